Context: an optimization exercise on an open-source flow, tuned for small area. The choices shown serve that exercise and are no tape-out recipe. RTL that was checked went through simulation tests only; none was proved equivalent to the original. Order is by start time. A run may have started before the one above it ended, and the first run may already hold edits. Some runs may be left out. An edit can pass the tests and still lose a function that they never use. Function not checked in runs 2 to 6, 8, 9, 11 to 14 and 18: the RTL went through the layout flow alone. The flow treats the clock pin as an ideal source, which a real chip does not have. Power figures rest on the tool's default switching activity, not on a simulated workload.

`design.v`:
```
module timer_mary89(clock, reset,adjust, start_stop, mode, d5, d4, d3, d2, d1, d0);
	input         clock, reset, adjust, start_stop, mode;
	output reg [3:0] d5, d4, d3, d2, d1, d0;
	reg [7:0] state;
	reg [3:0] a_0, a_1, a_2, a_3, a_4, a_5;
	reg [3:0] c_0, c_1, c_2, c_3, c_4, c_5, h_0, s_0, s_1;
	reg [3:0] alarm_0, alarm_1, alarm_2, alarm_3, alarm_4, alarm_5, temp_0, temp_1, temp_2;
	reg [3:0] clock_0, clock_1, clock_2, clock_3, clock_4, clock_5;
   reg [5:0] tick;
   reg [4:0] flash;
	wire click, for_flash;
	reg snap;
	parameter s0=0, s1=1, s2=2, s3=3, s4=4, s5=5, s6=6, s7=7, s8=8, s9=9;
   parameter s10=10, s11=11, s12=12, s13=13, s14=14, s15=15, s16=16, s17=17, s18=18, s19=19, s20=20;
	always @(posedge clock or negedge reset)begin
		if(!reset)
			tick <=0;
		else if(tick == 6'd50)
			tick <= 0;
		else
			tick <= tick + 1;
	end
	always @(posedge clock or negedge reset)begin 
		if(!reset)
			flash <=0;
		else if(flash == 5'd25)
			flash <= 0;
		else
			flash <= flash + 1;
	end 
	assign click = ((tick == 6'd50)?1'b1:1'b0);
	assign for_flash = ((flash == 5'd25)?1'b1:1'b0);
	always @(posedge clock or negedge reset) begin
	   if(!reset)begin							 
		  state <= s0;								 
		end
		else begin
			case(state)
				s0:state <= s1;					 
				s1:begin
					if(mode)  						 
						state <= s2;  				 
					else 
						state <= s1;				 
					end 
				s2:begin     						 
					if(start_stop) 				 
						state <= s3;				 
					else if(mode)					 
						state <= s1;				 
					else if(adjust)				 
						state <= s2;				 
					else 
						state <= s2;				 
					end 
				s3: begin							 
					 if(adjust)   					 
						state <= s8;				 
					 else if(start_stop)			 
						state <= s10;				 
					 else if(mode)					 
						state <= s9;				 
					 else 
						state <= s3;
					 end
				s4: begin 							 
					 if(mode)						 
				   	state <= s5; 				 
					 else if(start_stop)			 
						state <= s6;             
					 else 
						state <= s4;				 
					 end 
				s5: begin
					 if(mode)						 
						state <=s4;					 
					 else if(start_stop)			 
						state <= s7;				 
					 else 
						state <= s5;				 
					 end 
				s6: begin							 
					 if(adjust)						 
						state <= s8;				 
					 else 
						state <= s6;
					 end 
			   s7: begin							 
						if(adjust)					 
							state <= s8;			 
						else
							state <= s7;			
					 end 
			   s8: begin								 
					  if(adjust)						 
					     state <= s4;					 
					  else if(start_stop)			 
						  state <= s18;
					  else 
						  state <=s8;				    
					  end 
			   s9: begin								 
				    if(mode)							 
						state <= s3;					
					 else if(adjust)					 
					   state <= s11;					 
					 else 
						state <= s9;					 
				    end 
				s10:begin								 
					 if(start_stop)					 
						state <= s3;					 
					 else if(adjust)					 
						state <= s8;					 
					 else 
						state <= s10;					 
					 end 
				s11:begin
				    if(start_stop)				 
					   state <= s12;				 
					 else 
					   state <= s11;				 
					 end
				s12:begin
					 if(mode)						 
						state <= s13;				 
					 else 
					   state <= s12;				 
				    end
				s13:begin
					  if(start_stop)				 
					    state <= s14;				  
					  else
						 state <= s13;				  
					 end
				s14:begin
					  if(mode)
						 state <= s15;			     
					  else 
						 state <= s14;				  
					 end 
			   s15:begin							 
					  if(start_stop)
						 state <= s16;				
					  else 
						 state <= s15;
					 end
				s16:begin
					  if(adjust)
						  state <= s17;
					  else 
						  state <= s16;
					 end 
				s17:begin
					 if(mode)
						state <= s3;
					 else 
						state <= s17;
					 end
				s18:begin
					 if(mode)
						state <= s9;
					 else if(start_stop)
					   state <= s19;
					 else 
						state <= s18;
					 end 
				s19:begin
					 if(start_stop)
					   state <= s18;
					 else 
						state <= s19;
					 end
				s20:begin
				     state <= s20;
					 end
			endcase 
	   end
	end
	always @(posedge clock)begin
		case(state)
			s0: begin 
				alarm_0 <= 4'd0; alarm_1 <= 4'd0; alarm_2 <= 4'd1;
				alarm_3 <= 4'd0; alarm_4 <= 4'd0; alarm_5 <= 4'ha;	
		   end
			s4:begin
			   if(for_flash)begin  
					if(alarm_4 == a_4)
				      alarm_4 <= 4'hb;
			      else 
				      alarm_4 <= a_4;
	       	   end
				end 
			s6: begin
				 if(start_stop)begin
					if(alarm_4 == 4'd0)begin
						alarm_4 <= 4'd9;
					end
					else begin
					  alarm_4 <= alarm_4 + 4'd1;
					end 
				 end 
				 end 
			s7: begin
				 if(start_stop)begin
					if(alarm_2 == 4'd0)begin
						alarm_2 <= 4'd9;
					end
					else begin
						alarm_2 <= alarm_2 + 4'd1;
					end 
				 end
				 end
			s18:begin
				 if(alarm_0 == 4'd0 && alarm_1 == 4'd0 && alarm_2 == 4'd0)begin
					 alarm_0 <= h_0; alarm_1 <= h_0; alarm_2 <= h_0;
				 end 
				 else begin
				 if(click)begin
				   if(alarm_0 == 4'd0)begin
							alarm_0 <= 4'd9;
							if(alarm_1 == 4'd0)begin
							   alarm_1 <= 4'd5;
								if(alarm_2 == 4'd0)begin
								 alarm_2 <= 4'd9;
								end 
								else begin
								 alarm_2 <= alarm_2 - 4'd1;
								end 
							 end
							 else begin
							   alarm_1 <= alarm_1-4'd1;
							 end 
						end
    					else begin
							alarm_0 <= alarm_0 - 4'd1;
						end
			     end 
				 end
			  end 	 
		endcase 
	end 
	always @(posedge clock or negedge reset)begin
	  if(!reset)begin
	    clock_0 <= 4'd0; clock_1 <= 4'd0; clock_2 <= 4'd0;
		 clock_3 <= 4'd0; clock_4 <= 4'd2; clock_5 <= 4'd1;
	  end
	  else begin
		 case(state)
			s14:begin
				  if(start_stop)begin
					  if(clock_2== 4'd9)begin
					     clock_2 <= 4'd0;
						  if(clock_3 == 4'd5)begin
						    clock_3 <= 4'd0;
						  end 
						  else begin
							 clock_3 <= clock_3 + 4'd1;
						  end 
					  end
					  else begin
						  clock_2 <= clock_2 + 4'd1;
					  end  
				  end 
				 end 
			  s16:begin
					if(start_stop)begin
						if(clock_4==4'd2)begin
						   clock_4 <= 4'd0;
							if(clock_5 == 4'd1)begin
								clock_5 <= 4'd0;
							end 
							else begin
								clock_5 <= clock_5 + 4'd1;
						   end 						
						end
						else begin
							clock_4 <= clock_4 + 4'd1;
						end 
					end 
				   end
			  s17:begin
						if(click)begin	
							if(clock_0 == 4'd9)begin
								clock_0 <= 4'd0;
								if(clock_1 == 4'd5)begin
									clock_1 <= 4'd0;
									if(clock_2 == 4'd9)begin
										clock_2 <= 4'd0;
										if(clock_3 == 4'd5)begin
											clock_3 <= 4'd0;
											if(clock_4 == 4'd2)begin
												clock_4 <= 4'd0;
												if(clock_5 == 4'd1)begin
													clock_5 <= 4'd0;
												end 
												else begin
													clock_5 <= clock_5 + 4'd1;
												end
											end
											else begin
												clock_4 <= clock_4 + 4'd1;
											end 
										end 
										else begin
											clock_3 <= clock_3 + 4'd1;
										end
									end
									else begin
										clock_2 <= clock_2 + 4'd1;
									end
								 end 
								 else begin
									 clock_1 <= clock_1 + 4'd1;
								 end 
							end
							else begin
								clock_0 <= clock_0 + 4'd1;
						   end			  
					 end
			      end
		 endcase 
		end 
	end 
	always @(posedge clock or negedge reset) begin	
	  if(!reset)begin
			a_0 <= 4'd0; a_1 <= 4'd0; a_2 <= 4'd1; a_3 <= 4'd0;
			a_4 <= 4'd0; a_5 <= 4'd0;
	  end
	  else begin
	    case(state)
			s3:begin
				if(click)begin
					if(a_2== 4'd1)begin
					   a_2 <= 4'd0;
					end 
					if(a_0 == 4'd0)begin
							a_0 <= 4'd9;
							if(a_1 == 4'd0)begin
							   a_1 <= 4'd5;
							 end 
							 else begin
							   a_1 <= a_1-4'd1;
							 end 
						end
    					else begin
							a_0 <= a_0 - 4'd1;
						end
			     end 
			 end
		  endcase 
		end
	 end
	 always @(posedge clock or negedge reset) begin
	  if(!reset)begin
			c_0 <= 4'd0; c_1 <= 4'd0; c_2 <= 4'd0; c_3 <= 4'd0;
			c_4 <= 4'd2; c_5 <= 4'd1;
	  end
	  else begin
		 if(click)begin	
			if(c_0 == 4'd9)begin
				c_0 <= 4'd0;
				if(c_1 == 4'd5)begin
					c_1 <= 4'd0;
					if(c_2 == 4'd9)begin
					   c_2 <= 4'd0;
						if(c_3 == 4'd5)begin
							c_3 <= 4'd0;
							if(c_4 == 4'd2)begin
							   c_4 <= 4'd0;
								if(c_5 == 4'd1)begin
									c_5 <= 4'd0;
								end 
								else begin
								   c_5 <= c_5 + 4'd1;
								end
							end
							else begin
							   c_4 <= c_4 + 4'd1;
							end 
						end 
						else begin
						   c_3 <= c_3 + 4'd1;
						end
					end
					else begin
					   c_2 <= c_2 + 4'd1;
					end
				 end 
				 else begin
					 c_1 <= c_1 + 4'd1;
				 end 
			end
			else begin
				c_0 <= c_0 + 4'd1;
			end			  
		 end
	  end
	 end 
	always @(posedge clock or negedge reset) begin
	   if(!reset)
		   h_0 <= 4'd0;
	   else if(for_flash)begin  
		   if(h_0 == 4'd0)
				  h_0 <= 4'hb;
			 else 
				  h_0 <= 4'd0;
		end
	end
	always @(*)begin
		d0 = 4'd0; d1 = 4'd0; d2 = 4'd0;
		d3 = 4'd0; d4 = 4'd0; d5 = 4'd0;
		case(state)
			s0:begin  
			   d0 = 4'h8; d1 = 4'h8;
				d2 = 4'h8; d3 = 4'h3;
				d4 = 4'hb; d5 = 4'hb;
			end
			s1:begin  
				d0 = clock_0; d1 = clock_1;
				d2 = clock_2; d3 = clock_3;
				d4 = clock_4; d5 = clock_5;
			end 
			s2:begin   
				d0 = 4'd0; d1 = 4'd0;
			   d2 = 4'd1; d3 = 4'd0;
			   d4 = 4'd0; d5 = alarm_5;
			end
			s3:begin   
				d0 = a_0;  d1 = a_1;
				d2 = a_2;  d3 = a_3;
				d4 = a_4;  d5 = alarm_5;
			end
			s4:begin 			 
				d0 = alarm_0; d1 = alarm_1;
				d2 = alarm_2; d3 = alarm_3;
				d4 = h_0;     d5 = alarm_5;
			end
			s5:begin 			 
				d0 = alarm_0;  d1 = alarm_1;
				d2 = h_0;      d3 = h_0;
				d4 = a_4;  d5 = alarm_5;
			end 
			s6:begin				 
				d0 = alarm_0;  d1 = alarm_1;
				d2 = alarm_2;  d3 = alarm_3;
				d4 = alarm_4;  d5 = alarm_5;	
			end 
			s7:begin				 
				d0 = alarm_0;  d1 = alarm_1;
				d2 = alarm_2;  d3 = alarm_3;
				d4 = a_4;  d5 = alarm_5;
			   end 
			s8:begin
				d0 = alarm_0; d1 = alarm_1;
			   d2 = alarm_2; d3 = alarm_3;
			   d4 = a_4; d5 = alarm_5;
				end 
			s9:begin
				d0 = c_0;     d1 = c_1;
			   d2 = c_2; 	  d3 = c_3;
			   d4 = c_4;     d5 = c_5;
				end 
			s10:begin  
				d0 = a_0;  d1 = a_1;
				d2 = a_2;  d3 = a_3;
				d4 = a_4;  d5 = alarm_5;
			end
			s11:begin  
				d0 = h_0; d1 = h_0;
				d2 = c_2; d3 = c_3;
				d4 = c_4; d5 = c_5;
				end
			s12:begin  
				 d0 = clock_0; d1 = clock_1;
				 d2 = c_2; d3 = c_3;
				 d4 = c_4; d5 = c_5;
				 end
			s13:begin
			    d0 = c_0; d1 = c_1;
				 d2 = h_0; d3 = h_0;
				 d4 = c_4; d5 = c_5;
				 end
			s14:begin
			    d0 = c_0; d1 = c_1;
				 d2 = clock_2; d3 = clock_3;
				 d4 = c_4; d5 = c_5;	 
				 end
			s15:begin
				 d0 = c_0; d1 = c_1;
				 d2 = c_2; d3 = c_3;
				 d4 = h_0; d5 = h_0;			
				 end	
         s16:begin
				 d0 = c_0; d1 = c_1;
				 d2 = c_2; d3 = c_3;
				 d4 = c_4; d5 = c_5;	
				 end
			s17:begin
			    d0 = clock_0; d1 = clock_1;
				 d2 = clock_2; d3 = clock_3;
				 d4 = clock_4; d5 = clock_5;	
				 end
			s18:begin
				 d0 = alarm_0; d1 = alarm_1;
				 d2 = alarm_2; d3 = alarm_3;
				 d4 = a_4;     d5 = alarm_5;
				 end 
			s19:begin  
				 d0 = alarm_0; d1 = alarm_1;
				 d2 = alarm_2; d3 = alarm_3;
				 d4 = a_4;     d5 = alarm_5;
				 end
		   s20:begin
			    d0 = h_0; d1 = h_0;
				 d2 = h_0; d3 = h_0;
				 d4 = h_0; d5 = alarm_5;
				 end
		endcase 		
	end 	
endmodule
```
`run.sh`:
```
#!/bin/bash
# synth_recipe.tcl (not shown) runs the flow's synth.tcl, then flattens the netlist and writes it again
# the make line also repeats each setting of config.mk as NAME=value (left out here)
make -C /OpenROAD-flow-scripts/flow DESIGN_CONFIG=/design/flow/config.mk WORK_HOME=/design/flow/orfs CLKGATE_MAP_FILE= SYNTH_SCRIPT=/design/flow/synth_recipe.tcl finish
```
`config.mk`:
```
export PLATFORM = sky130hd
export DESIGN_NAME = timer_mary89
export DESIGN_NICKNAME = timer_mary89
export VERILOG_FILES = /design/flow/design.v
export SDC_FILE = /design/flow/constraint.sdc
export NUM_CORES = 4
export LEC_CHECK = 0
export CAP_MARGIN = 20
export CORE_MARGIN = 2
export CORE_UTILIZATION = 40
export SLEW_MARGIN = 20
```
`constraint.sdc`:
```
create_clock -name core_clock -period 5.0 [get_ports {clock}]
set_input_delay 1.0000 -clock core_clock [delete_from_list [all_inputs] [get_ports {clock}]]
set_output_delay 1.0000 -clock core_clock [all_outputs]
set_load 0.01 [all_outputs]
```
==> results of run 1 <==
worst paths after layout:
path | end | slack (ns) | cells after the start
worst max-delay path | d1[1] | 0.83 | 7
max in group asynchronous | a_2 | 3.73 | 2
worst min-delay path | flash[0] | 0.49 | 1
min in group asynchronous | clock_5[2] | 0.61 | 1
worst max register to register | alarm_1[2] | 1.99 | 5
worst min register to register | flash[0] | 0.49 | 1
final cells by class:
type	count	area [sq um]
clock buffers	13	240
clock inverters	3	18.8
fillers	1323	7470
inverters	23	86.3
multi-input cells	493	3150
flip-flops and latches	90	2340
well taps	180	225
repair buffers	36	350
kinds of logic after synthesis:
group,synth area share (%)
AO/OA/AOI/OAI,19.3
flip-flops,41.0
buffers and inverters,3.71
multiplexers,2.66
AND/OR/NAND/NOR,25.5
adder cells (fa/ha/maj),1.76
XOR/XNOR,5.99
worst max-delay path, delay by kind of cell, from the launching register on:
kind | cells | cell delay (ns)
buf+inv | 2 | 0.86
simple gates | 3 | 0.79
compound gates | 2 | 0.58
flops | 1 | 0.58
power by group through the flow:
stage | sequential, mW | combinational, mW | clock [mW]
3_5_place_dp | 1.05 | 1.45 | 0
3_3_place_gp | 1.04 | 1.43 | 0
4_1_cts | 1.03 | 1.46 | 0.640
6_report | 1.04 | 1.47 | 0.627
2_1_floorplan | 0.912 | 1.02 | 0
5_1_grt | 1.06 | 1.61 | 0.672
placed cells by master, fill, tap and decap left out, types with 5 or more instances in the layout:
cell,netlist,routed
mux2i_1,5,5
inv_1,22,22
nand3_1,29,29
nor3b_1,6,6
a22oi_1,12,12
a21o_1,5,5
edfxtp_1,16,16
nor2b_1,12,12
nand2b_1,18,18
nand4_1,16,16
dfstp_2,5,5
and2_1,6,6
dfrtp_1,69,69
o21ai_0,41,41
nand2_1,75,75
ha_1,8,8
clkbuf_16,0,9
a221o_1,9,9
clkdlybuf4s50_1,0,27
a31oi_1,7,7
buf_4,2,8
nor2_1,47,47
a21oi_1,35,35
nor3_1,17,17
xor2_1,11,11
xnor2_1,28,28
or3_1,7,7
mux2_2,7,7
a22o_1,6,6
layer usage:
metal	routed length (um)	track usage, %	vias to the layer above
met5	0	0	-
met2	6910	32.2	174
li1	-	-	2366
met4	211	6.46	0
met1	6890	28.8	2487
met3	835	3.51	15
==> results.txt, run 1 <==
RUN STATUS
-------------------------------------------------------------------------------
Status                                                             complete, no violations

PLACE
-------------------------------------------------------------------------------
DPL Wire Length                                                        10600 um
DP Area                                                              6130 sq um
Number of port buffers                                                       28
Pre-CTS setup slack                                                     1.24 ns
Gpl congestion                                                            0.944
Cell total after placement                                                  821

DIE
-------------------------------------------------------------------------------
Total Die Area                                                      15200 sq um
Count of standard-cell rows                                                  43
Standard cell core area                                             13900 sq um
Io pins                                                                      29
Horizontal die dimension                                                 123 um
Starting utilization of the core area                                     41.0%
Height of the chip                                                       123 um

FLOW RUN
-------------------------------------------------------------------------------
Max-capacitance violation count                                               0

SYNTH
-------------------------------------------------------------------------------
Async set-reset flop share out of synthesis                               82.2%
Primary flip-flop cell chosen by synthesis mapping                      dfrtp_1
Mapped Nets                                                                 647
Sequential-to-total area share from yosys stat                            41.0%
Combined area of all synthesized cells                               5700 sq um
Number of flops mapped to enable cells by yosys                              16
Count of cell types in the netlist                                           73
Yosys top cell area share                                                 30.3%
Ranking of synthesized cells by area                               dfrtp_1 (30%), edfxtp_1 (8.4%), nand2_1 (4.9%)
Cell taking the most area after synthesis                               dfrtp_1
Number of register bits inferred by synthesis                                90
Mean instance size in the synthesized netlist                        8.99 sq um
Gate Count Post-Synth                                                       634
Synth cell count leaders                                           nand2_1 (75), dfrtp_1 (69), nor2_1 (47)
Number of warnings reported in the yosys synthesis log                        1
Library cell with the highest instance count after synthesis            nand2_1

MIN PATH
-------------------------------------------------------------------------------
Path type of the worst min-delay path                                   reg2reg
Worst Min Path Start                                                   flash[0]

ROUTING
-------------------------------------------------------------------------------
Final ANT Viol Nets                                                           0
DRC violation count after routing                                             0
DRT Pass-1 Iters                                                              6
Total number of vias                                                       5042
Overall routed net length                                              14900 um
Violation count after the first detailed-routing iteration                  563
Routed length per instance                                              17.7 um
Per-cell via count in the routed design                                    6.02

SETUP PATH
-------------------------------------------------------------------------------
Worst EP required                                                       4.00 ns
Critical Path Fanout Max                                                     19
Critical Path Slowest Stage Cell                                        dfrtp_1
Cell chain of the critical path                                    buf_4 -> nor2_1 -> nand3_1 -> o21ai_1 -> a22oi_1 -> nand4_1 -> clkdlybuf4s50_1
Critical setup path kind                                                reg2out
Launching element of the worst setup path                              state[0]
Largest stage delay, worst path                                         0.58 ns
Startpoint of the most critical register-to-register path              state[2]
Crit path launch type                                                      flop
Arrival time reported for the critical path endpoint                    3.17 ns
Type of element capturing the critical path                        primary output

POWER AND IR DROP
-------------------------------------------------------------------------------
P per Cell Area                                                     490 nW/um^2
IR Drop Worst-Case VDD                                                   201 uV
Part of the total power dissipated in sequential elements                 33.2%
Comb power frac                                                           46.8%
Clock group share of total power                                          20.0%
Total chip power                                                        3.14 mW
Leakage                                                                 2.55 nW
Net switching component of the power                                    1.33 mW
Internal power of the cells                                             1.81 mW
Switching share of power                                                  42.3%

TIMING
-------------------------------------------------------------------------------
Max transition margin                                                     40.4%
Hold_ws                                                                0.495 ns
Number of endpoints with negative hold slack in the final report              0
RSZ-0062 raised after global routing                                      false
Final Max Slew Viols                                                          0
Time the worst path needs with I/O delays and setup                     4.17 ns
Ratio of final minimum period to clock period                             83.3%
Final setup vio count                                                         0
Least-Margin Pin Slew                                                  0.888 ns
Clock skew after layout                                               0.0131 ns
Final Worst Setup Slack                                                0.834 ns
Max frequency                                                           240 MHz
Final total negative setup slack                                           0 ns

CELLS AND AREA
-------------------------------------------------------------------------------
Final core area utilization                                               46.2%
Post-Layout Cell Count                                                      838
Area added between synthesis and finish                                   12.5%
Fraction of layout instances using a drive strength above 1               7.75%
Number of diodes added for antenna fixing                                     0
Registers with the most flip-flops                                 tick x6, flash x5, state x5
Largest register FFs                                                          6
Net count of the finished layout                                            666
Post-route cell area                                                 6410 sq um
Most flop-heavy register                                                   tick

GRT
-------------------------------------------------------------------------------
Initial antenna violation count                                               0
Global-route wire length before repair                                 24700 um
Largest net degree at the start of global routing                            75
Overflow left after global routing                                            0
Combined global-route utilization of all metal layers                     20.5%
Vias in the first global route                                             4775

CLOCK TREE
-------------------------------------------------------------------------------
Hold buffers post-CTS                                                         0
Clk slew on worst S/H paths                                             0.06 ns
CTS H-Tree Depth                                                              3
Inserted Clock Buffers                                                        9
Buffer cell driving the clock tree root                               clkbuf_16
Deepest clock path buffer count                                               2
Clock tree from TritonCTS                                                 built
Clk Latency, worst-skew pair                                            0.36 ns
Buffer count from post-CTS setup fixing                                       0
Post_cts resized                                                              0
TritonCTS sink count                                                         90

==> run 2: changes to the inputs <==
==> design.v (replaced) <==
module timer_mary89(clock, reset, adjust, start_stop, mode, d5, d4, d3, d2, d1, d0);
	input            clock, reset, adjust, start_stop, mode;
	output reg [3:0] d5, d4, d3, d2, d1, d0;
	localparam [4:0] s0=5'd0, s1=5'd1, s2=5'd2, s3=5'd3, s4=5'd4, s5=5'd5, s6=5'd6,
	                 s7=5'd7, s8=5'd8, s9=5'd9, s10=5'd10, s11=5'd11, s12=5'd12,
	                 s13=5'd13, s14=5'd14, s15=5'd15, s16=5'd16, s17=5'd17, s18=5'd18,
	                 s19=5'd19;
	reg [4:0] state;
	reg [5:0] tick;      
	reg [4:0] flash;     
	reg       h;         
	reg [3:0] c0; reg [2:0] c1; reg [3:0] c2; reg [2:0] c3; reg [1:0] c4; reg c5;
	reg [3:0] k0; reg [2:0] k1; reg [3:0] k2; reg [2:0] k3; reg [1:0] k4; reg k5;
	reg [3:0] a0; reg [2:0] a1; reg a2;
	reg [3:0] al0, al1, al2; reg [2:0] al4;
	wire click = (tick[4] & ~tick[2] & ~tick[1] & ~tick[0]);
	wire tfb = tick[5] ^ tick[4];
	always @(posedge clock or negedge reset)
		if (!reset) tick <= 6'd49;
		else tick <= {tick[4:0], tfb ^ click};
	wire fl = (~flash[3] & ~flash[1] & ~flash[0]);
	wire ffb = flash[4] ^ flash[2];
	always @(posedge clock or negedge reset)
		if (!reset) flash <= 5'd9;
		else flash <= {flash[3:0], ffb ^ fl};
	wire [3:0] hv = {h, 1'b0, h, h};
	wire st0 = (state == s0);
	always @(posedge clock)
		if (st0) h <= 1'b0;
		else if (fl) h <= ~h;
	always @(posedge clock or negedge reset) begin
		if (!reset) state <= s0;
		else case (state)
			s0:  state <= s1;
			s1:  if (mode) state <= s2;
			s2:  if (start_stop) state <= s3; else if (mode) state <= s1;
			s3:  if (adjust) state <= s8; else if (start_stop) state <= s10; else if (mode) state <= s9;
			s4:  if (mode) state <= s5; else if (start_stop) state <= s6;
			s5:  if (mode) state <= s4; else if (start_stop) state <= s7;
			s6:  if (adjust) state <= s8;
			s7:  if (adjust) state <= s8;
			s8:  if (adjust) state <= s4; else if (start_stop) state <= s18;
			s9:  if (mode) state <= s3; else if (adjust) state <= s11;
			s10: if (start_stop) state <= s3; else if (adjust) state <= s8;
			s11: if (start_stop) state <= s12;
			s12: if (mode) state <= s13;
			s13: if (start_stop) state <= s14;
			s14: if (mode) state <= s15;
			s15: if (start_stop) state <= s16;
			s16: if (adjust) state <= s17;
			s17: if (mode) state <= s3;
			s18: if (mode) state <= s9; else if (start_stop) state <= s19;
			s19: if (start_stop) state <= s18;
			default: state <= state;
		endcase
	end
	wire c0w = (c0 == 4'd9), c1w = (c1 == 3'd5), c2w = (c2 == 4'd9), c3w = (c3 == 3'd5), c4w = (c4 == 2'd2);
	always @(posedge clock) begin
		if (st0) begin
			c0 <= 4'd0; c1 <= 3'd0; c2 <= 4'd0; c3 <= 3'd0; c4 <= 2'd2; c5 <= 1'b1;
		end else if (click) begin
			c0 <= c0w ? 4'd0 : c0 + 4'd1;
			if (c0w) begin
				c1 <= c1w ? 3'd0 : c1 + 3'd1;
				if (c1w) begin
					c2 <= c2w ? 4'd0 : c2 + 4'd1;
					if (c2w) begin
						c3 <= c3w ? 3'd0 : c3 + 3'd1;
						if (c3w) begin
							c4 <= c4w ? 2'd0 : c4 + 2'd1;
							if (c4w) c5 <= ~c5;
						end
					end
				end
			end
		end
	end
	wire k0w = (k0 == 4'd9), k1w = (k1 == 3'd5), k2w = (k2 == 4'd9), k3w = (k3 == 3'd5), k4w = (k4 == 2'd2);
	wire run  = (state == s17) && click;
	wire setm = (state == s14) && start_stop;
	wire seth = (state == s16) && start_stop;
	wire inc2 = setm || (run && k0w && k1w);
	wire inc4 = seth || (run && k0w && k1w && k2w && k3w);
	always @(posedge clock) begin
		if (st0) begin
			k0 <= 4'd0; k1 <= 3'd0; k2 <= 4'd0; k3 <= 3'd0; k4 <= 2'd2; k5 <= 1'b1;
		end else begin
			if (run) k0 <= k0w ? 4'd0 : k0 + 4'd1;
			if (run && k0w) k1 <= k1w ? 3'd0 : k1 + 3'd1;
			if (inc2) k2 <= k2w ? 4'd0 : k2 + 4'd1;
			if (inc2 && k2w) k3 <= k3w ? 3'd0 : k3 + 3'd1;
			if (inc4) k4 <= k4w ? 2'd0 : k4 + 2'd1;
			if (inc4 && k4w) k5 <= ~k5;
		end
	end
	always @(posedge clock) begin
		if (st0) begin
			a0 <= 4'd0; a1 <= 3'd0; a2 <= 1'b1;
		end else if (state == s3 && click) begin
			a2 <= 1'b0;
			a0 <= (a0 == 4'd0) ? 4'd9 : a0 - 4'd1;
			if (a0 == 4'd0) a1 <= (a1 == 3'd0) ? 3'd5 : a1 - 3'd1;
		end
	end
	wire al0z = (al0 == 4'd0), al1z = (al1 == 4'd0), al2z = (al2 == 4'd0);
	always @(posedge clock) begin
		case (state)
			s0: begin
				al0 <= 4'd0; al1 <= 4'd0; al2 <= 4'd1; al4 <= 3'd0;
			end
			s4: if (fl) al4 <= (al4 == 3'd0) ? 3'd3 : 3'd0;
			s6: if (start_stop) al4 <= al4 + 3'd1;
			s7: if (start_stop) al2 <= al2z ? 4'd9 : al2 + 4'd1;
			s18: begin
				if (al0z && al1z && al2z) begin
					al0 <= hv; al1 <= hv; al2 <= hv;
				end else if (click) begin
					al0 <= al0z ? 4'd9 : al0 - 4'd1;
					if (al0z) begin
						al1 <= al1z ? 4'd5 : al1 - 4'd1;
						if (al1z) al2 <= al2z ? 4'd9 : al2 - 4'd1;
					end
				end
			end
			default: ;
		endcase
	end
	wire [3:0] al4v = {|al4, al4};
	always @(*) begin
		d0 = 4'd0; d1 = 4'd0; d2 = 4'd0; d3 = 4'd0; d4 = 4'd0; d5 = 4'd0;
		case (state)
			s0:  begin d0 = 4'h8; d1 = 4'h8; d2 = 4'h8; d3 = 4'h3; d4 = 4'hb; d5 = 4'hb; end
			s1, s17: begin d0 = k0; d1 = k1; d2 = k2; d3 = k3; d4 = k4; d5 = k5; end
			s2:  begin d2 = 4'd1; d5 = 4'ha; end
			s3, s10: begin d0 = a0; d1 = a1; d2 = a2; d5 = 4'ha; end
			s4:  begin d0 = al0; d1 = al1; d2 = al2; d4 = hv; d5 = 4'ha; end
			s5:  begin d0 = al0; d1 = al1; d2 = hv; d3 = hv; d5 = 4'ha; end
			s6:  begin d0 = al0; d1 = al1; d2 = al2; d4 = al4v; d5 = 4'ha; end
			s7, s8, s18, s19: begin d0 = al0; d1 = al1; d2 = al2; d5 = 4'ha; end
			s9, s16: begin d0 = c0; d1 = c1; d2 = c2; d3 = c3; d4 = c4; d5 = c5; end
			s11: begin d0 = hv; d1 = hv; d2 = c2; d3 = c3; d4 = c4; d5 = c5; end
			s12: begin d0 = k0; d1 = k1; d2 = c2; d3 = c3; d4 = c4; d5 = c5; end
			s13: begin d0 = c0; d1 = c1; d2 = hv; d3 = hv; d4 = c4; d5 = c5; end
			s14: begin d0 = c0; d1 = c1; d2 = k2; d3 = k3; d4 = c4; d5 = c5; end
			s15: begin d0 = c0; d1 = c1; d2 = c2; d3 = c3; d4 = hv; d5 = hv; end
			default: ;
		endcase
	end
endmodule
==> run 2 against run 1 <==
Against the previous run: still clean; register-to-register slack better by 0.18 ns; largest power group unchanged; core utilization up 1.7 points; critical path depth down 2; combinational power down 6%.
==> results.txt, run 2 <==
CLOCK TREE
-------------------------------------------------------------------------------
Inserted Clock Buffers                                                        9   unchanged
Clk slew on worst S/H paths                                             0.06 ns   about the same
Deepest clock path buffer count                                               2   unchanged
CTS H-Tree Depth                                                              3   unchanged
Buffer count from post-CTS setup fixing                                       0   unchanged
Clk Latency, worst-skew pair                                            0.35 ns   about the same
Hold buffers post-CTS                                                         0   unchanged
Buffer cell driving the clock tree root                               clkbuf_16
Post_cts resized                                                              0   unchanged
Clock tree from TritonCTS                                                 built
TritonCTS sink count                                                         74   -18%

SYNTH
-------------------------------------------------------------------------------
Number of register bits inferred by synthesis                                74   -18%
Mapped Nets                                                                 549   -15%
Primary flip-flop cell chosen by synthesis mapping                      dfxtp_1
Gate Count Post-Synth                                                       539   -15%
Count of cell types in the netlist                                           75   +2.7%
Number of warnings reported in the yosys synthesis log                        1   unchanged
Library cell with the highest instance count after synthesis             nor2_1
Async set-reset flop share out of synthesis                               21.6%   -61 points
Combined area of all synthesized cells                               4560 sq um   -20%
Yosys top cell area share                                                 18.9%   -11 points
Sequential-to-total area share from yosys stat                            37.7%   -3.4 points
Number of flops mapped to enable cells by yosys                              15   -1
Ranking of synthesized cells by area                               dfxtp_1 (19%), edfxtp_1 (9.9%), dfrtp_1 (6.0%)
Synth cell count leaders                                           nor2_1 (56), nand2_1 (46), dfxtp_1 (43)
Cell taking the most area after synthesis                               dfxtp_1
Mean instance size in the synthesized netlist                        8.46 sq um   -5.9%

SETUP PATH
-------------------------------------------------------------------------------
Arrival time reported for the critical path endpoint                    3.34 ns   +0.17 ns
Critical Path Fanout Max                                                     17   -2
Type of element capturing the critical path                        primary output
Critical Path Slowest Stage Cell                                        nor2b_1
Crit path launch type                                                      flop
Critical setup path kind                                                reg2out
Worst EP required                                                       4.00 ns   about the same
Cell chain of the critical path                                    nor2b_1 -> a22oi_1 -> o22ai_1 -> a221o_1 -> clkdlybuf4s50_1
Largest stage delay, worst path                                         0.70 ns   +0.12 ns

PLACE
-------------------------------------------------------------------------------
Number of port buffers                                                       27   -3.6%
Cell total after placement                                                  683   -17%
DPL Wire Length                                                         8500 um   -20%
DP Area                                                              4920 sq um   -20%
Gpl congestion                                                            0.920   -2.6%
Pre-CTS setup slack                                                     1.15 ns   -0.0848 ns

POWER AND IR DROP
-------------------------------------------------------------------------------
Net switching component of the power                                    1.22 mW   -7.6%
Total chip power                                                        2.99 mW   -4.8%
Internal power of the cells                                             1.76 mW   -2.8%
IR Drop Worst-Case VDD                                                   412 uV   +110%
Clock group share of total power                                          24.1%   +4.1 points
Leakage                                                                 1.93 nW   -24%
Part of the total power dissipated in sequential elements                 29.6%   -3.6 points
P per Cell Area                                                     569 nW/um^2   +16%
Comb power frac                                                           46.3%   -0.5 points
Switching share of power                                                  41.0%   -1.2 points

DIE
-------------------------------------------------------------------------------
Total Die Area                                                      12300 sq um   -19%
Standard cell core area                                             11000 sq um   -21%
Starting utilization of the core area                                     41.5%   +0.48 points
Height of the chip                                                       111 um   -10%
Count of standard-cell rows                                                  38   -12%
Io pins                                                                      29   unchanged
Horizontal die dimension                                                 111 um   -10%

GRT
-------------------------------------------------------------------------------
Initial antenna violation count                                               0   unchanged
Global-route wire length before repair                                 20300 um   -18%
Overflow left after global routing                                            0   unchanged
Largest net degree at the start of global routing                            42   -44%
Combined global-route utilization of all metal layers                     20.5%   -0.038 points
Vias in the first global route                                             3917   -18%

MIN PATH
-------------------------------------------------------------------------------
Path type of the worst min-delay path                                   reg2reg

CELLS AND AREA
-------------------------------------------------------------------------------
Fraction of layout instances using a drive strength above 1               7.71%   -0.045 points
Post-Layout Cell Count                                                      698   -17%
Most flop-heavy register                                                   tick
Largest register FFs                                                          6   unchanged
Final core area utilization                                               47.8%   +1.7 points
Number of diodes added for antenna fixing                                     0   unchanged
Net count of the finished layout                                            564   -15%
Registers with the most flip-flops                                 tick x6, flash x5, state x5
Most common library cell in the layout ignoring fill and taps            nor2_1
Area added between synthesis and finish                                   15.1%
Post-route cell area                                                 5250 sq um   -18%
Filler Cell Count                                                          1066   -19%
Commonest cells after routing, fill and taps aside                 nor2_1 (56), nand2_1 (46), dfxtp_1 (43)

TIMING
-------------------------------------------------------------------------------
RSZ-0062 raised after global routing                                      false
Final Max Slew Viols                                                          0   unchanged
Time the worst path needs with I/O delays and setup                     4.34 ns   +0.174 ns
Max transition margin                                                     31.1%   -9.3 points
Final setup vio count                                                         0   unchanged
Clock skew after layout                                              0.00760 ns   -0.00553 ns
Hold_ws                                                                0.350 ns   -0.145 ns
Least-Margin Pin Slew                                                   1.03 ns   +0.146 ns
Ratio of final minimum period to clock period                             86.8%   +3.5 points
Max frequency                                                           230 MHz   -4.0%
Final total negative setup slack                                           0 ns   unchanged
Number of endpoints with negative hold slack in the final report              0   unchanged
Final Worst Setup Slack                                                0.660 ns   -0.174 ns

ROUTING
-------------------------------------------------------------------------------
DRT Pass-1 Iters                                                              5   -1
Per-cell via count in the routed design                                    6.05   +0.63%
Total number of vias                                                       4226   -16%
Violation count after the first detailed-routing iteration                  465   -17%
Final ANT Viol Nets                                                           0   unchanged
Routed length per instance                                              17.4 um   -1.7%
Overall routed net length                                              12200 um   -18%
DRC violation count after routing                                             0   unchanged

FLOW RUN
-------------------------------------------------------------------------------
Max-capacitance violation count                                               0   unchanged

RUN STATUS
-------------------------------------------------------------------------------
Status                                                             complete, no violations

## run 2: cell count changes after synthesis, moves of 9 or more
cell and change:
nand4_1 -10, nor2_1 +9, dfxtp_1 +43, o21ai_0 -15, dfrtp_1 -58, nand3_1 -16, xnor2_1 -15, nand2_1 -29
## run 2: cells by family after synthesis
group,synth area share (%)
other cells,0.0822
simple gates,27.1
compound gates,23.0
mux,2.03
xor+xnor,3.65
buf+inv,5.16
fa+ha+maj,1.37
flops,37.7
## run 2: worst paths after layout
check	endpoint	cells past startpoint	slack [ns]	start
hold reg to reg	tick[4]	0	0.35	tick[3]
setup reg to reg	al1[0]	5	2.17	al0[0]
hold / removal	tick[4]	0	0.35	tick[3]
min in group asynchronous	state[2]	1	1.07	reset
setup / recovery	d0[1]	5	0.66	state[3]
max in group asynchronous	tick[1]	1	3.47	reset
## run 2: layout make-up
type | count | area, sq um | area share, %
clock buffer | 12 | 289 | 5.50
sequential | 74 | 1720 | 32.7
multi-input combinational | 411 | 2610 | 49.7
inverter | 22 | 82.6 | 1.57
clock inverter | 3 | 41.3 | 0.786
tap | 140 | 175 | 3.34
timing repair buffer | 36 | 338 | 6.43
## run 2: worst max-delay path, delay by kind of cell (launching register included)
kind	cells	cell delay, ns
simple gates	1	0.70
buf+inv	1	0.54
flops	1	0.66
compound gates	3	1.09
## run 2: power by group through the flow
stage,Sequential (mW),Combinational [mW],Clock (mW)
6_report,0.884,1.38,0.720
5_1_grt,0.903,1.51,0.756
4_1_cts,0.877,1.37,0.731
3_5_place_dp,0.888,1.36,0
3_3_place_gp,0.888,1.36,0
2_1_floorplan,0.776,0.973,0
## run 2: layer usage
layer  track usage (%)  share of wire (%)  up-vias
li1                  -                  -     2021
met2              31.4                 45      173
met5                 0                  0        -
met4              6.92                1.7        0
met1              28.4                 46     2014
met3              4.87                6.5       18
==> run 3: changes to the inputs <==
==> flow/run.sh (new file) <==
#!/bin/bash
# Own layout flow: the standard ORFS flow (standard synthesis unchanged), with
# smaller port buffers and a clock tree built from small buffers without dummy loads.
set -euo pipefail
CTS="-sink_clustering_enable -repair_clock_nets -dont_use_dummy_load -buf_list sky130_fd_sc_hd__clkbuf_4 -sink_clustering_size 30 -sink_clustering_max_diameter 100"
bash standard.sh "CTS_ARGS=$CTS" "BUFFER_PORTS_ARGS=-buffer_cell sky130_fd_sc_hd__buf_1" finish > flow_orfs.log 2>&1
==> standard.sh (new file) <==
#!/bin/bash
# synth_recipe.tcl (not shown) runs the flow's synth.tcl, then flattens the netlist and writes it again
# the make line also repeats each setting of config.mk as NAME=value (left out here)
make -C /OpenROAD-flow-scripts/flow DESIGN_CONFIG=/design/flow/config.mk WORK_HOME=/design/flow/orfs CLKGATE_MAP_FILE= SYNTH_SCRIPT=/design/flow/synth_recipe.tcl "${@:-finish}"
removed: run.sh
==> run 3 against run 2 <==
Against the previous run: via count shrank 0.64%; first-iteration DRC count shrank 17%; critical path type unchanged; clock power shrank 63%; largest cell class unchanged; maximum frequency grew 4.4%; sequential share of layout area grew 3.0 points; cell count shrank 1.1%; setup slack gained 0.18 ns; non-clock buffer count shrank 2.
==> results.txt, run 3 <==
DIE
-------------------------------------------------------------------------------
Standard cell core area                                             11000 sq um   unchanged
Count of standard-cell rows                                                  38   unchanged
Height of the chip                                                       111 um   unchanged
Io pins                                                                      29   unchanged
Horizontal die dimension                                                 111 um   unchanged
Total Die Area                                                      12300 sq um   unchanged
Starting utilization of the core area                                     41.5%   unchanged

SETUP PATH
-------------------------------------------------------------------------------
Critical Path Slowest Stage Cell                                        dfrtp_1
Worst EP required                                                       4.00 ns   about the same
Arrival time reported for the critical path endpoint                    3.16 ns   -0.18 ns
Largest stage delay, worst path                                         1.02 ns   +0.32 ns
Cell repeated most along the worst path                                   inv_1
Cell chain of the critical path                                    inv_1 -> mux2i_1 -> o32ai_1 -> a222oi_1 -> inv_1 -> buf_1
Type of element capturing the critical path                        primary output
Critical setup path kind                                                reg2out
Critical Path Fanout Max                                                     32   +15
Crit path launch type                                                      flop

TIMING
-------------------------------------------------------------------------------
Ratio of final minimum period to clock period                             83.2%   -3.6 points
Least-Margin Pin Slew                                                   1.02 ns   -0.0109 ns
Final setup vio count                                                         0   unchanged
RSZ-0062 raised after global routing                                      false
Clock skew after layout                                               0.0303 ns   +0.0227 ns
Number of endpoints with negative hold slack in the final report              0   unchanged
Time the worst path needs with I/O delays and setup                     4.16 ns   -0.181 ns
Final Max Slew Viols                                                          0   unchanged
Max transition margin                                                     31.8%   +0.73 points
Final total negative setup slack                                           0 ns   unchanged
Max frequency                                                           240 MHz   +4.4%

CLOCK TREE
-------------------------------------------------------------------------------
Clock tree from TritonCTS                                                 built
Hold buffers post-CTS                                                         0   unchanged
Clk slew on worst S/H paths                                             0.10 ns   +0.04 ns
Clk Latency, worst-skew pair                                            0.43 ns   +0.08 ns
Inserted Clock Buffers                                                        9   unchanged
Deepest clock path buffer count                                               2   unchanged
CTS H-Tree Depth                                                              3   unchanged
Post_cts resized                                                              0   unchanged
Buffer cell driving the clock tree root                                clkbuf_4
TritonCTS sink count                                                         74   unchanged
Buffer count from post-CTS setup fixing                                       0   unchanged

SYNTH
-------------------------------------------------------------------------------
Cell taking the most area after synthesis                               dfxtp_1
Number of warnings reported in the yosys synthesis log                        1   unchanged
Number of register bits inferred by synthesis                                74   unchanged
Mapped Nets                                                                 549   unchanged
Yosys top cell area share                                                 18.9%   unchanged
Primary flip-flop cell chosen by synthesis mapping                      dfxtp_1
Ranking of synthesized cells by area                               dfxtp_1 (19%), edfxtp_1 (9.9%), dfrtp_1 (6.0%)
Synth cell count leaders                                           nor2_1 (56), nand2_1 (46), dfxtp_1 (43)
Number of flops mapped to enable cells by yosys                              15   unchanged
Sequential-to-total area share from yosys stat                            37.7%   unchanged
Async set-reset flop share out of synthesis                               21.6%   unchanged
Mean instance size in the synthesized netlist                        8.46 sq um   unchanged
Combined area of all synthesized cells                               4560 sq um   unchanged
Gate Count Post-Synth                                                       539   unchanged
Library cell with the highest instance count after synthesis             nor2_1
Count of cell types in the netlist                                           75   unchanged

CELLS AND AREA
-------------------------------------------------------------------------------
Seq. cell area                                                       1720 sq um   unchanged
Area of the multi-input gates                                        2610 sq um   unchanged
Largest register FFs                                                          6   unchanged
Number of diodes added for antenna fixing                                     0   unchanged
Fraction of layout instances using a drive strength above 1               6.36%   -1.3 points
Area added between synthesis and finish                                   5.35%
Most common library cell in the layout ignoring fill and taps            nor2_1
Registers with the most flip-flops                                 tick x6, flash x5, state x5
Net count of the finished layout                                            562   -0.35%
Most flop-heavy register                                                   tick
Commonest cells after routing, fill and taps aside                 nor2_1 (56), nand2_1 (46), dfxtp_1 (43)
Final core area utilization                                               43.7%   -4.1 points
Filler Cell Count                                                          1103   +3.5%

ROUTING
-------------------------------------------------------------------------------
Routed length per instance                                              17.1 um   -1.5%
Total number of vias                                                       4199   -0.64%
DRT Pass-1 Iters                                                              8   +3
DRC violation count after routing                                             0   unchanged
Per-cell via count in the routed design                                    6.09   +0.51%
Violation count after the first detailed-routing iteration                  387   -17%
Final ANT Viol Nets                                                           0   unchanged
Overall routed net length                                              11800 um   -2.6%

GRT
-------------------------------------------------------------------------------
Largest net degree at the start of global routing                            42   unchanged
Global-route wire length before repair                                 19400 um   -4.1%
Overflow left after global routing                                            0   unchanged
Combined global-route utilization of all metal layers                     19.3%   -1.2 points
Initial antenna violation count                                               0   unchanged
Vias in the first global route                                             3782   -3.4%

PLACE
-------------------------------------------------------------------------------
Number of port buffers                                                       27   unchanged
Gpl congestion                                                            0.893   -2.9%
DPL Wire Length                                                         8500 um   about the same

RUN STATUS
-------------------------------------------------------------------------------
Status                                                             complete, no violations

FLOW RUN
-------------------------------------------------------------------------------
Max-capacitance violation count                                               0   unchanged

POWER AND IR DROP
-------------------------------------------------------------------------------
P per Cell Area                                                     491 nW/um^2   -14%
Leakage                                                                 1.73 nW   -10%
IR Drop Worst-Case VDD                                                   259 uV   -37%

MIN PATH
-------------------------------------------------------------------------------
Path type of the worst min-delay path                                   reg2reg

run 3: cell counts after synthesis:
Identical to the previous run, type by type.
run 3: worst paths after layout:
check                               from  endpoint  slack, ns  cells after the start
min in group asynchronous          reset  state[0]       0.68                      1
max in group asynchronous          reset  state[3]       3.76                      1
worst max-delay path            state[2]     d2[2]       0.84                      6
worst max register to register    al0[2]    al1[2]       2.19                      5
worst min register to register   tick[3]   tick[4]       0.36                      0
worst min-delay path             tick[3]   tick[4]       0.36                      0
run 3: kinds of logic (layout without fill, tap and decap cells):
family                   after synthesis  in the layout  synth area share, %
AND/OR/NAND/NOR                      225            225                 27.1
XOR/XNOR                              19             19                 3.65
other                                  1              1               0.0822
multiplexers                           9              9                 2.03
AO/OA/AOI/OAI                        152            152                 23.0
adder cells (fa/ha/maj)                5              5                 1.37
buffers and inverters                 54             65                 5.16
flip-flops                            74             74                 37.7
run 3: stage by stage:
step / hold WS [ns] / area [sq um] / instances / power [mW] / worst slack [ns]
floorplan: 0.333 / 4560 / 539 / 1.75 / 2.11
global placement: 0.336 / 4740 / 681 / 2.07 / 1.40
detailed placement: 0.337 / 4740 / 681 / 2.08 / 1.35
CTS: 0.361 / 4800 / 690 / 2.35 / 0.903
global route: 0.365 / 4800 / 690 / 2.53 / 0.539
finish: 0.361 / 4800 / 690 / 2.36 / 0.841
run 3: per-layer routing:
metal | vias up | track usage, % | routed length (um)
met1 | 2038 | 27.4 | 5490
met3 | 13 | 3.12 | 660
met2 | 141 | 29.7 | 5530
met4 | 0 | 7.08 | 150
met5 | - | 0 | 0
li1 | 2007 | - | -
run 3: cell type report:
type                    instances  share of cell area, %
repair buffers                 34                   3.20
flip-flops and latches         74                   35.8
clock buffers                   9                   1.41
inverters                      22                   1.72
well taps                     140                   3.65
multi-input cells             411                   54.3
run 3: critical path, delay by kind of cell, from the launching register on:
kind / cells / cell delay [ns]
AO/OA/AOI/OAI: 2 / 1.02
buffers and inverters: 3 / 0.52
flip-flops: 1 / 1.02
multiplexers: 1 / 0.18
run 3: power breakdown:
part	switching [mW]	total [mW]	internal (mW)
clock	0.186	0.270	0.0837
combinational	0.784	1.22	0.435
sequential	0.166	0.871	0.705
total	1.14	2.36	1.22
==> run 4: changes to the inputs <==
==> run.sh (new file) <==
#!/bin/bash
# synth_recipe.tcl (not shown) runs the flow's synth.tcl, then flattens the netlist and writes it again
# the make line also repeats each setting of config.mk as NAME=value (left out here)
make -C /OpenROAD-flow-scripts/flow DESIGN_CONFIG=/design/flow/config.mk WORK_HOME=/design/flow/orfs CLKGATE_MAP_FILE= SYNTH_SCRIPT=/design/flow/synth_recipe.tcl finish
--- a/config.mk
+++ b/config.mk
@@ -10,2 +10,3 @@
 export CORE_UTILIZATION = 40
+export GPL_TIMING_DRIVEN = 0
 export SLEW_MARGIN = 20
removed: flow/run.sh
removed: standard.sh
==> run 4 against run 3 <==
Against the previous run: die area unchanged; cell count rose by 4.5%; critical path depth grew 2; largest cell class unchanged; combinational power increased by 27%; hold slack lost 0.0070 ns; power is 29% higher; routed wire length rose by 11%; first-iteration DRC count rose by 25%; final area grew 11%.
==> results.txt, run 4 <==
ROUTING
-------------------------------------------------------------------------------
Total number of vias                                                       4319   +2.9%
Highest metal layer used by the detailed router                            met4
Per-cell via count in the routed design                                    5.99   -1.6%
Detail Route met3 WL                                                     802 um   +22%
Overall routed net length                                              13100 um   +11%
Final ANT Viol Nets                                                           0   unchanged
Routed length per instance                                              18.2 um   +6.1%
Met1 routed wirelength after detailed routing                           6000 um   +9.2%
Violation count after the first detailed-routing iteration                  485   +25%
DRC violation count after routing                                             0   unchanged
DRT Pass-1 Iters                                                              7   -1
DR WL met2                                                              5980 um   +8.2%

PLACE
-------------------------------------------------------------------------------
Gpl congestion                                                            0.912   +2.2%
DP Area                                                              5000 sq um   +5.5%
DPL Wire Length                                                         9570 um   +13%
Number of port buffers                                                       26   -3.7%

FLOW RUN
-------------------------------------------------------------------------------
Max-capacitance violation count                                               0   unchanged

TIMING
-------------------------------------------------------------------------------
Max transition margin                                                     36.1%   +4.3 points
Time the worst path needs with I/O delays and setup                     4.45 ns   +0.289 ns
Number of endpoints with negative hold slack in the final report              0   unchanged
Clock skew after layout                                              0.00853 ns   -0.0217 ns
Max frequency                                                           225 MHz   -6.5%
Ratio of final minimum period to clock period                             89.0%   +5.8 points
RSZ-0062 raised after global routing                                      false
Final total negative setup slack                                           0 ns   unchanged
Final Max Slew Viols                                                          0   unchanged
Least-Margin Pin Slew                                                  0.955 ns   -0.0680 ns
Final setup vio count                                                         0   unchanged

GRT
-------------------------------------------------------------------------------
Vias in the first global route                                             4247   +12%
Largest net degree at the start of global routing                            17   -60%
Global-route wire length before repair                                 21600 um   +11%
Overflow left after global routing                                            0   unchanged
Combined global-route utilization of all metal layers                     21.6%   +2.3 points
Initial antenna violation count                                               0   unchanged

POWER AND IR DROP
-------------------------------------------------------------------------------
Comb power frac                                                           51.0%   -0.7 points
Leakage                                                                 1.94 nW   +12%
Net switching component of the power                                    1.28 mW   +12%
Clock group share of total power                                          22.8%   +11 points
Internal power of the cells                                             1.77 mW   +44%
Switching share of power                                                  41.9%   -6.2 points
IR Drop Worst-Case VDD                                                   276 uV   +6.4%
P per Cell Area                                                     572 nW/um^2   +16%
Part of the total power dissipated in sequential elements                 26.2%   -11 points

CLOCK TREE
-------------------------------------------------------------------------------
TritonCTS sink count                                                         74   unchanged
Post_cts resized                                                              0   unchanged
Hold buffers post-CTS                                                         0   unchanged
Buffer count from post-CTS setup fixing                                       0   unchanged
CTS H-Tree Depth                                                              3   unchanged
Clk slew on worst S/H paths                                             0.05 ns   -0.05 ns
Deepest clock path buffer count                                               2   unchanged
Inserted Clock Buffers                                                        9   unchanged
Clk Latency, worst-skew pair                                            0.34 ns   -0.09 ns
Buffer cell driving the clock tree root                               clkbuf_16
Clock tree from TritonCTS                                                 built

CELLS AND AREA
-------------------------------------------------------------------------------
Net count of the finished layout                                            586   +4.3%
Largest register FFs                                                          6   unchanged
Registers with the most flip-flops                                 tick x6, flash x5, state x5
Commonest cells after routing, fill and taps aside                 nor2_1 (56), nand2_1 (46), dfxtp_1 (43)
Seq. cell area                                                       1720 sq um   unchanged
Post-route cell area                                                 5330 sq um   +11%
Number of diodes added for antenna fixing                                     0   unchanged
Area added between synthesis and finish                                   16.8%
Filler Cell Count                                                          1063   -3.6%
Fraction of layout instances using a drive strength above 1               7.06%   +0.69 points
Area of the multi-input gates                                        2610 sq um   unchanged
Most flop-heavy register                                                   tick
Most common library cell in the layout ignoring fill and taps            nor2_1

SYNTH
-------------------------------------------------------------------------------
Combined area of all synthesized cells                               4560 sq um   unchanged
Gate Count Post-Synth                                                       539   unchanged
Number of register bits inferred by synthesis                                74   unchanged
Synth cell count leaders                                           nor2_1 (56), nand2_1 (46), dfxtp_1 (43)
Sequential-to-total area share from yosys stat                            37.7%   unchanged
Library cell with the highest instance count after synthesis             nor2_1
Yosys top cell area share                                                 18.9%   unchanged
Number of warnings reported in the yosys synthesis log                        1   unchanged
Mean instance size in the synthesized netlist                        8.46 sq um   unchanged
Ranking of synthesized cells by area                               dfxtp_1 (19%), edfxtp_1 (9.9%), dfrtp_1 (6.0%)
Cell taking the most area after synthesis                               dfxtp_1
Mapped Nets                                                                 549   unchanged
Number of flops mapped to enable cells by yosys                              15   unchanged
Primary flip-flop cell chosen by synthesis mapping                      dfxtp_1
Count of cell types in the netlist                                           75   unchanged
Async set-reset flop share out of synthesis                               21.6%   unchanged

DIE
-------------------------------------------------------------------------------
Io pins                                                                      29   unchanged
Starting utilization of the core area                                     41.5%   unchanged
Total Die Area                                                      12300 sq um   unchanged
Standard cell core area                                             11000 sq um   unchanged
Horizontal die dimension                                                 111 um   unchanged
Height of the chip                                                       111 um   unchanged
Count of standard-cell rows                                                  38   unchanged

SETUP PATH
-------------------------------------------------------------------------------
Worst R2R End                                                            al1[2]
Critical Path Fanout Max                                                     10   -69%
Crit path to                                                              d2[2]
Largest stage delay, worst path                                         0.81 ns   -0.21 ns
R2R setup slack                                                         2.20 ns   about the same
Critical setup path kind                                                reg2out
Critical Path Slowest Stage Cell                                        o32ai_1
Arrival time reported for the critical path endpoint                    3.45 ns   +0.29 ns
Cell chain of the critical path                                    buf_2 -> nor2b_1 -> clkbuf_1 -> mux2i_1 -> o32ai_1 -> a222oi_1 -> inv_1 -> clkdlybuf4s50_1
Worst-case reg-to-reg path depth                                              5   unchanged
Startpoint of the most critical register-to-register path                al0[0]
Type of element capturing the critical path                        primary output
Worst EP required                                                       4.00 ns   about the same
Crit path launch type                                                      flop
Launching element of the worst setup path                              state[3]

MIN PATH
-------------------------------------------------------------------------------
Path type of the worst min-delay path                                   reg2reg

RUN STATUS
-------------------------------------------------------------------------------
Status                                                             complete, no violations

[run 4: cell counts after synthesis]
Identical to the previous run, type by type.
[run 4: cells by family (layout without fill, tap and decap cells)]
logic type / after synthesis / after routing / share of synthesized area [%]
fa+ha+maj: 5 / 5 / 1.37
other cells: 1 / 1 / 0.0822
simple gates: 225 / 225 / 27.1
compound gates: 152 / 152 / 23.0
xor+xnor: 19 / 19 / 3.65
mux: 9 / 9 / 2.03
flops: 74 / 74 / 37.7
buf+inv: 54 / 96 / 5.16
[run 4: critical path, delay by kind of cell (launching register included)]
kind | cells | cell delay (ns)
buffers and inverters | 4 | 1.36
AO/OA/AOI/OAI | 2 | 1.09
flip-flops | 1 | 0.31
AND/OR/NAND/NOR | 1 | 0.21
multiplexers | 1 | 0.15
[run 4: final cells by class]
class                      instances  area share, %
inverter                          22           1.55
tap                              140           3.29
clock inverter                     2          0.235
timing repair buffer              26           4.89
sequential                        74           32.3
multi-input combinational        411           49.0
buffer                            32           2.87
clock buffer                      14           5.97
[run 4: per-layer routing]
| layer | vias up | track usage (%) |
|---|---|---|
| met1 | 2051 | 29.4 |
| met4 | 0 | 9.67 |
| met2 | 158 | 33.4 |
| li1 | 2081 | - |
| met3 | 29 | 3.99 |
| met5 | - | 0 |
[run 4: power groups by stage]
stage / logic [mW] / clock network [mW] / registers [mW]
after floorplan: 0.973 / 0 / 0.776
after global placement: 1.51 / 0 / 0.804
after detailed placement: 1.52 / 0 / 0.807
after CTS: 1.53 / 0.709 / 0.795
after global routing: 1.68 / 0.737 / 0.809
final: 1.55 / 0.695 / 0.797
[run 4: per-stage QoR]
step / setup slack [ns] / hold slack, ns / instances / utilization [%] / power [mW]
floorplan: 2.11 / 0.333 / 539 / - / 1.75
global placement: 1.01 / 0.335 / 705 / 45.5 / 2.32
detailed placement: 1.03 / 0.343 / 705 / 45.5 / 2.32
CTS: 0.659 / 0.356 / 721 / 48.5 / 3.03
global route: 0.328 / 0.366 / 721 / 48.5 / 3.22
finish: 0.551 / 0.354 / 721 / 48.5 / 3.04
[run 4: worst min path at each step]
stage	start	endpoint	slack, ns	cells after the start
global placement	tick[3]	tick[4]	0.34	0
global route	tick[3]	tick[4]	0.37	0
detailed placement	tick[3]	tick[4]	0.34	0
finish	tick[3]	tick[4]	0.35	0
CTS	tick[3]	tick[4]	0.36	0
floorplan	tick[3]	tick[4]	0.33	0
==> run 5: changes to the inputs <==
==> flow/run.sh (new file) <==
#!/bin/bash
# Own layout flow: the standard ORFS flow (standard synthesis unchanged), with
# buf_1 port buffers and a clock tree of small buffers without dummy loads.
set -euo pipefail
CTS="-sink_clustering_enable -repair_clock_nets -dont_use_dummy_load -buf_list sky130_fd_sc_hd__clkbuf_4 -sink_clustering_size 15 -sink_clustering_max_diameter 60"
bash standard.sh "CTS_ARGS=$CTS" "BUFFER_PORTS_ARGS=-buffer_cell sky130_fd_sc_hd__buf_1" GPL_KEEP_OVERFLOW=0 finish > flow_orfs.log 2>&1
==> standard.sh (new file) <==
#!/bin/bash
# synth_recipe.tcl (not shown) runs the flow's synth.tcl, then flattens the netlist and writes it again
# the make line also repeats each setting of config.mk as NAME=value (left out here)
make -C /OpenROAD-flow-scripts/flow DESIGN_CONFIG=/design/flow/config.mk WORK_HOME=/design/flow/orfs CLKGATE_MAP_FILE= SYNTH_SCRIPT=/design/flow/synth_recipe.tcl "${@:-finish}"
--- a/config.mk
+++ b/config.mk
@@ -10,3 +10,2 @@
 export CORE_UTILIZATION = 40
-export GPL_TIMING_DRIVEN = 0
 export SLEW_MARGIN = 20
removed: run.sh
==> run 5 against run 4 <==
Against the previous run: still clean; non-clock buffer count decreased by 30; hold slack better by 0.011 ns; clock skew up 0.014 ns; synthesized cell count did not move; sequential cell count unchanged; via count shrank 5.2%; register-to-register slack worse by 0.45 ns; core utilization shrank 5.0 points; cell count down 5.1%; routed wire length down 11%; global-route usage fell by 2.5 points; first-iteration DRC count fell by 25%; critical path type unchanged; critical endpoint unchanged; largest cell class unchanged.
==> results.txt, run 5 <==
CELLS AND AREA
-------------------------------------------------------------------------------
Area added between synthesis and finish                                   4.69%
Fraction of layout instances using a drive strength above 1               5.70%   -1.4 points
Final core area utilization                                               43.5%   -5.0 points
Largest register FFs                                                          6   unchanged
Commonest cells after routing, fill and taps aside                 nor2_1 (56), nand2_1 (46), dfxtp_1 (43)
Most common library cell in the layout ignoring fill and taps            nor2_1
Post-Layout Cell Count                                                      684   -5.1%
Registers with the most flip-flops                                 tick x6, flash x5, state x5
Most flop-heavy register                                                   tick
Number of diodes added for antenna fixing                                     0   unchanged
Net count of the finished layout                                            556   -5.1%
Post-route cell area                                                 4770 sq um   -10%

PLACE
-------------------------------------------------------------------------------
Pre-CTS setup slack                                                     1.03 ns   -0.00203 ns
Gpl congestion                                                            0.891   -2.3%
Number of port buffers                                                       27   +3.8%
Cell total after placement                                                  675   -4.3%
DPL Wire Length                                                         8380 um   -12%
DP Area                                                              4710 sq um   -5.8%

CLOCK TREE
-------------------------------------------------------------------------------
Deepest clock path buffer count                                               2   unchanged
CTS H-Tree Depth                                                              3   unchanged
Hold buffers post-CTS                                                         0   unchanged
Post_cts resized                                                              0   unchanged
TritonCTS sink count                                                         74   unchanged
Clk slew on worst S/H paths                                             0.12 ns   +0.07 ns
Inserted Clock Buffers                                                        9   unchanged
Buffer cell driving the clock tree root                                clkbuf_4
Buffer count from post-CTS setup fixing                                       0   unchanged
Clk Latency, worst-skew pair                                            0.44 ns   +0.10 ns
Clock tree from TritonCTS                                                 built

TIMING
-------------------------------------------------------------------------------
Final total negative setup slack                                           0 ns   unchanged
Hold_ws                                                                0.365 ns   +0.0112 ns
Clock skew after layout                                               0.0225 ns   +0.0140 ns
Final Worst Setup Slack                                                0.473 ns   -0.0783 ns
Least-Margin Pin Slew                                                   1.05 ns   +0.0959 ns
Max transition margin                                                     29.9%   -6.2 points
Max frequency                                                           221 MHz   -1.7%
Time the worst path needs with I/O delays and setup                     4.53 ns   +0.0783 ns
Ratio of final minimum period to clock period                             90.5%   +1.6 points
Final Max Slew Viols                                                          0   unchanged
RSZ-0062 raised after global routing                                      false
Final setup vio count                                                         0   unchanged
Number of endpoints with negative hold slack in the final report              0   unchanged

POWER AND IR DROP
-------------------------------------------------------------------------------
Total chip power                                                        2.34 mW   -23%
IR Drop Worst-Case VDD                                                   241 uV   -13%
P per Cell Area                                                     491 nW/um^2   -14%
Leakage                                                                 1.70 nW   -12%

ROUTING
-------------------------------------------------------------------------------
DRT Pass-1 Iters                                                              5   -2
Overall routed net length                                              11600 um   -11%
Per-cell via count in the routed design                                    5.99   about the same
Routed length per instance                                              17.0 um   -6.4%
Violation count after the first detailed-routing iteration                  363   -25%
Final ANT Viol Nets                                                           0   unchanged
Total number of vias                                                       4096   -5.2%
DRC violation count after routing                                             0   unchanged

SYNTH
-------------------------------------------------------------------------------
Gate Count Post-Synth                                                       539   unchanged
Ranking of synthesized cells by area                               dfxtp_1 (19%), edfxtp_1 (9.9%), dfrtp_1 (6.0%)
Number of warnings reported in the yosys synthesis log                        1   unchanged
Yosys top cell area share                                                 18.9%   unchanged
Combined area of all synthesized cells                               4560 sq um   unchanged
Library cell with the highest instance count after synthesis             nor2_1
Number of flops mapped to enable cells by yosys                              15   unchanged
Count of cell types in the netlist                                           75   unchanged
Primary flip-flop cell chosen by synthesis mapping                      dfxtp_1
Number of register bits inferred by synthesis                                74   unchanged
Async set-reset flop share out of synthesis                               21.6%   unchanged
Cell taking the most area after synthesis                               dfxtp_1
Sequential-to-total area share from yosys stat                            37.7%   unchanged
Mean instance size in the synthesized netlist                        8.46 sq um   unchanged
Synth cell count leaders                                           nor2_1 (56), nand2_1 (46), dfxtp_1 (43)
Mapped Nets                                                                 549   unchanged

DIE
-------------------------------------------------------------------------------
Count of standard-cell rows                                                  38   unchanged
Total Die Area                                                      12300 sq um   unchanged
Height of the chip                                                       111 um   unchanged
Starting utilization of the core area                                     41.5%   unchanged
Standard cell core area                                             11000 sq um   unchanged
Io pins                                                                      29   unchanged
Horizontal die dimension                                                 111 um   unchanged

SETUP PATH
-------------------------------------------------------------------------------
Type of element capturing the critical path                        primary output
Worst EP required                                                       4.00 ns   about the same
Arrival time reported for the critical path endpoint                    3.53 ns   +0.08 ns
Critical Path Fanout Max                                                     28   +18
Critical setup path kind                                                reg2out
R2R setup slack                                                         1.75 ns   -0.45 ns
Crit path launch type                                                      flop

GRT
-------------------------------------------------------------------------------
Vias in the first global route                                             3872   -8.8%
Combined global-route utilization of all metal layers                     19.1%   -2.5 points
Overflow left after global routing                                            0   unchanged
Largest net degree at the start of global routing                            40   +23
Initial antenna violation count                                               0   unchanged
Global-route wire length before repair                                 19500 um   -9.9%

RUN STATUS
-------------------------------------------------------------------------------
Status                                                             complete, no violations

MIN PATH
-------------------------------------------------------------------------------
Path type of the worst min-delay path                                   reg2reg

FLOW RUN
-------------------------------------------------------------------------------
Max-capacitance violation count                                               0   unchanged

[run 5: logic make-up (layout without fill, tap and decap cells)]
logic type      count (synthesis)  in the layout  synth area share [%]
flops                          74             74                  37.7
xor+xnor                       19             19                  3.65
buf+inv                        54             59                  5.16
mux                             9              9                  2.03
compound gates                152            152                  23.0
simple gates                  225            225                  27.1
other cells                     1              1                0.0822
fa+ha+maj                       5              5                  1.37
[run 5: power by group]
group          switching (mW)  internal [mW]  leakage (nW)
logic                   0.687          0.427         0.975
registers               0.248          0.704         0.685
clock network           0.193         0.0837        0.0414
[run 5: worst max-delay path, cell delays in order (launching register included)]
cell and delay, ns:
dfrtp_1 1.00, nor2b_1 0.65, mux2i_1 0.16, o32ai_1 0.79
a222oi_1 0.27, inv_1 0.09, buf_1 0.15
[run 5: path summary, 6_finish.rpt]
check,from,depth (start not counted),endpoint
min in group asynchronous,reset,1,state[2]
worst min-delay path,tick[3],0,tick[4]
max in group asynchronous,reset,1,state[4]
worst max register to register,tick[4],5,c4[0]
worst max-delay path,state[3],6,d2[2]
worst min register to register,tick[3],0,tick[4]
[run 5: routing by layer]
metal  vias to the layer above  global-route usage [%]  wire length (um)
met1                      1958                    26.6              5570
met5                         -                       0                 0
met4                         0                    6.50               188
li1                       2006                       -                 -
met2                       113                    29.9              5300
met3                        19                    3.61               588
[run 5: cell type report]
type                    count  area, sq um
fillers                  1114         6210
multi-input cells         411         2610
flip-flops and latches     74         1720
well taps                 140          175
repair buffers             28          121
inverters                  22         82.6
clock buffers               9         67.6
==> run 6: changes to the inputs <==
==> flow/run.sh (replaced) <==
#!/bin/bash
# Own layout flow: the standard ORFS flow (standard synthesis unchanged), with
# buf_1 port buffers and a clock tree of small buffers without dummy loads.
set -euo pipefail
CTS="-sink_clustering_enable -repair_clock_nets -dont_use_dummy_load -buf_list sky130_fd_sc_hd__clkbuf_8 -sink_clustering_size 30 -sink_clustering_max_diameter 100"
bash standard.sh "CTS_ARGS=$CTS" "BUFFER_PORTS_ARGS=-buffer_cell sky130_fd_sc_hd__buf_1"  finish > flow_orfs.log 2>&1
==> run 6 against run 5 <==
Against the previous run: critical path depth unchanged; highest routed layer unchanged; sequential power down 8.3%; combinational power up 9.9%; setup slack better by 0.46 ns; maximum frequency up 11%; still clean on timing, DRC and antenna; hold slack worse by 0.012 ns; routed wire length up 1.3%; critical endpoint unchanged; synthesized cell count unchanged.
==> results.txt, run 6 <==
RUN STATUS
-------------------------------------------------------------------------------
Status                                                             complete, no violations

CELLS AND AREA
-------------------------------------------------------------------------------
Fraction of layout instances using a drive strength above 1               6.36%   +0.67 points
Most flop-heavy register                                                   tick
Most common library cell in the layout ignoring fill and taps            nor2_1
Registers with the most flip-flops                                 tick x6, flash x5, state x5
Commonest cells after routing, fill and taps aside                 nor2_1 (56), nand2_1 (46), dfxtp_1 (43)
Area added between synthesis and finish                                   6.58%
Number of diodes added for antenna fixing                                     0   unchanged
Largest register FFs                                                          6   unchanged
Net count of the finished layout                                            562   +1.1%

GRT
-------------------------------------------------------------------------------
Combined global-route utilization of all metal layers                     19.4%   +0.21 points
Largest net degree at the start of global routing                            42   +5.0%
Initial antenna violation count                                               0   unchanged
Global-route wire length before repair                                 19500 um   about the same
Vias in the first global route                                             3807   -1.7%
Overflow left after global routing                                            0   unchanged

POWER AND IR DROP
-------------------------------------------------------------------------------
Part of the total power dissipated in sequential elements                 35.6%   -5.0 points
Comb power frac                                                           49.8%   +2.2 points
P per Cell Area                                                     503 nW/um^2   +2.6%
IR Drop Worst-Case VDD                                                   261 uV   +8.0%
Internal power of the cells                                             1.30 mW   +7.2%
Total chip power                                                        2.45 mW   +4.4%
Net switching component of the power                                    1.14 mW   +1.5%
Switching share of power                                                  46.8%   -1.4 points
Leakage                                                                 1.75 nW   +3.0%
Clock group share of total power                                          14.6%   +2.8 points

SETUP PATH
-------------------------------------------------------------------------------
Worst EP required                                                       4.00 ns   about the same
Crit path launch type                                                      flop
Startpoint of the most critical register-to-register path                al0[2]
Type of element capturing the critical path                        primary output
Critical Path Fanout Max                                                     32   +14%
Critical Path Slowest Stage Cell                                        dfrtp_1
Cell chain of the critical path                                    inv_1 -> mux2i_1 -> o32ai_1 -> a222oi_1 -> inv_1 -> buf_1
Arrival time reported for the critical path endpoint                    3.07 ns   -0.46 ns
Critical setup path kind                                                reg2out
Worst R2R End                                                            al1[3]
Worst-case reg-to-reg path depth                                              5   unchanged
R2R setup slack                                                         2.21 ns   +0.46 ns
Largest stage delay, worst path                                         1.02 ns   +0.02 ns
Cell repeated most along the worst path                                   inv_1

TIMING
-------------------------------------------------------------------------------
Max transition margin                                                     31.4%   +1.5 points
Ratio of final minimum period to clock period                             81.4%   -9.1 points
Hold_ws                                                                0.353 ns   -0.0124 ns
Final Worst Setup Slack                                                0.929 ns   +0.455 ns
RSZ-0062 raised after global routing                                      false
Time the worst path needs with I/O delays and setup                     4.07 ns   -0.455 ns
Clock skew after layout                                               0.0205 ns   -0.00195 ns
Number of endpoints with negative hold slack in the final report              0   unchanged
Least-Margin Pin Slew                                                   1.03 ns   -0.0223 ns
Final setup vio count                                                         0   unchanged
Final total negative setup slack                                           0 ns   unchanged
Final Max Slew Viols                                                          0   unchanged
Max frequency                                                           246 MHz   +11%

DIE
-------------------------------------------------------------------------------
Total Die Area                                                      12300 sq um   unchanged
Io pins                                                                      29   unchanged
Height of the chip                                                       111 um   unchanged
Standard cell core area                                             11000 sq um   unchanged
Starting utilization of the core area                                     41.5%   unchanged
Count of standard-cell rows                                                  38   unchanged
Horizontal die dimension                                                 111 um   unchanged

SYNTH
-------------------------------------------------------------------------------
Count of cell types in the netlist                                           75   unchanged
Number of flops mapped to enable cells by yosys                              15   unchanged
Number of warnings reported in the yosys synthesis log                        1   unchanged
Mean instance size in the synthesized netlist                        8.46 sq um   unchanged
Mapped Nets                                                                 549   unchanged
Number of register bits inferred by synthesis                                74   unchanged
Combined area of all synthesized cells                               4560 sq um   unchanged
Primary flip-flop cell chosen by synthesis mapping                      dfxtp_1
Gate Count Post-Synth                                                       539   unchanged
Async set-reset flop share out of synthesis                               21.6%   unchanged
Synth cell count leaders                                           nor2_1 (56), nand2_1 (46), dfxtp_1 (43)
Ranking of synthesized cells by area                               dfxtp_1 (19%), edfxtp_1 (9.9%), dfrtp_1 (6.0%)
Sequential-to-total area share from yosys stat                            37.7%   unchanged
Yosys top cell area share                                                 18.9%   unchanged
Cell taking the most area after synthesis                               dfxtp_1
Library cell with the highest instance count after synthesis             nor2_1

CLOCK TREE
-------------------------------------------------------------------------------
Post_cts resized                                                              0   unchanged
Buffer cell driving the clock tree root                                clkbuf_8
Clock tree from TritonCTS                                                 built
CTS H-Tree Depth                                                              3   unchanged
Hold buffers post-CTS                                                         0   unchanged
Clk Latency, worst-skew pair                                            0.35 ns   -0.09 ns
TritonCTS sink count                                                         74   unchanged
Deepest clock path buffer count                                               2   unchanged
Clk slew on worst S/H paths                                             0.07 ns   -0.05 ns
Buffer count from post-CTS setup fixing                                       0   unchanged
Inserted Clock Buffers                                                        9   unchanged

ROUTING
-------------------------------------------------------------------------------
Violation count after the first detailed-routing iteration                  325   -10%
DRC violation count after routing                                             0   unchanged
Per-cell via count in the routed design                                    6.07   +1.4%
Routed length per instance                                              17.1 um   +0.43%
Final ANT Viol Nets                                                           0   unchanged
Total number of vias                                                       4190   +2.3%
Overall routed net length                                              11800 um   +1.3%
DRT Pass-1 Iters                                                              5   unchanged

MIN PATH
-------------------------------------------------------------------------------
Worst Min Path Start                                                    tick[3]
Worst hold path endpoint                                                tick[4]
Hold Path Cell Cnt                                                            0   unchanged
Path type of the worst min-delay path                                   reg2reg

PLACE
-------------------------------------------------------------------------------
Pre-CTS setup slack                                                     1.35 ns   +0.320 ns
DPL Wire Length                                                         8500 um   +1.4%
Number of port buffers                                                       27   unchanged
Gpl congestion                                                            0.893   +0.17%

FLOW RUN
-------------------------------------------------------------------------------
Max-capacitance violation count                                               0   unchanged

==> run 6: cell type report <==
cell class,instances,area (sq um)
Clock buffer,9,124
Fill cell,1098,6120
Inverter,22,82.6
Multi-Input combinational cell,411,2610
Sequential cell,74,1720
Tap cell,140,175
Timing Repair Buffer,34,154
==> run 6: worst max-delay path by stage <==
stage,startpoint,end,slack [ns],depth (start not counted)
after global routing,state[2],d2[3],0.63,6
after global placement,state[2],d2[2],1.40,6
after CTS,state[2],d2[2],1.0,6
after floorplan,state[3],d2[2],2.11,7
after detailed placement,state[2],d2[2],1.35,6
final,state[2],d2[2],0.93,6
==> run 6: cells by family (layout without fill, tap and decap cells) <==
| logic type | count (synthesis) | in the layout | share of synthesized area (%) |
|---|---|---|---|
| xor+xnor | 19 | 19 | 3.65 |
| flops | 74 | 74 | 37.7 |
| compound gates | 152 | 152 | 23.0 |
| fa+ha+maj | 5 | 5 | 1.37 |
| simple gates | 225 | 225 | 27.1 |
| buf+inv | 54 | 65 | 5.16 |
| other cells | 1 | 1 | 0.0822 |
| mux | 9 | 9 | 2.03 |
==> run 6: metrics by stage <==
step                      utilization [%]  cells  area (sq um)
after floorplan                         -    539          4560
after global placement               43.1    681          4740
after detailed placement             43.1    681          4740
after CTS                            44.3    690          4860
after global routing                 44.3    690          4860
final                                44.3    690          4860
==> run 6: layer usage <==
metal	share of wire, %	vias up	track usage, %
li1	-	2012	-
met1	47	2009	27.3
met2	46	150	29.9
met3	5.7	19	3.44
met4	1.7	0	6.67
met5	0	-	0
==> run 6: worst max-delay path, delay by kind of cell (launching register included) <==
kind,cells,cell delay [ns]
DFF,1,1.02
AOI/OAI and AO/OA,2,1.02
buffers and inverters,3,0.52
muxes,1,0.18
==> run 6: power groups by stage <==
stage	sequential (mW)	clock [mW]	combinational (mW)
2_1_floorplan	0.776	0	0.973
3_3_place_gp	0.876	0	1.19
3_5_place_dp	0.877	0	1.20
4_1_cts	0.864	0.368	1.21
5_1_grt	0.884	0.395	1.34
6_report	0.872	0.358	1.22
==> run 7: changes to the inputs <==
==> design.v (replaced) <==
module timer_mary89(clock, reset, adjust, start_stop, mode, d5, d4, d3, d2, d1, d0);
	input        clock, reset, adjust, start_stop, mode;
	output [3:0] d5, d4, d3, d2, d1, d0;
	reg [4:0] state;
	reg [5:0] tick;      
	reg [4:0] flash;     
	reg       h;         
	reg [3:0] c0; reg [2:0] c1; reg [3:0] c2; reg [2:0] c3; reg [1:0] c4; reg c5;
	reg [3:0] k0; reg [2:0] k1; reg [3:0] k2; reg [2:0] k3; reg [1:0] k4; reg k5;
	reg [3:0] a0; reg [2:0] a1; reg a2;
	reg [3:0] al0, al1, al2; reg [2:0] al4;
	wire click = tick[4] & ~tick[2] & ~tick[1] & ~tick[0];
	always @(posedge clock or negedge reset)
		if (!reset) tick <= 6'd49;
		else tick <= {tick[4:0], tick[5] ^ tick[4] ^ click};
	wire fl = ~flash[3] & ~flash[1] & ~flash[0];
	always @(posedge clock or negedge reset)
		if (!reset) flash <= 5'd9;
		else flash <= {flash[3:0], flash[4] ^ flash[2] ^ fl};
	wire st0  = (~state[0] & ~state[1] & ~state[2] & ~state[3] & ~state[4]);
	wire st3  = (state[0] & state[1] & ~state[2] & ~state[3] & ~state[4]);
	wire st4  = (~state[0] & ~state[1] & state[2] & ~state[3]);
	wire st6  = (~state[0] & state[1] & state[2] & ~state[3]);
	wire st7  = (state[0] & state[1] & state[2] & ~state[3]);
	wire st14 = (~state[0] & state[1] & state[2] & state[3]);
	wire st16 = (~state[0] & ~state[1] & state[4]);
	wire st17 = (state[0] & ~state[1] & state[4]);
	wire st18 = (~state[0] & state[1] & state[4]);
	always @(posedge clock or negedge reset)
		if (!reset) state <= 5'd0;
		else begin
			state[0] <= (state[0] & state[3] & ~start_stop) | (state[0] & state[4] & ~start_stop) | (state[0] & state[1] & state[2] & ~state[3] & ~adjust) | (~state[0] & state[1] & ~state[2] & start_stop) | (state[0] & ~state[1] & ~state[2] & state[3]) | (state[0] & ~state[1] & state[4]) | (state[0] & ~state[1] & ~state[3] & ~mode) | (~state[0] & ~state[1] & state[2] & mode) | (~state[0] & ~state[1] & ~state[2] & ~state[3] & ~state[4]) | (~state[1] & state[4] & adjust) | (~state[0] & state[2] & state[3] & mode) | (~state[0] & state[1] & ~state[2] & ~state[3] & mode) | (state[0] & state[1] & ~adjust & ~start_stop);
			state[1] <= (~state[0] & state[1] & ~state[2] & ~state[3] & ~mode) | (state[0] & ~state[1] & ~state[2] & mode) | (~state[0] & ~state[2] & state[3] & ~adjust & start_stop) | (~state[0] & state[1] & ~state[2] & ~state[4] & start_stop) | (~state[1] & state[2] & ~state[3] & start_stop & ~mode) | (state[0] & state[1] & state[4]) | (state[0] & state[1] & state[3] & ~start_stop) | (~state[0] & state[1] & state[2] & state[3]) | (state[1] & state[2] & ~state[3] & ~adjust) | (state[0] & ~state[1] & state[2] & state[3] & start_stop) | (state[1] & state[3] & ~adjust & ~start_stop) | (state[1] & ~state[3] & ~adjust & ~mode) | (state[0] & ~state[1] & ~state[2] & state[3] & adjust) | (state[1] & ~state[3] & ~state[4] & ~adjust & start_stop);
			state[2] <= (~state[1] & state[2]) | (~state[0] & ~state[1] & state[3] & adjust) | (state[2] & state[3] & ~start_stop) | (state[2] & ~state[3] & ~adjust) | (state[0] & state[1] & ~state[2] & state[3] & start_stop) | (~state[0] & state[2] & state[3]);
			state[3] <= (state[1] & state[3] & ~start_stop) | (state[0] & state[1] & ~state[2] & ~state[4] & mode) | (~state[0] & state[3] & ~adjust & ~start_stop) | (~state[0] & state[1] & state[4] & mode) | (state[0] & state[1] & ~state[2] & ~state[4] & start_stop) | (~state[0] & state[2] & state[3]) | (~state[1] & state[2] & state[3]) | (state[1] & state[2] & ~state[3] & adjust) | (state[0] & ~state[1] & state[3] & ~mode) | (state[0] & state[1] & ~state[3] & ~state[4] & adjust);
			state[4] <= (~state[0] & ~state[1] & ~state[2] & state[3] & ~adjust & start_stop) | (state[4] & ~mode) | (state[0] & state[1] & state[2] & state[3] & start_stop) | (~state[0] & ~state[1] & state[4]) | (state[0] & state[1] & state[4]);
		end
	always @(posedge clock)
		if (st0) h <= 1'b0;
		else if (fl) h <= ~h;
	wire [3:0] hv = {h, 1'b0, h, h};
	wire c0w = (c0 == 4'd9), c1w = (c1 == 3'd5), c2w = (c2 == 4'd9), c3w = (c3 == 3'd5), c4w = (c4 == 2'd2);
	always @(posedge clock) begin
		if (st0) begin
			c0 <= 4'd0; c1 <= 3'd0; c2 <= 4'd0; c3 <= 3'd0; c4 <= 2'd2; c5 <= 1'b1;
		end else if (click) begin
			c0 <= c0w ? 4'd0 : c0 + 4'd1;
			if (c0w) begin
				c1 <= c1w ? 3'd0 : c1 + 3'd1;
				if (c1w) begin
					c2 <= c2w ? 4'd0 : c2 + 4'd1;
					if (c2w) begin
						c3 <= c3w ? 3'd0 : c3 + 3'd1;
						if (c3w) begin
							c4 <= c4w ? 2'd0 : c4 + 2'd1;
							if (c4w) c5 <= ~c5;
						end
					end
				end
			end
		end
	end
	wire k0w = (k0 == 4'd9), k1w = (k1 == 3'd5), k2w = (k2 == 4'd9), k3w = (k3 == 3'd5), k4w = (k4 == 2'd2);
	wire run  = st17 & click;
	wire inc2 = (st14 & start_stop) | (run & k0w & k1w);
	wire inc4 = (st16 & start_stop) | (run & k0w & k1w & k2w & k3w);
	always @(posedge clock) begin
		if (st0) begin
			k0 <= 4'd0; k1 <= 3'd0; k2 <= 4'd0; k3 <= 3'd0; k4 <= 2'd2; k5 <= 1'b1;
		end else begin
			if (run) k0 <= k0w ? 4'd0 : k0 + 4'd1;
			if (run & k0w) k1 <= k1w ? 3'd0 : k1 + 3'd1;
			if (inc2) k2 <= k2w ? 4'd0 : k2 + 4'd1;
			if (inc2 & k2w) k3 <= k3w ? 3'd0 : k3 + 3'd1;
			if (inc4) k4 <= k4w ? 2'd0 : k4 + 2'd1;
			if (inc4 & k4w) k5 <= ~k5;
		end
	end
	always @(posedge clock) begin
		if (st0) begin
			a0 <= 4'd0; a1 <= 3'd0; a2 <= 1'b1;
		end else if (st3 & click) begin
			a2 <= 1'b0;
			a0 <= (a0 == 4'd0) ? 4'd9 : a0 - 4'd1;
			if (a0 == 4'd0) a1 <= (a1 == 3'd0) ? 3'd5 : a1 - 3'd1;
		end
	end
	wire al0z = (al0 == 4'd0), al1z = (al1 == 4'd0), al2z = (al2 == 4'd0);
	always @(posedge clock) begin
		if (st0) begin
			al0 <= 4'd0; al1 <= 4'd0; al2 <= 4'd1; al4 <= 3'd0;
		end else begin
			if (st4 & fl) al4 <= (al4 == 3'd0) ? 3'd3 : 3'd0;
			if (st6 & start_stop) al4 <= al4 + 3'd1;
			if (st7 & start_stop) al2 <= al2z ? 4'd9 : al2 + 4'd1;
			if (st18) begin
				if (al0z & al1z & al2z) begin
					al0 <= hv; al1 <= hv; al2 <= hv;
				end else if (click) begin
					al0 <= al0z ? 4'd9 : al0 - 4'd1;
					if (al0z) begin
						al1 <= al1z ? 4'd5 : al1 - 4'd1;
						if (al1z) al2 <= al2z ? 4'd9 : al2 - 4'd1;
					end
				end
			end
		end
	end
	assign d0[0] = (k0[0] & ((state[0] & ~state[1] & ~state[2] & ~state[3]) | (~state[0] & ~state[1] & state[2] & state[3]))) | (a0[0] & ((~state[0] & state[1] & ~state[2] & state[3]) | (state[0] & state[1] & ~state[2] & ~state[3] & ~state[4]))) | (al0[0] & ((state[1] & state[4]) | (state[2] & ~state[3]) | (~state[0] & ~state[1] & ~state[2] & state[3]))) | (c0[0] & ((~state[0] & ~state[1] & state[4]) | (state[0] & ~state[1] & state[3]) | (state[1] & state[2] & state[3]))) | (h & ((state[0] & state[1] & ~state[2] & state[3])));
	assign d0[1] = (k0[1] & ((state[0] & ~state[1] & ~state[2] & ~state[3]) | (~state[0] & ~state[1] & state[2] & state[3]))) | (a0[1] & ((~state[0] & state[1] & ~state[2] & state[3]) | (state[0] & state[1] & ~state[2] & ~state[3] & ~state[4]))) | (al0[1] & ((state[1] & state[4]) | (state[2] & ~state[3]) | (~state[0] & ~state[1] & ~state[2] & state[3]))) | (c0[1] & ((~state[0] & ~state[1] & state[4]) | (state[0] & ~state[1] & state[3]) | (state[1] & state[2] & state[3]))) | (h & ((state[0] & state[1] & ~state[2] & state[3])));
	assign d0[2] = (k0[2] & ((state[0] & ~state[1] & ~state[2] & ~state[3]) | (~state[0] & ~state[1] & state[2] & state[3]))) | (a0[2] & ((~state[0] & state[1] & ~state[2] & state[3]) | (state[0] & state[1] & ~state[2] & ~state[3] & ~state[4]))) | (al0[2] & ((state[1] & state[4]) | (state[2] & ~state[3]) | (~state[0] & ~state[1] & ~state[2] & state[3]))) | (c0[2] & ((~state[0] & ~state[1] & state[4]) | (state[0] & ~state[1] & state[3]) | (state[1] & state[2] & state[3])));
	assign d0[3] = ((~state[0] & ~state[1] & ~state[2] & ~state[3] & ~state[4])) | (k0[3] & ((state[0] & ~state[1] & ~state[2] & ~state[3]) | (~state[0] & ~state[1] & state[2] & state[3]))) | (a0[3] & ((~state[0] & state[1] & ~state[2] & state[3]) | (state[0] & state[1] & ~state[2] & ~state[3] & ~state[4]))) | (al0[3] & ((state[1] & state[4]) | (state[2] & ~state[3]) | (~state[0] & ~state[1] & ~state[2] & state[3]))) | (c0[3] & ((~state[0] & ~state[1] & state[4]) | (state[0] & ~state[1] & state[3]) | (state[1] & state[2] & state[3]))) | (h & ((state[0] & state[1] & ~state[2] & state[3])));
	assign d1[0] = (k1[0] & ((state[0] & ~state[1] & ~state[2] & ~state[3]) | (~state[0] & ~state[1] & state[2] & state[3]))) | (a1[0] & ((~state[0] & state[1] & ~state[2] & state[3]) | (state[0] & state[1] & ~state[2] & ~state[3] & ~state[4]))) | (al1[0] & ((state[1] & state[4]) | (state[2] & ~state[3]) | (~state[0] & ~state[1] & ~state[2] & state[3]))) | (c1[0] & ((~state[0] & ~state[1] & state[4]) | (state[0] & ~state[1] & state[3]) | (state[1] & state[2] & state[3]))) | (h & ((state[0] & state[1] & ~state[2] & state[3])));
	assign d1[1] = (k1[1] & ((state[0] & ~state[1] & ~state[2] & ~state[3]) | (~state[0] & ~state[1] & state[2] & state[3]))) | (a1[1] & ((~state[0] & state[1] & ~state[2] & state[3]) | (state[0] & state[1] & ~state[2] & ~state[3] & ~state[4]))) | (al1[1] & ((state[1] & state[4]) | (state[2] & ~state[3]) | (~state[0] & ~state[1] & ~state[2] & state[3]))) | (c1[1] & ((~state[0] & ~state[1] & state[4]) | (state[0] & ~state[1] & state[3]) | (state[1] & state[2] & state[3]))) | (h & ((state[0] & state[1] & ~state[2] & state[3])));
	assign d1[2] = (k1[2] & ((state[0] & ~state[1] & ~state[2] & ~state[3]) | (~state[0] & ~state[1] & state[2] & state[3]))) | (a1[2] & ((~state[0] & state[1] & ~state[2] & state[3]) | (state[0] & state[1] & ~state[2] & ~state[3] & ~state[4]))) | (al1[2] & ((state[1] & state[4]) | (state[2] & ~state[3]) | (~state[0] & ~state[1] & ~state[2] & state[3]))) | (c1[2] & ((~state[0] & ~state[1] & state[4]) | (state[0] & ~state[1] & state[3]) | (state[1] & state[2] & state[3])));
	assign d1[3] = ((~state[0] & ~state[1] & ~state[2] & ~state[3] & ~state[4])) | (al1[3] & ((state[1] & state[4]) | (state[2] & ~state[3]) | (~state[0] & ~state[1] & ~state[2] & state[3]))) | (h & ((state[0] & state[1] & ~state[2] & state[3])));
	assign d2[0] = (k2[0] & ((state[0] & ~state[1] & ~state[2] & ~state[3]) | (~state[0] & state[1] & state[2] & state[3]))) | ((~state[0] & state[1] & ~state[2] & ~state[3] & ~state[4])) | (a2 & ((~state[0] & state[1] & ~state[2] & state[3]) | (state[0] & state[1] & ~state[2] & ~state[3] & ~state[4]))) | (al2[0] & ((state[1] & state[4]) | (~state[0] & ~state[1] & ~state[2] & state[3]) | (~state[0] & state[2] & ~state[3]) | (state[1] & state[2] & ~state[3]))) | (h & ((state[0] & ~state[1] & state[2]))) | (c2[0] & ((~state[0] & ~state[1] & state[4]) | (state[0] & ~state[2] & state[3]) | (~state[0] & ~state[1] & state[2] & state[3]) | (state[0] & state[1] & state[3])));
	assign d2[1] = (k2[1] & ((state[0] & ~state[1] & ~state[2] & ~state[3]) | (~state[0] & state[1] & state[2] & state[3]))) | (al2[1] & ((state[1] & state[4]) | (~state[0] & ~state[1] & ~state[2] & state[3]) | (~state[0] & state[2] & ~state[3]) | (state[1] & state[2] & ~state[3]))) | (h & ((state[0] & ~state[1] & state[2]))) | (c2[1] & ((~state[0] & ~state[1] & state[4]) | (state[0] & ~state[2] & state[3]) | (~state[0] & ~state[1] & state[2] & state[3]) | (state[0] & state[1] & state[3])));
	assign d2[2] = (k2[2] & ((state[0] & ~state[1] & ~state[2] & ~state[3]) | (~state[0] & state[1] & state[2] & state[3]))) | (al2[2] & ((state[1] & state[4]) | (~state[0] & ~state[1] & ~state[2] & state[3]) | (~state[0] & state[2] & ~state[3]) | (state[1] & state[2] & ~state[3]))) | (c2[2] & ((~state[0] & ~state[1] & state[4]) | (state[0] & ~state[2] & state[3]) | (~state[0] & ~state[1] & state[2] & state[3]) | (state[0] & state[1] & state[3])));
	assign d2[3] = ((~state[0] & ~state[1] & ~state[2] & ~state[3] & ~state[4])) | (k2[3] & ((state[0] & ~state[1] & ~state[2] & ~state[3]) | (~state[0] & state[1] & state[2] & state[3]))) | (al2[3] & ((state[1] & state[4]) | (~state[0] & ~state[1] & ~state[2] & state[3]) | (~state[0] & state[2] & ~state[3]) | (state[1] & state[2] & ~state[3]))) | (h & ((state[0] & ~state[1] & state[2]))) | (c2[3] & ((~state[0] & ~state[1] & state[4]) | (state[0] & ~state[2] & state[3]) | (~state[0] & ~state[1] & state[2] & state[3]) | (state[0] & state[1] & state[3])));
	assign d3[0] = ((~state[0] & ~state[1] & ~state[2] & ~state[3] & ~state[4])) | (k3[0] & ((state[0] & ~state[1] & ~state[2] & ~state[3]) | (~state[0] & state[1] & state[2] & state[3]))) | (h & ((state[0] & ~state[1] & state[2]))) | (c3[0] & ((~state[0] & ~state[1] & state[4]) | (state[0] & ~state[2] & state[3]) | (~state[0] & ~state[1] & state[2] & state[3]) | (state[0] & state[1] & state[3])));
	assign d3[1] = ((~state[0] & ~state[1] & ~state[2] & ~state[3] & ~state[4])) | (k3[1] & ((state[0] & ~state[1] & ~state[2] & ~state[3]) | (~state[0] & state[1] & state[2] & state[3]))) | (h & ((state[0] & ~state[1] & state[2]))) | (c3[1] & ((~state[0] & ~state[1] & state[4]) | (state[0] & ~state[2] & state[3]) | (~state[0] & ~state[1] & state[2] & state[3]) | (state[0] & state[1] & state[3])));
	assign d3[2] = (k3[2] & ((state[0] & ~state[1] & ~state[2] & ~state[3]) | (~state[0] & state[1] & state[2] & state[3]))) | (c3[2] & ((~state[0] & ~state[1] & state[4]) | (state[0] & ~state[2] & state[3]) | (~state[0] & ~state[1] & state[2] & state[3]) | (state[0] & state[1] & state[3])));
	assign d3[3] = (h & ((state[0] & ~state[1] & state[2])));
	assign d4[0] = ((~state[0] & ~state[1] & ~state[2] & ~state[3] & ~state[4])) | (k4[0] & ((state[0] & ~state[1] & ~state[2] & ~state[3]))) | (h & ((~state[0] & ~state[1] & state[2] & ~state[3]) | (state[0] & state[1] & state[2] & state[3]))) | (al4[0] & ((~state[0] & state[1] & state[2] & ~state[3]))) | (c4[0] & ((~state[0] & ~state[1] & state[4]) | (state[0] & ~state[2] & state[3]) | (~state[0] & state[2] & state[3]) | (~state[1] & state[2] & state[3])));
	assign d4[1] = ((~state[0] & ~state[1] & ~state[2] & ~state[3] & ~state[4])) | (k4[1] & ((state[0] & ~state[1] & ~state[2] & ~state[3]))) | (h & ((~state[0] & ~state[1] & state[2] & ~state[3]) | (state[0] & state[1] & state[2] & state[3]))) | (al4[1] & ((~state[0] & state[1] & state[2] & ~state[3]))) | (c4[1] & ((~state[0] & ~state[1] & state[4]) | (state[0] & ~state[2] & state[3]) | (~state[0] & state[2] & state[3]) | (~state[1] & state[2] & state[3])));
	assign d4[2] = (al4[2] & ((~state[0] & state[1] & state[2] & ~state[3])));
	assign d4[3] = ((~state[0] & ~state[1] & ~state[2] & ~state[3] & ~state[4])) | (h & ((~state[0] & ~state[1] & state[2] & ~state[3]) | (state[0] & state[1] & state[2] & state[3]))) | ((|al4) & ((~state[0] & state[1] & state[2] & ~state[3])));
	assign d5[0] = ((~state[0] & ~state[1] & ~state[2] & ~state[3] & ~state[4])) | (k5 & ((state[0] & ~state[1] & ~state[2] & ~state[3]))) | (c5 & ((~state[0] & ~state[1] & state[4]) | (state[0] & ~state[2] & state[3]) | (~state[0] & state[2] & state[3]) | (~state[1] & state[2] & state[3]))) | (h & ((state[0] & state[1] & state[2] & state[3])));
	assign d5[1] = ((state[1] & ~state[3]) | (state[2] & ~state[3]) | (~state[0] & ~state[2] & ~state[4])) | (h & ((state[0] & state[1] & state[2] & state[3])));
	assign d5[2] = 1'b0;
	assign d5[3] = ((state[1] & ~state[3]) | (state[2] & ~state[3]) | (~state[0] & ~state[2] & ~state[4])) | (h & ((state[0] & state[1] & state[2] & state[3])));
endmodule
==> flow/run.sh (replaced) <==
#!/bin/bash
# Own layout flow: the standard ORFS flow with the standard synthesis unchanged, and:
# * port buffers of the smallest buffer (buf_1) instead of the resizer's default choice;
# * timing-driven placement keeps no resizer buffers (GPL_KEEP_OVERFLOW=0);
# * a clock tree of clkbuf_4/clkbuf_8 cells without dummy loads.
# Each step's full output goes to the ORFS logs (orfs/logs/...) and to flow_orfs.log here.
set -euo pipefail
CTS="-sink_clustering_enable -repair_clock_nets -dont_use_dummy_load -root_buf sky130_fd_sc_hd__clkbuf_8 -buf_list sky130_fd_sc_hd__clkbuf_4"
bash standard.sh "CTS_ARGS=$CTS" "BUFFER_PORTS_ARGS=-buffer_cell sky130_fd_sc_hd__buf_1" GPL_KEEP_OVERFLOW=0 finish > flow_orfs.log 2>&1
==> run 7 against run 6 <==
Against the previous run: area after synthesis down 4.4%; cell count up 0.43%; critical path depth unchanged; sequential share of layout area down 1.6 points; largest power group unchanged; register-to-register slack worse by 0.66 ns; global-route usage up 0.72 points; core utilization down 1.1 points; synthesized cell count up 2.6%.
==> results.txt, run 7 <==
RUN STATUS
-------------------------------------------------------------------------------
Status                                                             complete, no violations

CELLS AND AREA
-------------------------------------------------------------------------------
Area added between synthesis and finish                                   6.52%   about the same
Most common library cell in the layout ignoring fill and taps            nor2_1
Filler Cell Count                                                          1100   +0.18%
Number of diodes added for antenna fixing                                     0   unchanged
Commonest cells after routing, fill and taps aside                 nor2_1 (63), nand2_1 (59), dfxtp_1 (58)
Most flop-heavy register                                                   tick
Registers with the most flip-flops                                 tick x6, flash x5, state x5
Fraction of layout instances using a drive strength above 1               4.70%   -1.7 points
Final core area utilization                                               43.2%   -1.1 points
Largest register FFs                                                          6   unchanged
Net count of the finished layout                                            565   +0.53%

GRT
-------------------------------------------------------------------------------
Initial antenna violation count                                               0   unchanged
Vias in the first global route                                             3792   -0.39%
Overflow left after global routing                                            0   unchanged
Combined global-route utilization of all metal layers                     20.1%   +0.72 points
Global-route wire length before repair                                 18700 um   -4.4%
Largest net degree at the start of global routing                            35   -17%

POWER AND IR DROP
-------------------------------------------------------------------------------
IR Drop Worst-Case VDD                                                   222 uV   -15%
Net switching component of the power                                     995 uW   -13%
Comb power frac                                                           42.9%   -6.9 points
Leakage                                                                 1.72 nW   -1.8%
Clock group share of total power                                          16.7%   +2.1 points
Part of the total power dissipated in sequential elements                 40.3%   +4.7 points
Internal power of the cells                                             1.17 mW   -10%
P per Cell Area                                                     466 nW/um^2   -7.4%
Switching share of power                                                  46.0%   -0.81 points

SETUP PATH
-------------------------------------------------------------------------------
Crit-path leading delay family                                     compound AO/OA/AOI/OAI gates
Crit path launch type                                                      flop
R2R setup slack                                                         1.55 ns   -0.66 ns
Largest stage delay, worst path                                         1.00 ns   -0.02 ns
Critical Path Slowest Stage Cell                                        dfrtp_1
Type of element capturing the critical path                        primary output
Critical Path Fanout Max                                                     34   +6.3%
Buf/Inv on CP                                                                 1   -2
Arrival time reported for the critical path endpoint                    3.06 ns   about the same
Critical setup path kind                                                reg2out
Worst EP required                                                       4.00 ns   about the same
Cell chain of the critical path                                    nor2_1 -> a221o_1 -> a21boi_0 -> a221oi_1 -> nand2_1 -> buf_1

PLACE
-------------------------------------------------------------------------------
DPL Wire Length                                                         7850 um   -7.6%
Number of port buffers                                                       27   unchanged
Gpl congestion                                                            0.901   +0.93%

DIE
-------------------------------------------------------------------------------
Io pins                                                                      29   unchanged
Standard cell core area                                             10700 sq um   -2.2%
Horizontal die dimension                                                 108 um   -2.2%
Total Die Area                                                      11700 sq um   -4.3%
Height of the chip                                                       108 um   -2.2%
Starting utilization of the core area                                     40.6%   -0.97 points
Count of standard-cell rows                                                  38   unchanged

ROUTING
-------------------------------------------------------------------------------
Final ANT Viol Nets                                                           0   unchanged
DRC violation count after routing                                             0   unchanged
Per-cell via count in the routed design                                    5.87   -3.3%
Overall routed net length                                              11200 um   -5.3%
DRT Pass-1 Iters                                                              7   +2
Routed length per instance                                              16.1 um   -5.7%
Total number of vias                                                       4068   -2.9%
Violation count after the first detailed-routing iteration                  435   +34%

FLOW RUN
-------------------------------------------------------------------------------
Max-capacitance violation count                                               0   unchanged

TIMING
-------------------------------------------------------------------------------
Least-Margin Pin Slew                                                  0.994 ns   -0.0341 ns
Clock skew after layout                                               0.0279 ns   +0.00732 ns
Hold_ws                                                                0.360 ns   +0.00730 ns
Time the worst path needs with I/O delays and setup                     4.06 ns   -0.00658 ns
RSZ-0062 raised after global routing                                      false
Final total negative setup slack                                           0 ns   unchanged
Final Max Slew Viols                                                          0   unchanged
Max transition margin                                                     33.7%   +2.3 points
Ratio of final minimum period to clock period                             81.3%   -0.13 points
Final setup vio count                                                         0   unchanged
Max frequency                                                           246 MHz   +0.16%
Number of endpoints with negative hold slack in the final report              0   unchanged

SYNTH
-------------------------------------------------------------------------------
Mapped Nets                                                                 563   +2.6%
Number of register bits inferred by synthesis                                74   unchanged
Library cell with the highest instance count after synthesis             nor2_1
Primary flip-flop cell chosen by synthesis mapping                      dfxtp_1
Yosys top cell area share                                                 26.6%   +7.8 points
Sequential-to-total area share from yosys stat                            36.0%   -1.7 points
Count of cell types in the netlist                                           67   -11%
Number of flops mapped to enable cells by yosys                               0   -15
Number of warnings reported in the yosys synthesis log                        1   unchanged
Synth cell count leaders                                           nor2_1 (63), nand2_1 (59), dfxtp_1 (58)
Async set-reset flop share out of synthesis                               21.6%   unchanged
Gate Count Post-Synth                                                       553   +2.6%
Mean instance size in the synthesized netlist                        7.88 sq um   -6.9%
Cell taking the most area after synthesis                               dfxtp_1
Combined area of all synthesized cells                               4360 sq um   -4.4%
Ranking of synthesized cells by area                               dfxtp_1 (27%), dfrtp_1 (6.3%), nor2_1 (5.4%)

CLOCK TREE
-------------------------------------------------------------------------------
CTS H-Tree Depth                                                              3   unchanged
Clk Latency, worst-skew pair                                            0.36 ns   about the same
Clock tree from TritonCTS                                                 built
Hold buffers post-CTS                                                         0   unchanged
TritonCTS sink count                                                         74   unchanged
Buffer cell driving the clock tree root                                clkbuf_8
Deepest clock path buffer count                                               2   unchanged
Inserted Clock Buffers                                                        9   unchanged
Clk slew on worst S/H paths                                             0.07 ns   about the same
Post_cts resized                                                              0   unchanged
Buffer count from post-CTS setup fixing                                       0   unchanged

MIN PATH
-------------------------------------------------------------------------------
Path type of the worst min-delay path                                   reg2reg

[run 7: path summary, 6_finish.rpt]
kind,from,cells after the start,to
min in group asynchronous,reset,1,state[4]
hold reg to reg,tick[3],0,tick[4]
hold / removal,tick[3],0,tick[4]
setup reg to reg,tick[4],5,c5
max in group asynchronous,reset,1,tick[2]
setup / recovery,state[1],6,d2[0]
[run 7: cells by family after synthesis]
kind of cell             count (synthesis)  share of synthesized area, %
multiplexers                             7                          1.61
XOR/XNOR                                17                          3.42
AO/OA/AOI/OAI                          157                          23.8
flip-flops                              74                          36.0
AND/OR/NAND/NOR                        238                          28.8
adder cells (fa/ha/maj)                  5                          1.44
buffers and inverters                   54                          4.94
other                                    1                        0.0861
[run 7: final cells by class]
cell class | count | area (sq um) | share of cell area, %
Inverter | 17 | 63.8 | 1.37
Tap cell | 140 | 175 | 3.77
Timing Repair Buffer | 28 | 129 | 2.78
Clock buffer | 9 | 124 | 2.67
Sequential cell | 74 | 1570 | 33.8
Multi-Input combinational cell | 425 | 2580 | 55.6
[run 7: per-stage QoR]
| stage | setup slack, ns | instances | cell area (sq um) | total power [mW] |
|---|---|---|---|---|
| 6_report | 0.935 | 693 | 4640 | 2.16 |
| 5_1_grt | 0.724 | 693 | 4640 | 2.34 |
| 4_1_cts | 1.00 | 693 | 4640 | 2.16 |
| 3_5_place_dp | 1.41 | 684 | 4520 | 1.80 |
| 3_3_place_gp | 0.660 | 683 | 4480 | 1.76 |
| 2_1_floorplan | 2.12 | 553 | 4360 | 1.53 |
[run 7: power groups by stage]
stage / clock (mW) / sequential [mW] / combinational, mW
6_report: 0.362 / 0.873 / 0.929
3_3_place_gp: 0 / 0.872 / 0.891
3_5_place_dp: 0 / 0.877 / 0.920
4_1_cts: 0.375 / 0.865 / 0.924
5_1_grt: 0.399 / 0.895 / 1.04
2_1_floorplan: 0 / 0.716 / 0.818
[run 7: per-layer routing]
metal  global-route usage [%]  share of wire [%]  routed length [um]  up-vias
li1                         -                  -                   -     2006
met1                     28.0                 48                5320     1917
met2                     30.7                 46                5140      125
met3                     3.62                4.8                 533       20
met4                     7.97                1.7                 193        0
met5                        0                  0                   0        -
==> run 8: changes to the inputs <==
--- a/design.v
+++ b/design.v
@@ -41,3 +41,103 @@
 	wire [3:0] hv = {h, 1'b0, h, h};
-	wire c0w = (c0 == 4'd9), c1w = (c1 == 3'd5), c2w = (c2 == 4'd9), c3w = (c3 == 3'd5), c4w = (c4 == 2'd2);
+	wire c0w;
+	assign c0w = (c0[0] & c0[3]);
+	wire [3:0] c0i;
+	assign c0i[0] = (~c0[0]);
+	assign c0i[1] = (c0[0] & ~c0[1] & ~c0[3]) | (~c0[0] & c0[1]);
+	assign c0i[2] = (c0[0] & c0[1] & ~c0[2]) | (~c0[1] & c0[2]) | (~c0[0] & c0[2]);
+	assign c0i[3] = (~c0[0] & c0[3]) | (c0[0] & c0[1] & c0[2]);
+	wire c1w;
+	assign c1w = (c1[0] & c1[2]);
+	wire [2:0] c1i;
+	assign c1i[0] = (~c1[0]);
+	assign c1i[1] = (c1[0] & ~c1[1] & ~c1[2]) | (~c1[0] & c1[1]);
+	assign c1i[2] = (c1[0] & c1[1]) | (~c1[0] & c1[2]);
+	wire c2w;
+	assign c2w = (c2[0] & c2[3]);
+	wire [3:0] c2i;
+	assign c2i[0] = (~c2[0]);
+	assign c2i[1] = (c2[0] & ~c2[1] & ~c2[3]) | (~c2[0] & c2[1]);
+	assign c2i[2] = (c2[0] & c2[1] & ~c2[2]) | (~c2[1] & c2[2]) | (~c2[0] & c2[2]);
+	assign c2i[3] = (~c2[0] & c2[3]) | (c2[0] & c2[1] & c2[2]);
+	wire c3w;
+	assign c3w = (c3[0] & c3[2]);
+	wire [2:0] c3i;
+	assign c3i[0] = (~c3[0]);
+	assign c3i[1] = (c3[0] & ~c3[1] & ~c3[2]) | (~c3[0] & c3[1]);
+	assign c3i[2] = (c3[0] & c3[1]) | (~c3[0] & c3[2]);
+	wire c4w;
+	assign c4w = (c4[1]);
+	wire [1:0] c4i;
+	assign c4i[0] = (~c4[0] & ~c4[1]);
+	assign c4i[1] = (c4[0]);
+	wire k0w;
+	assign k0w = (k0[0] & k0[3]);
+	wire [3:0] k0i;
+	assign k0i[0] = (~k0[0]);
+	assign k0i[1] = (k0[0] & ~k0[1] & ~k0[3]) | (~k0[0] & k0[1]);
+	assign k0i[2] = (k0[0] & k0[1] & ~k0[2]) | (~k0[1] & k0[2]) | (~k0[0] & k0[2]);
+	assign k0i[3] = (~k0[0] & k0[3]) | (k0[0] & k0[1] & k0[2]);
+	wire k1w;
+	assign k1w = (k1[0] & k1[2]);
+	wire [2:0] k1i;
+	assign k1i[0] = (~k1[0]);
+	assign k1i[1] = (k1[0] & ~k1[1] & ~k1[2]) | (~k1[0] & k1[1]);
+	assign k1i[2] = (k1[0] & k1[1]) | (~k1[0] & k1[2]);
+	wire k2w;
+	assign k2w = (k2[0] & k2[3]);
+	wire [3:0] k2i;
+	assign k2i[0] = (~k2[0]);
+	assign k2i[1] = (k2[0] & ~k2[1] & ~k2[3]) | (~k2[0] & k2[1]);
+	assign k2i[2] = (k2[0] & k2[1] & ~k2[2]) | (~k2[1] & k2[2]) | (~k2[0] & k2[2]);
+	assign k2i[3] = (~k2[0] & k2[3]) | (k2[0] & k2[1] & k2[2]);
+	wire k3w;
+	assign k3w = (k3[0] & k3[2]);
+	wire [2:0] k3i;
+	assign k3i[0] = (~k3[0]);
+	assign k3i[1] = (k3[0] & ~k3[1] & ~k3[2]) | (~k3[0] & k3[1]);
+	assign k3i[2] = (k3[0] & k3[1]) | (~k3[0] & k3[2]);
+	wire k4w;
+	assign k4w = (k4[1]);
+	wire [1:0] k4i;
+	assign k4i[0] = (~k4[0] & ~k4[1]);
+	assign k4i[1] = (k4[0]);
+	wire a0z;
+	assign a0z = (~a0[0] & ~a0[1] & ~a0[2] & ~a0[3]);
+	wire [3:0] a0d;
+	assign a0d[0] = (~a0[0]);
+	assign a0d[1] = (~a0[0] & a0[3]) | (a0[0] & a0[1]) | (~a0[0] & ~a0[1] & a0[2]);
+	assign a0d[2] = (~a0[0] & a0[3]) | (a0[0] & a0[2]) | (a0[1] & a0[2]);
+	assign a0d[3] = (~a0[0] & ~a0[1] & ~a0[2] & ~a0[3]) | (a0[0] & a0[3]);
+	wire a1z;
+	assign a1z = (~a1[0] & ~a1[1] & ~a1[2]);
+	wire [2:0] a1d;
+	assign a1d[0] = (~a1[0]);
+	assign a1d[1] = (a1[0] & a1[1]) | (~a1[0] & a1[2]);
+	assign a1d[2] = (~a1[0] & ~a1[1] & ~a1[2]) | (a1[0] & a1[2]);
+	wire al0z;
+	assign al0z = (~al0[0] & ~al0[1] & ~al0[2] & ~al0[3]);
+	wire [3:0] al0d;
+	assign al0d[0] = (~al0[0]);
+	assign al0d[1] = (al0[0] & al0[1]) | (~al0[0] & ~al0[1] & al0[3]) | (~al0[0] & ~al0[1] & al0[2]);
+	assign al0d[2] = (~al0[0] & ~al0[1] & al0[3]) | (al0[0] & al0[2]) | (al0[1] & al0[2]);
+	assign al0d[3] = (~al0[0] & ~al0[1] & ~al0[2] & ~al0[3]) | (al0[0] & al0[3]) | (al0[1] & al0[3]);
+	wire al1z;
+	assign al1z = (~al1[0] & ~al1[1] & ~al1[2] & ~al1[3]);
+	wire [3:0] al1d;
+	assign al1d[0] = (~al1[0]);
+	assign al1d[1] = (al1[0] & al1[1]) | (~al1[0] & ~al1[1] & al1[3]) | (~al1[0] & ~al1[1] & al1[2]);
+	assign al1d[2] = (~al1[0] & ~al1[1] & ~al1[2]) | (al1[0] & al1[2]) | (al1[1] & al1[2]);
+	assign al1d[3] = (al1[0] & al1[3]) | (al1[1] & al1[3]);
+	wire al2z;
+	assign al2z = (~al2[0] & ~al2[1] & ~al2[2] & ~al2[3]);
+	wire [3:0] al2d;
+	assign al2d[0] = (~al2[0]);
+	assign al2d[1] = (al2[0] & al2[1]) | (~al2[0] & ~al2[1] & al2[3]) | (~al2[0] & ~al2[1] & al2[2]);
+	assign al2d[2] = (al2[0] & al2[2]) | (~al2[0] & ~al2[1] & ~al2[2] & al2[3]) | (al2[1] & al2[2]);
+	assign al2d[3] = (~al2[0] & ~al2[1] & ~al2[2] & ~al2[3]) | (al2[0] & al2[3]) | (al2[1] & al2[3]) | (al2[2] & al2[3]);
+	wire [3:0] al2u;
+	assign al2u[0] = (~al2[0]);
+	assign al2u[1] = (al2[0] & ~al2[1]) | (~al2[0] & al2[1]);
+	assign al2u[2] = (al2[0] & al2[1] & ~al2[2]) | (~al2[1] & al2[2]) | (~al2[0] & al2[2]);
+	assign al2u[3] = (~al2[0] & ~al2[1] & ~al2[2]) | (al2[0] & al2[1] & al2[2] & ~al2[3]) | (~al2[2] & al2[3]) | (~al2[1] & al2[3]) | (~al2[0] & al2[3]);
 	always @(posedge clock) begin
@@ -46,11 +146,11 @@
 		end else if (click) begin
-			c0 <= c0w ? 4'd0 : c0 + 4'd1;
+			c0 <= c0i;
 			if (c0w) begin
-				c1 <= c1w ? 3'd0 : c1 + 3'd1;
+				c1 <= c1i;
 				if (c1w) begin
-					c2 <= c2w ? 4'd0 : c2 + 4'd1;
+					c2 <= c2i;
 					if (c2w) begin
-						c3 <= c3w ? 3'd0 : c3 + 3'd1;
+						c3 <= c3i;
 						if (c3w) begin
-							c4 <= c4w ? 2'd0 : c4 + 2'd1;
+							c4 <= c4i;
 							if (c4w) c5 <= ~c5;
@@ -62,3 +162,2 @@
 	end
-	wire k0w = (k0 == 4'd9), k1w = (k1 == 3'd5), k2w = (k2 == 4'd9), k3w = (k3 == 3'd5), k4w = (k4 == 2'd2);
 	wire run  = st17 & click;
@@ -70,7 +169,7 @@
 		end else begin
-			if (run) k0 <= k0w ? 4'd0 : k0 + 4'd1;
-			if (run & k0w) k1 <= k1w ? 3'd0 : k1 + 3'd1;
-			if (inc2) k2 <= k2w ? 4'd0 : k2 + 4'd1;
-			if (inc2 & k2w) k3 <= k3w ? 3'd0 : k3 + 3'd1;
-			if (inc4) k4 <= k4w ? 2'd0 : k4 + 2'd1;
+			if (run) k0 <= k0i;
+			if (run & k0w) k1 <= k1i;
+			if (inc2) k2 <= k2i;
+			if (inc2 & k2w) k3 <= k3i;
+			if (inc4) k4 <= k4i;
 			if (inc4 & k4w) k5 <= ~k5;
@@ -83,7 +182,6 @@
 			a2 <= 1'b0;
-			a0 <= (a0 == 4'd0) ? 4'd9 : a0 - 4'd1;
-			if (a0 == 4'd0) a1 <= (a1 == 3'd0) ? 3'd5 : a1 - 3'd1;
-		end
-	end
-	wire al0z = (al0 == 4'd0), al1z = (al1 == 4'd0), al2z = (al2 == 4'd0);
+			a0 <= a0d;
+			if (a0z) a1 <= a1d;
+		end
+	end
 	always @(posedge clock) begin
@@ -94,3 +192,3 @@
 			if (st6 & start_stop) al4 <= al4 + 3'd1;
-			if (st7 & start_stop) al2 <= al2z ? 4'd9 : al2 + 4'd1;
+			if (st7 & start_stop) al2 <= al2u;
 			if (st18) begin
@@ -99,6 +197,6 @@
 				end else if (click) begin
-					al0 <= al0z ? 4'd9 : al0 - 4'd1;
+					al0 <= al0d;
 					if (al0z) begin
-						al1 <= al1z ? 4'd5 : al1 - 4'd1;
-						if (al1z) al2 <= al2z ? 4'd9 : al2 - 4'd1;
+						al1 <= al1d;
+						if (al1z) al2 <= al2d;
 					end
==> flow/run.sh (replaced) <==
#!/bin/bash
# Own layout flow: the standard ORFS flow with the standard synthesis unchanged, and:
# * port buffers of the smallest buffer (buf_1) instead of the resizer's default choice;
# * timing-driven placement keeps no resizer buffers (GPL_KEEP_OVERFLOW=0);
# * the clock tree built by hand before CTS (flow/man_cts.tcl): the flip-flops split by
#   position into 3 clusters, each driven by one clkbuf_8 fed from the clock port;
#   TritonCTS skips those nets. Every register gets the same one-buffer clock path.
# Each step's full output goes to the ORFS logs (orfs/logs/...) and to flow_orfs.log here.
set -euo pipefail
here=$(pwd)
CTS="-sink_clustering_enable -repair_clock_nets -dont_use_dummy_load -buf_list sky130_fd_sc_hd__clkbuf_8"
bash standard.sh "CTS_ARGS=$CTS" "PRE_CTS_TCL=$here/flow/man_cts.tcl" \
  "BUFFER_PORTS_ARGS=-buffer_cell sky130_fd_sc_hd__buf_1" GPL_KEEP_OVERFLOW=0 MAN_CTS_N=4 MAN_CTS_BUF=sky130_fd_sc_hd__clkbuf_8 finish > flow_orfs.log 2>&1
==> flow/man_cts.tcl (new file) <==
# manual clock tree: cluster the flip-flops by position into N groups, one clock buffer each
proc manual_clock_tree {nclus bufcell} {
  set block [ord::get_db_block]
  set clknet [$block findNet clock]
  set sinks {}
  foreach it [$clknet getITerms] {
    set inst [$it getInst]
    lappend sinks [list $it [lindex [$inst getLocation] 0] [lindex [$inst getLocation] 1]]
  }
  # sort by x then split into columns: simple k-means on x,y
  set n [llength $sinks]
  # init centers along x-sorted order
  set sorted [lsort -integer -index 1 $sinks]
  set centers {}
  for {set c 0} {$c < $nclus} {incr c} {
    set s [lindex $sorted [expr {int(($c + 0.5) * $n / $nclus)}]]
    lappend centers [list [lindex $s 1] [lindex $s 2]]
  }
  for {set iter 0} {$iter < 20} {incr iter} {
    set assign {}
    foreach s $sinks {
      set best 0; set bd 1e18
      for {set c 0} {$c < $nclus} {incr c} {
        set dx [expr {[lindex $s 1] - [lindex [lindex $centers $c] 0]}]
        set dy [expr {[lindex $s 2] - [lindex [lindex $centers $c] 1]}]
        set d [expr {abs($dx) + abs($dy)}]
        if {$d < $bd} {set bd $d; set best $c}
      }
      lappend assign $best
    }
    set newc {}
    for {set c 0} {$c < $nclus} {incr c} {
      set sx 0; set sy 0; set k 0
      foreach s $sinks a $assign { if {$a == $c} { set sx [expr {$sx + [lindex $s 1]}]; set sy [expr {$sy + [lindex $s 2]}]; incr k } }
      if {$k > 0} { lappend newc [list [expr {$sx / $k}] [expr {$sy / $k}]] } else { lappend newc [lindex $centers $c] }
    }
    set centers $newc
  }
  set master [[ord::get_db] findMaster $bufcell]
  for {set c 0} {$c < $nclus} {incr c} {
    set inst [odb::dbInst_create $block $master "clkbuf_man_$c"]
    set net [odb::dbNet_create $block "clknet_man_$c"]
    $net setSigType CLOCK
    [$inst findITerm A] connect $clknet
    [$inst findITerm X] connect $net
    $inst setLocation [expr {int([lindex [lindex $centers $c] 0])}] [expr {int([lindex [lindex $centers $c] 1])}]
    $inst setPlacementStatus PLACED
    set k 0
    foreach s $sinks a $assign { if {$a == $c} { set it [lindex $s 0]; $it disconnect; $it connect $net; incr k } }
    puts "clock cluster $c: $k sinks"
  }
}
# Build the clock tree by hand: NCL clusters of flip-flops, one clock buffer each, driven
# straight from the clock port. TritonCTS is then told to skip these nets.
set ncl 3
set bufc sky130_fd_sc_hd__clkbuf_8
if {[info exists ::env(MAN_CTS_N)]} { set ncl $::env(MAN_CTS_N) }
if {[info exists ::env(MAN_CTS_BUF)]} { set bufc $::env(MAN_CTS_BUF) }
manual_clock_tree $ncl $bufc
set skip {clock}
for {set c 0} {$c < $ncl} {incr c} { lappend skip clknet_man_$c }
set_cts_config -skip_nets $skip
set_propagated_clock [all_clocks]
--- a/config.mk
+++ b/config.mk
@@ -9,3 +9,3 @@
 export CORE_MARGIN = 2
-export CORE_UTILIZATION = 40
+export CORE_UTILIZATION = 65
 export SLEW_MARGIN = 20
==> run 8 against run 7 <==
Against the previous run: area after synthesis fell by 5.3%; die area down 40%; register-to-register slack improved by 0.89 ns.
==> results.txt, run 8 <==
POWER AND IR DROP
-------------------------------------------------------------------------------
Total chip power                                                        2.19 mW   +1.2%
Comb power frac                                                           47.3%   +4.4 points
Switching share of power                                                  46.7%   +0.71 points
IR Drop Worst-Case VDD                                                   399 uV   +80%
Part of the total power dissipated in sequential elements                 42.9%   +2.6 points
P per Cell Area                                                     507 nW/um^2   +8.8%
Net switching component of the power                                    1.02 mW   +2.7%
Internal power of the cells                                             1.17 mW   -0.16%
Leakage                                                                 1.68 nW   -2.2%
Clock group share of total power                                           9.8%   -6.9 points

ROUTING
-------------------------------------------------------------------------------
Routed length per instance                                              16.5 um   +2.5%
DRC violation count after routing                                             0   unchanged
Overall routed net length                                               9950 um   -11%
Violation count after the first detailed-routing iteration                  374   -14%
Total number of vias                                                       3805   -6.5%
DRT Pass-1 Iters                                                              5   -2
Per-cell via count in the routed design                                    6.32   +7.7%
Final ANT Viol Nets                                                           0   unchanged

SYNTH
-------------------------------------------------------------------------------
Cell taking the most area after synthesis                               dfxtp_1
Mapped Nets                                                                 530   -5.9%
Primary flip-flop cell chosen by synthesis mapping                      dfxtp_1
Number of flops mapped to enable cells by yosys                               0   unchanged
Number of warnings reported in the yosys synthesis log                        1   unchanged
Sequential-to-total area share from yosys stat                            38.0%   +2.0 points
Async set-reset flop share out of synthesis                               21.6%   unchanged
Yosys top cell area share                                                 28.1%   +1.5 points
Gate Count Post-Synth                                                       521   -5.8%
Ranking of synthesized cells by area                               dfxtp_1 (28%), dfrtp_1 (6.7%), nand2_1 (5.8%)
Number of register bits inferred by synthesis                                74   unchanged
Synth cell count leaders                                           nand2_1 (64), nor2_1 (63), dfxtp_1 (58)
Count of cell types in the netlist                                           69   +3.0%
Combined area of all synthesized cells                               4130 sq um   -5.3%
Mean instance size in the synthesized netlist                        7.92 sq um   +0.47%
Library cell with the highest instance count after synthesis            nand2_1

GRT
-------------------------------------------------------------------------------
Overflow left after global routing                                            0   unchanged
Largest net degree at the start of global routing                            34   -2.9%
Vias in the first global route                                             3445   -9.2%
Global-route wire length before repair                                 16900 um   -9.5%
Combined global-route utilization of all metal layers                     28.2%   +8.1 points
Initial antenna violation count                                               0   unchanged

CELLS AND AREA
-------------------------------------------------------------------------------
Number of diodes added for antenna fixing                                     0   unchanged
Area added between synthesis and finish                                   4.61%
Commonest cells after routing, fill and taps aside                 nand2_1 (64), nor2_1 (63), dfxtp_1 (58)
Final core area utilization                                               69.1%   +26 points
Fraction of layout instances using a drive strength above 1               5.71%   +1.0 points
Registers with the most flip-flops                                 tick x6, flash x5, state x5
Most common library cell in the layout ignoring fill and taps           nand2_1
Post-Layout Cell Count                                                      602   -13%
Net count of the finished layout                                            536   -5.1%
Post-route cell area                                                 4320 sq um   -7.0%
Most flop-heavy register                                                   tick
Largest register FFs                                                          6   unchanged

CLOCK TREE
-------------------------------------------------------------------------------
Clk Latency, worst-skew pair                                            0.17 ns   -0.19 ns
Clk slew on worst S/H paths                                             0.12 ns   +0.05 ns
Hold buffers post-CTS                                                         0   unchanged
Post_cts resized                                                              0   unchanged
Buffer count from post-CTS setup fixing                                       0   unchanged

TIMING
-------------------------------------------------------------------------------
Final setup vio count                                                         0   unchanged
Final Worst Setup Slack                                                 1.20 ns   +0.265 ns
Final Max Slew Viols                                                          0   unchanged
Final total negative setup slack                                           0 ns   unchanged
Max frequency                                                           263 MHz   +7.0%
Max transition margin                                                     35.9%   +2.2 points
Clock skew after layout                                               0.0432 ns   +0.0153 ns
Time the worst path needs with I/O delays and setup                     3.80 ns   -0.265 ns
Number of endpoints with negative hold slack in the final report              0   unchanged
Ratio of final minimum period to clock period                             76.0%   -5.3 points
RSZ-0062 raised after global routing                                      false
Hold_ws                                                                0.365 ns   +0.00500 ns
Least-Margin Pin Slew                                                  0.959 ns   -0.0352 ns

PLACE
-------------------------------------------------------------------------------
Cell total after placement                                                  598   -13%
DPL Wire Length                                                         7200 um   -8.3%
Number of port buffers                                                       27   unchanged
Gpl congestion                                                            0.927   +2.9%
Pre-CTS setup slack                                                     1.46 ns   +0.0556 ns
DP Area                                                              4260 sq um   -5.7%

SETUP PATH
-------------------------------------------------------------------------------
Crit path launch type                                                      flop
Critical Path Fanout Max                                                     26   -24%
Critical setup path kind                                                reg2out
R2R setup slack                                                         2.44 ns   +0.89 ns
Worst EP required                                                       4.00 ns   about the same
Type of element capturing the critical path                        primary output
Arrival time reported for the critical path endpoint                    2.80 ns   -0.26 ns

DIE
-------------------------------------------------------------------------------
Total Die Area                                                       7000 sq um   -40%
Horizontal die dimension                                                83.7 um   -23%
Count of standard-cell rows                                                  29   -24%
Io pins                                                                      29   unchanged
Standard cell core area                                              6240 sq um   -42%
Starting utilization of the core area                                     66.1%   +26 points
Height of the chip                                                      83.7 um   -23%

RUN STATUS
-------------------------------------------------------------------------------
Status                                                             complete, no violations

FLOW RUN
-------------------------------------------------------------------------------
Max-capacitance violation count                                               0   unchanged

MIN PATH
-------------------------------------------------------------------------------
Path type of the worst min-delay path                                   reg2reg

## run 8: cell count changes after synthesis, sizes merged, moves of 5 or more
| cell | previous run | this run |
|---|---|---|
| clkbuf | 30 | 25 |
| o211ai | 7 | 2 |
| a31oi | 8 | 2 |
| o21ai | 38 | 31 |
| a211oi | 7 | 2 |
| nor2b | 14 | 8 |
| o31ai | 11 | 3 |
| nor3 | 13 | 21 |
| nor3b | 10 | 2 |
| nand2 | 59 | 64 |
| xor2 | 7 | 12 |
| nand3 | 16 | 28 |
## run 8: logic make-up (layout without fill, tap and decap cells)
group,count (synthesis),count (layout),share of synthesized area [%]
adders and majority gates,4,4,1.21
muxes,13,13,3.28
DFF,74,74,38.0
buffers and inverters,48,52,4.76
AOI/OAI and AO/OA,124,124,20.0
and+or+nand+nor,235,235,27.9
other,1,1,0.0909
xor gates and xnor gates,22,22,4.67
## run 8: layout make-up
| cell class | instances | area, sq um |
|---|---|---|
| Multi-Input combinational cell | 399 | 2370 |
| Timing Repair Buffer | 31 | 159 |
| Fill cell | 538 | 1930 |
| Tap cell | 77 | 96.3 |
| Inverter | 17 | 63.8 |
| Buffer | 4 | 55.1 |
| Sequential cell | 74 | 1570 |
## run 8: final timing paths
| kind | from | to | cells after the start |
|---|---|---|---|
| setup / recovery | state[2] | d0[3] | 6 |
| hold / removal | tick[3] | tick[4] | 0 |
| setup reg to reg | state[0] | al2[2] | 4 |
| hold reg to reg | tick[3] | tick[4] | 0 |
| max in group asynchronous | reset | tick[1] | 1 |
| min in group asynchronous | reset | flash[1] | 1 |
## run 8: power groups by stage
stage	registers, mW	logic (mW)	clock network [mW]
finish	0.940	1.04	0.214
global route	0.962	1.15	0.240
CTS	0.931	1.02	0.223
detailed placement	0.945	1.02	0
global placement	0.939	0.975	0
floorplan	0.766	0.901	0
## run 8: metal layers
metal	GRT usage, %	up-vias	wire, um	share of wire (%)
met2	45.2	135	4570	46
met3	2.37	14	593	6.0
met4	5.87	0	196	2.0
li1	-	1879	-	-
met1	41.8	1777	4590	46
met5	0	-	0	0
## run 8: worst max-delay path, cell delays in order, from the launching register on
cell      delay [ns]
dfrtp_1         0.87
clkinv_1        0.46
mux2_2          0.37
nor2_1          0.40
a222oi_1        0.19
nand4_1         0.15
buf_1           0.18
==> run 9: changes to the inputs <==
--- a/flow/run.sh
+++ b/flow/run.sh
@@ -12,2 +12,2 @@
 bash standard.sh "CTS_ARGS=$CTS" "PRE_CTS_TCL=$here/flow/man_cts.tcl" \
-  "BUFFER_PORTS_ARGS=-buffer_cell sky130_fd_sc_hd__buf_1" GPL_KEEP_OVERFLOW=0 MAN_CTS_N=4 MAN_CTS_BUF=sky130_fd_sc_hd__clkbuf_8 finish > flow_orfs.log 2>&1
+  "BUFFER_PORTS_ARGS=-buffer_cell sky130_fd_sc_hd__buf_1" GPL_KEEP_OVERFLOW=0 MAN_CTS_N=3 MAN_CTS_BUF=sky130_fd_sc_hd__clkbuf_16 finish > flow_orfs.log 2>&1
==> flow/man_cts.tcl (replaced) <==
# Clock tree built by hand before CTS: the flip-flops are split by position into NCL groups
# of equal size (alternate median cuts in x and y), each group driven by one clock buffer
# placed at its centre and fed straight from the clock port. TritonCTS then skips these nets.
proc split_groups {items n axis} {
  if {$n <= 1} { return [list $items] }
  set idx [expr {$axis == 0 ? 1 : 2}]
  set sorted [lsort -integer -index $idx $items]
  set n1 [expr {$n / 2}]
  set k [expr {int(round([llength $sorted] * double($n1) / $n))}]
  set a [lrange $sorted 0 [expr {$k - 1}]]
  set b [lrange $sorted $k end]
  return [concat [split_groups $a $n1 [expr {1 - $axis}]] [split_groups $b [expr {$n - $n1}] [expr {1 - $axis}]]]
}

proc manual_clock_tree {nclus bufcell} {
  set block [ord::get_db_block]
  set clknet [$block findNet clock]
  set sinks {}
  set xmin 1e18; set xmax -1e18; set ymin 1e18; set ymax -1e18
  foreach it [$clknet getITerms] {
    set inst [$it getInst]
    set bb [$inst getBBox]
    set x [expr {([$bb xMin] + [$bb xMax]) / 2}]
    set y [expr {([$bb yMin] + [$bb yMax]) / 2}]
    lappend sinks [list $it $x $y]
    set xmin [expr {min($xmin, $x)}]; set xmax [expr {max($xmax, $x)}]
    set ymin [expr {min($ymin, $y)}]; set ymax [expr {max($ymax, $y)}]
  }
  set axis [expr {($xmax - $xmin) >= ($ymax - $ymin) ? 0 : 1}]
  set groups [split_groups $sinks $nclus $axis]
  set master [[ord::get_db] findMaster $bufcell]
  set c 0
  foreach g $groups {
    set inst [odb::dbInst_create $block $master "clkbuf_man_$c"]
    set net [odb::dbNet_create $block "clknet_man_$c"]
    $net setSigType CLOCK
    [$inst findITerm A] connect $clknet
    [$inst findITerm X] connect $net
    set sx 0; set sy 0
    foreach s $g {
      set it [lindex $s 0]
      $it disconnect
      $it connect $net
      set sx [expr {$sx + [lindex $s 1]}]; set sy [expr {$sy + [lindex $s 2]}]
    }
    set k [llength $g]
    $inst setLocation [expr {int($sx / $k)}] [expr {int($sy / $k)}]
    $inst setPlacementStatus PLACED
    puts "clock group $c: $k flip-flops, buffer at [expr {$sx / $k / 1000.0}] [expr {$sy / $k / 1000.0}] um"
    incr c
  }
}

set ncl 4
set bufc sky130_fd_sc_hd__clkbuf_8
if {[info exists ::env(MAN_CTS_N)]} { set ncl $::env(MAN_CTS_N) }
if {[info exists ::env(MAN_CTS_BUF)]} { set bufc $::env(MAN_CTS_BUF) }
manual_clock_tree $ncl $bufc
set skip {clock}
for {set c 0} {$c < $ncl} {incr c} { lappend skip clknet_man_$c }
set_cts_config -skip_nets $skip
set_propagated_clock [all_clocks]
--- a/config.mk
+++ b/config.mk
@@ -9,3 +9,3 @@
 export CORE_MARGIN = 2
-export CORE_UTILIZATION = 65
+export CORE_UTILIZATION = 70
 export SLEW_MARGIN = 20
==> run 9 against run 8 <==
Against the previous run: setup slack lost 0.019 ns; first-iteration DRC count grew 43%; highest routed layer unchanged; routed wire length grew 3.1%; via count grew 4.7%; synthesized cell count is the same; clock skew shrank 0.034 ns; register-to-register slack lost 0.03 ns; critical path depth shrank 1; maximum frequency shrank 0.50%; combinational power is essentially flat; hold slack lost 0.00076 ns.
==> results.txt, run 9 <==
TIMING
-------------------------------------------------------------------------------
Ratio of final minimum period to clock period                             76.4%   +0.38 points
Final total negative setup slack                                           0 ns   unchanged
Final Max Slew Viols                                                          0   unchanged
Final setup vio count                                                         0   unchanged
RSZ-0062 raised after global routing                                      false
Max frequency                                                           262 MHz   -0.50%
Clock skew after layout                                              0.00963 ns   -0.0336 ns
Max transition margin                                                     37.7%   +1.8 points
Least-Margin Pin Slew                                                  0.934 ns   -0.0247 ns
Time the worst path needs with I/O delays and setup                     3.82 ns   +0.0192 ns
Number of endpoints with negative hold slack in the final report              0   unchanged

SETUP PATH
-------------------------------------------------------------------------------
Type of element capturing the critical path                        primary output
Worst R2R End                                                             k3[1]
Crit-path leading delay family                                     simple AND/OR/NAND/NOR gates
Cell chain of the critical path                                    nor2_1 -> nand3_1 -> o21ai_0 -> or2_2 -> buf_1
R2R setup slack                                                         2.41 ns   -0.03 ns
Critical Path Fanout Max                                                     33   +27%
Buf/Inv on CP                                                                 1   -1
Crit path launch type                                                      flop
Arrival time reported for the critical path endpoint                    2.82 ns   +0.02 ns
Largest stage delay, worst path                                         0.97 ns   +0.10 ns
Worst EP required                                                       4.00 ns   about the same
Worst-case reg-to-reg path depth                                              6   +2
Critical setup path kind                                                reg2out
Startpoint of the most critical register-to-register path              state[1]
Critical Path Slowest Stage Cell                                        dfrtp_1

CELLS AND AREA
-------------------------------------------------------------------------------
Area added between synthesis and finish                                   4.67%   about the same
Net count of the finished layout                                            535   -0.19%
Largest register FFs                                                          6   unchanged
Registers with the most flip-flops                                 tick x6, flash x5, state x5
Area of the multi-input gates                                        2370 sq um   unchanged
Most common library cell in the layout ignoring fill and taps           nand2_1
Commonest cells after routing, fill and taps aside                 nand2_1 (64), nor2_1 (63), dfxtp_1 (58)
Fraction of layout instances using a drive strength above 1               5.53%   -0.18 points
Seq. cell area                                                       1570 sq um   unchanged
Most flop-heavy register                                                   tick
Filler Cell Count                                                           423   -21%
Number of diodes added for antenna fixing                                     0   unchanged
Post-route cell area                                                 4320 sq um   about the same

PLACE
-------------------------------------------------------------------------------
DP Area                                                              4240 sq um   -0.41%
Gpl congestion                                                            0.978   +5.5%
Number of port buffers                                                       27   unchanged
DPL Wire Length                                                         7480 um   +3.8%

SYNTH
-------------------------------------------------------------------------------
Number of warnings reported in the yosys synthesis log                        1   unchanged
Yosys top cell area share                                                 28.1%   unchanged
Async set-reset flop share out of synthesis                               21.6%   unchanged
Adder and majority gate portion of the synthesized area                   1.21%   unchanged
Combined area of all synthesized cells                               4130 sq um   unchanged
Mean instance size in the synthesized netlist                        7.92 sq um   unchanged
Count of cell types in the netlist                                           69   unchanged
Number of register bits inferred by synthesis                                74   unchanged
Synth cell count leaders                                           nand2_1 (64), nor2_1 (63), dfxtp_1 (58)
Largest family of logic cells by synthesized area                  simple AND/OR/NAND/NOR gates
Library cell with the highest instance count after synthesis            nand2_1
Sequential-to-total area share from yosys stat                            38.0%   unchanged
Synth Area in XOR/XNOR                                                    4.67%   unchanged
Mapped Nets                                                                 530   unchanged
Ranking of synthesized cells by area                               dfxtp_1 (28%), dfrtp_1 (6.7%), nand2_1 (5.8%)
Gate Count Post-Synth                                                       521   unchanged
Compound-gate portion of the synthesized area                             20.0%   unchanged
Primary flip-flop cell chosen by synthesis mapping                      dfxtp_1
Post-Synth Simple-Gate Area                                               27.9%   unchanged
Multiplexer share of the synthesized area                                 3.28%   unchanged
Number of flops mapped to enable cells by yosys                               0   unchanged
Cell taking the most area after synthesis                               dfxtp_1

CLOCK TREE
-------------------------------------------------------------------------------
Clk slew on worst S/H paths                                             0.10 ns   -0.02 ns
Hold buffers post-CTS                                                         0   unchanged
Post_cts resized                                                              0   unchanged
Clk Latency, worst-skew pair                                            0.16 ns   about the same
Buffer count from post-CTS setup fixing                                       0   unchanged

ROUTING
-------------------------------------------------------------------------------
DRT Pass-1 Iters                                                              5   unchanged
Final ANT Viol Nets                                                           0   unchanged
Violation count after the first detailed-routing iteration                  533   +43%
Total number of vias                                                       3983   +4.7%
DRC violation count after routing                                             0   unchanged
Overall routed net length                                              10300 um   +3.1%
Routed length per instance                                              17.2 um   +4.1%
Per-cell via count in the routed design                                    6.68   +5.7%

DIE
-------------------------------------------------------------------------------
Horizontal die dimension                                                80.8 um   -3.5%
Count of standard-cell rows                                                  27   -6.9%
Total Die Area                                                       6520 sq um   -6.8%
Starting utilization of the core area                                     73.6%   +7.5 points
Io pins                                                                      29   unchanged
Height of the chip                                                      80.8 um   -3.5%
Standard cell core area                                              5610 sq um   -10%

MIN PATH
-------------------------------------------------------------------------------
Worst hold path endpoint                                                tick[4]
Hold Path Cell Cnt                                                            0   unchanged
Worst Min Path Start                                                    tick[3]
Path type of the worst min-delay path                                   reg2reg

POWER AND IR DROP
-------------------------------------------------------------------------------
Leakage                                                                 1.69 nW   +0.28%
P per Cell Area                                                     517 nW/um^2   +2.0%
IR Drop Worst-Case VDD                                                   361 uV   -9.5%

GRT
-------------------------------------------------------------------------------
Overflow left after global routing                                            0   unchanged
Global-route wire length before repair                                 16800 um   -0.41%
Initial antenna violation count                                               0   unchanged
Largest net degree at the start of global routing                            34   unchanged
Combined global-route utilization of all metal layers                     31.9%   +3.8 points
Vias in the first global route                                             3561   +3.4%

RUN STATUS
-------------------------------------------------------------------------------
Status                                                             complete, no violations

FLOW RUN
-------------------------------------------------------------------------------
Max-capacitance violation count                                               0   unchanged

==> run 9: area by class of cell <==
cell class | instances | share of cell area [%]
inverter | 17 | 1.48
timing repair buffer | 31 | 3.42
tap | 72 | 2.09
multi-input combinational | 399 | 55.0
buffer | 3 | 1.74
sequential | 74 | 36.3
==> run 9: stage by stage <==
stage                     instances  power [mW]  utilization (%)  hold WS [ns]  worst slack, ns
final                           596        2.23             77.0         0.364             1.18
after global routing            596        2.39             77.0         0.374            0.989
after CTS                       596        2.20             77.0         0.361             1.26
after detailed placement        593        1.95             75.7         0.345             1.46
after global placement          589        1.90             74.6         0.339            0.497
after floorplan                 521        1.67                -         0.333             2.15
==> run 9: logic make-up after synthesis <==
group                    after synthesis
XOR/XNOR                              22
other                                  1
multiplexers                          13
AO/OA/AOI/OAI                        124
flip-flops                            74
adder cells (fa/ha/maj)                4
AND/OR/NAND/NOR                      235
buffers and inverters                 48
==> run 9: power breakdown <==
group | switching [mW] | internal (mW)
combinational | 0.628 | 0.401
clock | 0.149 | 0.110
sequential | 0.261 | 0.685
total | 1.04 | 1.20
==> run 9: metal layers <==
metal / share of wire (%) / routed length (um) / vias to the layer above / GRT usage [%]
met5: 0 / 0 / - / 0
met1: 44 / 4480 / 1856 / 46.4
met3: 8.0 / 823 / 18 / 2.44
li1: - / - / 1884 / -
met2: 47 / 4810 / 225 / 53.9
met4: 1.5 / 151 / 0 / 4.41
==> run 9: worst max-delay path by stage <==
stage / start / to / cells after the start
5_1_grt: state[0] / d4[3] / 5
2_1_floorplan: state[0] / d5[3] / 5
3_5_place_dp: state[0] / d4[3] / 5
4_1_cts: state[0] / d4[3] / 5
3_3_place_gp: tick[4] / flop / 5
6_report: state[0] / d4[3] / 5
==> run 10: changes to the inputs <==
--- a/design.v
+++ b/design.v
@@ -11,10 +11,10 @@
 	reg [3:0] al0, al1, al2; reg [2:0] al4;
-	wire click = tick[4] & ~tick[2] & ~tick[1] & ~tick[0];
+	wire click = ~tick[5] & ~tick[4] & ~tick[2] & ~tick[0];
 	always @(posedge clock or negedge reset)
-		if (!reset) tick <= 6'd49;
-		else tick <= {tick[4:0], tick[5] ^ tick[4] ^ click};
+		if (!reset) tick <= 6'd16;
+		else tick <= {tick[4:3], tick[2], tick[1] & ~click, tick[0], tick[5] ^ tick[0]};
 	wire fl = ~flash[3] & ~flash[1] & ~flash[0];
 	always @(posedge clock or negedge reset)
-		if (!reset) flash <= 5'd9;
-		else flash <= {flash[3:0], flash[4] ^ flash[2] ^ fl};
+		if (!reset) flash <= 5'd1;
+		else flash <= {flash[3], flash[2] & ~fl, flash[1:0], flash[4] ^ flash[1]};
 	wire st0  = (~state[0] & ~state[1] & ~state[2] & ~state[3] & ~state[4]);
--- a/flow/run.sh
+++ b/flow/run.sh
@@ -5,3 +5,3 @@
 # * the clock tree built by hand before CTS (flow/man_cts.tcl): the flip-flops split by
-#   position into 3 clusters, each driven by one clkbuf_8 fed from the clock port;
+#   position into 3 equal groups, each driven by one clkbuf_16 fed from the clock port;
 #   TritonCTS skips those nets. Every register gets the same one-buffer clock path.
==> run 10 against run 9 <==
Against the previous run: hold slack improved by 0.0093 ns; via count decreased by 4.7%; maximum frequency increased by 0.48%; sequential cell count unchanged; final area decreased by 1.9%; sequential power increased by 11%; largest cell class unchanged; first-iteration DRC count decreased by 30%; area after synthesis decreased by 1.3%; clock skew decreased by 0.00052 ns; global-route usage decreased by 1.8 points; critical path type unchanged; synthesized cell count decreased by 2.7%.
==> results.txt, run 10 <==
DIE
-------------------------------------------------------------------------------
Count of standard-cell rows                                                  27   unchanged
Horizontal die dimension                                                80.3 um   -0.62%
Total Die Area                                                       6440 sq um   -1.2%
Starting utilization of the core area                                     73.0%   -0.52 points
Height of the chip                                                      80.3 um   -0.62%
Io pins                                                                      29   unchanged
Standard cell core area                                              5570 sq um   -0.60%

CLOCK TREE
-------------------------------------------------------------------------------
Hold buffers post-CTS                                                         0   unchanged
Buffer count from post-CTS setup fixing                                       0   unchanged
Clk Latency, worst-skew pair                                            0.16 ns   about the same
Clk slew on worst S/H paths                                             0.10 ns   about the same
Post_cts resized                                                              0   unchanged

SETUP PATH
-------------------------------------------------------------------------------
Critical setup path kind                                                reg2out
R2R setup slack                                                         1.90 ns   -0.51 ns
Arrival time reported for the critical path endpoint                    2.80 ns   -0.02 ns
Worst-case reg-to-reg path depth                                              5   -1
Critical Path Slowest Stage Cell                                        dfrtp_1
Crit path launch type                                                      flop
Crit path depth                                                               7   +2
Startpoint of the most critical register-to-register path              state[0]
Type of element capturing the critical path                        primary output
Worst R2R End                                                             a1[2]
Largest stage delay, worst path                                         0.97 ns   about the same
Worst EP required                                                       4.00 ns   about the same
Buf/Inv on CP                                                                 2   +1
Crit-path leading delay family                                       flip-flops
Crit path to                                                              d0[3]
Launching element of the worst setup path                              state[1]
Critical Path Fanout Max                                                     37   +12%
Cell chain of the critical path                                    nor2_1 -> and2_2 -> buf_12 -> a211oi_1 -> nand2_1 -> a221o_1 -> buf_1

TIMING
-------------------------------------------------------------------------------
Final total negative setup slack                                           0 ns   unchanged
Max frequency                                                           263 MHz   +0.48%
RSZ-0062 raised after global routing                                      false
Ratio of final minimum period to clock period                             76.0%   -0.37 points
Clock skew after layout                                              0.00911 ns   -0.000524 ns
Least-Margin Pin Slew                                                  0.943 ns   +0.00886 ns
Hold_ws                                                                0.374 ns   +0.00933 ns
Final Max Slew Viols                                                          0   unchanged
Number of endpoints with negative hold slack in the final report              0   unchanged
Final setup vio count                                                         0   unchanged
Max transition margin                                                     37.1%   -0.59 points
Final Worst Setup Slack                                                 1.20 ns   +0.0183 ns
Time the worst path needs with I/O delays and setup                     3.80 ns   -0.0183 ns

POWER AND IR DROP
-------------------------------------------------------------------------------
Switching share of power                                                  46.0%   -0.44 points
Net switching component of the power                                    1.13 mW   +8.9%
P per Cell Area                                                     580 nW/um^2   +12%
Leakage                                                                 1.66 nW   -1.6%
Clock group share of total power                                          10.5%   -1.1 points
Part of the total power dissipated in sequential elements                 42.9%   +0.5 points
Comb power frac                                                           46.6%   +0.6 points
Internal power of the cells                                             1.33 mW   +11%
IR Drop Worst-Case VDD                                                   483 uV   +34%

ROUTING
-------------------------------------------------------------------------------
Final ANT Viol Nets                                                           0   unchanged
Overall routed net length                                               9620 um   -6.2%
Per-cell via count in the routed design                                    6.58   -1.6%
DRC violation count after routing                                             0   unchanged
Total number of vias                                                       3794   -4.7%
DRT Pass-1 Iters                                                              5   unchanged
Violation count after the first detailed-routing iteration                  372   -30%
Routed length per instance                                              16.7 um   -3.2%

SYNTH
-------------------------------------------------------------------------------
Number of flops mapped to enable cells by yosys                               0   unchanged
Mean instance size in the synthesized netlist                        8.03 sq um   +1.4%
Mapped Nets                                                                 516   -2.6%
Number of warnings reported in the yosys synthesis log                        1   unchanged
Number of register bits inferred by synthesis                                74   unchanged
Primary flip-flop cell chosen by synthesis mapping                      dfxtp_1
Combined area of all synthesized cells                               4070 sq um   -1.3%
Synth cell count leaders                                           nor2_1 (60), dfxtp_1 (58), nand2_1 (47)
Async set-reset flop share out of synthesis                               21.6%   unchanged
Library cell with the highest instance count after synthesis             nor2_1
Cell taking the most area after synthesis                               dfxtp_1
Sequential-to-total area share from yosys stat                            38.4%   +0.41 points
Yosys top cell area share                                                 28.5%   +0.37 points
Ranking of synthesized cells by area                               dfxtp_1 (29%), dfrtp_1 (8.6%), nor2_1 (5.5%)
Count of cell types in the netlist                                           61   -12%
Gate Count Post-Synth                                                       507   -2.7%

PLACE
-------------------------------------------------------------------------------
Pre-CTS setup slack                                                     1.48 ns   +0.0161 ns
Cell total after placement                                                  574   -3.2%
DPL Wire Length                                                         6810 um   -8.9%
Number of port buffers                                                       27   unchanged
Gpl congestion                                                            0.958   -2.0%

MIN PATH
-------------------------------------------------------------------------------
Path type of the worst min-delay path                                   reg2reg
Hold Path Cell Cnt                                                            0   unchanged

FLOW RUN
-------------------------------------------------------------------------------
Max-capacitance violation count                                               0   unchanged

CELLS AND AREA
-------------------------------------------------------------------------------
Registers with the most flip-flops                                 tick x6, flash x5, state x5
Post-Layout Cell Count                                                      577   -3.2%
Commonest cells after routing, fill and taps aside                 nor2_1 (60), dfxtp_1 (58), nand2_1 (47)
Largest register FFs                                                          6   unchanged
Net count of the finished layout                                            516   -3.6%
Most flop-heavy register                                                   tick
Fraction of layout instances using a drive strength above 1               3.17%   -2.4 points
Area added between synthesis and finish                                   4.00%
Number of diodes added for antenna fixing                                     0   unchanged
Most common library cell in the layout ignoring fill and taps            nor2_1

RUN STATUS
-------------------------------------------------------------------------------
Status                                                             complete, no violations

GRT
-------------------------------------------------------------------------------
Overflow left after global routing                                            0   unchanged
Vias in the first global route                                             3380   -5.1%
Largest net degree at the start of global routing                            38   +12%
Combined global-route utilization of all metal layers                     30.1%   -1.8 points
Global-route wire length before repair                                 15900 um   -5.1%
Initial antenna violation count                                               0   unchanged

-- run 10: cell types whose count changed after synthesis, moves of 6 or more --
| cell | change |
|---|---|
| o21ai_0 | +6 |
| a221o_1 | +14 |
| nand3_1 | -7 |
| mux2i_1 | +6 |
| a22oi_1 | -10 |
| nand2_1 | -17 |
| nor2b_1 | +6 |
-- run 10: how the worst min path moves through the flow --
stage | startpoint | end
after floorplan | tick[3] | tick[4]
after detailed placement | tick[3] | tick[4]
final | tick[3] | tick[4]
after global placement | tick[3] | tick[4]
after global routing | tick[3] | tick[4]
after CTS | tick[3] | tick[4]
-- run 10: stage by stage --
step,util (%),power [mW],cell area (sq um)
2_1_floorplan,-,1.87,4070
3_3_place_gp,74.0,2.13,4130
3_5_place_dp,74.6,2.18,4160
4_1_cts,76.0,2.44,4230
5_1_grt,76.0,2.66,4230
6_report,76.0,2.46,4230
-- run 10: worst register-to-register path, delay by kind of cell (launching register included) --
family	cells	cell delay (ns)
DFF	1	0.90
and+or+nand+nor	4	1.98
AOI/OAI and AO/OA	1	0.15
-- run 10: power by group through the flow --
stage	Sequential [mW]	Clock (mW)	Combinational, mW
final	1.05	0.258	1.15
after global routing	1.09	0.283	1.29
after CTS	1.04	0.266	1.14
after detailed placement	1.06	0	1.13
after global placement	1.05	0	1.08
after floorplan	0.870	0	1.00
-- run 10: cell type report --
type	count	area [sq um]
Tap cell	72	90.1
Buffer	3	75.1
Sequential cell	74	1560
Multi-Input combinational cell	383	2320
Fill cell	421	1340
Timing Repair Buffer	29	126
Inverter	16	60.1
-- run 10: logic make-up after synthesis --
kind of cell	count (synthesis)	share of synthesized area, %
DFF	74	38.4
other	1	0.0921
xor gates and xnor gates	16	3.44
adders and majority gates	4	1.23
buffers and inverters	50	4.82
AOI/OAI and AO/OA	137	22.8
and+or+nand+nor	208	25.0
muxes	17	4.24
-- run 10: routing by layer --
metal  up-vias  share of wire (%)  routed length [um]  GRT usage, %
li1       1839                  -                   -             -
met1      1800                 45                4340          43.2
met2       141                 48                4620          51.3
met3        14                5.5                 525          1.35
met4         0                1.4                 131          5.25
met5         -                  0                   0             0
==> run 11: changes to the inputs <==
==> design.v (replaced) <==
module timer_mary89(clock, reset, adjust, start_stop, mode, d5, d4, d3, d2, d1, d0);
	input        clock, reset, adjust, start_stop, mode;
	output [3:0] d5, d4, d3, d2, d1, d0;
	reg [4:0] state;
	reg [5:0] tick;      
	reg [4:0] flash;     
	reg       h;         
	reg [3:0] c0; reg [2:0] c1; reg [3:0] c2; reg [2:0] c3; reg [1:0] c4; reg c5;
	reg [3:0] k0; reg [2:0] k1; reg [3:0] k2; reg [2:0] k3; reg [1:0] k4; reg k5;
	reg [3:0] a0; reg [2:0] a1;
	wire a2v = a1[2] & a1[1];
	wire [2:0] a1v = {a1[2] & ~a1[1], a1[1] & ~a1[2], a1[0] & ~a2v};
	reg [3:0] al0, al1, al2; reg [2:0] al4;
	wire click = ~tick[5] & ~tick[4] & ~tick[2] & ~tick[0];
	always @(posedge clock or negedge reset)
		if (!reset) tick <= 6'd16;
		else tick <= {tick[4:3], tick[2], tick[1] & ~click, tick[0], tick[5] ^ tick[0]};
	wire fl = ~flash[3] & ~flash[1] & ~flash[0];
	always @(posedge clock or negedge reset)
		if (!reset) flash <= 5'd1;
		else flash <= {flash[3], flash[2] & ~fl, flash[1:0], flash[4] ^ flash[1]};
	wire st0  = (~state[0] & ~state[1] & ~state[2] & ~state[3] & ~state[4]);
	wire st3  = (state[0] & state[1] & ~state[2] & ~state[3] & ~state[4]);
	wire st4  = (~state[0] & ~state[1] & state[2] & ~state[3]);
	wire st6  = (~state[0] & state[1] & state[2]);
	wire st7  = (state[0] & state[1] & state[2] & ~state[3]);
	wire st14 = (state[2] & state[4]);
	wire st16 = (~state[0] & ~state[1] & state[4]);
	wire st17 = (state[0] & ~state[1] & ~state[2] & state[4]);
	wire st18 = (~state[0] & state[1] & state[4]);
	always @(posedge clock or negedge reset)
		if (!reset) state <= 5'd0;
		else begin
			state[0] <= (state[0] & ~state[1] & ~mode) | (state[0] & state[3] & ~start_stop) | (state[0] & state[4] & ~start_stop) | (state[0] & state[1] & state[2] & ~state[3] & ~adjust) | (state[0] & ~state[1] & state[3]) | (state[0] & ~state[1] & state[4]) | (~state[0] & state[1] & ~state[2] & start_stop) | (~state[0] & ~state[1] & state[2] & mode) | (~state[0] & ~state[1] & ~state[2] & ~state[3] & ~state[4]) | (~state[1] & state[4] & adjust) | (~state[0] & state[1] & ~state[2] & ~state[3] & mode) | (state[0] & state[1] & ~adjust & ~start_stop);
			state[1] <= (~state[0] & state[1] & ~state[2] & ~state[3] & ~mode) | (state[0] & ~state[1] & ~state[2] & mode) | (~state[0] & ~state[2] & state[3] & ~adjust & start_stop) | (~state[0] & state[1] & ~state[2] & ~state[4] & start_stop) | (~state[1] & state[2] & ~state[3] & start_stop & ~mode) | (state[0] & ~state[1] & ~state[2] & state[3] & adjust) | (state[0] & state[4] & mode) | (state[0] & state[1] & state[3] & ~start_stop) | (state[1] & state[2] & ~state[3] & ~adjust) | (state[1] & state[4] & ~mode) | (state[1] & state[3] & ~adjust & ~start_stop) | (state[1] & ~state[3] & ~adjust & ~mode) | (state[0] & state[1] & ~state[3] & ~adjust & start_stop);
			state[2] <= (~state[1] & state[2]) | (~state[0] & ~state[1] & state[3] & adjust) | (state[2] & ~state[3] & ~adjust) | (state[0] & state[1] & ~state[2] & state[3] & start_stop) | (state[2] & state[3] & ~start_stop);
			state[3] <= (state[1] & state[3] & ~start_stop) | (state[0] & state[1] & ~state[2] & ~state[4] & mode) | (~state[0] & state[3] & ~adjust & ~start_stop) | (~state[0] & state[1] & state[4] & mode) | (state[0] & state[1] & ~state[2] & ~state[4] & start_stop) | (~state[1] & state[2] & state[3]) | (state[1] & state[2] & ~state[3] & adjust) | (state[0] & ~state[1] & state[3] & ~mode) | (state[0] & state[1] & ~state[3] & ~state[4] & adjust);
			state[4] <= (~state[0] & ~state[1] & state[4]) | (state[4] & ~mode) | (~state[0] & ~state[1] & ~state[2] & state[3] & ~adjust & start_stop) | (state[0] & state[2] & state[3] & ~state[4] & start_stop) | (state[0] & state[1] & state[4]);
		end
	always @(posedge clock or negedge reset)
		if (!reset) h <= 1'b0;
		else if (fl) h <= ~h;
	wire [3:0] hv = {h, 1'b0, h, h};
	wire c0w;
	assign c0w = (c0[0] & c0[3]);
	wire [3:0] c0i;
	assign c0i[0] = (~c0[0]);
	assign c0i[1] = (c0[0] & ~c0[1] & ~c0[3]) | (~c0[0] & c0[1]);
	assign c0i[2] = (c0[0] & c0[1] & ~c0[2]) | (~c0[1] & c0[2]) | (~c0[0] & c0[2]);
	assign c0i[3] = (~c0[0] & c0[3]) | (c0[0] & c0[1] & c0[2]);
	wire c1w;
	assign c1w = (c1[0] & c1[2]);
	wire [2:0] c1i;
	assign c1i[0] = (~c1[0]);
	assign c1i[1] = (c1[0] & ~c1[1] & ~c1[2]) | (~c1[0] & c1[1]);
	assign c1i[2] = (c1[0] & c1[1]) | (~c1[0] & c1[2]);
	wire c2w;
	assign c2w = (c2[0] & c2[3]);
	wire [3:0] c2i;
	assign c2i[0] = (~c2[0]);
	assign c2i[1] = (c2[0] & ~c2[1] & ~c2[3]) | (~c2[0] & c2[1]);
	assign c2i[2] = (c2[0] & c2[1] & ~c2[2]) | (~c2[1] & c2[2]) | (~c2[0] & c2[2]);
	assign c2i[3] = (~c2[0] & c2[3]) | (c2[0] & c2[1] & c2[2]);
	wire c3w;
	assign c3w = (c3[0] & c3[2]);
	wire [2:0] c3i;
	assign c3i[0] = (~c3[0]);
	assign c3i[1] = (c3[0] & ~c3[1] & ~c3[2]) | (~c3[0] & c3[1]);
	assign c3i[2] = (c3[0] & c3[1]) | (~c3[0] & c3[2]);
	wire c4w;
	assign c4w = (c4[1]);
	wire [1:0] c4i;
	assign c4i[0] = (~c4[0] & ~c4[1]);
	assign c4i[1] = (c4[0]);
	wire k0w;
	assign k0w = (k0[0] & k0[3]);
	wire [3:0] k0i;
	assign k0i[0] = (~k0[0]);
	assign k0i[1] = (k0[0] & ~k0[1] & ~k0[3]) | (~k0[0] & k0[1]);
	assign k0i[2] = (k0[0] & k0[1] & ~k0[2]) | (~k0[1] & k0[2]) | (~k0[0] & k0[2]);
	assign k0i[3] = (~k0[0] & k0[3]) | (k0[0] & k0[1] & k0[2]);
	wire k1w;
	assign k1w = (k1[0] & k1[2]);
	wire [2:0] k1i;
	assign k1i[0] = (~k1[0]);
	assign k1i[1] = (k1[0] & ~k1[1] & ~k1[2]) | (~k1[0] & k1[1]);
	assign k1i[2] = (k1[0] & k1[1]) | (~k1[0] & k1[2]);
	wire k2w;
	assign k2w = (k2[0] & k2[3]);
	wire [3:0] k2i;
	assign k2i[0] = (~k2[0]);
	assign k2i[1] = (k2[0] & ~k2[1] & ~k2[3]) | (~k2[0] & k2[1]);
	assign k2i[2] = (k2[0] & k2[1] & ~k2[2]) | (~k2[1] & k2[2]) | (~k2[0] & k2[2]);
	assign k2i[3] = (~k2[0] & k2[3]) | (k2[0] & k2[1] & k2[2]);
	wire k3w;
	assign k3w = (k3[0] & k3[2]);
	wire [2:0] k3i;
	assign k3i[0] = (~k3[0]);
	assign k3i[1] = (k3[0] & ~k3[1] & ~k3[2]) | (~k3[0] & k3[1]);
	assign k3i[2] = (k3[0] & k3[1]) | (~k3[0] & k3[2]);
	wire k4w;
	assign k4w = (k4[1]);
	wire [1:0] k4i;
	assign k4i[0] = (~k4[0] & ~k4[1]);
	assign k4i[1] = (k4[0]);
	wire a0z;
	assign a0z = (~a0[0] & ~a0[1] & ~a0[2] & ~a0[3]);
	wire [3:0] a0d;
	assign a0d[0] = (~a0[0]);
	assign a0d[1] = (~a0[0] & a0[3]) | (a0[0] & a0[1]) | (~a0[0] & ~a0[1] & a0[2]);
	assign a0d[2] = (~a0[0] & a0[3]) | (a0[0] & a0[2]) | (a0[1] & a0[2]);
	assign a0d[3] = (~a0[0] & ~a0[1] & ~a0[2] & ~a0[3]) | (a0[0] & a0[3]);
	wire a1z;
	assign a1z = (~a1[0] & ~a1[1] & ~a1[2]);
	wire [2:0] a1d;
	assign a1d[0] = (~a1[0]) | (a1[1] & a1[2]);
	assign a1d[1] = (a1[0] & a1[1] & ~a1[2]) | (~a1[0] & a1[2]);
	assign a1d[2] = (~a1[0] & ~a1[1] & ~a1[2]) | (a1[0] & a1[2]);
	wire al0z;
	assign al0z = (~al0[0] & ~al0[1] & ~al0[2] & ~al0[3]);
	wire [3:0] al0d;
	assign al0d[0] = (~al0[0]);
	assign al0d[1] = (al0[0] & al0[1]) | (~al0[0] & ~al0[1] & al0[3]) | (~al0[0] & ~al0[1] & al0[2]);
	assign al0d[2] = (~al0[0] & ~al0[1] & al0[3]) | (al0[0] & al0[2]) | (al0[1] & al0[2]);
	assign al0d[3] = (~al0[0] & ~al0[1] & ~al0[2] & ~al0[3]) | (al0[0] & al0[3]) | (al0[1] & al0[3]);
	wire al1z;
	assign al1z = (~al1[0] & ~al1[1] & ~al1[2] & ~al1[3]);
	wire [3:0] al1d;
	assign al1d[0] = (~al1[0]);
	assign al1d[1] = (al1[0] & al1[1]) | (~al1[0] & ~al1[1] & al1[3]) | (~al1[0] & ~al1[1] & al1[2]);
	assign al1d[2] = (~al1[0] & ~al1[1] & ~al1[2]) | (al1[0] & al1[2]) | (al1[1] & al1[2]);
	assign al1d[3] = (al1[0] & al1[3]) | (al1[1] & al1[3]);
	wire al2z;
	assign al2z = (~al2[0] & ~al2[1] & ~al2[2] & ~al2[3]);
	wire [3:0] al2d;
	assign al2d[0] = (~al2[0]);
	assign al2d[1] = (al2[0] & al2[1]) | (~al2[0] & ~al2[1] & al2[3]) | (~al2[0] & ~al2[1] & al2[2]);
	assign al2d[2] = (al2[0] & al2[2]) | (~al2[0] & ~al2[1] & ~al2[2] & al2[3]) | (al2[1] & al2[2]);
	assign al2d[3] = (~al2[0] & ~al2[1] & ~al2[2] & ~al2[3]) | (al2[0] & al2[3]) | (al2[1] & al2[3]) | (al2[2] & al2[3]);
	wire [3:0] al2u;
	assign al2u[0] = (~al2[0]);
	assign al2u[1] = (al2[0] & ~al2[1]) | (~al2[0] & al2[1]);
	assign al2u[2] = (al2[0] & al2[1] & ~al2[2]) | (~al2[1] & al2[2]) | (~al2[0] & al2[2]);
	assign al2u[3] = (~al2[0] & ~al2[1] & ~al2[2]) | (al2[0] & al2[1] & al2[2] & ~al2[3]) | (~al2[2] & al2[3]) | (~al2[1] & al2[3]) | (~al2[0] & al2[3]);
	always @(posedge clock) begin
		if (st0) begin
			c0 <= 4'd0; c1 <= 3'd0; c2 <= 4'd0; c3 <= 3'd0; c4 <= 2'd2; c5 <= 1'b1;
		end else if (click) begin
			c0 <= c0i;
			if (c0w) begin
				c1 <= c1i;
				if (c1w) begin
					c2 <= c2i;
					if (c2w) begin
						c3 <= c3i;
						if (c3w) begin
							c4 <= c4i;
							if (c4w) c5 <= ~c5;
						end
					end
				end
			end
		end
	end
	wire run  = st17 & click;
	wire inc2 = (st14 & start_stop) | (run & k0w & k1w);
	wire inc4 = (st16 & start_stop) | (run & k0w & k1w & k2w & k3w);
	always @(posedge clock) begin
		if (st0) begin
			k0 <= 4'd0; k1 <= 3'd0; k2 <= 4'd0; k3 <= 3'd0; k4 <= 2'd2; k5 <= 1'b1;
		end else begin
			if (run) k0 <= k0i;
			if (run & k0w) k1 <= k1i;
			if (inc2) k2 <= k2i;
			if (inc2 & k2w) k3 <= k3i;
			if (inc4) k4 <= k4i;
			if (inc4 & k4w) k5 <= ~k5;
		end
	end
	always @(posedge clock) begin
		if (st0) begin
			a0 <= 4'd0; a1 <= 3'd7;
		end else if (st3 & click) begin
			a0 <= a0d;
			if (a0z) a1 <= a1d;
		end
	end
	always @(posedge clock) begin
		if (st0) begin
			al0 <= 4'd0; al1 <= 4'd0; al2 <= 4'd1; al4 <= 3'd0;
		end else begin
			if (st4 & fl) al4 <= (al4 == 3'd0) ? 3'd3 : 3'd0;
			if (st6 & start_stop) al4 <= al4 + 3'd1;
			if (st7 & start_stop) al2 <= al2u;
			if (st18) begin
				if (al0z & al1z & al2z) begin
					al0 <= hv; al1 <= hv; al2 <= hv;
				end else if (click) begin
					al0 <= al0d;
					if (al0z) begin
						al1 <= al1d;
						if (al1z) al2 <= al2d;
					end
				end
			end
		end
	end
	assign d0[0] = (k0[0] & ((state[0] & ~state[1] & ~state[2] & ~state[3]) | (~state[0] & state[2] & state[3]))) | (a0[0] & ((~state[0] & state[1] & state[3]) | (state[0] & state[1] & ~state[2] & ~state[3] & ~state[4]))) | (al0[0] & ((state[1] & state[4]) | (state[2] & ~state[3]) | (~state[0] & ~state[1] & ~state[2] & state[3]))) | (c0[0] & ((~state[0] & ~state[1] & state[4]) | (state[0] & ~state[1] & state[3]) | (state[1] & state[2] & state[3]))) | (h & ((state[0] & state[1] & ~state[2] & state[3])));
	assign d0[1] = (k0[1] & ((state[0] & ~state[1] & ~state[2] & ~state[3]) | (~state[0] & state[2] & state[3]))) | (a0[1] & ((~state[0] & state[1] & state[3]) | (state[0] & state[1] & ~state[2] & ~state[3] & ~state[4]))) | (al0[1] & ((state[1] & state[4]) | (state[2] & ~state[3]) | (~state[0] & ~state[1] & ~state[2] & state[3]))) | (c0[1] & ((~state[0] & ~state[1] & state[4]) | (state[0] & ~state[1] & state[3]) | (state[1] & state[2] & state[3]))) | (h & ((state[0] & state[1] & ~state[2] & state[3])));
	assign d0[2] = (k0[2] & ((state[0] & ~state[1] & ~state[2] & ~state[3]) | (~state[0] & state[2] & state[3]))) | (a0[2] & ((~state[0] & state[1] & state[3]) | (state[0] & state[1] & ~state[2] & ~state[3] & ~state[4]))) | (al0[2] & ((state[1] & state[4]) | (state[2] & ~state[3]) | (~state[0] & ~state[1] & ~state[2] & state[3]))) | (c0[2] & ((~state[0] & ~state[1] & state[4]) | (state[0] & ~state[1] & state[3]) | (state[1] & state[2] & state[3])));
	assign d0[3] = ((~state[0] & ~state[1] & ~state[2] & ~state[3] & ~state[4])) | (k0[3] & ((state[0] & ~state[1] & ~state[2] & ~state[3]) | (~state[0] & state[2] & state[3]))) | (a0[3] & ((~state[0] & state[1] & state[3]) | (state[0] & state[1] & ~state[2] & ~state[3] & ~state[4]))) | (al0[3] & ((state[1] & state[4]) | (state[2] & ~state[3]) | (~state[0] & ~state[1] & ~state[2] & state[3]))) | (c0[3] & ((~state[0] & ~state[1] & state[4]) | (state[0] & ~state[1] & state[3]) | (state[1] & state[2] & state[3]))) | (h & ((state[0] & state[1] & ~state[2] & state[3])));
	assign d1[0] = (k1[0] & ((state[0] & ~state[1] & ~state[2] & ~state[3]) | (~state[0] & state[2] & state[3]))) | (a1v[0] & ((~state[0] & state[1] & state[3]) | (state[0] & state[1] & ~state[2] & ~state[3] & ~state[4]))) | (al1[0] & ((state[1] & state[4]) | (state[2] & ~state[3]) | (~state[0] & ~state[1] & ~state[2] & state[3]))) | (c1[0] & ((~state[0] & ~state[1] & state[4]) | (state[0] & ~state[1] & state[3]) | (state[1] & state[2] & state[3]))) | (h & ((state[0] & state[1] & ~state[2] & state[3])));
	assign d1[1] = (k1[1] & ((state[0] & ~state[1] & ~state[2] & ~state[3]) | (~state[0] & state[2] & state[3]))) | (a1v[1] & ((~state[0] & state[1] & state[3]) | (state[0] & state[1] & ~state[2] & ~state[3] & ~state[4]))) | (al1[1] & ((state[1] & state[4]) | (state[2] & ~state[3]) | (~state[0] & ~state[1] & ~state[2] & state[3]))) | (c1[1] & ((~state[0] & ~state[1] & state[4]) | (state[0] & ~state[1] & state[3]) | (state[1] & state[2] & state[3]))) | (h & ((state[0] & state[1] & ~state[2] & state[3])));
	assign d1[2] = (k1[2] & ((state[0] & ~state[1] & ~state[2] & ~state[3]) | (~state[0] & state[2] & state[3]))) | (a1v[2] & ((~state[0] & state[1] & state[3]) | (state[0] & state[1] & ~state[2] & ~state[3] & ~state[4]))) | (al1[2] & ((state[1] & state[4]) | (state[2] & ~state[3]) | (~state[0] & ~state[1] & ~state[2] & state[3]))) | (c1[2] & ((~state[0] & ~state[1] & state[4]) | (state[0] & ~state[1] & state[3]) | (state[1] & state[2] & state[3])));
	assign d1[3] = ((~state[0] & ~state[1] & ~state[2] & ~state[3] & ~state[4])) | (al1[3] & ((state[1] & state[4]) | (state[2] & ~state[3]) | (~state[0] & ~state[1] & ~state[2] & state[3]))) | (h & ((state[0] & state[1] & ~state[2] & state[3])));
	assign d2[0] = (k2[0] & ((state[0] & ~state[1] & ~state[2] & ~state[3]) | (state[2] & state[4]))) | ((~state[0] & state[1] & ~state[2] & ~state[3] & ~state[4])) | (a2v & ((~state[0] & state[1] & state[3]) | (state[0] & state[1] & ~state[2] & ~state[3] & ~state[4]))) | (al2[0] & ((state[1] & state[4]) | (~state[0] & ~state[1] & ~state[2] & state[3]) | (~state[0] & state[2] & ~state[3]) | (state[1] & state[2] & ~state[3]))) | (h & ((state[0] & ~state[1] & state[2] & ~state[4]))) | (c2[0] & ((~state[0] & ~state[1] & state[4]) | (state[0] & ~state[2] & state[3]) | (~state[0] & state[2] & state[3]) | (state[1] & state[2] & state[3])));
	assign d2[1] = (k2[1] & ((state[0] & ~state[1] & ~state[2] & ~state[3]) | (state[2] & state[4]))) | (al2[1] & ((state[1] & state[4]) | (~state[0] & ~state[1] & ~state[2] & state[3]) | (~state[0] & state[2] & ~state[3]) | (state[1] & state[2] & ~state[3]))) | (h & ((state[0] & ~state[1] & state[2] & ~state[4]))) | (c2[1] & ((~state[0] & ~state[1] & state[4]) | (state[0] & ~state[2] & state[3]) | (~state[0] & state[2] & state[3]) | (state[1] & state[2] & state[3])));
	assign d2[2] = (k2[2] & ((state[0] & ~state[1] & ~state[2] & ~state[3]) | (state[2] & state[4]))) | (al2[2] & ((state[1] & state[4]) | (~state[0] & ~state[1] & ~state[2] & state[3]) | (~state[0] & state[2] & ~state[3]) | (state[1] & state[2] & ~state[3]))) | (c2[2] & ((~state[0] & ~state[1] & state[4]) | (state[0] & ~state[2] & state[3]) | (~state[0] & state[2] & state[3]) | (state[1] & state[2] & state[3])));
	assign d2[3] = ((~state[0] & ~state[1] & ~state[2] & ~state[3] & ~state[4])) | (k2[3] & ((state[0] & ~state[1] & ~state[2] & ~state[3]) | (state[2] & state[4]))) | (al2[3] & ((state[1] & state[4]) | (~state[0] & ~state[1] & ~state[2] & state[3]) | (~state[0] & state[2] & ~state[3]) | (state[1] & state[2] & ~state[3]))) | (h & ((state[0] & ~state[1] & state[2] & ~state[4]))) | (c2[3] & ((~state[0] & ~state[1] & state[4]) | (state[0] & ~state[2] & state[3]) | (~state[0] & state[2] & state[3]) | (state[1] & state[2] & state[3])));
	assign d3[0] = ((~state[0] & ~state[1] & ~state[2] & ~state[3] & ~state[4])) | (k3[0] & ((state[0] & ~state[1] & ~state[2] & ~state[3]) | (state[2] & state[4]))) | (h & ((state[0] & ~state[1] & state[2] & ~state[4]))) | (c3[0] & ((~state[0] & ~state[1] & state[4]) | (state[0] & ~state[2] & state[3]) | (~state[0] & state[2] & state[3]) | (state[1] & state[2] & state[3])));
	assign d3[1] = ((~state[0] & ~state[1] & ~state[2] & ~state[3] & ~state[4])) | (k3[1] & ((state[0] & ~state[1] & ~state[2] & ~state[3]) | (state[2] & state[4]))) | (h & ((state[0] & ~state[1] & state[2] & ~state[4]))) | (c3[1] & ((~state[0] & ~state[1] & state[4]) | (state[0] & ~state[2] & state[3]) | (~state[0] & state[2] & state[3]) | (state[1] & state[2] & state[3])));
	assign d3[2] = (k3[2] & ((state[0] & ~state[1] & ~state[2] & ~state[3]) | (state[2] & state[4]))) | (c3[2] & ((~state[0] & ~state[1] & state[4]) | (state[0] & ~state[2] & state[3]) | (~state[0] & state[2] & state[3]) | (state[1] & state[2] & state[3])));
	assign d3[3] = (h & ((state[0] & ~state[1] & state[2] & ~state[4])));
	assign d4[0] = ((~state[0] & ~state[1] & ~state[2] & ~state[3] & ~state[4])) | (k4[0] & ((state[0] & ~state[1] & ~state[2] & ~state[3]))) | (h & ((~state[0] & ~state[1] & state[2] & ~state[3]) | (state[1] & state[2] & state[3]))) | (al4[0] & ((~state[0] & state[1] & state[2]))) | (c4[0] & ((~state[0] & ~state[1] & state[4]) | (state[0] & ~state[2] & state[3]) | (~state[1] & state[2] & state[3])));
	assign d4[1] = ((~state[0] & ~state[1] & ~state[2] & ~state[3] & ~state[4])) | (k4[1] & ((state[0] & ~state[1] & ~state[2] & ~state[3]))) | (h & ((~state[0] & ~state[1] & state[2] & ~state[3]) | (state[1] & state[2] & state[3]))) | (al4[1] & ((~state[0] & state[1] & state[2]))) | (c4[1] & ((~state[0] & ~state[1] & state[4]) | (state[0] & ~state[2] & state[3]) | (~state[1] & state[2] & state[3])));
	assign d4[2] = (al4[2] & ((~state[0] & state[1] & state[2])));
	assign d4[3] = ((~state[0] & ~state[1] & ~state[2] & ~state[3] & ~state[4])) | (h & ((~state[0] & ~state[1] & state[2] & ~state[3]) | (state[1] & state[2] & state[3]))) | ((|al4) & ((~state[0] & state[1] & state[2])));
	assign d5[0] = ((~state[0] & ~state[1] & ~state[2] & ~state[3] & ~state[4])) | (k5 & ((state[0] & ~state[1] & ~state[2] & ~state[3]))) | (c5 & ((~state[0] & ~state[1] & state[4]) | (state[0] & ~state[2] & state[3]) | (~state[1] & state[2] & state[3]))) | (h & ((state[1] & state[2] & state[3])));
	assign d5[1] = ((state[1] & ~state[3]) | (state[2] & ~state[3]) | (~state[0] & ~state[2] & ~state[4])) | (h & ((state[1] & state[2] & state[3])));
	assign d5[2] = 1'b0;
	assign d5[3] = ((state[1] & ~state[3]) | (state[2] & ~state[3]) | (~state[0] & ~state[2] & ~state[4])) | (h & ((state[1] & state[2] & state[3])));
endmodule
--- a/flow/run.sh
+++ b/flow/run.sh
@@ -10,4 +10,5 @@
 here=$(pwd)
+BUFS="sky130_fd_sc_hd__clkbuf_16 sky130_fd_sc_hd__clkbuf_16 sky130_fd_sc_hd__clkbuf_8"
 CTS="-sink_clustering_enable -repair_clock_nets -dont_use_dummy_load -buf_list sky130_fd_sc_hd__clkbuf_8"
 bash standard.sh "CTS_ARGS=$CTS" "PRE_CTS_TCL=$here/flow/man_cts.tcl" \
-  "BUFFER_PORTS_ARGS=-buffer_cell sky130_fd_sc_hd__buf_1" GPL_KEEP_OVERFLOW=0 MAN_CTS_N=3 MAN_CTS_BUF=sky130_fd_sc_hd__clkbuf_16 finish > flow_orfs.log 2>&1
+  "BUFFER_PORTS_ARGS=-buffer_cell sky130_fd_sc_hd__buf_1" GPL_KEEP_OVERFLOW=0 "MAN_CTS_BUFS=$BUFS" finish > flow_orfs.log 2>&1
--- a/flow/man_cts.tcl
+++ b/flow/man_cts.tcl
@@ -3,3 +3,4 @@
 # placed at its centre and fed straight from the clock port. TritonCTS then skips these nets.
-proc split_groups {items n axis} {
+proc split_groups {items weights axis} {
+  set n [llength $weights]
   if {$n <= 1} { return [list $items] }
@@ -8,9 +9,15 @@
   set n1 [expr {$n / 2}]
-  set k [expr {int(round([llength $sorted] * double($n1) / $n))}]
+  set wa 0.0; set wt 0.0
+  for {set i 0} {$i < $n} {incr i} {
+    set wt [expr {$wt + [lindex $weights $i]}]
+    if {$i < $n1} { set wa [expr {$wa + [lindex $weights $i]}] }
+  }
+  set k [expr {int(round([llength $sorted] * $wa / $wt))}]
   set a [lrange $sorted 0 [expr {$k - 1}]]
   set b [lrange $sorted $k end]
-  return [concat [split_groups $a $n1 [expr {1 - $axis}]] [split_groups $b [expr {$n - $n1}] [expr {1 - $axis}]]]
+  return [concat [split_groups $a [lrange $weights 0 [expr {$n1 - 1}]] [expr {1 - $axis}]] \
+                 [split_groups $b [lrange $weights $n1 end] [expr {1 - $axis}]]]
 }
 
-proc manual_clock_tree {nclus bufcell} {
+proc manual_clock_tree {bufcells} {
   set block [ord::get_db_block]
@@ -29,6 +36,8 @@
   set axis [expr {($xmax - $xmin) >= ($ymax - $ymin) ? 0 : 1}]
-  set groups [split_groups $sinks $nclus $axis]
-  set master [[ord::get_db] findMaster $bufcell]
+  set weights {}
+  foreach b $bufcells { lappend weights [expr {[string match *_16 $b] ? 2.0 : 1.0}] }
+  set groups [split_groups $sinks $weights $axis]
   set c 0
-  foreach g $groups {
+  foreach g $groups bufcell $bufcells {
+    set master [[ord::get_db] findMaster $bufcell]
     set inst [odb::dbInst_create $block $master "clkbuf_man_$c"]
@@ -48,3 +57,3 @@
     $inst setPlacementStatus PLACED
-    puts "clock group $c: $k flip-flops, buffer at [expr {$sx / $k / 1000.0}] [expr {$sy / $k / 1000.0}] um"
+    puts "clock group $c: $k flip-flops, $bufcell at [expr {$sx / $k / 1000.0}] [expr {$sy / $k / 1000.0}] um"
     incr c
@@ -53,9 +62,7 @@
 
-set ncl 4
-set bufc sky130_fd_sc_hd__clkbuf_8
-if {[info exists ::env(MAN_CTS_N)]} { set ncl $::env(MAN_CTS_N) }
-if {[info exists ::env(MAN_CTS_BUF)]} { set bufc $::env(MAN_CTS_BUF) }
-manual_clock_tree $ncl $bufc
+set bufs {sky130_fd_sc_hd__clkbuf_16 sky130_fd_sc_hd__clkbuf_16 sky130_fd_sc_hd__clkbuf_16}
+if {[info exists ::env(MAN_CTS_BUFS)]} { set bufs $::env(MAN_CTS_BUFS) }
+manual_clock_tree $bufs
 set skip {clock}
-for {set c 0} {$c < $ncl} {incr c} { lappend skip clknet_man_$c }
+for {set c 0} {$c < [llength $bufs]} {incr c} { lappend skip clknet_man_$c }
 set_cts_config -skip_nets $skip
==> run 11 against run 10 <==
Against the previous run: still clean; via count grew 0.16%; synthesized cell count shrank 0.39%; area after synthesis shrank 1.0%; critical path type unchanged; largest power group unchanged; highest routed layer unchanged.
==> results.txt, run 11 <==
CELLS AND AREA
-------------------------------------------------------------------------------
Filler Cell Count                                                           436   +3.6%
Most flop-heavy register                                                   tick
Net count of the finished layout                                            521   +0.97%
Area added between synthesis and finish                                   4.28%
Most common library cell in the layout ignoring fill and taps           nand2_1
Number of diodes added for antenna fixing                                     0   unchanged
Post-Layout Cell Count                                                      582   +0.87%
Largest register FFs                                                          6   unchanged
Fraction of layout instances using a drive strength above 1               4.90%   +1.7 points
Registers with the most flip-flops                                 tick x6, flash x5, state x5
Post-route cell area                                                 4200 sq um   -0.74%
Commonest cells after routing, fill and taps aside                 nand2_1 (67), dfxtp_1 (56), nor2_1 (49)

CLOCK TREE
-------------------------------------------------------------------------------
Clk slew on worst S/H paths                                             0.11 ns   about the same
Buffer count from post-CTS setup fixing                                       0   unchanged
Clk Latency, worst-skew pair                                            0.17 ns   about the same
Hold buffers post-CTS                                                         0   unchanged
Post_cts resized                                                              0   unchanged

TIMING
-------------------------------------------------------------------------------
Hold_ws                                                                0.364 ns   -0.00962 ns
Ratio of final minimum period to clock period                             78.9%   +2.9 points
Number of endpoints with negative hold slack in the final report              0   unchanged
Final Max Slew Viols                                                          0   unchanged
Final total negative setup slack                                           0 ns   unchanged
Final setup vio count                                                         0   unchanged
Max frequency                                                           254 MHz   -3.6%
Time the worst path needs with I/O delays and setup                     3.94 ns   +0.143 ns
Clock skew after layout                                               0.0154 ns   +0.00630 ns
Least-Margin Pin Slew                                                  0.970 ns   +0.0267 ns
Max transition margin                                                     35.3%   -1.8 points
RSZ-0062 raised after global routing                                      false

ROUTING
-------------------------------------------------------------------------------
Violation count after the first detailed-routing iteration                  446   +20%
Total number of vias                                                       3800   +0.16%
Final ANT Viol Nets                                                           0   unchanged
Overall routed net length                                               9570 um   -0.49%
DRC violation count after routing                                             0   unchanged
DRT Pass-1 Iters                                                              5   unchanged
Routed length per instance                                              16.4 um   -1.3%
Per-cell via count in the routed design                                    6.53   -0.70%

SYNTH
-------------------------------------------------------------------------------
Yosys top cell area share                                                 27.8%   -0.70 points
Ranking of synthesized cells by area                               dfxtp_1 (28%), dfrtp_1 (9.3%), nand2_1 (6.2%)
Number of flops mapped to enable cells by yosys                               0   unchanged
Synth cell count leaders                                           nand2_1 (67), dfxtp_1 (56), nor2_1 (49)
Sequential-to-total area share from yosys stat                            38.4%   about the same
Mean instance size in the synthesized netlist                        7.98 sq um   -0.62%
Number of warnings reported in the yosys synthesis log                        1   unchanged
Gate Count Post-Synth                                                       505   -0.39%
Async set-reset flop share out of synthesis                               23.3%   +1.7 points
Combined area of all synthesized cells                               4030 sq um   -1.0%
Primary flip-flop cell chosen by synthesis mapping                      dfxtp_1
Mapped Nets                                                                 514   -0.39%
Count of cell types in the netlist                                           67   +9.8%
Library cell with the highest instance count after synthesis            nand2_1
Cell taking the most area after synthesis                               dfxtp_1
Number of register bits inferred by synthesis                                73   -1.4%

SETUP PATH
-------------------------------------------------------------------------------
Worst EP required                                                       4.00 ns   about the same
Worst R2R End                                                             a1[2]
Buf/Inv on CP                                                                 3   +1
Crit path launch type                                                      flop
Critical setup path kind                                                reg2out
Critical Path Slowest Stage Cell                                        dfrtp_1
Type of element capturing the critical path                        primary output
R2R setup slack                                                         2.03 ns   +0.13 ns
Crit-path leading delay family                                     simple AND/OR/NAND/NOR gates
Worst-case reg-to-reg path depth                                              5   unchanged
Critical Path Fanout Max                                                     34   -8.1%
Cell repeated most along the worst path                                   buf_2
Arrival time reported for the critical path endpoint                    2.94 ns   +0.14 ns
Largest stage delay, worst path                                         0.76 ns   -0.21 ns
Startpoint of the most critical register-to-register path              state[0]
Cell chain of the critical path                                    or2_2 -> nor4_2 -> buf_2 -> buf_2 -> a211oi_1 -> nand3_1 -> buf_1

FLOW RUN
-------------------------------------------------------------------------------
Max-capacitance violation count                                               0   unchanged

GRT
-------------------------------------------------------------------------------
Vias in the first global route                                             3482   +3.0%
Initial antenna violation count                                               0   unchanged
Largest net degree at the start of global routing                            35   -7.9%
Overflow left after global routing                                            0   unchanged
Global-route wire length before repair                                 16300 um   +2.5%
Combined global-route utilization of all metal layers                     31.3%   +1.2 points

PLACE
-------------------------------------------------------------------------------
Gpl congestion                                                            0.862   -10%
Number of port buffers                                                       27   unchanged
DPL Wire Length                                                         6860 um   +0.67%
Cell total after placement                                                  579   +0.87%
DP Area                                                              4140 sq um   -0.48%

RUN STATUS
-------------------------------------------------------------------------------
Status                                                             complete, no violations

MIN PATH
-------------------------------------------------------------------------------
Worst hold path endpoint                                                tick[4]
Path type of the worst min-delay path                                   reg2reg
Hold Path Cell Cnt                                                            0   unchanged
Worst Min Path Start                                                    tick[3]

DIE
-------------------------------------------------------------------------------
Horizontal die dimension                                                79.9 um   -0.49%
Starting utilization of the core area                                     72.7%   -0.30 points
Standard cell core area                                              5540 sq um   -0.61%
Io pins                                                                      29   unchanged
Total Die Area                                                       6380 sq um   -0.97%
Height of the chip                                                      79.9 um   -0.49%
Count of standard-cell rows                                                  27   unchanged

POWER AND IR DROP
-------------------------------------------------------------------------------
P per Cell Area                                                     562 nW/um^2   -3.2%
IR Drop Worst-Case VDD                                                   326 uV   -33%
Leakage                                                                 1.68 nW   +1.0%

[run 11: cell count changes in the layout (fill, tap and decap cells not counted), sizes merged, moves of 4 or more]
cell | before | now
a221o | 16 | 2
buf | 29 | 35
nand2 | 47 | 67
nor2b | 14 | 9
o21ai | 36 | 23
a22oi | 4 | 9
a221oi | 3 | 7
and3 | 8 | 3
nor3 | 20 | 28
nor2 | 60 | 49
a21oi | 34 | 29
[run 11: per-layer routing]
metal  share of wire, %  vias to the layer above  track usage [%]
li1                   -                     1862                -
met1                 45                     1784             44.5
met2                 47                      138             53.2
met3                5.7                       16             1.92
met4                1.4                        0             5.93
met5                  0                        -                0
[run 11: worst max path at each step]
stage,start,to,cells past startpoint,slack (ns)
detailed placement,state[2],d0[3],7,1.36
floorplan,state[1],d5[0],6,2.08
global placement,state[2],d4[3],5,-3.80
CTS,state[2],d0[3],7,1.14
finish,state[2],d0[3],7,1.06
global route,state[2],d0[3],7,0.86
[run 11: cells by family after synthesis]
kind of cell | count (synthesis) | share of synthesized area, %
other | 1 | 0.0930
AOI/OAI and AO/OA | 128 | 21.8
muxes | 13 | 3.26
xor gates and xnor gates | 16 | 3.48
DFF | 73 | 38.4
adders and majority gates | 4 | 1.24
buffers and inverters | 49 | 4.97
and+or+nand+nor | 221 | 26.7
[run 11: through the flow]
stage / utilization [%] / power [mW] / worst slack, ns
after CTS: 75.9 / 2.34 / 1.14
after global placement: 73.7 / 2.05 / -3.80
after floorplan: - / 1.80 / 2.08
after detailed placement: 74.7 / 2.10 / 1.36
after global routing: 75.9 / 2.56 / 0.862
final: 75.9 / 2.36 / 1.06
[run 11: final cells by class]
cell class | instances | area, sq um | share of cell area [%]
sequential | 73 | 1550 | 36.9
multi-input combinational | 383 | 2290 | 54.6
buffer | 3 | 63.8 | 1.52
timing repair buffer | 35 | 146 | 3.48
inverter | 16 | 60.1 | 1.43
tap | 72 | 90.1 | 2.14
[run 11: where the power goes]
part	leakage, nW	internal (mW)	switching [mW]
sequential	0.675	0.717	0.287
clock	0.0318	0.0929	0.148
combinational	0.971	0.449	0.667
total	1.68	1.26	1.10
==> run 12: changes to the inputs <==
--- a/config.mk
+++ b/config.mk
@@ -9,3 +9,3 @@
 export CORE_MARGIN = 2
-export CORE_UTILIZATION = 70
+export CORE_UTILIZATION = 80
 export SLEW_MARGIN = 20
==> run 12 against run 11 <==
Against the previous run: sequential share of layout area is 0.077 points lower; register-to-register slack is essentially flat; combinational power barely moved; clock power about the same; core utilization rose by 12 points; synthesized cell count stayed put; clock skew grew 0.0096 ns; sequential power is essentially flat; hold slack improved by 0.010 ns; critical endpoint unchanged; critical path type unchanged; routed wire length is 8.0% higher; critical path depth increased by 1.
==> results.txt, run 12 <==
ROUTING
-------------------------------------------------------------------------------
DRT Pass-1 Iters                                                              6   +1
Routed length per instance                                              17.9 um   +8.7%
Violation count after the first detailed-routing iteration                  566   +27%
Final ANT Viol Nets                                                           0   unchanged
Overall routed net length                                              10300 um   +8.0%
DRC violation count after routing                                             0   unchanged
Total number of vias                                                       3995   +5.1%
Per-cell via count in the routed design                                    6.91   +5.9%

SETUP PATH
-------------------------------------------------------------------------------
Critical Path Fanout Max                                                     34   unchanged
Crit path launch type                                                      flop
Worst-case reg-to-reg path depth                                              7   +2
Worst EP required                                                       4.00 ns   about the same
Arrival time reported for the critical path endpoint                    3.10 ns   +0.16 ns
Critical setup path kind                                                reg2out
Type of element capturing the critical path                        primary output
Startpoint of the most critical register-to-register path              state[2]
Worst R2R End                                                            al1[0]
R2R setup slack                                                         2.02 ns   about the same

DIE
-------------------------------------------------------------------------------
Total Die Area                                                       5620 sq um   -12%
Height of the chip                                                      75.0 um   -6.1%
Io pins                                                                      29   unchanged
Standard cell core area                                              4790 sq um   -14%
Horizontal die dimension                                                75.0 um   -6.1%
Starting utilization of the core area                                     84.2%   +11 points
Count of standard-cell rows                                                  25   -7.4%

CLOCK TREE
-------------------------------------------------------------------------------
Post_cts resized                                                              0   unchanged
Buffer count from post-CTS setup fixing                                       0   unchanged
Clk Latency, worst-skew pair                                            0.17 ns   about the same
Hold buffers post-CTS                                                         0   unchanged
Clk slew on worst S/H paths                                             0.11 ns   about the same

CELLS AND AREA
-------------------------------------------------------------------------------
Seq. cell area                                                       1550 sq um   unchanged
Fraction of layout instances using a drive strength above 1               5.09%   +0.19 points
Number of diodes added for antenna fixing                                     0   unchanged
Largest register FFs                                                          6   unchanged
Registers with the most flip-flops                                 tick x6, flash x5, state x5
Final core area utilization                                               88.0%   +12 points
Area added between synthesis and finish                                   4.50%
Area of the multi-input gates                                        2290 sq um   unchanged
Post-Layout Cell Count                                                      578   -0.69%
Commonest cells after routing, fill and taps aside                 nand2_1 (67), dfxtp_1 (56), nor2_1 (49)
Net count of the finished layout                                            522   +0.19%
Filler Cell Count                                                           253   -42%
Most common library cell in the layout ignoring fill and taps           nand2_1
Most flop-heavy register                                                   tick
Post-route cell area                                                 4210 sq um   +0.21%

SYNTH
-------------------------------------------------------------------------------
Number of register bits inferred by synthesis                                73   unchanged
Synth cell count leaders                                           nand2_1 (67), dfxtp_1 (56), nor2_1 (49)
Combined area of all synthesized cells                               4030 sq um   unchanged
Number of warnings reported in the yosys synthesis log                        1   unchanged
Primary flip-flop cell chosen by synthesis mapping                      dfxtp_1
Sequential-to-total area share from yosys stat                            38.4%   unchanged
Mean instance size in the synthesized netlist                        7.98 sq um   unchanged
Number of flops mapped to enable cells by yosys                               0   unchanged
Ranking of synthesized cells by area                               dfxtp_1 (28%), dfrtp_1 (9.3%), nand2_1 (6.2%)
Library cell with the highest instance count after synthesis            nand2_1
Async set-reset flop share out of synthesis                               23.3%   unchanged
Gate Count Post-Synth                                                       505   unchanged
Cell taking the most area after synthesis                               dfxtp_1
Count of cell types in the netlist                                           67   unchanged
Mapped Nets                                                                 514   unchanged
Yosys top cell area share                                                 27.8%   unchanged

POWER AND IR DROP
-------------------------------------------------------------------------------
Leakage                                                                 1.69 nW   +0.44%
Switching share of power                                                  47.5%   +0.83 points
Clock group share of total power                                          10.0%   -0.2 points
Internal power of the cells                                             1.26 mW   +0.11%
IR Drop Worst-Case VDD                                                   403 uV   +24%
Total chip power                                                        2.40 mW   +1.7%
Net switching component of the power                                    1.14 mW   +3.5%
Comb power frac                                                           48.0%   +0.8 points
P per Cell Area                                                     570 nW/um^2   +1.5%
Part of the total power dissipated in sequential elements                 42.0%   -0.6 points

GRT
-------------------------------------------------------------------------------
Overflow left after global routing                                            0   unchanged
Largest net degree at the start of global routing                            35   unchanged
Global-route wire length before repair                                 16100 um   -1.7%
Combined global-route utilization of all metal layers                     36.0%   +4.7 points
Initial antenna violation count                                               0   unchanged
Vias in the first global route                                             3383   -2.8%

MIN PATH
-------------------------------------------------------------------------------
Path type of the worst min-delay path                                   reg2reg
Hold Path Cell Cnt                                                            0   unchanged
Worst Min Path Start                                                    tick[3]
Worst hold path endpoint                                                tick[4]

TIMING
-------------------------------------------------------------------------------
Least-Margin Pin Slew                                                  0.930 ns   -0.0398 ns
RSZ-0062 raised after global routing                                      false
Ratio of final minimum period to clock period                             82.1%   +3.2 points
Number of endpoints with negative hold slack in the final report              0   unchanged
Final setup vio count                                                         0   unchanged
Max frequency                                                           244 MHz   -3.9%
Time the worst path needs with I/O delays and setup                     4.10 ns   +0.160 ns
Final Worst Setup Slack                                                0.895 ns   -0.160 ns
Max transition margin                                                     38.0%   +2.7 points
Clock skew after layout                                               0.0250 ns   +0.00963 ns
Final Max Slew Viols                                                          0   unchanged

PLACE
-------------------------------------------------------------------------------
DP Area                                                              4130 sq um   -0.15%
Gpl congestion                                                            0.890   +3.2%
DPL Wire Length                                                         7230 um   +5.4%
Number of port buffers                                                       27   unchanged
Pre-CTS setup slack                                                     1.21 ns   -0.146 ns
Cell total after placement                                                  574   -0.86%

RUN STATUS
-------------------------------------------------------------------------------
Status                                                             complete, no violations

FLOW RUN
-------------------------------------------------------------------------------
Max-capacitance violation count                                               0   unchanged

-- run 12: worst max path at each step --
stage / from / to / slack (ns) / depth (start not counted)
global placement: state[2] / d4[3] / -3.42 / 5
detailed placement: state[2] / d0[3] / 1.21 / 8
global route: state[2] / d0[3] / 0.73 / 8
finish: state[2] / d0[3] / 0.90 / 8
floorplan: state[1] / d5[0] / 2.08 / 6
CTS: state[2] / d0[3] / 1.0 / 8
-- run 12: cell families after synthesis --
group                      count (synthesis)  share of synthesized area, %
xor gates and xnor gates                  16                          3.48
buffers and inverters                     49                          4.97
adders and majority gates                  4                          1.24
AOI/OAI and AO/OA                        128                          21.8
and+or+nand+nor                          221                          26.7
DFF                                       73                          38.4
muxes                                     13                          3.26
other                                      1                        0.0930
-- run 12: final cells by class --
cell class / count / share of cell area, %
inverter: 16 / 1.43
buffer: 3 / 1.52
multi-input combinational: 383 / 54.5
sequential: 73 / 36.8
tap: 67 / 1.99
timing repair buffer: 36 / 3.83
-- run 12: layer usage --
layer / global-route usage, % / part of all wire (%) / vias up
li1: - / - / 1851
met1: 49.6 / 40 / 1852
met2: 60.9 / 48 / 256
met3: 3.35 / 9.0 / 36
met4: 10.3 / 3.1 / 0
met5: 0 / 0 / -
-- run 12: critical path, cell delays in order, from the launching register on --
cell and delay, ns:
dfrtp_1 0.74, or2_2 0.49, nor4_2 0.56, buf_4 0.28
buf_2 0.24, buf_2 0.24, a211oi_1 0.08, nand3_1 0.13
buf_1 0.16
-- run 12: per-stage QoR --
| step | hold WS [ns] | setup TNS, ns |
|---|---|---|
| global route | 0.389 | 0 |
| floorplan | 0.333 | 0 |
| global placement | 0.345 | -113.73 |
| detailed placement | 0.344 | 0 |
| CTS | 0.379 | 0 |
| finish | 0.374 | 0 |
-- run 12: power by group through the flow --
stage | sequential [mW] | combinational [mW] | clock (mW)
CTS | 0.993 | 1.12 | 0.242
global placement | 0.994 | 1.05 | 0
floorplan | 0.830 | 0.966 | 0
finish | 1.01 | 1.15 | 0.241
detailed placement | 1.01 | 1.11 | 0
global route | 1.04 | 1.26 | 0.258
==> run 13: changes to the inputs <==
--- a/flow/run.sh
+++ b/flow/run.sh
@@ -10,3 +10,3 @@
 here=$(pwd)
-BUFS="sky130_fd_sc_hd__clkbuf_16 sky130_fd_sc_hd__clkbuf_16 sky130_fd_sc_hd__clkbuf_8"
+BUFS="sky130_fd_sc_hd__clkbuf_16 sky130_fd_sc_hd__clkbuf_16 sky130_fd_sc_hd__clkbuf_16"
 CTS="-sink_clustering_enable -repair_clock_nets -dont_use_dummy_load -buf_list sky130_fd_sc_hd__clkbuf_8"
--- a/config.mk
+++ b/config.mk
@@ -9,3 +9,3 @@
 export CORE_MARGIN = 2
-export CORE_UTILIZATION = 80
+export CORE_UTILIZATION = 70
 export SLEW_MARGIN = 20
==> run 13 against run 12 <==
Against the previous run: area after synthesis stayed put; power is 0.82% lower; setup slack better by 0.22 ns; final area hardly changed; maximum frequency is 5.6% higher; sequential cell count stayed put; largest power group unchanged; routed wire length is 7.2% lower; largest cell class unchanged; hold slack worse by 0.013 ns.
==> results.txt, run 13 <==
RUN STATUS
-------------------------------------------------------------------------------
Status                                                             complete, no violations

CELLS AND AREA
-------------------------------------------------------------------------------
Registers with the most flip-flops                                 tick x6, flash x5, state x5
Commonest cells after routing, fill and taps aside                 nand2_1 (67), dfxtp_1 (56), nor2_1 (49)
Area added between synthesis and finish                                   4.56%   about the same
Final core area utilization                                               76.1%   -12 points
Fraction of layout instances using a drive strength above 1               4.90%   -0.19 points
Largest register FFs                                                          6   unchanged
Post-route cell area                                                 4210 sq um   about the same
Number of diodes added for antenna fixing                                     0   unchanged
Net count of the finished layout                                            521   -0.19%
Most common library cell in the layout ignoring fill and taps           nand2_1
Filler Cell Count                                                           433   +71%
Most flop-heavy register                                                   tick

DIE
-------------------------------------------------------------------------------
Io pins                                                                      29   unchanged
Total Die Area                                                       6380 sq um   +13%
Count of standard-cell rows                                                  27   +8.0%
Horizontal die dimension                                                79.9 um   +6.5%
Starting utilization of the core area                                     72.7%   -11 points
Height of the chip                                                      79.9 um   +6.5%
Standard cell core area                                              5540 sq um   +16%

SYNTH
-------------------------------------------------------------------------------
Cell taking the most area after synthesis                               dfxtp_1
Async set-reset flop share out of synthesis                               23.3%   unchanged
Number of register bits inferred by synthesis                                73   unchanged
Primary flip-flop cell chosen by synthesis mapping                      dfxtp_1
Mean instance size in the synthesized netlist                        7.98 sq um   unchanged
Count of cell types in the netlist                                           67   unchanged
Gate Count Post-Synth                                                       505   unchanged
Library cell with the highest instance count after synthesis            nand2_1
Mapped Nets                                                                 514   unchanged
Ranking of synthesized cells by area                               dfxtp_1 (28%), dfrtp_1 (9.3%), nand2_1 (6.2%)
Synth cell count leaders                                           nand2_1 (67), dfxtp_1 (56), nor2_1 (49)
Sequential-to-total area share from yosys stat                            38.4%   unchanged
Number of warnings reported in the yosys synthesis log                        1   unchanged
Combined area of all synthesized cells                               4030 sq um   unchanged
Number of flops mapped to enable cells by yosys                               0   unchanged
Yosys top cell area share                                                 27.8%   unchanged

TIMING
-------------------------------------------------------------------------------
Hold_ws                                                                0.361 ns   -0.0135 ns
Number of endpoints with negative hold slack in the final report              0   unchanged
Ratio of final minimum period to clock period                             77.7%   -4.4 points
Clock skew after layout                                               0.0101 ns   -0.0150 ns
Max frequency                                                           257 MHz   +5.6%
Max transition margin                                                     37.4%   -0.58 points
Time the worst path needs with I/O delays and setup                     3.89 ns   -0.218 ns
Final setup vio count                                                         0   unchanged
Least-Margin Pin Slew                                                  0.939 ns   +0.00866 ns
RSZ-0062 raised after global routing                                      false
Final Max Slew Viols                                                          0   unchanged

ROUTING
-------------------------------------------------------------------------------
Overall routed net length                                               9600 um   -7.2%
Violation count after the first detailed-routing iteration                  495   -13%
Routed length per instance                                              16.5 um   -7.8%
Per-cell via count in the routed design                                    6.58   -4.8%
Final ANT Viol Nets                                                           0   unchanged
DRT Pass-1 Iters                                                              9   +3
DRC violation count after routing                                             0   unchanged
Total number of vias                                                       3831   -4.1%

SETUP PATH
-------------------------------------------------------------------------------
Crit path launch type                                                      flop
Worst EP required                                                       4.00 ns   about the same
Critical Path Fanout Max                                                     34   unchanged
Cell repeated most along the worst path                                   buf_2
Crit-path leading delay family                                     simple AND/OR/NAND/NOR gates
Buf/Inv on CP                                                                 3   -1
Cell chain of the critical path                                    or2_2 -> nor4_2 -> buf_2 -> buf_2 -> a211oi_1 -> nand3_1 -> buf_1
Critical Path Slowest Stage Cell                                        dfrtp_1
Type of element capturing the critical path                        primary output
Largest stage delay, worst path                                         0.74 ns   about the same
Critical setup path kind                                                reg2out
Arrival time reported for the critical path endpoint                    2.89 ns   -0.21 ns

GRT
-------------------------------------------------------------------------------
Initial antenna violation count                                               0   unchanged
Largest net degree at the start of global routing                            35   unchanged
Vias in the first global route                                             3474   +2.7%
Global-route wire length before repair                                 16300 um   +1.3%
Overflow left after global routing                                            0   unchanged
Combined global-route utilization of all metal layers                     31.1%   -4.9 points

FLOW RUN
-------------------------------------------------------------------------------
Max-capacitance violation count                                               0   unchanged

PLACE
-------------------------------------------------------------------------------
Number of port buffers                                                       27   unchanged
DPL Wire Length                                                         6860 um   -5.2%
Gpl congestion                                                            0.862   -3.1%
DP Area                                                              4140 sq um   +0.15%

CLOCK TREE
-------------------------------------------------------------------------------
Clk Latency, worst-skew pair                                            0.16 ns   about the same
Clk slew on worst S/H paths                                             0.10 ns   about the same
Buffer count from post-CTS setup fixing                                       0   unchanged
Post_cts resized                                                              0   unchanged
Hold buffers post-CTS                                                         0   unchanged

MIN PATH
-------------------------------------------------------------------------------
Path type of the worst min-delay path                                   reg2reg

POWER AND IR DROP
-------------------------------------------------------------------------------
Leakage                                                                 1.68 nW   -0.14%
P per Cell Area                                                     565 nW/um^2   -0.88%
IR Drop Worst-Case VDD                                                   423 uV   +4.9%

-- run 13: changes by cell type in the layout (fill, tap and decap cells not counted) --
cell,change
buf_8,-1
clkbuf_16,+1
clkbuf_8,-1
-- run 13: worst paths after layout --
path / start / endpoint / slack, ns / cells after the start
min: tick[3] / tick[4] / 0.36 / 0
max: state[2] / d0[3] / 1.11 / 7
min in group asynchronous: reset / state[2] / 0.94 / 1
max reg2reg: state[0] / a1[2] / 2.10 / 5
min reg2reg: tick[3] / tick[4] / 0.36 / 0
max in group asynchronous: reset / flash[1] / 3.51 / 1
-- run 13: cell families (layout without fill, tap and decap cells) --
logic type / Yosys count / in the layout / share of synthesized area (%)
AND/OR/NAND/NOR: 221 / 221 / 26.7
AO/OA/AOI/OAI: 128 / 128 / 21.8
flip-flops: 73 / 73 / 38.4
buffers and inverters: 49 / 54 / 4.97
XOR/XNOR: 16 / 16 / 3.48
multiplexers: 13 / 13 / 3.26
adder cells (fa/ha/maj): 4 / 4 / 1.24
other: 1 / 1 / 0.0930
-- run 13: cell type report --
type / instances / area, sq um / share of cell area (%)
Buffer: 3 / 75.1 / 1.78
Inverter: 16 / 60.1 / 1.43
Multi-Input combinational cell: 383 / 2290 / 54.4
Sequential cell: 73 / 1550 / 36.8
Tap cell: 72 / 90.1 / 2.14
Timing Repair Buffer: 35 / 146 / 3.47
-- run 13: metal layers --
layer  track usage, %  share of wire [%]  wire, um
met5                0                  0         0
met2             53.6                 48      4560
met4             5.59                1.5       148
met1             43.7                 44      4240
met3             2.04                6.7       640
-- run 13: worst reg2reg max path, cell delays in order (launching register included) --
cell,delay (ns)
dfrtp_1,0.93
nand4bb_1,0.32
or4_4,0.52
or4_1,0.55
or4_1,0.44
nand3_1,0.09
-- run 13: where the power goes --
group,switching [mW],internal [mW]
logic,0.666,0.448
clock network,0.152,0.110
registers,0.287,0.717
-- run 13: metrics by stage --
step	total power [mW]	worst slack [ns]	std cells	TNS [ns]
floorplan	1.80	2.08	505	0
global placement	2.05	-3.80	571	-130.24
detailed placement	2.10	1.36	579	0
CTS	2.36	1.16	582	0
global route	2.57	0.886	582	0
finish	2.38	1.11	582	0
==> run 14: changes to the inputs <==
--- a/flow/run.sh
+++ b/flow/run.sh
@@ -10,3 +10,3 @@
 here=$(pwd)
-BUFS="sky130_fd_sc_hd__clkbuf_16 sky130_fd_sc_hd__clkbuf_16 sky130_fd_sc_hd__clkbuf_16"
+BUFS="sky130_fd_sc_hd__clkbuf_16 sky130_fd_sc_hd__clkbuf_16 sky130_fd_sc_hd__clkbuf_8"
 CTS="-sink_clustering_enable -repair_clock_nets -dont_use_dummy_load -buf_list sky130_fd_sc_hd__clkbuf_8"
--- a/config.mk
+++ b/config.mk
@@ -7,5 +7,5 @@
 export LEC_CHECK = 0
-export CAP_MARGIN = 20
+export CAP_MARGIN = 0
 export CORE_MARGIN = 2
 export CORE_UTILIZATION = 70
-export SLEW_MARGIN = 20
+export SLEW_MARGIN = 0
==> run 14 against run 13 <==
Against the previous run: largest power group unchanged; final area barely moved; still clean; first-iteration DRC count shrank 12%; sequential power is essentially flat; maximum frequency is 1.7% higher; power decreased by 0.37%; sequential cell count unchanged; via count shrank 2.1%.
==> results.txt, run 14 <==
POWER AND IR DROP
-------------------------------------------------------------------------------
P per Cell Area                                                     563 nW/um^2   -0.28%
IR Drop Worst-Case VDD                                                   324 uV   -23%
Leakage                                                                 1.67 nW   -0.64%

TIMING
-------------------------------------------------------------------------------
Final Max Slew Viols                                                          0   unchanged
Max frequency                                                           262 MHz   +1.7%
Number of endpoints with negative hold slack in the final report              0   unchanged
Max transition margin                                                     34.4%   -3.0 points
Clock skew after layout                                               0.0164 ns   +0.00636 ns
Time the worst path needs with I/O delays and setup                     3.82 ns   -0.0641 ns
RSZ-0062 raised after global routing                                      false
Final setup vio count                                                         0   unchanged
Least-Margin Pin Slew                                                  0.976 ns   +0.0367 ns
Ratio of final minimum period to clock period                             76.5%   -1.3 points
Final Worst Setup Slack                                                 1.18 ns   +0.0641 ns

SETUP PATH
-------------------------------------------------------------------------------
Crit path launch type                                                      flop
Buf/Inv on CP                                                                 4   +1
Worst R2R End                                                             c4[0]
Type of element capturing the critical path                        primary output
R2R setup slack                                                         1.89 ns   -0.21 ns
Cell repeated most along the worst path                                   buf_6
Worst EP required                                                       4.00 ns   about the same
Crit path depth                                                               7   unchanged
Worst-case reg-to-reg path depth                                              6   +1
Critical Path Slowest Stage Cell                                        dfrtp_1
Arrival time reported for the critical path endpoint                    2.82 ns   -0.07 ns
Critical setup path kind                                                reg2out
Largest stage delay, worst path                                         0.76 ns   +0.02 ns
Crit-path leading delay family                                     simple AND/OR/NAND/NOR gates
Critical Path Fanout Max                                                     34   unchanged
Startpoint of the most critical register-to-register path               tick[5]
Cell chain of the critical path                                    or2_2 -> nor4_2 -> buf_4 -> buf_6 -> buf_6 -> a211o_1 -> buf_1

CELLS AND AREA
-------------------------------------------------------------------------------
Largest register FFs                                                          6   unchanged
Number of diodes added for antenna fixing                                     0   unchanged
Seq. cell area                                                       1550 sq um   unchanged
Post-Layout Cell Count                                                      580   -0.34%
Filler Cell Count                                                           426   -1.6%
Registers with the most flip-flops                                 tick x6, flash x5, state x5
Area of the multi-input gates                                        2290 sq um   unchanged
Most common library cell in the layout ignoring fill and taps           nand2_1
Commonest cells after routing, fill and taps aside                 nand2_1 (67), dfxtp_1 (56), nor2_1 (49)
Net count of the finished layout                                            519   -0.38%
Fraction of layout instances using a drive strength above 1               4.53%   -0.37 points
Most flop-heavy register                                                   tick
Area added between synthesis and finish                                   4.47%   about the same

SYNTH
-------------------------------------------------------------------------------
Multiplexer share of the synthesized area                                 3.26%   unchanged
Combined area of all synthesized cells                               4030 sq um   unchanged
Library cell with the highest instance count after synthesis            nand2_1
Adder and majority gate portion of the synthesized area                   1.24%   unchanged
Mean instance size in the synthesized netlist                        7.98 sq um   unchanged
Number of register bits inferred by synthesis                                73   unchanged
Number of warnings reported in the yosys synthesis log                        1   unchanged
Number of flops mapped to enable cells by yosys                               0   unchanged
Mapped Nets                                                                 514   unchanged
Synth Area in XOR/XNOR                                                    3.48%   unchanged
Async set-reset flop share out of synthesis                               23.3%   unchanged
Compound-gate portion of the synthesized area                             21.8%   unchanged
Ranking of synthesized cells by area                               dfxtp_1 (28%), dfrtp_1 (9.3%), nand2_1 (6.2%)
Sequential-to-total area share from yosys stat                            38.4%   unchanged
Count of cell types in the netlist                                           67   unchanged
Cell taking the most area after synthesis                               dfxtp_1
Yosys top cell area share                                                 27.8%   unchanged
Largest family of logic cells by synthesized area                  simple AND/OR/NAND/NOR gates
Synth cell count leaders                                           nand2_1 (67), dfxtp_1 (56), nor2_1 (49)
Gate Count Post-Synth                                                       505   unchanged
Post-Synth Simple-Gate Area                                               26.7%   unchanged
Primary flip-flop cell chosen by synthesis mapping                      dfxtp_1

GRT
-------------------------------------------------------------------------------
Largest net degree at the start of global routing                            35   unchanged
Combined global-route utilization of all metal layers                     30.6%   -0.50 points
Met3 usage in global routing                                              1.81%   -0.23 points
Overflow left after global routing                                            0   unchanged
Initial antenna violation count                                               0   unchanged
Vias in the first global route                                             3395   -2.3%
Global-route wire length before repair                                 16000 um   -1.6%
Met1 track utilization from global routing                                43.9%   +0.22 points
Global-route met2 utilization                                             52.1%   -1.5 points
Routing layer with the top usage in global route                           met2

ROUTING
-------------------------------------------------------------------------------
Total number of vias                                                       3749   -2.1%
DRC violation count after routing                                             0   unchanged
Final ANT Viol Nets                                                           0   unchanged
Violation count after the first detailed-routing iteration                  437   -12%
DRT Pass-1 Iters                                                              5   -4
Per-cell via count in the routed design                                    6.46   -1.8%
Routed length per instance                                              16.4 um   -0.77%
Overall routed net length                                               9490 um   -1.1%

CLOCK TREE
-------------------------------------------------------------------------------
Post_cts resized                                                              0   unchanged
Clk Latency, worst-skew pair                                            0.17 ns   about the same
Hold buffers post-CTS                                                         0   unchanged
Buffer count from post-CTS setup fixing                                       0   unchanged
Clk slew on worst S/H paths                                             0.11 ns   about the same

MIN PATH
-------------------------------------------------------------------------------
Worst Min Path Start                                                    tick[3]
Path type of the worst min-delay path                                   reg2reg
Worst hold path endpoint                                                tick[4]
Hold Path Cell Cnt                                                            0   unchanged

DIE
-------------------------------------------------------------------------------
Height of the chip                                                      79.9 um   unchanged
Io pins                                                                      29   unchanged
Starting utilization of the core area                                     72.7%   unchanged
Horizontal die dimension                                                79.9 um   unchanged
Standard cell core area                                              5540 sq um   unchanged
Count of standard-cell rows                                                  27   unchanged
Total Die Area                                                       6380 sq um   unchanged

PLACE
-------------------------------------------------------------------------------
Number of port buffers                                                       27   unchanged
DPL Wire Length                                                         6850 um   -0.21%
Cell total after placement                                                  577   -0.35%
Pre-CTS setup slack                                                     1.47 ns   +0.107 ns
Gpl congestion                                                            0.862   unchanged

FLOW RUN
-------------------------------------------------------------------------------
Max-capacitance violation count                                               0   unchanged

RUN STATUS
-------------------------------------------------------------------------------
Status                                                             complete, no violations

run 14: changes by cell type in the layout (fill, tap and decap cells not counted):
cell	before	now
buf_6	0	2
buf_2	6	0
clkbuf_8	0	1
clkbuf_16	3	2
buf_4	2	4
run 14: metal layers:
| metal | up-vias | routed length [um] |
|---|---|---|
| met2 | 133 | 4470 |
| met5 | - | 0 |
| met3 | 12 | 484 |
| met1 | 1752 | 4410 |
| li1 | 1852 | - |
| met4 | 0 | 124 |
run 14: worst max path at each step:
stage / from / to / slack, ns
floorplan: state[1] / d5[0] / 2.08
global placement: state[2] / d4[3] / -3.80
detailed placement: state[2] / d1[3] / 1.47
CTS: state[2] / d1[3] / 1.25
global route: state[2] / d1[3] / 1.00
finish: state[2] / d1[3] / 1.18
run 14: power breakdown:
| part | switching [mW] | internal (mW) | leakage (nW) |
|---|---|---|---|
| Sequential | 0.291 | 0.717 | 0.675 |
| Combinational | 0.666 | 0.457 | 0.965 |
| Clock | 0.148 | 0.0929 | 0.0318 |
run 14: worst register-to-register path, stage by stage, from the launching register on:
cell and delay, ns:
dfrtp_1 0.44, nor4_2 0.85, buf_4 0.30, nand4_1 0.42
nor4_1 0.66, mux2i_1 0.27, nor2_1 0.06
run 14: final cells by class:
cell class | instances | area share [%]
Timing Repair Buffer | 33 | 3.66
Buffer | 3 | 1.52
Multi-Input combinational cell | 383 | 54.5
Tap cell | 72 | 2.14
Inverter | 16 | 1.43
Sequential cell | 73 | 36.8
run 14: kinds of logic after synthesis:
logic type,after synthesis
simple gates,221
compound gates,128
flops,73
buf+inv,49
xor+xnor,16
mux,13
fa+ha+maj,4
other cells,1
run 14: through the flow:
step	util (%)	hold WS, ns	setup TNS, ns	total power, mW	instance area (sq um)
floorplan	-	0.333	0	1.80	4030
global placement	73.7	0.336	-130.24	2.05	4080
detailed placement	74.8	0.340	0	2.11	4150
CTS	76.0	0.365	0	2.35	4210
global route	76.0	0.385	0	2.55	4210
finish	76.0	0.365	0	2.37	4210
==> run 15: changes to the inputs <==
==> design.v (replaced) <==
module timer_mary89(clock, reset, adjust, start_stop, mode, d5, d4, d3, d2, d1, d0);
	input        clock, reset, adjust, start_stop, mode;
	output [3:0] d5, d4, d3, d2, d1, d0;
	reg [4:0] state;
	reg [5:0] tick;      
	reg [4:0] flash;     
	reg       h;         
	reg [3:0] c0; reg [2:0] c1; reg [3:0] c2; reg [2:0] c3; reg [1:0] c4; reg c5;
	reg [3:0] k0; reg [2:0] k1; reg [3:0] k2; reg [2:0] k3; reg [1:0] k4; reg k5;
	reg [3:0] a0; reg [2:0] a1;
	wire a2v = a1[2] & a1[1];
	wire [2:0] a1v = {a1[2] & ~a1[1], a1[1] & ~a1[2], a1[0] & ~a2v};
	reg [3:0] al0, al1, al2; reg [2:0] al4;
	wire click = ~tick[5] & ~tick[4] & ~tick[2] & ~tick[0];
	always @(posedge clock or negedge reset)
		if (!reset) tick <= 6'd16;
		else tick <= {tick[4:3], tick[2], tick[1] & ~click, tick[0], tick[5] ^ tick[0]};
	wire fl = ~flash[3] & ~flash[1] & ~flash[0];
	always @(posedge clock or negedge reset)
		if (!reset) flash <= 5'd1;
		else flash <= {flash[3], flash[2] & ~fl, flash[1:0], flash[4] ^ flash[1]};
	wire st0  = (~state[0] & ~state[1] & ~state[2] & ~state[4]);
	wire st3  = (state[0] & state[1] & ~state[2] & ~state[3] & ~state[4]);
	wire st4  = (~state[0] & ~state[1] & state[2] & ~state[3] & ~state[4]);
	wire st6  = (~state[0] & state[1] & state[2] & ~state[4]);
	wire st7  = (state[0] & state[1] & state[2] & ~state[3]);
	wire st14 = (state[3] & state[4]);
	wire st16 = (~state[0] & ~state[1] & ~state[2] & state[4]);
	wire st17 = (state[0] & ~state[1] & ~state[2] & state[4]);
	wire st18 = (state[0] & state[1] & state[4]);
	always @(posedge clock or negedge reset)
		if (!reset) state <= 5'd0;
		else begin
			state[0] <= (state[0] & ~state[1] & ~mode) | (~state[0] & ~state[1] & ~state[4] & mode) | (~state[0] & ~state[2] & ~state[3] & ~state[4] & mode) | (state[0] & state[1] & state[2] & ~state[3] & ~adjust) | (state[0] & state[3] & ~state[4] & ~start_stop) | (~state[0] & state[1] & ~state[2] & start_stop) | (state[0] & ~state[2] & state[4] & mode) | (~state[0] & ~state[1] & ~state[2] & adjust) | (~state[2] & state[3] & start_stop) | (state[0] & state[1] & ~adjust & ~start_stop) | (~state[1] & state[3] & ~state[4] & mode) | (~state[0] & ~state[1] & ~state[2] & ~state[4]) | (~state[0] & state[1] & state[4] & ~adjust & start_stop) | (state[0] & state[4] & ~start_stop & ~mode);
			state[1] <= (state[2] & ~state[3] & ~state[4] & start_stop & ~mode) | (state[0] & ~state[2] & mode) | (state[1] & ~state[2] & state[4]) | (state[1] & ~state[2] & ~mode) | (state[1] & state[2] & ~state[3] & ~state[4]) | (state[1] & state[3] & ~start_stop) | (state[1] & state[4] & ~adjust) | (state[1] & ~state[2] & start_stop);
			state[2] <= (state[2] & ~start_stop) | (state[0] & state[1] & ~state[3] & ~state[4] & adjust) | (~state[0] & state[3] & adjust & ~start_stop) | (state[2] & ~state[4]) | (state[1] & state[2] & adjust) | (state[0] & state[2]) | (state[0] & state[3] & adjust & ~mode);
			state[3] <= (state[0] & state[1] & ~state[2] & ~state[3] & ~adjust & mode) | (~state[0] & state[3] & ~adjust & ~start_stop) | (state[0] & state[3] & ~mode) | (state[0] & state[1] & state[4] & mode) | (state[2] & state[3] & ~state[4]) | (state[0] & state[1] & ~state[2] & ~state[3] & ~state[4] & ~adjust & start_stop);
			state[4] <= (state[0] & state[1] & ~state[3] & ~state[4] & adjust) | (~state[0] & ~state[2] & state[4]) | (state[0] & ~state[1] & state[3] & start_stop) | (~state[1] & state[2] & state[4]) | (~state[2] & state[4] & ~mode) | (state[2] & state[4] & ~adjust) | (state[1] & state[2] & ~state[3] & ~state[4] & adjust) | (~state[0] & ~state[2] & state[3] & adjust & ~start_stop);
		end
	always @(posedge clock or negedge reset)
		if (!reset) h <= 1'b0;
		else if (fl) h <= ~h;
	wire [3:0] hv = {h, 1'b0, h, h};
	wire c0w;
	assign c0w = (c0[0] & c0[3]);
	wire [3:0] c0i;
	assign c0i[0] = (~c0[0]);
	assign c0i[1] = (c0[0] & ~c0[1] & ~c0[3]) | (~c0[0] & c0[1]);
	assign c0i[2] = (c0[0] & c0[1] & ~c0[2]) | (~c0[1] & c0[2]) | (~c0[0] & c0[2]);
	assign c0i[3] = (~c0[0] & c0[3]) | (c0[0] & c0[1] & c0[2]);
	wire c1w;
	assign c1w = (c1[0] & c1[2]);
	wire [2:0] c1i;
	assign c1i[0] = (~c1[0]);
	assign c1i[1] = (c1[0] & ~c1[1] & ~c1[2]) | (~c1[0] & c1[1]);
	assign c1i[2] = (c1[0] & c1[1]) | (~c1[0] & c1[2]);
	wire c2w;
	assign c2w = (c2[0] & c2[3]);
	wire [3:0] c2i;
	assign c2i[0] = (~c2[0]);
	assign c2i[1] = (c2[0] & ~c2[1] & ~c2[3]) | (~c2[0] & c2[1]);
	assign c2i[2] = (c2[0] & c2[1] & ~c2[2]) | (~c2[1] & c2[2]) | (~c2[0] & c2[2]);
	assign c2i[3] = (~c2[0] & c2[3]) | (c2[0] & c2[1] & c2[2]);
	wire c3w;
	assign c3w = (c3[0] & c3[2]);
	wire [2:0] c3i;
	assign c3i[0] = (~c3[0]);
	assign c3i[1] = (c3[0] & ~c3[1] & ~c3[2]) | (~c3[0] & c3[1]);
	assign c3i[2] = (c3[0] & c3[1]) | (~c3[0] & c3[2]);
	wire c4w;
	assign c4w = (c4[1]);
	wire [1:0] c4i;
	assign c4i[0] = (~c4[0] & ~c4[1]);
	assign c4i[1] = (c4[0]);
	wire k0w;
	assign k0w = (k0[0] & k0[3]);
	wire [3:0] k0i;
	assign k0i[0] = (~k0[0]);
	assign k0i[1] = (k0[0] & ~k0[1] & ~k0[3]) | (~k0[0] & k0[1]);
	assign k0i[2] = (k0[0] & k0[1] & ~k0[2]) | (~k0[1] & k0[2]) | (~k0[0] & k0[2]);
	assign k0i[3] = (~k0[0] & k0[3]) | (k0[0] & k0[1] & k0[2]);
	wire k1w;
	assign k1w = (k1[0] & k1[2]);
	wire [2:0] k1i;
	assign k1i[0] = (~k1[0]);
	assign k1i[1] = (k1[0] & ~k1[1] & ~k1[2]) | (~k1[0] & k1[1]);
	assign k1i[2] = (k1[0] & k1[1]) | (~k1[0] & k1[2]);
	wire k2w;
	assign k2w = (k2[0] & k2[3]);
	wire [3:0] k2i;
	assign k2i[0] = (~k2[0]);
	assign k2i[1] = (k2[0] & ~k2[1] & ~k2[3]) | (~k2[0] & k2[1]);
	assign k2i[2] = (k2[0] & k2[1] & ~k2[2]) | (~k2[1] & k2[2]) | (~k2[0] & k2[2]);
	assign k2i[3] = (~k2[0] & k2[3]) | (k2[0] & k2[1] & k2[2]);
	wire k3w;
	assign k3w = (k3[0] & k3[2]);
	wire [2:0] k3i;
	assign k3i[0] = (~k3[0]);
	assign k3i[1] = (k3[0] & ~k3[1] & ~k3[2]) | (~k3[0] & k3[1]);
	assign k3i[2] = (k3[0] & k3[1]) | (~k3[0] & k3[2]);
	wire k4w;
	assign k4w = (k4[1]);
	wire [1:0] k4i;
	assign k4i[0] = (~k4[0] & ~k4[1]);
	assign k4i[1] = (k4[0]);
	wire a0z;
	assign a0z = (~a0[0] & ~a0[1] & ~a0[2] & ~a0[3]);
	wire [3:0] a0d;
	assign a0d[0] = (~a0[0]);
	assign a0d[1] = (~a0[0] & a0[3]) | (a0[0] & a0[1]) | (~a0[0] & ~a0[1] & a0[2]);
	assign a0d[2] = (~a0[0] & a0[3]) | (a0[0] & a0[2]) | (a0[1] & a0[2]);
	assign a0d[3] = (~a0[0] & ~a0[1] & ~a0[2] & ~a0[3]) | (a0[0] & a0[3]);
	wire a1z;
	assign a1z = (~a1[0] & ~a1[1] & ~a1[2]);
	wire [2:0] a1d;
	assign a1d[0] = (~a1[0]) | (a1[1] & a1[2]);
	assign a1d[1] = (a1[0] & a1[1] & ~a1[2]) | (~a1[0] & a1[2]);
	assign a1d[2] = (~a1[0] & ~a1[1] & ~a1[2]) | (a1[0] & a1[2]);
	wire al0z;
	assign al0z = (~al0[0] & ~al0[1] & ~al0[2] & ~al0[3]);
	wire [3:0] al0d;
	assign al0d[0] = (~al0[0]);
	assign al0d[1] = (al0[0] & al0[1]) | (~al0[0] & ~al0[1] & al0[3]) | (~al0[0] & ~al0[1] & al0[2]);
	assign al0d[2] = (~al0[0] & ~al0[1] & al0[3]) | (al0[0] & al0[2]) | (al0[1] & al0[2]);
	assign al0d[3] = (~al0[0] & ~al0[1] & ~al0[2] & ~al0[3]) | (al0[0] & al0[3]) | (al0[1] & al0[3]);
	wire al1z;
	assign al1z = (~al1[0] & ~al1[1] & ~al1[2] & ~al1[3]);
	wire [3:0] al1d;
	assign al1d[0] = (~al1[0]);
	assign al1d[1] = (al1[0] & al1[1]) | (~al1[0] & ~al1[1] & al1[3]) | (~al1[0] & ~al1[1] & al1[2]);
	assign al1d[2] = (~al1[0] & ~al1[1] & ~al1[2]) | (al1[0] & al1[2]) | (al1[1] & al1[2]);
	assign al1d[3] = (al1[0] & al1[3]) | (al1[1] & al1[3]);
	wire al2z;
	assign al2z = (~al2[0] & ~al2[1] & ~al2[2] & ~al2[3]);
	wire [3:0] al2d;
	assign al2d[0] = (~al2[0]);
	assign al2d[1] = (al2[0] & al2[1]) | (~al2[0] & ~al2[1] & al2[3]) | (~al2[0] & ~al2[1] & al2[2]);
	assign al2d[2] = (al2[0] & al2[2]) | (~al2[0] & ~al2[1] & ~al2[2] & al2[3]) | (al2[1] & al2[2]);
	assign al2d[3] = (~al2[0] & ~al2[1] & ~al2[2] & ~al2[3]) | (al2[0] & al2[3]) | (al2[1] & al2[3]) | (al2[2] & al2[3]);
	wire [3:0] al2u;
	assign al2u[0] = (~al2[0]);
	assign al2u[1] = (al2[0] & ~al2[1]) | (~al2[0] & al2[1]);
	assign al2u[2] = (al2[0] & al2[1] & ~al2[2]) | (~al2[1] & al2[2]) | (~al2[0] & al2[2]);
	assign al2u[3] = (~al2[0] & ~al2[1] & ~al2[2]) | (al2[0] & al2[1] & al2[2] & ~al2[3]) | (~al2[2] & al2[3]) | (~al2[1] & al2[3]) | (~al2[0] & al2[3]);
	always @(posedge clock) begin
		if (st0) begin
			c0 <= 4'd0; c1 <= 3'd0; c2 <= 4'd0; c3 <= 3'd0; c4 <= 2'd2; c5 <= 1'b1;
		end else if (click) begin
			c0 <= c0i;
			if (c0w) begin
				c1 <= c1i;
				if (c1w) begin
					c2 <= c2i;
					if (c2w) begin
						c3 <= c3i;
						if (c3w) begin
							c4 <= c4i;
							if (c4w) c5 <= ~c5;
						end
					end
				end
			end
		end
	end
	wire run  = st17 & click;
	wire inc2 = (st14 & start_stop) | (run & k0w & k1w);
	wire inc4 = (st16 & start_stop) | (run & k0w & k1w & k2w & k3w);
	always @(posedge clock) begin
		if (st0) begin
			k0 <= 4'd0; k1 <= 3'd0; k2 <= 4'd0; k3 <= 3'd0; k4 <= 2'd2; k5 <= 1'b1;
		end else begin
			if (run) k0 <= k0i;
			if (run & k0w) k1 <= k1i;
			if (inc2) k2 <= k2i;
			if (inc2 & k2w) k3 <= k3i;
			if (inc4) k4 <= k4i;
			if (inc4 & k4w) k5 <= ~k5;
		end
	end
	always @(posedge clock) begin
		if (st0) begin
			a0 <= 4'd0; a1 <= 3'd7;
		end else if (st3 & click) begin
			a0 <= a0d;
			if (a0z) a1 <= a1d;
		end
	end
	always @(posedge clock) begin
		if (st0) begin
			al0 <= 4'd0; al1 <= 4'd0; al2 <= 4'd1; al4 <= 3'd0;
		end else begin
			if (st4 & fl) al4 <= (al4 == 3'd0) ? 3'd3 : 3'd0;
			if (st6 & start_stop) al4 <= al4 + 3'd1;
			if (st7 & start_stop) al2 <= al2u;
			if (st18) begin
				if (al0z & al1z & al2z) begin
					al0 <= hv; al1 <= hv; al2 <= hv;
				end else if (click) begin
					al0 <= al0d;
					if (al0z) begin
						al1 <= al1d;
						if (al1z) al2 <= al2d;
					end
				end
			end
		end
	end
	assign d0[0] = (k0[0] & ((state[0] & ~state[1] & ~state[2]) | (~state[0] & state[2] & state[3]))) | (a0[0] & ((state[0] & state[1] & ~state[2] & ~state[3] & ~state[4]) | (~state[0] & ~state[2] & state[3]))) | (al0[0] & ((state[1] & state[4]) | (state[2] & ~state[3] & ~state[4]))) | (c0[0] & ((~state[0] & ~state[1] & state[4]) | (state[0] & ~state[1] & state[3]) | (state[0] & ~state[2] & state[3]))) | (h & ((state[1] & state[2] & state[3])));
	assign d0[1] = (k0[1] & ((state[0] & ~state[1] & ~state[2]) | (~state[0] & state[2] & state[3]))) | (a0[1] & ((state[0] & state[1] & ~state[2] & ~state[3] & ~state[4]) | (~state[0] & ~state[2] & state[3]))) | (al0[1] & ((state[1] & state[4]) | (state[2] & ~state[3] & ~state[4]))) | (c0[1] & ((~state[0] & ~state[1] & state[4]) | (state[0] & ~state[1] & state[3]) | (state[0] & ~state[2] & state[3]))) | (h & ((state[1] & state[2] & state[3])));
	assign d0[2] = (k0[2] & ((state[0] & ~state[1] & ~state[2]) | (~state[0] & state[2] & state[3]))) | (a0[2] & ((state[0] & state[1] & ~state[2] & ~state[3] & ~state[4]) | (~state[0] & ~state[2] & state[3]))) | (al0[2] & ((state[1] & state[4]) | (state[2] & ~state[3] & ~state[4]))) | (c0[2] & ((~state[0] & ~state[1] & state[4]) | (state[0] & ~state[1] & state[3]) | (state[0] & ~state[2] & state[3])));
	assign d0[3] = ((~state[0] & ~state[1] & ~state[2] & ~state[4])) | (k0[3] & ((state[0] & ~state[1] & ~state[2]) | (~state[0] & state[2] & state[3]))) | (a0[3] & ((state[0] & state[1] & ~state[2] & ~state[3] & ~state[4]) | (~state[0] & ~state[2] & state[3]))) | (al0[3] & ((state[1] & state[4]) | (state[2] & ~state[3] & ~state[4]))) | (c0[3] & ((~state[0] & ~state[1] & state[4]) | (state[0] & ~state[1] & state[3]) | (state[0] & ~state[2] & state[3]))) | (h & ((state[1] & state[2] & state[3])));
	assign d1[0] = (k1[0] & ((state[0] & ~state[1] & ~state[2]) | (~state[0] & state[2] & state[3]))) | (a1v[0] & ((state[0] & state[1] & ~state[2] & ~state[3] & ~state[4]) | (~state[0] & ~state[2] & state[3]))) | (al1[0] & ((state[1] & state[4]) | (state[2] & ~state[3] & ~state[4]))) | (c1[0] & ((~state[0] & ~state[1] & state[4]) | (state[0] & ~state[1] & state[3]) | (state[0] & ~state[2] & state[3]))) | (h & ((state[1] & state[2] & state[3])));
	assign d1[1] = (k1[1] & ((state[0] & ~state[1] & ~state[2]) | (~state[0] & state[2] & state[3]))) | (a1v[1] & ((state[0] & state[1] & ~state[2] & ~state[3] & ~state[4]) | (~state[0] & ~state[2] & state[3]))) | (al1[1] & ((state[1] & state[4]) | (state[2] & ~state[3] & ~state[4]))) | (c1[1] & ((~state[0] & ~state[1] & state[4]) | (state[0] & ~state[1] & state[3]) | (state[0] & ~state[2] & state[3]))) | (h & ((state[1] & state[2] & state[3])));
	assign d1[2] = (k1[2] & ((state[0] & ~state[1] & ~state[2]) | (~state[0] & state[2] & state[3]))) | (a1v[2] & ((state[0] & state[1] & ~state[2] & ~state[3] & ~state[4]) | (~state[0] & ~state[2] & state[3]))) | (al1[2] & ((state[1] & state[4]) | (state[2] & ~state[3] & ~state[4]))) | (c1[2] & ((~state[0] & ~state[1] & state[4]) | (state[0] & ~state[1] & state[3]) | (state[0] & ~state[2] & state[3])));
	assign d1[3] = ((~state[0] & ~state[1] & ~state[2] & ~state[4])) | (al1[3] & ((state[1] & state[4]) | (state[2] & ~state[3] & ~state[4]))) | (h & ((state[1] & state[2] & state[3])));
	assign d2[0] = (k2[0] & ((state[0] & ~state[1] & ~state[2]) | (state[3] & state[4]))) | ((~state[0] & state[1] & ~state[2] & ~state[3] & ~state[4])) | (a2v & ((state[0] & state[1] & ~state[2] & ~state[3] & ~state[4]) | (~state[0] & ~state[2] & state[3]))) | (al2[0] & ((state[1] & state[4]) | (~state[0] & state[2] & ~state[3] & ~state[4]) | (state[1] & state[2] & ~state[3]))) | (h & ((state[0] & ~state[1] & state[2] & ~state[4]))) | (c2[0] & ((~state[0] & ~state[1] & state[4]) | (state[0] & state[1] & state[3]) | (~state[0] & state[2] & state[3])));
	assign d2[1] = (k2[1] & ((state[0] & ~state[1] & ~state[2]) | (state[3] & state[4]))) | (al2[1] & ((state[1] & state[4]) | (~state[0] & state[2] & ~state[3] & ~state[4]) | (state[1] & state[2] & ~state[3]))) | (h & ((state[0] & ~state[1] & state[2] & ~state[4]))) | (c2[1] & ((~state[0] & ~state[1] & state[4]) | (state[0] & state[1] & state[3]) | (~state[0] & state[2] & state[3])));
	assign d2[2] = (k2[2] & ((state[0] & ~state[1] & ~state[2]) | (state[3] & state[4]))) | (al2[2] & ((state[1] & state[4]) | (~state[0] & state[2] & ~state[3] & ~state[4]) | (state[1] & state[2] & ~state[3]))) | (c2[2] & ((~state[0] & ~state[1] & state[4]) | (state[0] & state[1] & state[3]) | (~state[0] & state[2] & state[3])));
	assign d2[3] = ((~state[0] & ~state[1] & ~state[2] & ~state[4])) | (k2[3] & ((state[0] & ~state[1] & ~state[2]) | (state[3] & state[4]))) | (al2[3] & ((state[1] & state[4]) | (~state[0] & state[2] & ~state[3] & ~state[4]) | (state[1] & state[2] & ~state[3]))) | (h & ((state[0] & ~state[1] & state[2] & ~state[4]))) | (c2[3] & ((~state[0] & ~state[1] & state[4]) | (state[0] & state[1] & state[3]) | (~state[0] & state[2] & state[3])));
	assign d3[0] = ((~state[0] & ~state[1] & ~state[2] & ~state[4])) | (k3[0] & ((state[0] & ~state[1] & ~state[2]) | (state[3] & state[4]))) | (h & ((state[0] & ~state[1] & state[2] & ~state[4]))) | (c3[0] & ((~state[0] & ~state[1] & state[4]) | (state[0] & state[1] & state[3]) | (~state[0] & state[2] & state[3])));
	assign d3[1] = ((~state[0] & ~state[1] & ~state[2] & ~state[4])) | (k3[1] & ((state[0] & ~state[1] & ~state[2]) | (state[3] & state[4]))) | (h & ((state[0] & ~state[1] & state[2] & ~state[4]))) | (c3[1] & ((~state[0] & ~state[1] & state[4]) | (state[0] & state[1] & state[3]) | (~state[0] & state[2] & state[3])));
	assign d3[2] = (k3[2] & ((state[0] & ~state[1] & ~state[2]) | (state[3] & state[4]))) | (c3[2] & ((~state[0] & ~state[1] & state[4]) | (state[0] & state[1] & state[3]) | (~state[0] & state[2] & state[3])));
	assign d3[3] = (h & ((state[0] & ~state[1] & state[2] & ~state[4])));
	assign d4[0] = ((~state[0] & ~state[1] & ~state[2] & ~state[4])) | (k4[0] & ((state[0] & ~state[1] & ~state[2]))) | (h & ((~state[0] & ~state[1] & state[2] & ~state[3]))) | (al4[0] & ((~state[0] & state[1] & state[2] & ~state[4]))) | (c4[0] & ((~state[0] & ~state[1] & ~state[2] & state[4]) | (state[0] & state[3]) | (state[2] & state[3])));
	assign d4[1] = ((~state[0] & ~state[1] & ~state[2] & ~state[4])) | (k4[1] & ((state[0] & ~state[1] & ~state[2]))) | (h & ((~state[0] & ~state[1] & state[2] & ~state[3]))) | (al4[1] & ((~state[0] & state[1] & state[2] & ~state[4]))) | (c4[1] & ((~state[0] & ~state[1] & ~state[2] & state[4]) | (state[0] & state[3]) | (state[2] & state[3])));
	assign d4[2] = (al4[2] & ((~state[0] & state[1] & state[2] & ~state[4])));
	assign d4[3] = ((~state[0] & ~state[1] & ~state[2] & ~state[4])) | (h & ((~state[0] & ~state[1] & state[2] & ~state[3]))) | ((|al4) & ((~state[0] & state[1] & state[2] & ~state[4])));
	assign d5[0] = ((~state[0] & ~state[1] & ~state[2] & ~state[4])) | (k5 & ((state[0] & ~state[1] & ~state[2]))) | (c5 & ((~state[0] & ~state[1] & ~state[2] & state[4]) | (state[0] & state[3]) | (state[2] & state[3]))) | (h & ((~state[0] & ~state[1] & state[2] & state[4])));
	assign d5[1] = ((state[1] & ~state[3]) | (~state[0] & ~state[3] & ~state[4]) | (~state[0] & state[1]) | (state[0] & state[2] & ~state[3])) | (h & ((~state[0] & ~state[1] & state[2] & state[4])));
	assign d5[2] = 1'b0;
	assign d5[3] = ((state[1] & ~state[3]) | (~state[0] & ~state[3] & ~state[4]) | (~state[0] & state[1]) | (state[0] & state[2] & ~state[3])) | (h & ((~state[0] & ~state[1] & state[2] & state[4])));
endmodule
--- a/flow/run.sh
+++ b/flow/run.sh
@@ -4,4 +4,5 @@
 # * timing-driven placement keeps no resizer buffers (GPL_KEEP_OVERFLOW=0);
-# * the clock tree built by hand before CTS (flow/man_cts.tcl): the flip-flops split by
-#   position into 3 equal groups, each driven by one clkbuf_16 fed from the clock port;
+# * the clock tree built by hand before CTS (flow/man_cts.tcl): the flip-flops are split by
+#   position into groups, one per buffer in BUFS, with sizes in proportion to the buffers'
+#   strength; each group is driven by its buffer, fed straight from the clock port.
 #   TritonCTS skips those nets. Every register gets the same one-buffer clock path.
--- a/config.mk
+++ b/config.mk
@@ -7,5 +7,5 @@
 export LEC_CHECK = 0
-export CAP_MARGIN = 0
+export CAP_MARGIN = 20
 export CORE_MARGIN = 2
 export CORE_UTILIZATION = 70
-export SLEW_MARGIN = 0
+export SLEW_MARGIN = 20
==> run 15 against run 14 <==
Against the previous run: cell count shrank 1.7%; combinational power is 4% higher; highest routed layer unchanged; largest cell class unchanged; global-route usage increased by 0.96 points; hold slack improved by 0.0081 ns.
==> results.txt, run 15 <==
SYNTH
-------------------------------------------------------------------------------
Synth cell count leaders                                           nand2_1 (57), dfxtp_1 (56), nor2_1 (42)
Number of register bits inferred by synthesis                                73   unchanged
Gate Count Post-Synth                                                       490   -3.0%
Mapped Nets                                                                 499   -2.9%
Ranking of synthesized cells by area                               dfxtp_1 (29%), dfrtp_1 (9.6%), nand2_1 (5.5%)
Sequential-to-total area share from yosys stat                            39.6%   +1.2 points
Cell taking the most area after synthesis                               dfxtp_1
Primary flip-flop cell chosen by synthesis mapping                      dfxtp_1
Yosys top cell area share                                                 28.7%   +0.84 points
Mean instance size in the synthesized netlist                        7.98 sq um   about the same
Count of cell types in the netlist                                           58   -13%
Number of warnings reported in the yosys synthesis log                        1   unchanged
Combined area of all synthesized cells                               3910 sq um   -2.9%
Number of flops mapped to enable cells by yosys                               0   unchanged
Async set-reset flop share out of synthesis                               23.3%   unchanged
Library cell with the highest instance count after synthesis            nand2_1

TIMING
-------------------------------------------------------------------------------
Number of endpoints with negative hold slack in the final report              0   unchanged
Ratio of final minimum period to clock period                             74.5%   -1.9 points
Max transition margin                                                     31.7%   -2.7 points
Max frequency                                                           268 MHz   +2.6%
RSZ-0062 raised after global routing                                      false
Final setup vio count                                                         0   unchanged
Least-Margin Pin Slew                                                   1.02 ns   +0.0454 ns
Hold_ws                                                                0.373 ns   +0.00813 ns
Clock skew after layout                                               0.0175 ns   +0.00103 ns
Time the worst path needs with I/O delays and setup                     3.73 ns   -0.0959 ns
Final total negative setup slack                                           0 ns   unchanged
Final Worst Setup Slack                                                 1.27 ns   +0.0959 ns
Final Max Slew Viols                                                          0   unchanged

SETUP PATH
-------------------------------------------------------------------------------
Worst R2R End                                                             a1[2]
Type of element capturing the critical path                        primary output
R2R setup slack                                                         1.96 ns   +0.07 ns
Worst EP required                                                       4.00 ns   about the same
Startpoint of the most critical register-to-register path              state[1]
Crit path launch type                                                      flop
Cell chain of the critical path                                    or4bb_1 -> a21oi_1 -> a32oi_1 -> nand3_1 -> buf_1
Largest stage delay, worst path                                         0.85 ns   +0.09 ns
Critical setup path kind                                                reg2out
Critical Path Fanout Max                                                     25   -26%
Worst-case reg-to-reg path depth                                              5   -1
Arrival time reported for the critical path endpoint                    2.73 ns   -0.09 ns
Critical Path Slowest Stage Cell                                        dfrtp_1

POWER AND IR DROP
-------------------------------------------------------------------------------
Internal power of the cells                                             1.31 mW   +3.0%
Total chip power                                                        2.51 mW   +6.0%
IR Drop Worst-Case VDD                                                   441 uV   +36%
Clock group share of total power                                           9.6%   -0.6 points
Part of the total power dissipated in sequential elements                 44.0%   +1.5 points
Net switching component of the power                                    1.21 mW   +9.6%
Switching share of power                                                  48.1%   +1.5 points
Leakage                                                                 1.61 nW   -3.9%
P per Cell Area                                                     613 nW/um^2   +8.9%
Comb power frac                                                           46.4%   -1.0 points

PLACE
-------------------------------------------------------------------------------
Number of port buffers                                                       27   unchanged
DPL Wire Length                                                         6950 um   +1.6%
Cell total after placement                                                  567   -1.7%
Pre-CTS setup slack                                                     1.58 ns   +0.114 ns
DP Area                                                              4040 sq um   -2.7%
Gpl congestion                                                            0.962   +12%

CELLS AND AREA
-------------------------------------------------------------------------------
Filler Cell Count                                                           457   +7.3%
Largest register FFs                                                          6   unchanged
Post-Layout Cell Count                                                      570   -1.7%
Commonest cells after routing, fill and taps aside                 nand2_1 (57), dfxtp_1 (56), nor2_1 (42)
Number of diodes added for antenna fixing                                     0   unchanged
Fraction of layout instances using a drive strength above 1               3.01%   -1.5 points
Most common library cell in the layout ignoring fill and taps           nand2_1
Most flop-heavy register                                                   tick
Post-route cell area                                                 4100 sq um   -2.6%
Net count of the finished layout                                            509   -1.9%
Seq. cell area                                                       1550 sq um   unchanged
Final core area utilization                                               75.4%   -0.61 points
Area of the multi-input gates                                        2200 sq um   -4.3%
Area added between synthesis and finish                                   4.80%
Registers with the most flip-flops                                 tick x6, flash x5, state x5

DIE
-------------------------------------------------------------------------------
Height of the chip                                                      78.8 um   -1.4%
Count of standard-cell rows                                                  27   unchanged
Standard cell core area                                              5440 sq um   -1.8%
Total Die Area                                                       6200 sq um   -2.8%
Io pins                                                                      29   unchanged
Starting utilization of the core area                                     71.9%   -0.81 points
Horizontal die dimension                                                78.8 um   -1.4%

GRT
-------------------------------------------------------------------------------
Combined global-route utilization of all metal layers                     31.6%   +0.96 points
Vias in the first global route                                             3372   -0.68%
Initial antenna violation count                                               0   unchanged
Global-route wire length before repair                                 16300 um   +1.8%
Largest net degree at the start of global routing                            31   -11%
Overflow left after global routing                                            0   unchanged

RUN STATUS
-------------------------------------------------------------------------------
Status                                                             complete, no violations

MIN PATH
-------------------------------------------------------------------------------
Worst hold path endpoint                                                tick[4]
Worst Min Path Start                                                    tick[3]
Hold Path Cell Cnt                                                            0   unchanged
Path type of the worst min-delay path                                   reg2reg

CLOCK TREE
-------------------------------------------------------------------------------
Clk slew on worst S/H paths                                             0.11 ns   about the same
Post_cts resized                                                              0   unchanged
Hold buffers post-CTS                                                         0   unchanged
Buffer count from post-CTS setup fixing                                       0   unchanged
Clk Latency, worst-skew pair                                            0.17 ns   about the same

ROUTING
-------------------------------------------------------------------------------
Total number of vias                                                       3836   +2.3%
Per-cell via count in the routed design                                    6.73   +4.1%
Final ANT Viol Nets                                                           0   unchanged
Violation count after the first detailed-routing iteration                  608   +39%
DRC violation count after routing                                             0   unchanged
DRT Pass-1 Iters                                                              7   +2
Routed length per instance                                              17.2 um   +5.1%
Overall routed net length                                               9800 um   +3.3%

FLOW RUN
-------------------------------------------------------------------------------
Max-capacitance violation count                                               0   unchanged

-- run 15: cell types whose count changed in the layout (fill, tap and decap cells not counted), sizes merged, moves of 5 or more --
cell	before	now
nor2	49	42
o21ai	23	40
nand2	67	57
nand4	5	11
a221oi	7	2
-- run 15: layout make-up --
class | count | area share (%)
Buffer | 3 | 1.56
Inverter | 20 | 1.83
Multi-Input combinational cell | 370 | 53.6
Sequential cell | 73 | 37.8
Tap cell | 72 | 2.20
Timing Repair Buffer | 32 | 3.08
-- run 15: how the worst max path moves through the flow --
stage	startpoint	end	slack (ns)	cells after the start
floorplan	state[0]	d5[3]	2.18	6
global placement	state[2]	k2[0]	-0.37	2
detailed placement	state[1]	d1[0]	1.58	5
CTS	state[1]	d1[0]	1.37	5
global route	state[0]	d0[3]	1.11	4
finish	state[1]	d1[0]	1.27	5
-- run 15: power groups by stage --
stage          Sequential [mW]  Clock [mW]  Combinational, mW
3_5_place_dp              1.10           0               1.14
5_1_grt                   1.14       0.264               1.31
3_3_place_gp              1.09           0               1.10
6_report                  1.11       0.241               1.17
4_1_cts                   1.09       0.245               1.15
2_1_floorplan            0.906           0              0.984
-- run 15: layer usage --
layer / vias to the layer above / part of all wire, % / global-route usage (%)
li1: 1818 / - / -
met1: 1815 / 44 / 44.6
met2: 187 / 47 / 53.2
met3: 16 / 7.6 / 3.75
met4: 0 / 1.3 / 5.26
met5: - / 0 / 0
-- run 15: worst max-delay path, delay by kind of cell (launching register included) --
kind / cells / cell delay (ns)
buffers and inverters: 1 / 0.16
AND/OR/NAND/NOR: 2 / 0.71
AO/OA/AOI/OAI: 2 / 0.82
flip-flops: 1 / 0.85
-- run 15: logic make-up after synthesis --
family / count (synthesis) / synth area share (%)
other: 1 / 0.0958
adder cells (fa/ha/maj): 4 / 1.28
XOR/XNOR: 16 / 3.58
AND/OR/NAND/NOR: 204 / 25.6
multiplexers: 12 / 3.07
flip-flops: 73 / 39.6
AO/OA/AOI/OAI: 133 / 22.0
buffers and inverters: 47 / 4.76
==> run 16: changes to the inputs <==
--- a/flow/run.sh
+++ b/flow/run.sh
@@ -14,2 +14,2 @@
 bash standard.sh "CTS_ARGS=$CTS" "PRE_CTS_TCL=$here/flow/man_cts.tcl" \
-  "BUFFER_PORTS_ARGS=-buffer_cell sky130_fd_sc_hd__buf_1" GPL_KEEP_OVERFLOW=0 "MAN_CTS_BUFS=$BUFS" finish > flow_orfs.log 2>&1
+  "BUFFER_PORTS_ARGS=-buffer_cell sky130_fd_sc_hd__buf_1" GPL_KEEP_OVERFLOW=0 RECOVER_POWER=100 "MAN_CTS_BUFS=$BUFS" finish > flow_orfs.log 2>&1
==> run 16 against run 15 <==
Against the previous run: still clean; sequential cell count is the same; first-iteration DRC count grew 7.6%; clock power is essentially flat; setup slack lost 0.0049 ns; maximum frequency shrank 0.13%; critical endpoint unchanged; largest power group unchanged.
==> results.txt, run 16 <==
RUN STATUS
-------------------------------------------------------------------------------
Status                                                             complete, no violations

TIMING
-------------------------------------------------------------------------------
Time the worst path needs with I/O delays and setup                     3.73 ns   +0.00493 ns
Clock skew after layout                                               0.0165 ns   -0.000994 ns
Final Max Slew Viols                                                          0   unchanged
Max frequency                                                           268 MHz   -0.13%
Ratio of final minimum period to clock period                             74.6%   +0.099 points
Least-Margin Pin Slew                                                   1.31 ns   +0.289 ns
Final total negative setup slack                                           0 ns   unchanged
Final setup vio count                                                         0   unchanged
RSZ-0062 raised after global routing                                      false
Max transition margin                                                     11.8%   -20 points
Final Worst Setup Slack                                                 1.27 ns   -0.00493 ns
Number of endpoints with negative hold slack in the final report              0   unchanged
Hold_ws                                                                0.375 ns   +0.00233 ns

SETUP PATH
-------------------------------------------------------------------------------
Largest stage delay, worst path                                         0.85 ns   about the same
Cell chain of the critical path                                    or4bb_1 -> a21oi_1 -> a32oi_1 -> nand3_1 -> buf_1
Type of element capturing the critical path                        primary output
Worst EP required                                                       4.00 ns   about the same
Buf/Inv on CP                                                                 1   unchanged
R2R setup slack                                                         1.92 ns   -0.04 ns
Critical setup path kind                                                reg2out
Startpoint of the most critical register-to-register path              state[1]
Worst-case reg-to-reg path depth                                              5   unchanged
Critical Path Fanout Max                                                     25   unchanged
Worst R2R End                                                             a1[2]
Crit path launch type                                                      flop
Crit-path leading delay family                                       flip-flops
Arrival time reported for the critical path endpoint                    2.73 ns   about the same
Critical Path Slowest Stage Cell                                        dfrtp_1

POWER AND IR DROP
-------------------------------------------------------------------------------
P per Cell Area                                                     614 nW/um^2   +0.19%
Leakage                                                                 1.58 nW   -1.6%
Net switching component of the power                                    1.20 mW   -0.69%
Internal power of the cells                                             1.30 mW   -0.35%
IR Drop Worst-Case VDD                                                   437 uV   -0.90%
Comb power frac                                                           46.4%   about the same
Clock group share of total power                                           9.7%   about the same
Switching share of power                                                  48.0%   -0.086 points
Part of the total power dissipated in sequential elements                 44.0%   about the same

ROUTING
-------------------------------------------------------------------------------
Total number of vias                                                       3824   -0.31%
DRT Pass-1 Iters                                                              5   -2
Overall routed net length                                               9760 um   -0.50%
Routed length per instance                                              17.1 um   -0.50%
DRC violation count after routing                                             0   unchanged
Per-cell via count in the routed design                                    6.71   -0.31%
Final ANT Viol Nets                                                           0   unchanged
Violation count after the first detailed-routing iteration                  654   +7.6%

PLACE
-------------------------------------------------------------------------------
Number of port buffers                                                       27   unchanged
DP Area                                                              4040 sq um   unchanged
Cell total after placement                                                  567   unchanged
Pre-CTS setup slack                                                     1.58 ns   unchanged
DPL Wire Length                                                         6950 um   unchanged
Gpl congestion                                                            0.962   unchanged

GRT
-------------------------------------------------------------------------------
Combined global-route utilization of all metal layers                     31.6%   unchanged
Vias in the first global route                                             3372   unchanged
Overflow left after global routing                                            0   unchanged
Largest net degree at the start of global routing                            31   unchanged
Initial antenna violation count                                               0   unchanged
Global-route wire length before repair                                 16300 um   unchanged

CELLS AND AREA
-------------------------------------------------------------------------------
Number of diodes added for antenna fixing                                     0   unchanged
Most common library cell in the layout ignoring fill and taps           nand2_1
Post-Layout Cell Count                                                      570   unchanged
Commonest cells after routing, fill and taps aside                 nand2_1 (57), dfxtp_1 (56), nor2_1 (42)
Filler Cell Count                                                           461   +0.88%
Fraction of layout instances using a drive strength above 1               1.00%   -2.0 points
Seq. cell area                                                       1550 sq um   unchanged
Area added between synthesis and finish                                   4.06%
Area of the multi-input gates                                        2170 sq um   -1.0%
Post-route cell area                                                 4070 sq um   -0.70%
Registers with the most flip-flops                                 tick x6, flash x5, state x5
Net count of the finished layout                                            509   unchanged
Most flop-heavy register                                                   tick
Largest register FFs                                                          6   unchanged

SYNTH
-------------------------------------------------------------------------------
Sequential-to-total area share from yosys stat                            39.6%   unchanged
Library cell with the highest instance count after synthesis            nand2_1
Gate Count Post-Synth                                                       490   unchanged
Cell taking the most area after synthesis                               dfxtp_1
Number of register bits inferred by synthesis                                73   unchanged
Mean instance size in the synthesized netlist                        7.98 sq um   unchanged
Number of flops mapped to enable cells by yosys                               0   unchanged
Mapped Nets                                                                 499   unchanged
Count of cell types in the netlist                                           58   unchanged
Ranking of synthesized cells by area                               dfxtp_1 (29%), dfrtp_1 (9.6%), nand2_1 (5.5%)
Combined area of all synthesized cells                               3910 sq um   unchanged
Post-Synth Simple-Gate Area                                               25.6%   unchanged
Multiplexer share of the synthesized area                                 3.07%   unchanged
Synth cell count leaders                                           nand2_1 (57), dfxtp_1 (56), nor2_1 (42)
Adder and majority gate portion of the synthesized area                   1.28%   unchanged
Largest family of logic cells by synthesized area                  simple AND/OR/NAND/NOR gates
Primary flip-flop cell chosen by synthesis mapping                      dfxtp_1
Yosys top cell area share                                                 28.7%   unchanged
Synth Area in XOR/XNOR                                                    3.58%   unchanged
Async set-reset flop share out of synthesis                               23.3%   unchanged
Compound-gate portion of the synthesized area                             22.0%   unchanged
Number of warnings reported in the yosys synthesis log                        1   unchanged

MIN PATH
-------------------------------------------------------------------------------
Hold Path Cell Cnt                                                            0   unchanged
Worst Min Path Start                                                    tick[3]
Worst hold path endpoint                                                tick[4]
Path type of the worst min-delay path                                   reg2reg

DIE
-------------------------------------------------------------------------------
Starting utilization of the core area                                     71.9%   unchanged
Horizontal die dimension                                                78.8 um   unchanged
Io pins                                                                      29   unchanged
Standard cell core area                                              5440 sq um   unchanged
Count of standard-cell rows                                                  27   unchanged
Total Die Area                                                       6200 sq um   unchanged
Height of the chip                                                      78.8 um   unchanged

CLOCK TREE
-------------------------------------------------------------------------------
Post_cts resized                                                              0   unchanged
Clk slew on worst S/H paths                                             0.11 ns   about the same
Buffer count from post-CTS setup fixing                                       0   unchanged
Hold buffers post-CTS                                                         0   unchanged
Clk Latency, worst-skew pair                                            0.17 ns   about the same

FLOW RUN
-------------------------------------------------------------------------------
Max-capacitance violation count                                               0   unchanged

## run 16: cell counts after synthesis
Identical to the previous run, type by type.
## run 16: worst reg2reg max path: cells and delay by family, from the launching register on
family | cells | cell delay (ns)
simple gates | 5 | 2.15
flops | 1 | 0.85
## run 16: cell type report
type	instances	share of cell area, %
buffer	3	1.57
inverter	20	1.84
timing repair buffer	32	2.95
multi-input combinational	370	53.4
sequential	73	38.0
tap	72	2.21
## run 16: how the worst max path moves through the flow
stage | startpoint | to | slack (ns) | cells past startpoint
detailed placement | state[1] | d1[0] | 1.58 | 5
global route | state[0] | d0[3] | 1.12 | 4
CTS | state[1] | d1[0] | 1.37 | 5
global placement | state[2] | k2[0] | -0.37 | 2
finish | state[1] | d1[0] | 1.27 | 5
floorplan | state[0] | d5[3] | 2.18 | 6
## run 16: power by group through the flow
stage	sequential, mW	combinational [mW]	clock (mW)
after floorplan	0.906	0.984	0
after global placement	1.09	1.10	0
after detailed placement	1.10	1.14	0
after CTS	1.09	1.15	0.245
after global routing	1.13	1.30	0.264
final	1.10	1.16	0.242
## run 16: logic make-up after synthesis
group,count (synthesis)
AOI/OAI and AO/OA,133
xor gates and xnor gates,16
adders and majority gates,4
buffers and inverters,47
DFF,73
muxes,12
other,1
and+or+nand+nor,204
## run 16: metal layers
layer	up-vias	part of all wire [%]	GRT usage, %
met3	24	8.4	3.75
met5	-	0	0
met2	207	47	53.2
met4	0	1.8	5.26
met1	1781	43	44.6
li1	1812	-	-
## run 16: per-stage QoR
step | utilization [%] | total power [mW]
global placement | 73.4 | 2.18
global route | 74.9 | 2.70
floorplan | - | 1.89
CTS | 75.4 | 2.48
detailed placement | 74.2 | 2.24
finish | 74.9 | 2.50
==> run 17: changes to the inputs <==
--- a/flow/run.sh
+++ b/flow/run.sh
@@ -4,2 +4,3 @@
 # * timing-driven placement keeps no resizer buffers (GPL_KEEP_OVERFLOW=0);
+# * after global routing, gates off the critical paths are downsized (RECOVER_POWER=100);
 # * the clock tree built by hand before CTS (flow/man_cts.tcl): the flip-flops are split by
==> run 17 against run 16 <==
Against the previous run: register-to-register slack is essentially flat; area after synthesis is the same; sequential share of layout area is the same; setup slack is the same; critical path type unchanged; largest power group unchanged.
==> results.txt, run 17 <==
RUN STATUS
-------------------------------------------------------------------------------
Status                                                             complete, no violations

TIMING
-------------------------------------------------------------------------------
Final Max Slew Viols                                                          0   unchanged
Number of endpoints with negative hold slack in the final report              0   unchanged
Final total negative setup slack                                           0 ns   unchanged
RSZ-0062 raised after global routing                                      false
Ratio of final minimum period to clock period                             74.6%   unchanged
Final setup vio count                                                         0   unchanged
Max frequency                                                           268 MHz   unchanged
Time the worst path needs with I/O delays and setup                     3.73 ns   unchanged
Clock skew after layout                                               0.0165 ns   unchanged
Final Worst Setup Slack                                                 1.27 ns   unchanged
Max transition margin                                                     11.8%   unchanged
Least-Margin Pin Slew                                                   1.31 ns   unchanged

DIE
-------------------------------------------------------------------------------
Height of the chip                                                      78.8 um   unchanged
Standard cell core area                                              5440 sq um   unchanged
Count of standard-cell rows                                                  27   unchanged
Starting utilization of the core area                                     71.9%   unchanged
Io pins                                                                      29   unchanged
Horizontal die dimension                                                78.8 um   unchanged
Total Die Area                                                       6200 sq um   unchanged

GRT
-------------------------------------------------------------------------------
Initial antenna violation count                                               0   unchanged
Largest net degree at the start of global routing                            31   unchanged
Overflow left after global routing                                            0   unchanged
Combined global-route utilization of all metal layers                     31.6%   unchanged
Global-route wire length before repair                                 16300 um   unchanged
Vias in the first global route                                             3372   unchanged

CELLS AND AREA
-------------------------------------------------------------------------------
Number of diodes added for antenna fixing                                     0   unchanged
Final core area utilization                                               74.9%   unchanged
Filler Cell Count                                                           461   unchanged
Commonest cells after routing, fill and taps aside                 nand2_1 (57), dfxtp_1 (56), nor2_1 (42)
Fraction of layout instances using a drive strength above 1               1.00%   unchanged
Net count of the finished layout                                            509   unchanged
Post-Layout Cell Count                                                      570   unchanged
Most common library cell in the layout ignoring fill and taps           nand2_1
Registers with the most flip-flops                                 tick x6, flash x5, state x5
Area added between synthesis and finish                                   4.06%   unchanged
Largest register FFs                                                          6   unchanged
Most flop-heavy register                                                   tick

PLACE
-------------------------------------------------------------------------------
Gpl congestion                                                            0.962   unchanged
DPL Wire Length                                                         6950 um   unchanged
Cell total after placement                                                  567   unchanged
Number of port buffers                                                       27   unchanged
Pre-CTS setup slack                                                     1.58 ns   unchanged

SYNTH
-------------------------------------------------------------------------------
Library cell with the highest instance count after synthesis            nand2_1
Synth cell count leaders                                           nand2_1 (57), dfxtp_1 (56), nor2_1 (42)
Combined area of all synthesized cells                               3910 sq um   unchanged
Mean instance size in the synthesized netlist                        7.98 sq um   unchanged
Primary flip-flop cell chosen by synthesis mapping                      dfxtp_1
Ranking of synthesized cells by area                               dfxtp_1 (29%), dfrtp_1 (9.6%), nand2_1 (5.5%)
Yosys top cell area share                                                 28.7%   unchanged
Gate Count Post-Synth                                                       490   unchanged
Async set-reset flop share out of synthesis                               23.3%   unchanged
Number of register bits inferred by synthesis                                73   unchanged
Number of warnings reported in the yosys synthesis log                        1   unchanged
Mapped Nets                                                                 499   unchanged
Count of cell types in the netlist                                           58   unchanged
Cell taking the most area after synthesis                               dfxtp_1
Number of flops mapped to enable cells by yosys                               0   unchanged
Sequential-to-total area share from yosys stat                            39.6%   unchanged

MIN PATH
-------------------------------------------------------------------------------
Hold Path Cell Cnt                                                            0   unchanged
Path type of the worst min-delay path                                   reg2reg

POWER AND IR DROP
-------------------------------------------------------------------------------
Total chip power                                                        2.50 mW   unchanged
IR Drop Worst-Case VDD                                                   437 uV   unchanged
P per Cell Area                                                     614 nW/um^2   unchanged
Leakage                                                                 1.58 nW   unchanged

SETUP PATH
-------------------------------------------------------------------------------
Crit path launch type                                                      flop
Critical setup path kind                                                reg2out
Worst EP required                                                       4.00 ns   about the same
Type of element capturing the critical path                        primary output
Worst-case reg-to-reg path depth                                              5   unchanged
Critical Path Fanout Max                                                     25   unchanged
Arrival time reported for the critical path endpoint                    2.73 ns   about the same
R2R setup slack                                                         1.92 ns   about the same

ROUTING
-------------------------------------------------------------------------------
Violation count after the first detailed-routing iteration                  654   unchanged
Total number of vias                                                       3824   unchanged
Routed length per instance                                              17.1 um   unchanged
Final ANT Viol Nets                                                           0   unchanged
Per-cell via count in the routed design                                    6.71   unchanged
DRC violation count after routing                                             0   unchanged
DRT Pass-1 Iters                                                              5   unchanged
Overall routed net length                                               9760 um   unchanged

CLOCK TREE
-------------------------------------------------------------------------------
Buffer count from post-CTS setup fixing                                       0   unchanged
Hold buffers post-CTS                                                         0   unchanged
Clk slew on worst S/H paths                                             0.11 ns   about the same
Clk Latency, worst-skew pair                                            0.17 ns   about the same
Post_cts resized                                                              0   unchanged

FLOW RUN
-------------------------------------------------------------------------------
Max-capacitance violation count                                               0   unchanged

[run 17: cell counts after synthesis]
No cell type changed its count.
[run 17: worst paths after layout]
check | end | startpoint
max in group asynchronous | flash[3] | reset
worst min-delay path | tick[4] | tick[3]
worst max-delay path | d1[0] | state[1]
min in group asynchronous | tick[5] | reset
worst min register to register | tick[4] | tick[3]
worst max register to register | a1[2] | state[1]
[run 17: through the flow]
step                      cell area (sq um)  hold slack, ns
after detailed placement               4040           0.342
after global routing                   4070           0.384
after floorplan                        3910           0.333
after CTS                              4100           0.374
final                                  4070           0.375
after global placement                 3990           0.345
[run 17: area by class of cell]
class / instances / area, sq um / area share [%]
inverters: 20 / 75.1 / 1.84
well taps: 72 / 90.1 / 2.21
plain buffers: 3 / 63.8 / 1.57
multi-input cells: 370 / 2170 / 53.4
repair buffers: 32 / 120 / 2.95
flip-flops and latches: 73 / 1550 / 38.0
[run 17: power breakdown]
part           switching [mW]  internal, mW  leakage (nW)  total, mW
combinational           0.707         0.453         0.874       1.16
sequential              0.345         0.755         0.676       1.10
clock                   0.149        0.0929        0.0318      0.242
[run 17: cells by family (layout without fill, tap and decap cells)]
logic type / count (synthesis) / in the layout / share of synthesized area, %
xor+xnor: 16 / 16 / 3.58
fa+ha+maj: 4 / 4 / 1.28
other cells: 1 / 1 / 0.0958
compound gates: 133 / 133 / 22.0
buf+inv: 47 / 55 / 4.76
simple gates: 204 / 204 / 25.6
mux: 12 / 12 / 3.07
flops: 73 / 73 / 39.6
[run 17: routing by layer]
layer / vias up / part of all wire [%] / GRT usage [%]
li1: 1812 / - / -
met1: 1781 / 43 / 44.6
met2: 207 / 47 / 53.2
met3: 24 / 8.4 / 3.75
met4: 0 / 1.8 / 5.26
met5: - / 0 / 0
[run 17: worst max-delay path, cell delays in order, from the launching register on]
cell and delay [ns]:
dfrtp_1 0.85, or4bb_1 0.58, a21oi_1 0.63, a32oi_1 0.22
nand3_1 0.13, buf_1 0.16
==> run 18: changes to the inputs <==
--- a/design.v
+++ b/design.v
@@ -187,21 +187,24 @@
 	end
-	always @(posedge clock) begin
-		if (st0) begin
-			al0 <= 4'd0; al1 <= 4'd0; al2 <= 4'd1; al4 <= 3'd0;
-		end else begin
-			if (st4 & fl) al4 <= (al4 == 3'd0) ? 3'd3 : 3'd0;
-			if (st6 & start_stop) al4 <= al4 + 3'd1;
-			if (st7 & start_stop) al2 <= al2u;
-			if (st18) begin
-				if (al0z & al1z & al2z) begin
-					al0 <= hv; al1 <= hv; al2 <= hv;
-				end else if (click) begin
-					al0 <= al0d;
-					if (al0z) begin
-						al1 <= al1d;
-						if (al1z) al2 <= al2d;
-					end
-				end
-			end
-		end
+	wire allz = al0z & al1z & al2z;
+	wire al01z = al0z & al1z;
+	wire al0_n0 = (st18 & click & ~allz & ~al0[0]) | (st18 & allz & h) | (~st0 & ~st18 & al0[0]) | (~st0 & ~click & al0[0]);
+	wire al0_n1 = (st18 & click & ~al0[0] & ~al0[1] & al0[2]) | (st18 & click & ~al0[0] & ~al0[1] & al0[3]) | (st18 & allz & h) | (~st0 & ~st18 & al0[1]) | (st18 & al0[0] & al0[1]) | (st18 & ~click & al0[1]);
+	wire al0_n2 = (~st0 & ~st18 & al0[2]) | (st18 & click & ~al0[0] & ~al0[1] & al0[3]) | (st18 & al0[0] & al0[2]) | (st18 & ~click & al0[2]) | (st18 & al0[1] & al0[2]);
+	wire al0_n3 = (~st0 & ~st18 & al0[3]) | (st18 & click & ~allz & ~al0[0] & ~al0[1] & ~al0[2] & ~al0[3]) | (st18 & allz & h) | (~st0 & al0[0] & al0[3]) | (st18 & ~click & al0[3]) | (st18 & al0[1] & al0[3]);
+	wire al1_n0 = (st18 & click & ~allz & al0z & ~al1[0]) | (st18 & allz & h) | (~st0 & ~st18 & al1[0]) | (st18 & ~al0z & al1[0]) | (st18 & ~click & al1[0]);
+	wire al1_n1 = (st18 & click & al0z & ~al1[0] & ~al1[1] & al1[3]) | (st18 & allz & h) | (~st0 & ~st18 & al1[1]) | (st18 & click & al0z & ~al1[0] & ~al1[1] & al1[2]) | (st18 & ~al0z & al1[1]) | (st18 & ~click & al1[1]) | (st18 & al1[0] & al1[1]);
+	wire al1_n2 = (~st0 & ~st18 & al1[2]) | (st18 & click & ~allz & al0z & ~al1[0] & ~al1[1] & ~al1[2]) | (st18 & ~al0z & al1[2]) | (st18 & al1[1] & al1[2]) | (st18 & al1[0] & al1[2]) | (st18 & ~click & al1[2]);
+	wire al1_n3 = (~st0 & ~st18 & al1[3]) | (st18 & allz & h) | (st18 & ~click & al1[3]) | (~st0 & ~al0z & al1[3]) | (~st0 & al1[0] & al1[3]) | (~st0 & al1[1] & al1[3]);
+	wire al2_n0 = (st0) | (st7 & start_stop & ~al2[0]) | (st18 & click & ~allz & al01z & ~al2[0]) | (~st18 & ~st7 & al2[0]) | (st18 & allz & h) | (~st7 & ~al01z & al2[0]) | (st7 & ~start_stop & al2[0]) | (st18 & ~click & al2[0]);
+	wire al2_n1 = (st18 & click & al01z & ~al2[0] & ~al2[1] & al2[3]) | (st18 & allz & h) | (st7 & start_stop & al2[0] & ~al2[1]) | (st18 & click & al01z & ~al2[0] & ~al2[1] & al2[2]) | (~st0 & ~st18 & ~al2[0] & al2[1]) | (~st0 & ~st7 & al2[0] & al2[1]) | (st18 & ~click & al2[1]) | (st7 & ~start_stop & al2[1]) | (st18 & ~al01z & al2[1]);
+	wire al2_n2 = (st18 & click & al01z & ~al2[0] & ~al2[1] & ~al2[2] & al2[3]) | (st7 & start_stop & al2[0] & al2[1] & ~al2[2]) | (~st0 & ~st18 & ~al2[0] & al2[2]) | (~st0 & ~st7 & al2[0] & al2[2]) | (st18 & ~click & al2[2]) | (st7 & ~start_stop & al2[2]) | (st18 & ~al01z & al2[2]) | (st7 & ~al2[1] & al2[2]) | (st18 & al2[1] & al2[2]);
+	wire al2_n3 = (st7 & start_stop & ~al2[0] & ~al2[1] & ~al2[2]) | (st18 & click & ~allz & al01z & ~al2[0] & ~al2[1] & ~al2[2] & ~al2[3]) | (st18 & allz & h) | (st7 & start_stop & al2[0] & al2[1] & al2[2] & ~al2[3]) | (~st0 & ~st7 & al2[1] & al2[3]) | (~st0 & ~st18 & ~al2[1] & al2[3]) | (st18 & ~click & al2[3]) | (st7 & ~start_stop & al2[3]) | (st18 & al2[0] & al2[3]) | (st7 & ~al2[0] & al2[3]) | (st18 & ~al01z & al2[3]) | (st7 & ~al2[2] & al2[3]) | (st18 & al2[2] & al2[3]);
+	wire al4_n0 = (st4 & fl & ~al4[0] & ~al4[1] & ~al4[2]) | (st6 & start_stop & ~al4[0]) | (~st0 & ~st4 & ~st6 & al4[0]) | (st4 & ~fl & al4[0]) | (st6 & ~start_stop & al4[0]);
+	wire al4_n1 = (st4 & fl & ~al4[0] & ~al4[1] & ~al4[2]) | (st6 & start_stop & al4[0] & ~al4[1]) | (~st0 & ~st4 & ~st6 & al4[1]) | (st6 & ~al4[0] & al4[1]) | (st4 & ~fl & al4[1]) | (st6 & ~start_stop & al4[1]);
+	wire al4_n2 = (~st0 & ~st4 & ~st6 & al4[2]) | (st6 & start_stop & al4[0] & al4[1] & ~al4[2]) | (st6 & ~al4[1] & al4[2]) | (st4 & ~fl & al4[2]) | (st6 & ~al4[0] & al4[2]) | (st6 & ~start_stop & al4[2]);
+	always @(posedge clock) begin
+		al0 <= {al0_n3, al0_n2, al0_n1, al0_n0};
+		al1 <= {al1_n3, al1_n2, al1_n1, al1_n0};
+		al2 <= {al2_n3, al2_n2, al2_n1, al2_n0};
+		al4 <= {al4_n2, al4_n1, al4_n0};
 	end
==> run 18 against run 17 <==
Against the previous run: the layout now fails its checks (max-capacitance violations, max-slew violations); setup slack got worse by 0.38 ns; combinational power fell by 5%; via count fell by 0.37%; die area grew 1.5%; first-iteration DRC count shrank 22%; power down 2.8%; synthesized cell count rose by 0.82%; register-to-register slack lost 0.61 ns; cell count decreased by 0.53%; routed wire length barely moved; critical path type unchanged; largest cell class unchanged.
==> results.txt, run 18 <==
RUN STATUS
-------------------------------------------------------------------------------
Status                                                             complete, but fails checks
Failing layout criteria                                            max-capacitance violations, max-slew violations

SETUP PATH
-------------------------------------------------------------------------------
Critical setup path kind                                                reg2out
Arrival time reported for the critical path endpoint                    3.11 ns   +0.38 ns
R2R setup slack                                                         1.31 ns   -0.61 ns
Critical Path Fanout Max                                                     31   +24%
Worst R2R End                                                             a1[2]
Worst-case reg-to-reg path depth                                              5   unchanged
Crit path launch type                                                      flop
Startpoint of the most critical register-to-register path               tick[2]
Worst EP required                                                       4.00 ns   about the same
Type of element capturing the critical path                        primary output

PLACE
-------------------------------------------------------------------------------
Gpl congestion                                                            0.937   -2.6%
Pre-CTS setup slack                                                     1.64 ns   +0.0609 ns
Number of port buffers                                                       27   unchanged
DPL Wire Length                                                         6940 um   -0.11%
DP Area                                                              4060 sq um   +0.56%
Cell total after placement                                                  564   -0.53%

CELLS AND AREA
-------------------------------------------------------------------------------
Area added between synthesis and finish                                   2.14%
Fraction of layout instances using a drive strength above 1               1.82%   +0.81 points
Most common library cell in the layout ignoring fill and taps           nand2_1
Number of diodes added for antenna fixing                                     0   unchanged
Registers with the most flip-flops                                 tick x6, flash x5, state x5
Post-Layout Cell Count                                                      567   -0.53%
Largest register FFs                                                          6   unchanged
Most flop-heavy register                                                   tick
Post-route cell area                                                 4060 sq um   -0.31%
Filler Cell Count                                                           440   -4.6%
Net count of the finished layout                                            502   -1.4%
Area of the multi-input gates                                        2200 sq um   +1.3%
Commonest cells after routing, fill and taps aside                 nand2_1 (67), dfxtp_1 (56), nor2_1 (53)
Seq. cell area                                                       1550 sq um   unchanged

TIMING
-------------------------------------------------------------------------------
Clock skew after layout                                               0.0219 ns   +0.00543 ns
Final Max Slew Viols                                                         16   +16
Final Worst Setup Slack                                                0.887 ns   -0.382 ns
Number of endpoints with negative hold slack in the final report              0   unchanged
Ratio of final minimum period to clock period                             82.3%   +7.6 points
Max frequency                                                           243 MHz   -9.3%
Max transition margin                                                    -27.1%   -39 points
Least-Margin Pin Slew                                                   1.89 ns   +0.578 ns
Final total negative setup slack                                           0 ns   unchanged
RSZ-0062 raised after global routing                                      false
Final setup vio count                                                         0   unchanged
Time the worst path needs with I/O delays and setup                     4.11 ns   +0.382 ns

GRT
-------------------------------------------------------------------------------
Largest net degree at the start of global routing                            32   +3.2%
Overflow left after global routing                                            0   unchanged
Global-route wire length before repair                                 16100 um   -1.2%
Combined global-route utilization of all metal layers                     31.0%   -0.55 points
Vias in the first global route                                             3412   +1.2%
Initial antenna violation count                                               0   unchanged

CLOCK TREE
-------------------------------------------------------------------------------
Post_cts resized                                                              0   unchanged
Clk Latency, worst-skew pair                                            0.17 ns   about the same
Hold buffers post-CTS                                                         0   unchanged
Clk slew on worst S/H paths                                             0.10 ns   about the same
Buffer count from post-CTS setup fixing                                       0   unchanged

ROUTING
-------------------------------------------------------------------------------
Overall routed net length                                               9760 um   about the same
Final ANT Viol Nets                                                           0   unchanged
Routed length per instance                                              17.2 um   +0.55%
Total number of vias                                                       3810   -0.37%
DRT Pass-1 Iters                                                              8   +3
Per-cell via count in the routed design                                    6.72   +0.16%
Violation count after the first detailed-routing iteration                  513   -22%
DRC violation count after routing                                             0   unchanged

SYNTH
-------------------------------------------------------------------------------
Async set-reset flop share out of synthesis                               23.3%   unchanged
Primary flip-flop cell chosen by synthesis mapping                      dfxtp_1
Post-Synth Simple-Gate Area                                               27.5%   +1.9 points
Cell taking the most area after synthesis                               dfxtp_1
Ranking of synthesized cells by area                               dfxtp_1 (28%), dfrtp_1 (9.4%), nand2_1 (6.3%)
Yosys top cell area share                                                 28.2%   -0.44 points
Count of cell types in the netlist                                           64   +10%
Adder and majority gate portion of the synthesized area                      0%   -1.3 points
Compound-gate portion of the synthesized area                             22.0%   about the same
Library cell with the highest instance count after synthesis            nand2_1
Mean instance size in the synthesized netlist                        8.04 sq um   +0.74%
Combined area of all synthesized cells                               3970 sq um   +1.6%
Gate Count Post-Synth                                                       494   +0.82%
Number of register bits inferred by synthesis                                73   unchanged
Number of warnings reported in the yosys synthesis log                        1   unchanged
Synth Area in XOR/XNOR                                                    3.31%   -0.28 points
Sequential-to-total area share from yosys stat                            39.0%   -0.61 points
Multiplexer share of the synthesized area                                 3.56%   +0.49 points
Mapped Nets                                                                 499   unchanged
Number of flops mapped to enable cells by yosys                               0   unchanged
Largest family of logic cells by synthesized area                  simple AND/OR/NAND/NOR gates
Synth cell count leaders                                           nand2_1 (67), dfxtp_1 (56), nor2_1 (53)

MIN PATH
-------------------------------------------------------------------------------
Hold Path Cell Cnt                                                            0   unchanged
Worst hold path endpoint                                                tick[4]
Path type of the worst min-delay path                                   reg2reg
Worst Min Path Start                                                    tick[3]

DIE
-------------------------------------------------------------------------------
Starting utilization of the core area                                     72.2%   +0.23 points
Io pins                                                                      29   unchanged
Standard cell core area                                              5510 sq um   +1.2%
Horizontal die dimension                                                79.3 um   +0.74%
Height of the chip                                                      79.3 um   +0.74%
Total Die Area                                                       6300 sq um   +1.5%
Count of standard-cell rows                                                  27   unchanged

POWER AND IR DROP
-------------------------------------------------------------------------------
IR Drop Worst-Case VDD                                                   362 uV   -17%
P per Cell Area                                                     599 nW/um^2   -2.5%
Leakage                                                                 1.61 nW   +1.9%

FLOW RUN
-------------------------------------------------------------------------------
Max-capacitance violation count                                               2   +2

==> run 18: cell count changes after synthesis, moves of 7 or more <==
cell / before / now
nor3_1: 25 / 13
nand4_1: 11 / 4
nand2_1: 57 / 67
nor2_1: 42 / 53
o21ai_0: 39 / 29
a22oi_1: 11 / 4
inv_1: 20 / 12
==> run 18: area by class of cell <==
cell class                 count  share of cell area (%)
multi-input combinational    378                    54.3
tap                           72                    2.22
sequential                    73                    38.2
buffer                         3                    1.57
inverter                      12                    1.11
timing repair buffer          29                    2.68
==> run 18: per-layer routing <==
layer | wire [um] | GRT usage [%] | vias to the layer above
met4 | 170 | 5.86 | 0
met1 | 4150 | 44.1 | 1783
met2 | 4550 | 51.9 | 191
met3 | 888 | 3.07 | 27
li1 | - | - | 1809
met5 | 0 | 0 | -
==> run 18: critical path: stages, from the launching register on <==
cell,delay [ns]
dfrtp_1,0.72
nor4_1,1.33
clkbuf_1,0.54
a211oi_1,0.10
nand2_1,0.09
buf_1,0.15
==> run 18: power breakdown <==
| part | internal (mW) | leakage [nW] | switching (mW) | total [mW] |
|---|---|---|---|---|
| Sequential | 0.752 | 0.676 | 0.345 | 1.10 |
| Clock | 0.0929 | 0.0318 | 0.147 | 0.240 |
| Combinational | 0.438 | 0.903 | 0.657 | 1.10 |
| Total | 1.28 | 1.61 | 1.15 | 2.43 |
==> run 18: per-stage QoR <==
step | hold WS [ns] | utilization, % | total power [mW]
global route | 0.386 | 73.7 | 2.61
detailed placement | 0.345 | 73.7 | 2.19
global placement | 0.345 | 73.2 | 2.14
finish | 0.373 | 73.7 | 2.43
floorplan | 0.333 | - | 1.86
CTS | 0.378 | 74.9 | 2.43
==> run 18: cells by family after synthesis <==
group	count (synthesis)
AO/OA/AOI/OAI	127
XOR/XNOR	15
buffers and inverters	43
flip-flops	73
multiplexers	14
other	1
AND/OR/NAND/NOR	221
==> run 18: worst max path at each step <==
stage | start | end | slack [ns] | depth (start not counted)
after detailed placement | state[0] | d0[3] | 1.64 | 6
after global routing | state[0] | d0[3] | 0.67 | 5
after floorplan | state[2] | d0[0] | 2.36 | 6
after CTS | state[0] | d0[3] | 1.44 | 6
after global placement | state[0] | d0[3] | 0.31 | 4
final | state[0] | d0[3] | 0.89 | 5

port drivers added, routing unchanged:
No port has a modelled driver above. Below, the same layouts with a new extraction and two added sets of constraints.
Step 1, drivers: a clkbuf_16 drives clock and a buf_2 each remaining input, both assumed.
Step 2 moves the port delays by t, midway between the first and last clock arrival at a register: inputs arrive t later, outputs are due t later. That takes back most of the time a late clock gives input paths.
a / b / c = no drivers / after step 1 / after step 2; a / b = the first two.
run | shift t [ns] | slack for setup (ns) | hold WS [ns]
run 1 | 0.391 | 0.834 / 0.792 / 1.183 | 0.495 / 0.495 / 0.495
run 2 | 0.389 | 0.660 / 0.621 / 1.010 | 0.350 / 0.350 / 0.350
run 3 | 0.449 | 0.841 / 0.810 / 1.259 | 0.361 / 0.361 / 0.361
run 4 | 0.376 | 0.551 / 0.516 / 0.891 | 0.354 / 0.354 / 0.354
run 5 | 0.458 | 0.473 / 0.442 / 0.900 | 0.365 / 0.365 / 0.365
run 6 | 0.376 | 0.929 / 0.896 / 1.272 | 0.353 / 0.353 / 0.353
run 7 | 0.377 | 0.935 / 0.900 / 1.277 | 0.360 / 0.360 / 0.360
run 8 | 0.214 | 1.200 / 1.138 / 1.352 | 0.365 / 0.365 / 0.365
run 9 | 0.218 | 1.181 / 1.119 / 1.337 | 0.364 / 0.364 / 0.364
run 10 | 0.223 | 1.199 / 1.134 / 1.357 | 0.374 / 0.374 / 0.374
run 11 | 0.225 | 1.056 / 0.992 / 1.217 | 0.364 / 0.364 / 0.364
run 12 | 0.220 | 0.895 / 0.833 / 1.053 | 0.374 / 0.374 / 0.374
run 13 | 0.221 | 1.113 / 1.050 / 1.271 | 0.361 / 0.361 / 0.361
run 14 | 0.225 | 1.177 / 1.114 / 1.338 | 0.365 / 0.365 / 0.365
run 15 | 0.222 | 1.273 / 1.212 / 1.433 | 0.373 / 0.373 / 0.373
run 16 | 0.220 | 1.268 / 1.207 / 1.427 | 0.375 / 0.375 / 0.375
run 17 | 0.220 | 1.268 / 1.207 / 1.427 | 0.375 / 0.375 / 0.375
run 18 | 0.224 | 0.887 / 0.823 / 1.047 | 0.373 / 0.373 / 0.373
